Source: an optimization exercise on an open RTL-to-GDS flow (aim: small area, a short achievable clock period and few clock cycles). Production flows keep margins and buffers that such runs may drop.
The RTL was checked by simulation tests, not by an equivalence proof against the original design.
Runs are listed by start time; runs that overlapped did not see each other's results, and the first one shown may already differ from the original design.
The series may have gaps, and a smaller design here may also do less where the tests do not look.
Power figures rest on the tool's default switching activity, not on a simulated workload.

`flow/run.sh`:
```
#!/bin/bash
# synth_recipe.tcl (not shown) runs the flow's synth.tcl, then flattens the netlist and writes it again
# the make line also repeats each setting of config.mk as NAME=value (left out here)
make -C /OpenROAD-flow-scripts/flow DESIGN_CONFIG=/design/flow/config.mk WORK_HOME=/design/flow/orfs CLKGATE_MAP_FILE= SYNTH_SCRIPT=/design/flow/synth_recipe.tcl finish
```
`flow/config.mk`:
```
export PLATFORM = sky130hd
export DESIGN_NAME = router
export DESIGN_NICKNAME = router
export VERILOG_FILES = /design/flow/design.v
export SDC_FILE = /design/flow/constraint.sdc
export NUM_CORES = 4
export LEC_CHECK = 0
export CAP_MARGIN = 20
export CORE_MARGIN = 2
export CORE_UTILIZATION = 40
export SLEW_MARGIN = 20
```
`flow/constraint.sdc`:
```
create_clock -name core_clock -period 6.5 [get_ports {clk}]
set_input_delay 1.3000 -clock core_clock [delete_from_list [all_inputs] [get_ports {clk}]]
set_output_delay 1.3000 -clock core_clock [all_outputs]
set_load 0.01 [all_outputs]
```
`flow/design.v`:
```
module arb (
        req,
        grt,
        clk,
        rst_
);
input  [4:0]  req;
output [4:0]  grt;
input             clk, rst_;
assign  grt[0]  =                   req[0];
assign  grt[1]  = (req[0]   == 0) & req[1];
assign  grt[2]  = (req[1:0] == 0) & req[2];
assign  grt[3]  = (req[2:0] == 0) & req[3];
assign  grt[4]  = (req[3:0] == 0) & req[4];
endmodule
module rtcomp (
	addr,
	ivch,
	en,
	port,
	ovch,
	my_xpos,
	my_ypos,
	clk,
	rst_
);
input	[3:0]	addr;
input	[3:0]	ivch;
input			en;
output	[2:0]	port;
output	[0:0]	ovch;
input	[1:0]	my_xpos;
input	[1:0]	my_ypos;
input	clk;
input	rst_;
wire	[2:0]	port0;
reg	[2:0]	port1;
wire	[0:0]	ovch0;
reg	[0:0]	ovch1;
wire	[1:0]	dst_xpos;
wire	[1:0]	dst_ypos;
wire	[1:0]	delta_x1;	 
wire	[1:0]	delta_x3;	 
assign	dst_xpos= addr[1:0];
assign	dst_ypos= addr[3:2];
assign	port	= en ? port0 : port1;
assign	ovch	= en ? ovch0 : ovch1;
always @ (posedge clk) begin
	if (rst_ == 1'b0) begin
		port1	<= 0;
		ovch1	<= 0;
	end else if (en) begin
		port1	<= port0;
		ovch1	<= ovch0;
	end
end
assign	port0	= ( dst_xpos == my_xpos && dst_ypos == my_ypos ) ? 4 :
                  ( dst_xpos > my_xpos ) ? 1 :
                  ( dst_xpos < my_xpos ) ? 3 :
                  ( dst_ypos > my_ypos ) ? 2 : 0;
assign ovch0	= ivch;
endmodule
module fifo (
	idata,
	odata,
	wr_en,
	rd_en,
	empty,
	full,
	ordy,
	clk,
	rst_
);
input	[34:0]	idata;
output	[34:0]	odata;
input			wr_en;
input			rd_en;
output			empty;
output			full;
output			ordy;
input	clk, rst_;
reg	[34:0]	ram	[0:4];
reg	[2:0]	rd_addr, wr_addr;
reg	[3:0]	d_cnt;
wire			set;
integer	i;
always @ (posedge clk) begin
	if (rst_ == 1'b0)
		wr_addr	<= 0;
	else if (set)
		if (wr_addr == 4)
			wr_addr	<= 0;
		else
			wr_addr	<= wr_addr + 1;
end
always @ (posedge clk) begin
	if (rst_ == 1'b0)
		rd_addr	<= 0;
	else if (~empty & rd_en)
		if (rd_addr == 4)
			rd_addr	<= 0;
		else
			rd_addr	<= rd_addr + 1;
end
always @ (posedge clk) begin
	if (rst_ == 1'b0)
		d_cnt	<= 0;
	else if (~full  & wr_en & ~(rd_en & ~empty))
		d_cnt	<= d_cnt + 1;
	else if (~empty & rd_en & ~wr_en)
		d_cnt	<= d_cnt - 1;
end
assign	full	= (d_cnt == 5);
assign	empty	= (d_cnt == 0);
assign	set	= (~full | rd_en) & wr_en;
assign	ordy	= ((5 - d_cnt) >= 5) ? 1'b1 : 1'b0;
assign	odata	= ~empty ? ram[rd_addr] : 0;
always @ (posedge clk) begin
	if (rst_ == 1'b0)
		for (i = 0; i < 5; i = i + 1)
			ram[i]	<= 0;
	else if (set)
		ram[wr_addr]	<= idata;
end
endmodule
module vc (
        bdata,
        send,
        olck,
        irdy_0,
        irdy_1,
        irdy_2,
        irdy_3,
        irdy_4,
        ilck_0,
        ilck_1,
        ilck_2,
        ilck_3,
        ilck_4,
        grt_0,
        grt_1,
        grt_2,
        grt_3,
        grt_4,
        req,
        port,
        ovch,
        clk,
        rst_
);
parameter       ROUTERID= 0;
parameter       PCHID   = 0;
parameter       VCHID   = 0;
input   [34:0]      bdata;
output                  send;
output                  olck;
input   [1:0]        irdy_0;
input   [1:0]        irdy_1;
input   [1:0]        irdy_2;
input   [1:0]        irdy_3;
input   [1:0]        irdy_4;
input   [1:0]        ilck_0;
input   [1:0]        ilck_1;
input   [1:0]        ilck_2;
input   [1:0]        ilck_3;
input   [1:0]        ilck_4;
input                   grt_0;
input                   grt_1;
input                   grt_2;
input                   grt_3;
input                   grt_4;
output                  req;
input   [2:0]      port;
input   [0:0]       ovch;
input   clk, rst_;
reg     [1:0]           state;
wire    [2:0]      btype;
reg                     req;      
wire                    ilck;     
wire                    grt;	  
wire                    irdy;	  
reg                     send;
assign  btype   = bdata[34:32];
assign  ilck    = (
                   (port == 0 && ilck_0[ovch]) ||
                   (port == 1 && ilck_1[ovch]) ||
                   (port == 2 && ilck_2[ovch]) ||
                   (port == 3 && ilck_3[ovch]) ||
                   (port == 4 && ilck_4[ovch]) );
assign  grt     = (
                   (port == 0 && grt_0) ||
                   (port == 1 && grt_1) ||
                   (port == 2 && grt_2) ||
                   (port == 3 && grt_3) ||
                   (port == 4 && grt_4) );
assign  irdy    = (
                   (port == 0 && irdy_0[ovch]) ||
                   (port == 1 && irdy_1[ovch]) ||
                   (port == 2 && irdy_2[ovch]) ||
                   (port == 3 && irdy_3[ovch]) ||
                   (port == 4 && irdy_4[ovch]) );
assign  olck    = (state != 2'b00);
always @ (posedge clk) begin
	if (rst_ == 1'b0) begin
		state	<= 2'b00;
		send	<= 1'b0;
		req	<= 1'b0;
	end else begin
		case (state)
		2'b00: begin
			if (btype == 3'b001 ||
			    btype == 3'b011) begin
				state	<= 2'b01;
				send	<= 1'b0;
				req	<= 1'b1;
			end
		end
                2'b01: begin
			if (ilck == 1'b1) begin
				req     <= 1'b0;
			end if (grt == 1'b0) begin
				req     <= 1'b1;
			end if (irdy == 1'b1 && grt == 1'b1) begin
                                state   <= 2'b10;
				send	<= 1'b1;
				req     <= 1'b1;
			end
                end
		2'b10: begin
			if (btype == 3'b011 ||
			    btype == 3'b010) begin
				state	<= 2'b00;
				send	<= 1'b0;
				req	<= 1'b0;
			end
		end
		endcase
	end
end
endmodule
module vcmux (
        ovalid0,
        ovalid1,
        odata0,
        odata1,
        ovch0,
        ovch1,
        req0,
        req1,
        port0,
        port1,
        ovalid,
        odata,
        ovch,
        req,
        port,
        vcsel,
        clk,
        rst_
);
input                   ovalid0;
input                   ovalid1;
input   [34:0]      odata0;
input   [34:0]      odata1;
input   [0:0]       ovch0;
input   [0:0]       ovch1;
input                   req0;
input                   req1;
input   [2:0]      port0;
input   [2:0]      port1;
output                  ovalid;
output  [34:0]      odata;
output  [0:0]       ovch;
output                  req;
output  [2:0]      port;
output  [1:0]        vcsel;
input   clk, rst_;
reg    [1:0]         last;
wire   [1:0]         grt;
wire   [1:0]         hold;
wire                    anyhold;
assign  hold    = last & {req1, req0};
assign  anyhold = |hold;
assign  vcsel   = grt;
always @ (posedge clk) begin
        if (rst_ == 1'b0)
                last    <= 2'b0;
        else if (last != grt)
                last    <= grt;
end
assign  grt[0]  = anyhold ? hold[0] : ( req0);
assign  grt[1]  = anyhold ? hold[1] : (!req0 &  req1);
assign  ovalid  = ovalid0 | ovalid1;
assign  req     = req0 | req1;
assign  odata   =
                  (last[0] == 1'b1) ? odata0 :
                  (last[1] == 1'b1) ? odata1 : 35'b0;
assign  ovch    =
                  (last[0] == 1'b1) ? ovch0 :
                  (last[1] == 1'b1) ? ovch1 : 1'b0;
assign  port    =
                  (vcsel[0] == 1'b1) ? port0 :
                  (vcsel[1] == 1'b1) ? port1 : 3'b0;
endmodule
module inputc (
        idata,
        ivalid,
        ivch,
        oack,
        ordy,
        olck,
        odata,
        ovalid,
        ovch,
        irdy_0,
        irdy_1,
        irdy_2,
        irdy_3,
        irdy_4,
        ilck_0,
        ilck_1,
        ilck_2,
        ilck_3,
        ilck_4,
        grt_0,
        grt_1,
        grt_2,
        grt_3,
        grt_4,
        port,
        req,
        my_xpos,
        my_ypos,
        clk,
        rst_
);
parameter       ROUTERID= 0;
parameter       PCHID   = 0;
input   [34:0]      idata;
input                   ivalid;
input   [0:0]       ivch;
output  [1:0]        oack;
output  [1:0]        ordy;
output  [1:0]        olck;
output  [34:0]      odata;
output                  ovalid;
output  [0:0]       ovch;
input   [1:0]        irdy_0;
input   [1:0]        irdy_1;
input   [1:0]        irdy_2;
input   [1:0]        irdy_3;
input   [1:0]        irdy_4;
input   [1:0]        ilck_0;
input   [1:0]        ilck_1;
input   [1:0]        ilck_2;
input   [1:0]        ilck_3;
input   [1:0]        ilck_4;
input                   grt_0;
input                   grt_1;
input                   grt_2;
input                   grt_3;
input                   grt_4;
output  [2:0]      port;
output                  req;
input   [1:0]     my_xpos;
input   [1:0]     my_ypos;
input   clk, rst_;
wire    [34:0]      odata0;
wire                    ovalid0;
wire    [0:0]       ovch0;
wire    [2:0]      port0;
wire                    req0;
wire                    send0;
wire    [34:0]      bdata0;
wire    [2:0]      btype0;
wire    [34:0]      odata1;
wire                    ovalid1;
wire    [0:0]       ovch1;
wire    [2:0]      port1;
wire                    req1;
wire                    send1;
wire    [34:0]      bdata1;
wire    [2:0]      btype1;
wire    [1:0]        vcsel;
assign  oack[0]        = send0;
assign  oack[1]        = send1;
vcmux vcmux (
        .ovalid0 ( ovalid0 ),
        .ovalid1 ( ovalid1 ),
        .odata0  ( odata0 ),
        .odata1  ( odata1 ),
        .ovch0   ( ovch0 ),
        .ovch1   ( ovch1 ),
        .req0    ( req0 ),
        .req1    ( req1 ),
        .port0   ( port0 ),
        .port1   ( port1 ),
        .ovalid  ( ovalid ),
        .odata   ( odata  ),
        .ovch    ( ovch   ),
        .req     ( req    ),
        .port    ( port   ),
        .vcsel   ( vcsel  ),
        .clk     ( clk    ),
        .rst_    ( rst_   )
);
vc #( ROUTERID, PCHID, 0 ) vc_0 (
       .bdata ( bdata0  ),
       .send  ( send0   ),
       .olck  ( olck[0] ),
       .irdy_0( irdy_0  ),
       .irdy_1( irdy_1  ),
       .irdy_2( irdy_2  ),
       .irdy_3( irdy_3  ),
       .irdy_4( irdy_4  ),
       .ilck_0( ilck_0  ),
       .ilck_1( ilck_1  ),
       .ilck_2( ilck_2  ),
       .ilck_3( ilck_3  ),
       .ilck_4( ilck_4  ),
       .grt_0 ( vcsel[0] ? grt_0 : 1'b0 ),
       .grt_1 ( vcsel[0] ? grt_1 : 1'b0 ),
       .grt_2 ( vcsel[0] ? grt_2 : 1'b0 ),
       .grt_3 ( vcsel[0] ? grt_3 : 1'b0 ),
       .grt_4 ( vcsel[0] ? grt_4 : 1'b0 ),
       .req   ( req0    ),
       .port  ( port0   ),
       .ovch  ( ovch0   ),
       .clk ( clk  ),
       .rst_( rst_ )
);
vc #( ROUTERID, PCHID, 1 ) vc_1 (
       .bdata ( bdata1  ),
       .send  ( send1   ),
       .olck  ( olck[1] ),
       .irdy_0( irdy_0  ),
       .irdy_1( irdy_1  ),
       .irdy_2( irdy_2  ),
       .irdy_3( irdy_3  ),
       .irdy_4( irdy_4  ),
       .ilck_0( ilck_0  ),
       .ilck_1( ilck_1  ),
       .ilck_2( ilck_2  ),
       .ilck_3( ilck_3  ),
       .ilck_4( ilck_4  ),
       .grt_0 ( vcsel[1] ? grt_0 : 1'b0 ),
       .grt_1 ( vcsel[1] ? grt_1 : 1'b0 ),
       .grt_2 ( vcsel[1] ? grt_2 : 1'b0 ),
       .grt_3 ( vcsel[1] ? grt_3 : 1'b0 ),
       .grt_4 ( vcsel[1] ? grt_4 : 1'b0 ),
       .req   ( req1    ),
       .port  ( port1   ),
       .ovch  ( ovch1   ),
       .clk ( clk  ),
       .rst_( rst_ )
);
assign  odata0   = send0 && btype0 != 3'b000 ? bdata0 : 35'b0;
assign  odata1   = send1 && btype1 != 3'b000 ? bdata1 : 35'b0;
assign  ovalid0  = send0 && btype0 != 3'b000;
assign  ovalid1  = send1 && btype1 != 3'b000;
assign  btype0  = bdata0[34:32];
assign  btype1  = bdata1[34:32];
rtcomp rc0 (
        .addr   ( bdata0[3:0] ),
        .ivch   ( bdata0[11:8] ),
        .en     ( btype0 == 3'b001 || btype0 == 3'b011 ),
        .port   ( port0  ),
        .ovch   ( ovch0  ),
        .my_xpos( my_xpos ),
        .my_ypos( my_ypos ),
        .clk    ( clk  ),
        .rst_   ( rst_ )
);
rtcomp rc1 (
        .addr   ( bdata1[3:0] ),
        .ivch   ( bdata1[11:8] ),
        .en     ( btype1 == 3'b001 || btype1 == 3'b011 ),
        .port   ( port1  ),
        .ovch   ( ovch1  ),
        .my_xpos( my_xpos ),
        .my_ypos( my_ypos ),
        .clk    ( clk  ),
        .rst_   ( rst_ )
);
fifo    ibuf0 (
        .idata  ( ivch == 0 ? idata  : 35'b0 ),
        .odata  ( bdata0 ),
        .wr_en  ( ivch == 0 ? ivalid : 1'b0 ),
        .rd_en  ( send0 ),
        .empty  (   ),
        .full   (   ),
        .ordy   ( ordy[0]        ),
        .clk    ( clk  ),
        .rst_   ( rst_ )
);
fifo    ibuf1 (
        .idata  ( ivch == 1 ? idata  : 35'b0 ),
        .odata  ( bdata1 ),
        .wr_en  ( ivch == 1 ? ivalid : 1'b0 ),
        .rd_en  ( send1 ),
        .empty  (   ),
        .full   (   ),
        .ordy   ( ordy[1]        ),
        .clk    ( clk  ),
        .rst_   ( rst_ )
);
endmodule
module muxcont (
        port_0,
        req_0,
        port_1,
        req_1,
        port_2,
        req_2,
        port_3,
        req_3,
        port_4,
        req_4,
        sel,
        grt,
        clk,
        rst_
);
parameter       PORTID = 0;
input  [2:0] port_0;
input             req_0;
input  [2:0] port_1;
input             req_1;
input  [2:0] port_2;
input             req_2;
input  [2:0] port_3;
input             req_3;
input  [2:0] port_4;
input             req_4;
output [4:0]  sel;
output [4:0]  grt;
input             clk, rst_;
reg    [4:0]  last;
wire   [4:0]  req;
wire   [4:0]  grt0;
wire   [4:0]  hold;
wire              anyhold;
assign  req[0]  = req_0 & (port_0 == PORTID);
assign  req[1]  = req_1 & (port_1 == PORTID);
assign  req[2]  = req_2 & (port_2 == PORTID);
assign  req[3]  = req_3 & (port_3 == PORTID);
assign  req[4]  = req_4 & (port_4 == PORTID);
assign  hold    = last & req;
assign  anyhold = |hold;
assign  sel     = last;
always @ (posedge clk) begin
        if (rst_ == 1'b0)
                last    <= 5'b0;
        else if (last != grt)
                last    <= grt;
end
assign  grt[0]  = anyhold ? hold[0] : grt0[0];
assign  grt[1]  = anyhold ? hold[1] : grt0[1];
assign  grt[2]  = anyhold ? hold[2] : grt0[2];
assign  grt[3]  = anyhold ? hold[3] : grt0[3];
assign  grt[4]  = anyhold ? hold[4] : grt0[4];
arb a0 (
        .req ( req  ),
        .grt ( grt0 ),
        .clk ( clk  ),
        .rst_( rst_ )
);
endmodule
module mux (
        idata_0,
        ivalid_0,
        ivch_0,
        idata_1,
        ivalid_1,
        ivch_1,
        idata_2,
        ivalid_2,
        ivch_2,
        idata_3,
        ivalid_3,
        ivch_3,
        idata_4,
        ivalid_4,
        ivch_4,
        sel,
        odata,
        ovalid,
        ovch
);
input    [34:0]    idata_0;
input                  ivalid_0;
input    [0:0]     ivch_0;
input    [34:0]    idata_1;
input                  ivalid_1;
input    [0:0]     ivch_1;
input    [34:0]    idata_2;
input                  ivalid_2;
input    [0:0]     ivch_2;
input    [34:0]    idata_3;
input                  ivalid_3;
input    [0:0]     ivch_3;
input    [34:0]    idata_4;
input                  ivalid_4;
input    [0:0]     ivch_4;
input    [4:0]     sel;
output   [34:0]    odata;
output                 ovalid;
output   [0:0]     ovch;
assign odata =
                (sel == 5'b00001) ? idata_0 :
                (sel == 5'b00010) ? idata_1 :
                (sel == 5'b00100) ? idata_2 :
                (sel == 5'b01000) ? idata_3 :
                (sel == 5'b10000) ? idata_4 :
                35'b0;
assign ovalid =
                (sel == 5'b00001) ? ivalid_0 :
                (sel == 5'b00010) ? ivalid_1 :
                (sel == 5'b00100) ? ivalid_2 :
                (sel == 5'b01000) ? ivalid_3 :
                (sel == 5'b10000) ? ivalid_4 :
                1'b0;
assign ovch =
                (sel == 5'b00001) ? ivch_0 :
                (sel == 5'b00010) ? ivch_1 :
                (sel == 5'b00100) ? ivch_2 :
                (sel == 5'b01000) ? ivch_3 :
                (sel == 5'b10000) ? ivch_4 :
                1'b0;
endmodule
module cb (
        idata_0,
        ivalid_0,
        ivch_0,
        port_0,
        req_0,
        grt_0,
        idata_1,
        ivalid_1,
        ivch_1,
        port_1,
        req_1,
        grt_1,
        idata_2,
        ivalid_2,
        ivch_2,
        port_2,
        req_2,
        grt_2,
        idata_3,
        ivalid_3,
        ivch_3,
        port_3,
        req_3,
        grt_3,
        idata_4,
        ivalid_4,
        ivch_4,
        port_4,
        req_4,
        grt_4,
        odata_0,
        ovalid_0,
        ovch_0,
        odata_1,
        ovalid_1,
        ovch_1,
        odata_2,
        ovalid_2,
        ovch_2,
        odata_3,
        ovalid_3,
        ovch_3,
        odata_4,
        ovalid_4,
        ovch_4,
        clk,
        rst_
);
input   [34:0]      idata_0;
input                   ivalid_0;
input   [0:0]       ivch_0;
input   [2:0]      port_0;
input                   req_0;
output  [4:0]       grt_0;
input   [34:0]      idata_1;
input                   ivalid_1;
input   [0:0]       ivch_1;
input   [2:0]      port_1;
input                   req_1;
output  [4:0]       grt_1;
input   [34:0]      idata_2;
input                   ivalid_2;
input   [0:0]       ivch_2;
input   [2:0]      port_2;
input                   req_2;
output  [4:0]       grt_2;
input   [34:0]      idata_3;
input                   ivalid_3;
input   [0:0]       ivch_3;
input   [2:0]      port_3;
input                   req_3;
output  [4:0]       grt_3;
input   [34:0]      idata_4;
input                   ivalid_4;
input   [0:0]       ivch_4;
input   [2:0]      port_4;
input                   req_4;
output  [4:0]       grt_4;
output  [34:0]      odata_0;
output                  ovalid_0;
output  [0:0]       ovch_0;
output  [34:0]      odata_1;
output                  ovalid_1;
output  [0:0]       ovch_1;
output  [34:0]      odata_2;
output                  ovalid_2;
output  [0:0]       ovch_2;
output  [34:0]      odata_3;
output                  ovalid_3;
output  [0:0]       ovch_3;
output  [34:0]      odata_4;
output                  ovalid_4;
output  [0:0]       ovch_4;
input                   clk;
input                   rst_;
wire    [4:0]     cb_sel_0;
wire    [4:0]     cb_sel_1;
wire    [4:0]     cb_sel_2;
wire    [4:0]     cb_sel_3;
wire    [4:0]     cb_sel_4;
wire    [4:0]     cb_grt_0;
wire    [4:0]     cb_grt_1;
wire    [4:0]     cb_grt_2;
wire    [4:0]     cb_grt_3;
wire    [4:0]     cb_grt_4;
muxcont #( 0 ) muxcont_0 (
        .port_0   ( port_0   ),
        .req_0    ( req_0    ),
        .port_1   ( port_1   ),
        .req_1    ( req_1    ),
        .port_2   ( port_2   ),
        .req_2    ( req_2    ),
        .port_3   ( port_3   ),
        .req_3    ( req_3    ),
        .port_4   ( port_4   ),
        .req_4    ( req_4    ),
        .sel ( cb_sel_0 ),
        .grt ( cb_grt_0 ),
        .clk ( clk  ),
        .rst_( rst_ )
);
muxcont #( 1 ) muxcont_1 (
        .port_0   ( port_0   ),
        .req_0    ( req_0    ),
        .port_1   ( port_1   ),
        .req_1    ( req_1    ),
        .port_2   ( port_2   ),
        .req_2    ( req_2    ),
        .port_3   ( port_3   ),
        .req_3    ( req_3    ),
        .port_4   ( port_4   ),
        .req_4    ( req_4    ),
        .sel ( cb_sel_1 ),
        .grt ( cb_grt_1 ),
        .clk ( clk  ),
        .rst_( rst_ )
);
muxcont #( 2 ) muxcont_2 (
        .port_0   ( port_0   ),
        .req_0    ( req_0    ),
        .port_1   ( port_1   ),
        .req_1    ( req_1    ),
        .port_2   ( port_2   ),
        .req_2    ( req_2    ),
        .port_3   ( port_3   ),
        .req_3    ( req_3    ),
        .port_4   ( port_4   ),
        .req_4    ( req_4    ),
        .sel ( cb_sel_2 ),
        .grt ( cb_grt_2 ),
        .clk ( clk  ),
        .rst_( rst_ )
);
muxcont #( 3 ) muxcont_3 (
        .port_0   ( port_0   ),
        .req_0    ( req_0    ),
        .port_1   ( port_1   ),
        .req_1    ( req_1    ),
        .port_2   ( port_2   ),
        .req_2    ( req_2    ),
        .port_3   ( port_3   ),
        .req_3    ( req_3    ),
        .port_4   ( port_4   ),
        .req_4    ( req_4    ),
        .sel ( cb_sel_3 ),
        .grt ( cb_grt_3 ),
        .clk ( clk  ),
        .rst_( rst_ )
);
muxcont #( 4 ) muxcont_4 (
        .port_0   ( port_0   ),
        .req_0    ( req_0    ),
        .port_1   ( port_1   ),
        .req_1    ( req_1    ),
        .port_2   ( port_2   ),
        .req_2    ( req_2    ),
        .port_3   ( port_3   ),
        .req_3    ( req_3    ),
        .port_4   ( port_4   ),
        .req_4    ( req_4    ),
        .sel ( cb_sel_4 ),
        .grt ( cb_grt_4 ),
        .clk ( clk  ),
        .rst_( rst_ )
);
mux mux_0 (
        .idata_0  ( idata_0  ),
        .ivalid_0 ( ivalid_0 ),
        .ivch_0   ( ivch_0   ),
        .idata_1  ( idata_1  ),
        .ivalid_1 ( ivalid_1 ),
        .ivch_1   ( ivch_1   ),
        .idata_2  ( idata_2  ),
        .ivalid_2 ( ivalid_2 ),
        .ivch_2   ( ivch_2   ),
        .idata_3  ( idata_3  ),
        .ivalid_3 ( ivalid_3 ),
        .ivch_3   ( ivch_3   ),
        .idata_4  ( idata_4  ),
        .ivalid_4 ( ivalid_4 ),
        .ivch_4   ( ivch_4   ),
        .odata  ( odata_0    ),
        .ovalid ( ovalid_0   ),
        .ovch   ( ovch_0     ),
        .sel ( cb_sel_0 )
);
mux mux_1 (
        .idata_0  ( idata_0  ),
        .ivalid_0 ( ivalid_0 ),
        .ivch_0   ( ivch_0   ),
        .idata_1  ( idata_1  ),
        .ivalid_1 ( ivalid_1 ),
        .ivch_1   ( ivch_1   ),
        .idata_2  ( idata_2  ),
        .ivalid_2 ( ivalid_2 ),
        .ivch_2   ( ivch_2   ),
        .idata_3  ( idata_3  ),
        .ivalid_3 ( ivalid_3 ),
        .ivch_3   ( ivch_3   ),
        .idata_4  ( idata_4  ),
        .ivalid_4 ( ivalid_4 ),
        .ivch_4   ( ivch_4   ),
        .odata  ( odata_1    ),
        .ovalid ( ovalid_1   ),
        .ovch   ( ovch_1     ),
        .sel ( cb_sel_1 )
);
mux mux_2 (
        .idata_0  ( idata_0  ),
        .ivalid_0 ( ivalid_0 ),
        .ivch_0   ( ivch_0   ),
        .idata_1  ( idata_1  ),
        .ivalid_1 ( ivalid_1 ),
        .ivch_1   ( ivch_1   ),
        .idata_2  ( idata_2  ),
        .ivalid_2 ( ivalid_2 ),
        .ivch_2   ( ivch_2   ),
        .idata_3  ( idata_3  ),
        .ivalid_3 ( ivalid_3 ),
        .ivch_3   ( ivch_3   ),
        .idata_4  ( idata_4  ),
        .ivalid_4 ( ivalid_4 ),
        .ivch_4   ( ivch_4   ),
        .odata  ( odata_2    ),
        .ovalid ( ovalid_2   ),
        .ovch   ( ovch_2     ),
        .sel ( cb_sel_2 )
);
mux mux_3 (
        .idata_0  ( idata_0  ),
        .ivalid_0 ( ivalid_0 ),
        .ivch_0   ( ivch_0   ),
        .idata_1  ( idata_1  ),
        .ivalid_1 ( ivalid_1 ),
        .ivch_1   ( ivch_1   ),
        .idata_2  ( idata_2  ),
        .ivalid_2 ( ivalid_2 ),
        .ivch_2   ( ivch_2   ),
        .idata_3  ( idata_3  ),
        .ivalid_3 ( ivalid_3 ),
        .ivch_3   ( ivch_3   ),
        .idata_4  ( idata_4  ),
        .ivalid_4 ( ivalid_4 ),
        .ivch_4   ( ivch_4   ),
        .odata  ( odata_3    ),
        .ovalid ( ovalid_3   ),
        .ovch   ( ovch_3     ),
        .sel ( cb_sel_3 )
);
mux mux_4 (
        .idata_0  ( idata_0  ),
        .ivalid_0 ( ivalid_0 ),
        .ivch_0   ( ivch_0   ),
        .idata_1  ( idata_1  ),
        .ivalid_1 ( ivalid_1 ),
        .ivch_1   ( ivch_1   ),
        .idata_2  ( idata_2  ),
        .ivalid_2 ( ivalid_2 ),
        .ivch_2   ( ivch_2   ),
        .idata_3  ( idata_3  ),
        .ivalid_3 ( ivalid_3 ),
        .ivch_3   ( ivch_3   ),
        .idata_4  ( idata_4  ),
        .ivalid_4 ( ivalid_4 ),
        .ivch_4   ( ivch_4   ),
        .odata  ( odata_4    ),
        .ovalid ( ovalid_4   ),
        .ovch   ( ovch_4     ),
        .sel ( cb_sel_4 )
);
assign grt_0[0]  = cb_grt_0[0];
assign grt_0[1]  = cb_grt_1[0];
assign grt_0[2]  = cb_grt_2[0];
assign grt_0[3]  = cb_grt_3[0];
assign grt_0[4]  = cb_grt_4[0];
assign grt_1[0]  = cb_grt_0[1];
assign grt_1[1]  = cb_grt_1[1];
assign grt_1[2]  = cb_grt_2[1];
assign grt_1[3]  = cb_grt_3[1];
assign grt_1[4]  = cb_grt_4[1];
assign grt_2[0]  = cb_grt_0[2];
assign grt_2[1]  = cb_grt_1[2];
assign grt_2[2]  = cb_grt_2[2];
assign grt_2[3]  = cb_grt_3[2];
assign grt_2[4]  = cb_grt_4[2];
assign grt_3[0]  = cb_grt_0[3];
assign grt_3[1]  = cb_grt_1[3];
assign grt_3[2]  = cb_grt_2[3];
assign grt_3[3]  = cb_grt_3[3];
assign grt_3[4]  = cb_grt_4[3];
assign grt_4[0]  = cb_grt_0[4];
assign grt_4[1]  = cb_grt_1[4];
assign grt_4[2]  = cb_grt_2[4];
assign grt_4[3]  = cb_grt_3[4];
assign grt_4[4]  = cb_grt_4[4];
endmodule
module outputc (
        idata,
        ivalid,
        ivch,
        odata,
        ovalid,
        ovch,
        iack,
        ordy,
        ilck,
        olck,
        clk,
        rst_
);
parameter       ROUTERID= 0;
parameter       PCHID   = 0;
input   [34:0]      idata;
input                   ivalid;
input   [0:0]       ivch;
output  [34:0]      odata;
output                  ovalid;
output  [0:0]       ovch;
input   [1:0]        iack;
output  [1:0]        ordy;
input   [1:0]        ilck;
output  [1:0]        olck;
input   clk, rst_;
reg     [34:0]      odata;
reg                     ovalid;
reg     [0:0]       ovch;
wire    [2:0]      itype;
wire    [2:0]      otype;
reg     [1:0]        olck;
reg     [3:0]   cnt0;
reg     [3:0]   cnt1;
assign  itype   = (ivalid == 1'b1) ? idata[34:32] :
                                        3'b000;
assign  otype   = (ovalid == 1'b1) ? odata[34:32] :
                                        3'b000;
always @ (posedge clk) begin
        if (rst_ == 1'b0) begin
                odata   <= 35'b0;
                ovalid  <= 1'b0;
                ovch    <= 1'b0;
        end else if (ivalid) begin
                odata   <= idata;
                ovalid  <= ivalid;
                ovch    <= ivch;
        end else if (~ivalid & ovalid) begin
                odata   <= 35'b0;
                ovalid  <= 1'b0;
                ovch    <= 1'b0;
        end
end
always @ (posedge clk) begin
        if (rst_ == 1'b0)
                olck[0] <= 1'b0;
        else if ( (ivalid && ivch == 0) || (ovalid && ovch == 0) )
                olck[0] <= 1'b1;
        else if (olck[0] && ~ilck[0])
                olck[0] <= 1'b0;
end
always @ (posedge clk) begin
        if (rst_ == 1'b0)
                olck[1] <= 1'b0;
        else if ( (ivalid && ivch == 1) || (ovalid && ovch == 1) )
                olck[1] <= 1'b1;
        else if (olck[1] && ~ilck[1])
                olck[1] <= 1'b0;
end
assign  ordy[0] = ((5 - cnt0) >= 5) ? 1'b1 : 1'b0;
assign  ordy[1] = ((5 - cnt1) >= 5) ? 1'b1 : 1'b0;
always @ (posedge clk) begin
        if (rst_ == 1'b0)
                cnt0  <= 0;
        else if (iack[0] && ~(ivalid && ivch == 0) && cnt0 != 0)
                cnt0  <= cnt0 - 1;
        else if (~iack[0] && (ivalid && ivch == 0))
                cnt0  <= cnt0 + 1;
end
always @ (posedge clk) begin
        if (rst_ == 1'b0)
                cnt1  <= 0;
        else if (iack[1] && ~(ivalid && ivch == 1) && cnt1 != 0)
                cnt1  <= cnt1 - 1;
        else if (~iack[1] && (ivalid && ivch == 1))
                cnt1  <= cnt1 + 1;
end
endmodule
module router (
        idata_0,
        ivalid_0,
        ivch_0,
        oack_0,
        ordy_0,
        olck_0,
        idata_1,
        ivalid_1,
        ivch_1,
        oack_1,
        ordy_1,
        olck_1,
        idata_2,
        ivalid_2,
        ivch_2,
        oack_2,
        ordy_2,
        olck_2,
        idata_3,
        ivalid_3,
        ivch_3,
        oack_3,
        ordy_3,
        olck_3,
        idata_4,
        ivalid_4,
        ivch_4,
        oack_4,
        ordy_4,
        olck_4,
        odata_0,
        ovalid_0,
        ovch_0,
        iack_0,
        ilck_0,
        odata_1,
        ovalid_1,
        ovch_1,
        iack_1,
        ilck_1,
        odata_2,
        ovalid_2,
        ovch_2,
        iack_2,
        ilck_2,
        odata_3,
        ovalid_3,
        ovch_3,
        iack_3,
        ilck_3,
        odata_4,
        ovalid_4,
        ovch_4,
        iack_4,
        ilck_4,
        my_xpos,
        my_ypos,
        clk,
        rst_
);
parameter       ROUTERID = 0;
input   [34:0] idata_0;
input              ivalid_0;
input   [0:0]  ivch_0;
output  [1:0]   oack_0;
output  [1:0]   ordy_0;
output  [1:0]   olck_0;
input   [34:0] idata_1;
input              ivalid_1;
input   [0:0]  ivch_1;
output  [1:0]   oack_1;
output  [1:0]   ordy_1;
output  [1:0]   olck_1;
input   [34:0] idata_2;
input              ivalid_2;
input   [0:0]  ivch_2;
output  [1:0]   oack_2;
output  [1:0]   ordy_2;
output  [1:0]   olck_2;
input   [34:0] idata_3;
input              ivalid_3;
input   [0:0]  ivch_3;
output  [1:0]   oack_3;
output  [1:0]   ordy_3;
output  [1:0]   olck_3;
input   [34:0] idata_4;
input              ivalid_4;
input   [0:0]  ivch_4;
output  [1:0]   oack_4;
output  [1:0]   ordy_4;
output  [1:0]   olck_4;
output  [34:0] odata_0;
output             ovalid_0;
output  [0:0]  ovch_0;
input   [1:0]   iack_0;
input   [1:0]   ilck_0;
output  [34:0] odata_1;
output             ovalid_1;
output  [0:0]  ovch_1;
input   [1:0]   iack_1;
input   [1:0]   ilck_1;
output  [34:0] odata_2;
output             ovalid_2;
output  [0:0]  ovch_2;
input   [1:0]   iack_2;
input   [1:0]   ilck_2;
output  [34:0] odata_3;
output             ovalid_3;
output  [0:0]  ovch_3;
input   [1:0]   iack_3;
input   [1:0]   ilck_3;
output  [34:0] odata_4;
output             ovalid_4;
output  [0:0]  ovch_4;
input   [1:0]   iack_4;
input   [1:0]   ilck_4;
input [1:0]  my_xpos;
input [1:0]  my_ypos;
input    clk;
input    rst_;
wire [34:0] ic_odata_0;
wire [34:0] ic_odata_1;
wire [34:0] ic_odata_2;
wire [34:0] ic_odata_3;
wire [34:0] ic_odata_4;
wire            ic_ovalid_0;
wire            ic_ovalid_1;
wire            ic_ovalid_2;
wire            ic_ovalid_3;
wire            ic_ovalid_4;
wire [0:0]  ic_ovch_0;
wire [0:0]  ic_ovch_1;
wire [0:0]  ic_ovch_2;
wire [0:0]  ic_ovch_3;
wire [0:0]  ic_ovch_4;
wire [2:0] ic_port_0;
wire [2:0] ic_port_1;
wire [2:0] ic_port_2;
wire [2:0] ic_port_3;
wire [2:0] ic_port_4;
wire            ic_req_0;
wire            ic_req_1;
wire            ic_req_2;
wire            ic_req_3;
wire            ic_req_4;
wire [34:0] cb_odata_0;
wire [34:0] cb_odata_1;
wire [34:0] cb_odata_2;
wire [34:0] cb_odata_3;
wire [34:0] cb_odata_4;
wire            cb_ovalid_0;
wire            cb_ovalid_1;
wire            cb_ovalid_2;
wire            cb_ovalid_3;
wire            cb_ovalid_4;
wire [0:0]  cb_ovch_0;
wire [0:0]  cb_ovch_1;
wire [0:0]  cb_ovch_2;
wire [0:0]  cb_ovch_3;
wire [0:0]  cb_ovch_4;
wire [4:0]  cb_grt_0;
wire [4:0]  cb_grt_1;
wire [4:0]  cb_grt_2;
wire [4:0]  cb_grt_3;
wire [4:0]  cb_grt_4;
wire [1:0]   oc_ordy_0;
wire [1:0]   oc_ordy_1;
wire [1:0]   oc_ordy_2;
wire [1:0]   oc_ordy_3;
wire [1:0]   oc_ordy_4;
wire [1:0]   oc_olck_0;
wire [1:0]   oc_olck_1;
wire [1:0]   oc_olck_2;
wire [1:0]   oc_olck_3;
wire [1:0]   oc_olck_4;
inputc #( ROUTERID, 0 ) ic_0 (
       .idata ( idata_0     ),
       .ivalid( ivalid_0    ),
       .ivch  ( ivch_0      ),
       .oack  ( oack_0      ),
       .ordy  ( ordy_0      ),
       .olck  ( olck_0      ),
       .odata ( ic_odata_0  ),
       .ovalid( ic_ovalid_0 ),
       .ovch  ( ic_ovch_0   ),
       .irdy_0( oc_ordy_0   ),
       .irdy_1( oc_ordy_1   ),
       .irdy_2( oc_ordy_2   ),
       .irdy_3( oc_ordy_3   ),
       .irdy_4( oc_ordy_4   ),
       .ilck_0( oc_olck_0   ),
       .ilck_1( oc_olck_1   ),
       .ilck_2( oc_olck_2   ),
       .ilck_3( oc_olck_3   ),
       .ilck_4( oc_olck_4   ),
       .grt_0 ( cb_grt_0[0] ),
       .grt_1 ( cb_grt_0[1] ),
       .grt_2 ( cb_grt_0[2] ),
       .grt_3 ( cb_grt_0[3] ),
       .grt_4 ( cb_grt_0[4] ),
       .port  ( ic_port_0   ),
       .req   ( ic_req_0    ),
       .my_xpos( my_xpos    ),
       .my_ypos( my_ypos    ),
       .clk ( clk  ),
       .rst_( rst_ )
);
inputc #( ROUTERID, 1 ) ic_1 (
       .idata ( idata_1     ),
       .ivalid( ivalid_1    ),
       .ivch  ( ivch_1      ),
       .oack  ( oack_1      ),
       .ordy  ( ordy_1      ),
       .olck  ( olck_1      ),
       .odata ( ic_odata_1  ),
       .ovalid( ic_ovalid_1 ),
       .ovch  ( ic_ovch_1   ),
       .irdy_0( oc_ordy_0   ),
       .irdy_1( oc_ordy_1   ),
       .irdy_2( oc_ordy_2   ),
       .irdy_3( oc_ordy_3   ),
       .irdy_4( oc_ordy_4   ),
       .ilck_0( oc_olck_0   ),
       .ilck_1( oc_olck_1   ),
       .ilck_2( oc_olck_2   ),
       .ilck_3( oc_olck_3   ),
       .ilck_4( oc_olck_4   ),
       .grt_0 ( cb_grt_1[0] ),
       .grt_1 ( cb_grt_1[1] ),
       .grt_2 ( cb_grt_1[2] ),
       .grt_3 ( cb_grt_1[3] ),
       .grt_4 ( cb_grt_1[4] ),
       .port  ( ic_port_1   ),
       .req   ( ic_req_1    ),
       .my_xpos( my_xpos    ),
       .my_ypos( my_ypos    ),
       .clk ( clk  ),
       .rst_( rst_ )
);
inputc #( ROUTERID, 2 ) ic_2 (
       .idata ( idata_2     ),
       .ivalid( ivalid_2    ),
       .ivch  ( ivch_2      ),
       .oack  ( oack_2      ),
       .ordy  ( ordy_2      ),
       .olck  ( olck_2      ),
       .odata ( ic_odata_2  ),
       .ovalid( ic_ovalid_2 ),
       .ovch  ( ic_ovch_2   ),
       .irdy_0( oc_ordy_0   ),
       .irdy_1( oc_ordy_1   ),
       .irdy_2( oc_ordy_2   ),
       .irdy_3( oc_ordy_3   ),
       .irdy_4( oc_ordy_4   ),
       .ilck_0( oc_olck_0   ),
       .ilck_1( oc_olck_1   ),
       .ilck_2( oc_olck_2   ),
       .ilck_3( oc_olck_3   ),
       .ilck_4( oc_olck_4   ),
       .grt_0 ( cb_grt_2[0] ),
       .grt_1 ( cb_grt_2[1] ),
       .grt_2 ( cb_grt_2[2] ),
       .grt_3 ( cb_grt_2[3] ),
       .grt_4 ( cb_grt_2[4] ),
       .port  ( ic_port_2   ),
       .req   ( ic_req_2    ),
       .my_xpos( my_xpos    ),
       .my_ypos( my_ypos    ),
       .clk ( clk  ),
       .rst_( rst_ )
);
inputc #( ROUTERID, 3 ) ic_3 (
       .idata ( idata_3     ),
       .ivalid( ivalid_3    ),
       .ivch  ( ivch_3      ),
       .oack  ( oack_3      ),
       .ordy  ( ordy_3      ),
       .olck  ( olck_3      ),
       .odata ( ic_odata_3  ),
       .ovalid( ic_ovalid_3 ),
       .ovch  ( ic_ovch_3   ),
       .irdy_0( oc_ordy_0   ),
       .irdy_1( oc_ordy_1   ),
       .irdy_2( oc_ordy_2   ),
       .irdy_3( oc_ordy_3   ),
       .irdy_4( oc_ordy_4   ),
       .ilck_0( oc_olck_0   ),
       .ilck_1( oc_olck_1   ),
       .ilck_2( oc_olck_2   ),
       .ilck_3( oc_olck_3   ),
       .ilck_4( oc_olck_4   ),
       .grt_0 ( cb_grt_3[0] ),
       .grt_1 ( cb_grt_3[1] ),
       .grt_2 ( cb_grt_3[2] ),
       .grt_3 ( cb_grt_3[3] ),
       .grt_4 ( cb_grt_3[4] ),
       .port  ( ic_port_3   ),
       .req   ( ic_req_3    ),
       .my_xpos( my_xpos    ),
       .my_ypos( my_ypos    ),
       .clk ( clk  ),
       .rst_( rst_ )
);
inputc #( ROUTERID, 4 ) ic_4 (
       .idata ( idata_4     ),
       .ivalid( ivalid_4    ),
       .ivch  ( ivch_4      ),
       .oack  ( oack_4      ),
       .ordy  ( ordy_4      ),
       .olck  ( olck_4      ),
       .odata ( ic_odata_4  ),
       .ovalid( ic_ovalid_4 ),
       .ovch  ( ic_ovch_4   ),
       .irdy_0( oc_ordy_0   ),
       .irdy_1( oc_ordy_1   ),
       .irdy_2( oc_ordy_2   ),
       .irdy_3( oc_ordy_3   ),
       .irdy_4( oc_ordy_4   ),
       .ilck_0( oc_olck_0   ),
       .ilck_1( oc_olck_1   ),
       .ilck_2( oc_olck_2   ),
       .ilck_3( oc_olck_3   ),
       .ilck_4( oc_olck_4   ),
       .grt_0 ( cb_grt_4[0] ),
       .grt_1 ( cb_grt_4[1] ),
       .grt_2 ( cb_grt_4[2] ),
       .grt_3 ( cb_grt_4[3] ),
       .grt_4 ( cb_grt_4[4] ),
       .port  ( ic_port_4   ),
       .req   ( ic_req_4    ),
       .my_xpos( my_xpos    ),
       .my_ypos( my_ypos    ),
       .clk ( clk  ),
       .rst_( rst_ )
);
cb cb (
        .idata_0 ( ic_odata_0  ),
        .ivalid_0( ic_ovalid_0 ),
        .ivch_0  ( ic_ovch_0   ),
        .port_0  ( ic_port_0   ),
        .req_0   ( ic_req_0    ),
        .grt_0   ( cb_grt_0    ),
        .idata_1 ( ic_odata_1  ),
        .ivalid_1( ic_ovalid_1 ),
        .ivch_1  ( ic_ovch_1   ),
        .port_1  ( ic_port_1   ),
        .req_1   ( ic_req_1    ),
        .grt_1   ( cb_grt_1    ),
        .idata_2 ( ic_odata_2  ),
        .ivalid_2( ic_ovalid_2 ),
        .ivch_2  ( ic_ovch_2   ),
        .port_2  ( ic_port_2   ),
        .req_2   ( ic_req_2    ),
        .grt_2   ( cb_grt_2    ),
        .idata_3 ( ic_odata_3  ),
        .ivalid_3( ic_ovalid_3 ),
        .ivch_3  ( ic_ovch_3   ),
        .port_3  ( ic_port_3   ),
        .req_3   ( ic_req_3    ),
        .grt_3   ( cb_grt_3    ),
        .idata_4 ( ic_odata_4  ),
        .ivalid_4( ic_ovalid_4 ),
        .ivch_4  ( ic_ovch_4   ),
        .port_4  ( ic_port_4   ),
        .req_4   ( ic_req_4    ),
        .grt_4   ( cb_grt_4    ),
        .odata_0 ( cb_odata_0  ),
        .ovalid_0( cb_ovalid_0 ),
        .ovch_0  ( cb_ovch_0   ),
        .odata_1 ( cb_odata_1  ),
        .ovalid_1( cb_ovalid_1 ),
        .ovch_1  ( cb_ovch_1   ),
        .odata_2 ( cb_odata_2  ),
        .ovalid_2( cb_ovalid_2 ),
        .ovch_2  ( cb_ovch_2   ),
        .odata_3 ( cb_odata_3  ),
        .ovalid_3( cb_ovalid_3 ),
        .ovch_3  ( cb_ovch_3   ),
        .odata_4 ( cb_odata_4  ),
        .ovalid_4( cb_ovalid_4 ),
        .ovch_4  ( cb_ovch_4   ),
        .clk ( clk  ),
        .rst_( rst_ )
);
outputc #( ROUTERID, 0 ) oc_0 (
       .idata ( cb_odata_0  ),
       .ivalid( cb_ovalid_0 ),
       .ivch  ( cb_ovch_0   ),
       .odata ( odata_0     ),
       .ovalid( ovalid_0    ),
       .ovch  ( ovch_0      ),
       .iack  ( iack_0      ),
       .ordy  ( oc_ordy_0   ),
       .ilck  ( ilck_0      ),
       .olck  ( oc_olck_0   ),
       .clk ( clk  ),
       .rst_( rst_ )
);
outputc #( ROUTERID, 1 ) oc_1 (
       .idata ( cb_odata_1  ),
       .ivalid( cb_ovalid_1 ),
       .ivch  ( cb_ovch_1   ),
       .odata ( odata_1     ),
       .ovalid( ovalid_1    ),
       .ovch  ( ovch_1      ),
       .iack  ( iack_1      ),
       .ordy  ( oc_ordy_1   ),
       .ilck  ( ilck_1      ),
       .olck  ( oc_olck_1   ),
       .clk ( clk  ),
       .rst_( rst_ )
);
outputc #( ROUTERID, 2 ) oc_2 (
       .idata ( cb_odata_2  ),
       .ivalid( cb_ovalid_2 ),
       .ivch  ( cb_ovch_2   ),
       .odata ( odata_2     ),
       .ovalid( ovalid_2    ),
       .ovch  ( ovch_2      ),
       .iack  ( iack_2      ),
       .ordy  ( oc_ordy_2   ),
       .ilck  ( ilck_2      ),
       .olck  ( oc_olck_2   ),
       .clk ( clk  ),
       .rst_( rst_ )
);
outputc #( ROUTERID, 3 ) oc_3 (
       .idata ( cb_odata_3  ),
       .ivalid( cb_ovalid_3 ),
       .ivch  ( cb_ovch_3   ),
       .odata ( odata_3     ),
       .ovalid( ovalid_3    ),
       .ovch  ( ovch_3      ),
       .iack  ( iack_3      ),
       .ordy  ( oc_ordy_3   ),
       .ilck  ( ilck_3      ),
       .olck  ( oc_olck_3   ),
       .clk ( clk  ),
       .rst_( rst_ )
);
outputc #( ROUTERID, 4 ) oc_4 (
       .idata ( cb_odata_4  ),
       .ivalid( cb_ovalid_4 ),
       .ivch  ( cb_ovch_4   ),
       .odata ( odata_4     ),
       .ovalid( ovalid_4    ),
       .ovch  ( ovch_4      ),
       .iack  ( iack_4      ),
       .ordy  ( oc_ordy_4   ),
       .ilck  ( ilck_4      ),
       .olck  ( oc_olck_4   ),
       .clk ( clk  ),
       .rst_( rst_ )
);
endmodule
```
==> flow_metrics.tcl, run 1 <==
set metrics [dict create \
    status "timing/DRC/antenna clean" \
    cp-end-kind "flip-flop" \
    crit_path_cell_trace "buf_4 > mux4_2 > or4b_1 > nand2_1 > mux2i_1 > o22ai_1 > a22oi_1 > nand3_1 > nand3_1 > inv_1 > ha_1 > a21o_1 > a21oi_1 > mux2i_1 > xnor2_1 > nor2_1" \
    postCtsHoldBufs 0 \
    timing.final.hold_violations 0 \
    yosysMostFrequentCell "edfxtp_1" \
    routedWlPerCell_um 31.1 \
    fmax_mhz 170 \
    p_leak_nw 59.5 \
    vdd_ir_drop_max_v 0.000221 \
    cts-buffers-inserted 358 \
    fin_crit_sh_pct 90.5 \
    cp_slowest_stage_delay_ns 0.72 \
    path_class "reg2reg" \
    antenna_found_initial 43 \
    async_flop_share_pct 0 \
    synth_cells 11200 \
    die_w_um 614 \
    synth_top_area_share_pct 56.6 \
    max_cap_violations 0 \
    synthTopCellsByCount "2800 x edfxtp_1, 2325 x nor2_1, 704 x mux4_2" \
    synth_area_leaders "edfxtp_1 57%, mux4_2 11%, dfxtp_1 6.3%" \
    die-area_mm2 0.376 \
    synth_flop_cell "edfxtp_1" \
    grt_pass1_vias 98200 \
    finalWorstSetupSlack_ns 0.616 \
    via_count 101000 \
    finalPower_mw 50.7 \
    drc 0 \
    clockRootBuffer "clkbuf_16" \
    period_needed_ns 5.88 \
    crit_path_max_fanout 17 \
    tightest_slew_ns 1.28 \
    syn-num-nets 11600 \
    synthToLayoutAreaGrowth_pct 15.4 \
    clkLatencyLatePin_ns 1.02 \
    grt_max_degree 133 \
    yosys.area.top_type "edfxtp_1" \
    die_y_um 614 \
    crit_required_ns 7.30 \
    crit_slowest_cell "a22oi_1" \
    syn_area_mm2 0.149 \
    synth-edff-count 2800 \
    critPathLaunchType "flip-flop" \
    layout-drive-gt1-share_pct 15.7 \
    ios 426 \
    synth.distinct_cells 119 \
    dr.pass1.iters 13 \
    vias_per_cell 5.96 \
    place.gp.congestion 0.972 \
    slew_headroom_pct 14.4 \
    hold_class "reg2reg" \
    ctsResizeCount 0 \
    yosysWarnings 23 \
    power_density_mw_per_mm2 296 \
    grt_pass1_wl_mm 734 \
    clk_path_buf_depth 4 \
    drt_iter0_drc 14100 \
    setup_viol 0 \
    rsz0062_at_grt "false" \
    cts_tree "done" \
    ys_ff_latch 3270 \
    drv_slew 0 \
    finalWirelength_mm 526 \
    seq_area_frac_synth_pct 62.9 \
    track_usage_pct 27.3 \
    htreeDepth 5 \
    grt_overflow 0 \
    clock_skew_ns 0.104 \
    clock-sinks 3270 \
    start_util_pct 40.2 \
    post-cts-setup-buffers 0 \
    core_area_mm2 0.369 \
    dpl.hpwl_mm 355 \
    rows 223 \
    syn_area_per_cell_um2 13.3 \
    ant_nets 0 \
    port_buffers 425 \
    cp.arrival_ns 6.68 \
    path_clk_slew_ns 0.06 \
    place_ws_ns 0.442 \
    finalNetCount 12100 \
    finalSetupTns_ns 0 \
]
==> critical path, delay by kind of cell, from the launching register on <==
kind,cells,cell delay (ns)
XOR/XNOR,1,0.15
buffers and inverters,2,0.50
multiplexers,3,1.19
AND/OR/NAND/NOR,5,1.44
AO/OA/AOI/OAI,4,1.65
adder cells (fa/ha/maj),1,0.29
flip-flops,1,0.52
==> cell type report <==
type | instances | area (um2)
sequential | 3270 | 93600
inverter | 549 | 2070
fill | 32500 | 198000
timing repair buffer | 819 | 7370
antenna | 13 | 32.5
tap | 4950 | 6190
multi-input combinational | 6655 | 50700
clock buffer | 441 | 9470
clock inverter | 210 | 2060
==> power by group <==
group | total [mW] | internal [mW] | switching, mW | leakage, nW
Clock | 20.2 | 11.4 | 8.77 | 5.63
Combinational | 6.60 | 2.15 | 4.45 | 22.4
Sequential | 23.9 | 23.4 | 0.505 | 31.5
Total | 50.7 | 37.0 | 13.7 | 59.5
==> cell usage in the layout, fill, tap and decap left out, types with 24 or more instances in the layout <==
cell type	count
a211oi_1	101
a21o_1	36
a21oi_1	319
a221oi_1	50
a222oi_1	88
a22o_1	35
a22oi_1	122
a31oi_1	77
buf_4	380
bufinv_16	24
clkbuf_1	69
clkbuf_16	363
clkdlybuf4s50_1	419
clkinv_1	65
clkinv_2	76
dfxtp_1	441
edfxtp_1	2800
ha_1	190
inv_1	545
mux2_2	25
mux2i_1	433
mux4_2	704
nand2_1	697
nand2b_1	231
nand3_1	69
nor2_1	2316
nor2b_1	42
nor3_1	53
o21ai_0	211
o22a_1	87
o22ai_1	114
or2_2	30
or3_1	30
xnor2_1	50
==> metrics by stage <==
stage	instance area [um2]	hold WS [ns]	util, %	std cells
2_1_floorplan	149000	0.467	-	11200
6_report	171000	0.451	46.4	16900
4_1_cts	171000	0.458	46.4	16900
3_3_place_gp	160000	0.441	43.3	16200
3_5_place_dp	160000	0.445	43.3	16200
5_1_grt	171000	0.478	46.4	16900
==> metal layers <==
metal,share of wire [%],vias up,GRT usage (%)
li1,-,42600,-
met1,38,51500,35.5
met2,45,5533,42.3
met3,9.8,1187,5.92
met4,7.0,18,16.0
met5,0.037,-,0
==> path summary, 6_finish.rpt <==
| kind | startpoint | to | slack, ns | cells past startpoint |
|---|---|---|---|---|
| min | ic_3.ibuf0.rd_addr[1]$_SDFFE_PN0P_ | flip-flop | 0.45 | 2 |
| max reg2reg | flip-flop | oc_4.cnt0[3]$_SDFFE_PN0P_ | 0.62 | 16 |
| max | flip-flop | oc_4.cnt0[3]$_SDFFE_PN0P_ | 0.62 | 16 |
| min reg2reg | ic_3.ibuf0.rd_addr[1]$_SDFFE_PN0P_ | flip-flop | 0.45 | 2 |
==> state kept, by name, indices dropped and copies added (netlist names), 5 cells and up, named ones only <==
register and cells:
oc_3.odata 35, cb.muxcont_2.last 5, ic_0.ibuf0.ram 280, cb.muxcont_0.last 5, ic_1.ibuf0.ram 280, ic_4.ibuf1.ram 280
ic_1.ibuf1.ram 280, ic_4.ibuf0.ram 280, cb.muxcont_3.last 5, ic_3.ibuf1.ram 280, oc_4.odata 35, oc_0.odata 35
ic_3.ibuf0.ram 280, oc_2.odata 35, cb.muxcont_4.last 5, oc_1.odata 35, ic_2.ibuf1.ram 280, cb.muxcont_1.last 5
ic_2.ibuf0.ram 280, ic_0.ibuf1.ram 280
==> kinds of logic after synthesis <==
kind of cell / share of synthesized area [%]
simple gates: 10.7
flops: 62.9
compound gates: 7.00
buf+inv: 3.25
mux: 13.9
fa+ha+maj: 1.87
xor+xnor: 0.371
Testbench counts, summed over its fixed seeds: cycles 13,206.
==> inputs of run 2 (changes only) <==
==> flow/design.v (replaced) <==
module shadow (
        idata_0, ivalid_0, ivch_0,
        idata_1, ivalid_1, ivch_1,
        idata_2, ivalid_2, ivch_2,
        idata_3, ivalid_3, ivch_3,
        idata_4, ivalid_4, ivch_4,
        iack_0, ilck_0,
        iack_1, ilck_1,
        iack_2, ilck_2,
        iack_3, ilck_3,
        iack_4, ilck_4,
        oack_0, olck_0,
        oack_1, olck_1,
        oack_2, olck_2,
        oack_3, olck_3,
        oack_4, olck_4,
        my_xpos, my_ypos,
        clk, rst_
);
input   [34:0] idata_0, idata_1, idata_2, idata_3, idata_4;
input              ivalid_0, ivalid_1, ivalid_2, ivalid_3, ivalid_4;
input   [0:0]  ivch_0, ivch_1, ivch_2, ivch_3, ivch_4;
input   [1:0]   iack_0, iack_1, iack_2, iack_3, iack_4;
input   [1:0]   ilck_0, ilck_1, ilck_2, ilck_3, ilck_4;
output  [1:0]   oack_0, oack_1, oack_2, oack_3, oack_4;
output  [1:0]   olck_0, olck_1, olck_2, olck_3, olck_4;
input [1:0]  my_xpos, my_ypos;
input              clk, rst_;
wire [34:0] idata [0:4];
wire        ivalid[0:4];
wire        ivch  [0:4];
wire [1:0]  iack  [0:4];
wire [1:0]  ilck  [0:4];
assign idata[0] = idata_0; assign ivalid[0] = ivalid_0; assign ivch[0] = ivch_0;
assign idata[1] = idata_1; assign ivalid[1] = ivalid_1; assign ivch[1] = ivch_1;
assign idata[2] = idata_2; assign ivalid[2] = ivalid_2; assign ivch[2] = ivch_2;
assign idata[3] = idata_3; assign ivalid[3] = ivalid_3; assign ivch[3] = ivch_3;
assign idata[4] = idata_4; assign ivalid[4] = ivalid_4; assign ivch[4] = ivch_4;
assign iack[0] = iack_0; assign iack[1] = iack_1; assign iack[2] = iack_2;
assign iack[3] = iack_3; assign iack[4] = iack_4;
assign ilck[0] = ilck_0; assign ilck[1] = ilck_1; assign ilck[2] = ilck_2;
assign ilck[3] = ilck_3; assign ilck[4] = ilck_4;
reg  [5:0]  ram   [0:49];        
reg  [2:0]  wr_a  [0:9];
reg  [2:0]  rd_a  [0:9];
reg  [3:0]  d_cnt [0:9];
reg  [1:0]  state [0:9];
reg  [9:0]  send;
reg  [9:0]  req;
reg  [2:0]  port1 [0:9];
reg  [9:0]  ovch1;
reg  [1:0]  vlast [0:4];
reg  [4:0]  mlast [0:4];
reg  [4:0]  oval;
reg  [4:0]  ovc;
reg  [1:0]  olk   [0:4];
reg  [3:0]  cnt0  [0:4];
reg  [3:0]  cnt1  [0:4];
wire [1:0]  irdy  [0:4];
wire [4:0]  mgrt  [0:4];         
wire [4:0]  cvalid;              
wire [4:0]  cvch;
wire [9:0]  vreq;
wire [2:0]  vport [0:9];
wire [9:0]  vovch;
wire [9:0]  vval;                
wire [1:0]  vsel  [0:4];
wire [4:0]  preq;
wire [2:0]  pport [0:4];
wire [4:0]  pval;
wire [4:0]  pvch;
genvar p, v, q, e;
generate
for (p = 0; p < 5; p = p + 1) begin : g_p
        wire [2:0] ty   = idata[p][34:32];
        wire [1:0] dx   = idata[p][1:0];
        wire [1:0] dy   = idata[p][3:2];
        wire [2:0] rt   = ( dx == my_xpos && dy == my_ypos ) ? 4 :
                          ( dx > my_xpos ) ? 1 :
                          ( dx < my_xpos ) ? 3 :
                          ( dy > my_ypos ) ? 2 : 0;
        wire [5:0] tag  = {ty == 3'b001 || ty == 3'b011,
                           ty == 3'b010 || ty == 3'b011,
                           idata[p][8], rt};
        for (v = 0; v < 2; v = v + 1) begin : g_v
                localparam k = p*2 + v;
                wire       wr_en = ivch[p] == v ? ivalid[p] : 1'b0;
                wire       rd_en = send[k];
                wire       full  = d_cnt[k] == 5;
                wire       empty = d_cnt[k] == 0;
                wire       set   = (~full | rd_en) & wr_en;
                wire [5:0] fr    = rd_a[k] == 0 ? ram[k*5]   :
                                   rd_a[k] == 1 ? ram[k*5+1] :
                                   rd_a[k] == 2 ? ram[k*5+2] :
                                   rd_a[k] == 3 ? ram[k*5+3] : ram[k*5+4];
                wire       bhead = ~empty & fr[5];
                wire       btail = ~empty & fr[4];
                always @ (posedge clk) begin
                        if (rst_ == 1'b0)
                                wr_a[k] <= 0;
                        else if (set)
                                wr_a[k] <= (wr_a[k] == 4) ? 0 : wr_a[k] + 1;
                end
                always @ (posedge clk) begin
                        if (rst_ == 1'b0)
                                rd_a[k] <= 0;
                        else if (~empty & rd_en)
                                rd_a[k] <= (rd_a[k] == 4) ? 0 : rd_a[k] + 1;
                end
                always @ (posedge clk) begin
                        if (rst_ == 1'b0)
                                d_cnt[k] <= 0;
                        else if (~full & wr_en & ~(rd_en & ~empty))
                                d_cnt[k] <= d_cnt[k] + 1;
                        else if (~empty & rd_en & ~wr_en)
                                d_cnt[k] <= d_cnt[k] - 1;
                end
                for (e = 0; e < 5; e = e + 1) begin : g_e
                        always @ (posedge clk)
                                if (set && wr_a[k] == e)
                                        ram[k*5+e] <= tag;
                end
                assign vport[k] = bhead ? fr[2:0] : port1[k];
                assign vovch[k] = bhead ? fr[3]   : ovch1[k];
                always @ (posedge clk) begin
                        if (rst_ == 1'b0) begin
                                port1[k] <= 0;
                                ovch1[k] <= 0;
                        end else if (bhead) begin
                                port1[k] <= fr[2:0];
                                ovch1[k] <= fr[3];
                        end
                end
                wire lck = olk[0][vovch[k]] && vport[k] == 0 ||
                           olk[1][vovch[k]] && vport[k] == 1 ||
                           olk[2][vovch[k]] && vport[k] == 2 ||
                           olk[3][vovch[k]] && vport[k] == 3 ||
                           olk[4][vovch[k]] && vport[k] == 4;
                wire rdy = irdy[0][vovch[k]] && vport[k] == 0 ||
                           irdy[1][vovch[k]] && vport[k] == 1 ||
                           irdy[2][vovch[k]] && vport[k] == 2 ||
                           irdy[3][vovch[k]] && vport[k] == 3 ||
                           irdy[4][vovch[k]] && vport[k] == 4;
                wire g   = vsel[p][v] && (
                           mgrt[0][p] && vport[k] == 0 ||
                           mgrt[1][p] && vport[k] == 1 ||
                           mgrt[2][p] && vport[k] == 2 ||
                           mgrt[3][p] && vport[k] == 3 ||
                           mgrt[4][p] && vport[k] == 4 );
                always @ (posedge clk) begin
                        if (rst_ == 1'b0) begin
                                state[k] <= 2'b00;
                                send[k]  <= 0;
                                req[k]   <= 0;
                        end else begin
                                case (state[k])
                                2'b00: begin
                                        if (bhead) begin
                                                state[k] <= 2'b01;
                                                send[k]  <= 0;
                                                req[k]   <= 1;
                                        end
                                end
                                2'b01: begin
                                        if (lck)
                                                req[k] <= 0;
                                        if (!g)
                                                req[k] <= 1;
                                        if (rdy && g) begin
                                                state[k] <= 2'b10;
                                                send[k]  <= 1;
                                                req[k]   <= 1;
                                        end
                                end
                                2'b10: begin
                                        if (btail) begin
                                                state[k] <= 2'b00;
                                                send[k]  <= 0;
                                                req[k]   <= 0;
                                        end
                                end
                                endcase
                        end
                end
                assign vreq[k] = req[k];
                assign vval[k] = send[k] & ~empty;
        end
        wire [1:0] hold = vlast[p] & {req[p*2+1], req[p*2]};
        wire       anyh = |hold;
        assign vsel[p]  = {anyh ? hold[1] : (!req[p*2] & req[p*2+1]),
                           anyh ? hold[0] : req[p*2]};
        always @ (posedge clk) begin
                if (rst_ == 1'b0)
                        vlast[p] <= 2'b00;
                else
                        vlast[p] <= vsel[p];
        end
        assign preq[p]  = req[p*2] | req[p*2+1];
        assign pval[p]  = vval[p*2] | vval[p*2+1];
        assign pvch[p]  = vlast[p][0] ? vovch[p*2] : vlast[p][1] ? vovch[p*2+1] : 1'b0;
        assign pport[p] = vsel[p][0] ? vport[p*2] : vsel[p][1] ? vport[p*2+1] : 3'd0;
end
for (q = 0; q < 5; q = q + 1) begin : g_q
        wire [4:0] r    = {preq[4] & pport[4] == q, preq[3] & pport[3] == q,
                           preq[2] & pport[2] == q, preq[1] & pport[1] == q,
                           preq[0] & pport[0] == q};
        wire [4:0] hold = mlast[q] & r;
        wire [4:0] a    = {r[4] & r[3:0] == 0, r[3] & r[2:0] == 0,
                           r[2] & r[1:0] == 0, r[1] & ~r[0], r[0]};
        assign mgrt[q]  = |hold ? hold : a;
        always @ (posedge clk) begin
                if (rst_ == 1'b0)
                        mlast[q] <= 5'b0;
                else
                        mlast[q] <= mgrt[q];
        end
        wire [4:0] s = mlast[q];
        assign cvalid[q] = (s == 5'b00001) ? pval[0] :
                           (s == 5'b00010) ? pval[1] :
                           (s == 5'b00100) ? pval[2] :
                           (s == 5'b01000) ? pval[3] :
                           (s == 5'b10000) ? pval[4] : 1'b0;
        assign cvch[q]   = (s == 5'b00001) ? pvch[0] :
                           (s == 5'b00010) ? pvch[1] :
                           (s == 5'b00100) ? pvch[2] :
                           (s == 5'b01000) ? pvch[3] :
                           (s == 5'b10000) ? pvch[4] : 1'b0;
        always @ (posedge clk) begin
                if (rst_ == 1'b0) begin
                        oval[q] <= 0;
                        ovc[q]  <= 0;
                end else if (cvalid[q]) begin
                        oval[q] <= 1;
                        ovc[q]  <= cvch[q];
                end else if (oval[q]) begin
                        oval[q] <= 0;
                        ovc[q]  <= 0;
                end
        end
        always @ (posedge clk) begin
                if (rst_ == 1'b0)
                        olk[q][0] <= 0;
                else if ((cvalid[q] && cvch[q] == 0) || (oval[q] && ovc[q] == 0))
                        olk[q][0] <= 1;
                else if (olk[q][0] && ~ilck[q][0])
                        olk[q][0] <= 0;
        end
        always @ (posedge clk) begin
                if (rst_ == 1'b0)
                        olk[q][1] <= 0;
                else if ((cvalid[q] && cvch[q] == 1) || (oval[q] && ovc[q] == 1))
                        olk[q][1] <= 1;
                else if (olk[q][1] && ~ilck[q][1])
                        olk[q][1] <= 0;
        end
        assign irdy[q][0] = ((5 - cnt0[q]) >= 5) ? 1'b1 : 1'b0;
        assign irdy[q][1] = ((5 - cnt1[q]) >= 5) ? 1'b1 : 1'b0;
        always @ (posedge clk) begin
                if (rst_ == 1'b0)
                        cnt0[q] <= 0;
                else if (iack[q][0] && ~(cvalid[q] && cvch[q] == 0) && cnt0[q] != 0)
                        cnt0[q] <= cnt0[q] - 1;
                else if (~iack[q][0] && (cvalid[q] && cvch[q] == 0))
                        cnt0[q] <= cnt0[q] + 1;
        end
        always @ (posedge clk) begin
                if (rst_ == 1'b0)
                        cnt1[q] <= 0;
                else if (iack[q][1] && ~(cvalid[q] && cvch[q] == 1) && cnt1[q] != 0)
                        cnt1[q] <= cnt1[q] - 1;
                else if (~iack[q][1] && (cvalid[q] && cvch[q] == 1))
                        cnt1[q] <= cnt1[q] + 1;
        end
end
endgenerate
assign oack_0 = send[1:0]; assign olck_0 = {state[1] != 0, state[0] != 0};
assign oack_1 = send[3:2]; assign olck_1 = {state[3] != 0, state[2] != 0};
assign oack_2 = send[5:4]; assign olck_2 = {state[5] != 0, state[4] != 0};
assign oack_3 = send[7:6]; assign olck_3 = {state[7] != 0, state[6] != 0};
assign oack_4 = send[9:8]; assign olck_4 = {state[9] != 0, state[8] != 0};
endmodule
module router (
        idata_0, ivalid_0, ivch_0, oack_0, ordy_0, olck_0,
        idata_1, ivalid_1, ivch_1, oack_1, ordy_1, olck_1,
        idata_2, ivalid_2, ivch_2, oack_2, ordy_2, olck_2,
        idata_3, ivalid_3, ivch_3, oack_3, ordy_3, olck_3,
        idata_4, ivalid_4, ivch_4, oack_4, ordy_4, olck_4,
        odata_0, ovalid_0, ovch_0, iack_0, ilck_0,
        odata_1, ovalid_1, ovch_1, iack_1, ilck_1,
        odata_2, ovalid_2, ovch_2, iack_2, ilck_2,
        odata_3, ovalid_3, ovch_3, iack_3, ilck_3,
        odata_4, ovalid_4, ovch_4, iack_4, ilck_4,
        my_xpos, my_ypos,
        clk, rst_
);
parameter       ROUTERID = 0;
input   [34:0] idata_0;
input              ivalid_0;
input   [0:0]  ivch_0;
output  [1:0]   oack_0;
output  [1:0]   ordy_0;
output  [1:0]   olck_0;
input   [34:0] idata_1;
input              ivalid_1;
input   [0:0]  ivch_1;
output  [1:0]   oack_1;
output  [1:0]   ordy_1;
output  [1:0]   olck_1;
input   [34:0] idata_2;
input              ivalid_2;
input   [0:0]  ivch_2;
output  [1:0]   oack_2;
output  [1:0]   ordy_2;
output  [1:0]   olck_2;
input   [34:0] idata_3;
input              ivalid_3;
input   [0:0]  ivch_3;
output  [1:0]   oack_3;
output  [1:0]   ordy_3;
output  [1:0]   olck_3;
input   [34:0] idata_4;
input              ivalid_4;
input   [0:0]  ivch_4;
output  [1:0]   oack_4;
output  [1:0]   ordy_4;
output  [1:0]   olck_4;
output  [34:0] odata_0;
output             ovalid_0;
output  [0:0]  ovch_0;
input   [1:0]   iack_0;
input   [1:0]   ilck_0;
output  [34:0] odata_1;
output             ovalid_1;
output  [0:0]  ovch_1;
input   [1:0]   iack_1;
input   [1:0]   ilck_1;
output  [34:0] odata_2;
output             ovalid_2;
output  [0:0]  ovch_2;
input   [1:0]   iack_2;
input   [1:0]   ilck_2;
output  [34:0] odata_3;
output             ovalid_3;
output  [0:0]  ovch_3;
input   [1:0]   iack_3;
input   [1:0]   ilck_3;
output  [34:0] odata_4;
output             ovalid_4;
output  [0:0]  ovch_4;
input   [1:0]   iack_4;
input   [1:0]   ilck_4;
input [1:0]  my_xpos;
input [1:0]  my_ypos;
input    clk;
input    rst_;
wire [34:0] idata [0:4];
wire        ivalid[0:4];
wire        ivch  [0:4];
wire [1:0]  iack  [0:4];
reg  [34:0] odata [0:4];
reg         ovalid[0:4];
reg         ovch  [0:4];
wire [1:0]  ordy  [0:4];
assign idata[0] = idata_0; assign ivalid[0] = ivalid_0; assign ivch[0] = ivch_0; assign iack[0] = iack_0;
assign idata[1] = idata_1; assign ivalid[1] = ivalid_1; assign ivch[1] = ivch_1; assign iack[1] = iack_1;
assign idata[2] = idata_2; assign ivalid[2] = ivalid_2; assign ivch[2] = ivch_2; assign iack[2] = iack_2;
assign idata[3] = idata_3; assign ivalid[3] = ivalid_3; assign ivch[3] = ivch_3; assign iack[3] = iack_3;
assign idata[4] = idata_4; assign ivalid[4] = ivalid_4; assign ivch[4] = ivch_4; assign iack[4] = iack_4;
assign odata_0 = odata[0]; assign ovalid_0 = ovalid[0]; assign ovch_0 = ovch[0];
assign odata_1 = odata[1]; assign ovalid_1 = ovalid[1]; assign ovch_1 = ovch[1];
assign odata_2 = odata[2]; assign ovalid_2 = ovalid[2]; assign ovch_2 = ovch[2];
assign odata_3 = odata[3]; assign ovalid_3 = ovalid[3]; assign ovch_3 = ovch[3];
assign odata_4 = odata[4]; assign ovalid_4 = ovalid[4]; assign ovch_4 = ovch[4];
assign ordy_0 = ordy[0]; assign ordy_1 = ordy[1]; assign ordy_2 = ordy[2];
assign ordy_3 = ordy[3]; assign ordy_4 = ordy[4];
shadow sh (
        .idata_0(idata_0), .ivalid_0(ivalid_0), .ivch_0(ivch_0),
        .idata_1(idata_1), .ivalid_1(ivalid_1), .ivch_1(ivch_1),
        .idata_2(idata_2), .ivalid_2(ivalid_2), .ivch_2(ivch_2),
        .idata_3(idata_3), .ivalid_3(ivalid_3), .ivch_3(ivch_3),
        .idata_4(idata_4), .ivalid_4(ivalid_4), .ivch_4(ivch_4),
        .iack_0(iack_0), .ilck_0(ilck_0),
        .iack_1(iack_1), .ilck_1(ilck_1),
        .iack_2(iack_2), .ilck_2(ilck_2),
        .iack_3(iack_3), .ilck_3(ilck_3),
        .iack_4(iack_4), .ilck_4(ilck_4),
        .oack_0(oack_0), .olck_0(olck_0),
        .oack_1(oack_1), .olck_1(olck_1),
        .oack_2(oack_2), .olck_2(olck_2),
        .oack_3(oack_3), .olck_3(olck_3),
        .oack_4(oack_4), .olck_4(olck_4),
        .my_xpos(my_xpos), .my_ypos(my_ypos),
        .clk(clk), .rst_(rst_)
);
reg  [31:0] mem  [0:24];         
reg  [2:0]  wptr [0:4];          
reg  [2:0]  rptr [0:4];          
reg  [4:0]  rsel [0:4];          
reg  [4:0]  wsel [0:4];          
reg         tseen[0:4];          
reg  [2:0]  tpos [0:4];          
reg  [4:0]  dst  [0:4];          
reg         dvc  [0:4];          
reg         pref [0:4];          
reg  [4:0]  avr, hwr, lstr;      
reg  [1:0]  rdyr [0:4];          
wire [34:0] front[0:4];          
wire [4:0]  av;                  
wire [4:0]  hw;                  
wire [4:0]  last;                
wire [4:0]  gnt;                 
reg  [2:0]  cnt  [0:9];          
reg  [4:0]  own  [0:9];          
reg  [9:0]  oz, cz, co;          
reg  [9:0]  hok;                 
reg  [4:0]  cand [0:9];          
reg  [4:0]  mj;                  
reg  [4:0]  hrr  [0:4];          
wire [4:0]  grt  [0:4];          
function [4:0] ffs5;
        input [4:0] x;
        ffs5 = {x[4] & ~(x[3] | x[2] | x[1] | x[0]),
                x[3] & ~(x[2] | x[1] | x[0]),
                x[2] & ~(x[1] | x[0]),
                x[1] & ~x[0],
                x[0]};
endfunction
function [4:0] rrpick;
        input [4:0] r;
        input [4:0] s;
        reg   [4:0] m, hi;
        begin
                m  = {s[4] | s[3] | s[2] | s[1] | s[0],
                      s[3] | s[2] | s[1] | s[0],
                      s[2] | s[1] | s[0],
                      s[1] | s[0],
                      s[0]};
                hi = r & m;
                rrpick = (hi != 0) ? ffs5(hi) : ffs5(r);
        end
endfunction
genvar p, q, i;
generate
for (p = 0; p < 5; p = p + 1) begin : g_in
        wire [2:0] ty = idata[p][34:32];
        wire       itail = (ty == 3'b010 || ty == 3'b011);
        wire [1:0] dx = idata[p][1:0];
        wire [1:0] dy = idata[p][3:2];
        wire [4:0] route = (dx == my_xpos && dy == my_ypos) ? 5'b10000 :
                           (dx > my_xpos) ? 5'b00010 :
                           (dx < my_xpos) ? 5'b01000 :
                           (dy > my_ypos) ? 5'b00100 : 5'b00001;
        wire       empty = (wptr[p] == 0);
        assign front[p][31:0] = ({32{rsel[p][0]}} & mem[p*5])   | ({32{rsel[p][1]}} & mem[p*5+1]) |
                                ({32{rsel[p][2]}} & mem[p*5+2]) | ({32{rsel[p][3]}} & mem[p*5+3]) |
                                ({32{rsel[p][4]}} & mem[p*5+4]);
        assign front[p][34:32] = {~rsel[p][0] & ~lstr[p], lstr[p], rsel[p][0]};
        assign av[p]    = avr[p];
        assign hw[p]    = hwr[p];
        assign last[p]  = lstr[p];
        assign gnt[p]   = grt[0][p] | grt[1][p] | grt[2][p] | grt[3][p] | grt[4][p];
        assign ordy[p]  = rdyr[p];
        for (i = 0; i < 5; i = i + 1) begin : g_mem
                always @ (posedge clk)
                        if (ivalid[p] && wsel[p][i])
                                mem[p*5+i] <= idata[p][31:0];
        end
        wire       fin    = gnt[p] && lstr[p];
        wire [2:0] wn     = wptr[p] + ivalid[p];
        wire       tsn    = tseen[p] | (ivalid[p] & itail);
        wire [2:0] tpn    = (ivalid[p] & itail) ? wptr[p] : tpos[p];
        wire [2:0] r1     = rptr[p] + 1;
        wire       av0    = wn != rptr[p];
        wire       av1    = wn != r1;
        wire       lst0   = tsn && rptr[p] == tpn;
        wire       lst1   = tsn && r1 == tpn;
        wire       hw0    = av0 && rptr[p] == 0;
        wire       mt     = (empty && !ivalid[p]) || fin;
        wire       pn     = (ivalid[p] && empty) ? ~ivch[p] : empty ? ~pref[p] : pref[p];
        always @ (posedge clk) begin
                if (rst_ == 1'b0) begin
                        wptr[p]  <= 0;
                        rptr[p]  <= 0;
                        rsel[p]  <= 5'b00001;
                        wsel[p]  <= 5'b00001;
                        tseen[p] <= 0;
                        pref[p]  <= 0;
                        avr[p]   <= 0;
                        hwr[p]   <= 0;
                        lstr[p]  <= 0;
                        rdyr[p]  <= 2'b01;
                end else begin
                        if (fin) begin
                                wptr[p]  <= 0;
                                rptr[p]  <= 0;
                                rsel[p]  <= 5'b00001;
                                wsel[p]  <= 5'b00001;
                                tseen[p] <= 0;
                                avr[p]   <= 0;
                                hwr[p]   <= 0;
                                lstr[p]  <= 0;
                        end else if (gnt[p]) begin
                                wptr[p]  <= wn;
                                rptr[p]  <= r1;
                                rsel[p]  <= {rsel[p][3:0], 1'b0};
                                if (ivalid[p])
                                        wsel[p] <= {wsel[p][3:0], 1'b0};
                                tseen[p] <= tsn;
                                avr[p]   <= av1;
                                hwr[p]   <= 0;
                                lstr[p]  <= lst1;
                        end else begin
                                wptr[p]  <= wn;
                                if (ivalid[p])
                                        wsel[p] <= {wsel[p][3:0], 1'b0};
                                tseen[p] <= tsn;
                                avr[p]   <= av0;
                                hwr[p]   <= hw0;
                                lstr[p]  <= lst0;
                        end
                        pref[p] <= pn;
                        rdyr[p] <= mt ? {pn, ~pn} : 2'b00;
                end
        end
        always @ (posedge clk) begin
                tpos[p] <= tpn;
                if (ivalid[p] && empty) begin
                        dst[p] <= route;
                        dvc[p] <= idata[p][8];
                end
        end
end
for (q = 0; q < 5; q = q + 1) begin : g_out
        wire [4:0] hq  = hw & {dst[4][q], dst[3][q], dst[2][q], dst[1][q], dst[0][q]};
        wire [4:0] hv  = {dvc[4], dvc[3], dvc[2], dvc[1], dvc[0]};
        wire [4:0] h0  = hq & ~hv;
        wire [4:0] h1  = hq & hv;
        wire [2:0] n0  = h0[0] + h0[1] + h0[2] + h0[3] + h0[4];
        wire [2:0] n1  = h1[0] + h1[1] + h1[2] + h1[3] + h1[4];
        wire       b0  = (own[q*2]   & av) != 0;
        wire       b1  = (own[q*2+1] & av) != 0;
        wire       s0  = b0 | (hok[q*2]   & (cz[q*2]   | (co[q*2]   & iack[q][0])));
        wire       s1  = b1 | (hok[q*2+1] & (cz[q*2+1] | (co[q*2+1] & iack[q][1])));
        wire       vs  = mj[q] ? s1 : !s0;
        wire       gv  = s0 | s1;
        wire       bv  = vs ? b1 : b0;
        wire [4:0] g   = !gv ? 5'b0 : vs ? (b1 ? own[q*2+1] : cand[q*2+1]) :
                                            (b0 ? own[q*2]   : cand[q*2]);
        assign grt[q]  = g;
        wire       gl  = (g & last) != 0;
        wire [34:0] gd = ({35{g[0]}} & front[0]) | ({35{g[1]}} & front[1]) |
                         ({35{g[2]}} & front[2]) | ({35{g[3]}} & front[3]) |
                         ({35{g[4]}} & front[4]);
        always @ (posedge clk) begin
                odata[q] <= gd;
                ovch[q]  <= vs;
                cand[q*2]   <= rrpick(h0, hrr[q]);
                cand[q*2+1] <= rrpick(h1, hrr[q]);
                mj[q]       <= (n1 > n0) || (n1 == n0 && b1);
        end
        always @ (posedge clk) begin
                if (rst_ == 1'b0) begin
                        ovalid[q] <= 0;
                        hrr[q]    <= 5'b00001;
                end else begin
                        ovalid[q] <= gv;
                        if (gv && !bv)
                                hrr[q] <= {g[3:0], g[4]};
                end
        end
        for (i = 0; i < 2; i = i + 1) begin : g_w
                wire       sent = gv && vs == i;
                wire       hdv  = (i ? h1 : h0) != 0;
                wire       dec  = iack[q][i] && !cz[q*2+i];
                wire [2:0] cn   = cnt[q*2+i] + sent - dec;
                always @ (posedge clk) begin
                        if (rst_ == 1'b0) begin
                                cnt[q*2+i] <= 0;
                                cz[q*2+i]  <= 1;
                                co[q*2+i]  <= 0;
                                own[q*2+i] <= 0;
                                oz[q*2+i]  <= 1;
                                hok[q*2+i] <= 0;
                        end else begin
                                cnt[q*2+i] <= cn;
                                cz[q*2+i]  <= cn == 0;
                                co[q*2+i]  <= cn == 1;
                                if (sent) begin
                                        own[q*2+i] <= gl ? 5'b0 : g;
                                        oz[q*2+i]  <= gl;
                                        hok[q*2+i] <= bv && gl && hdv;
                                end else
                                        hok[q*2+i] <= oz[q*2+i] && hdv;
                        end
                end
        end
end
endgenerate
endmodule
--- a/flow/config.mk
+++ b/flow/config.mk
@@ -7,5 +7,6 @@
 export LEC_CHECK = 0
 export CAP_MARGIN = 20
 export CORE_MARGIN = 2
-export CORE_UTILIZATION = 40
+export CORE_UTILIZATION = 35
+export SETUP_SLACK_MARGIN = 3.3
 export SLEW_MARGIN = 20
==> run 2 against run 1 <==
  * Still clean on timing, DRC and antenna
  * Clock skew barely moved
  * Total power down 28%
  * Sequential cell count decreased by 1360
  * Sequential power decreased by 38%
  * Register-to-register slack better by 1.7 ns
  * Clock-buffer cell count shrank 177
  * First-iteration DRC count down 37%
  * Combinational power rose by 45%
  * Clock power is 41% lower
  * Worst hold slack worse by 0.013 ns
  * Critical path depth up 6
  * Highest routed layer unchanged
==> flow_metrics.tcl, run 2 <==
set metrics [dict create \
    synthTopCellsByCount "1130 x edfxtp_1, 780 x dfxtp_1, 632 x nor2_1" \
    clock_skew_ns 0.105 \
    max_cap_violations 0 \
    finalSetupTns_ns 0 \
    path_class "reg2reg" \
    grt_pass1_wl_mm 438 \
    grt_max_degree 184 \
    die-area_mm2 0.247 \
    netSwitchingPower_mw 11.7 \
    clockRootBuffer "clkbuf_16" \
    power_density_mw_per_mm2 330 \
    intPower_mw 24.6 \
    dp.cells 10700 \
    synthAdderAreaFrac_pct 5.51 \
    top_register "mem" \
    crit_slowest_cell "or3_4" \
    path_clk_slew_ns 0.06 \
    place.gp.congestion 0.942 \
    seq_area_frac_synth_pct 58.2 \
    rows 181 \
    synth_top_area_share_pct 39.8 \
    ant_nets 0 \
    synth.distinct_cells 118 \
    async_flop_share_pct 0 \
    port_buffers 425 \
    clock-sinks 1910 \
    clkPwrFrac_pct 33.1 \
    synth_flop_cell "edfxtp_1" \
    largest_register_ffs 800 \
    status "timing/DRC/antenna clean" \
    syn-num-nets 7895 \
    synth_mux_area_share_pct 3.15 \
    synth_compound_area_share_pct 16.9 \
    power_frac_comb_pct 26.4 \
    drv_slew 0 \
    ys_ff_latch 1910 \
    via_count 67400 \
    grt_pass1_vias 65200 \
    drt_iter0_drc 8820 \
    fin_crit_sh_pct 64.0 \
    synth_xor_area_share_pct 1.35 \
    fmax_mhz 240 \
    routedWlPerCell_um 26.6 \
    finalWirelength_mm 309 \
    synth_area_leaders "edfxtp_1 40%, dfxtp_1 18%, ha_1 4.3%" \
    multi_input_area_mm2 0.0372 \
    vdd_ir_drop_max_v 0.000288 \
    cp.arrival_ns 4.85 \
    track_usage_pct 23.6 \
    ios 426 \
    n_fill_cell 21700 \
    crit_path_max_fanout 4 \
    rsz0062_at_grt "true" \
    cp-end-kind "flip-flop" \
    cts-buffers-inserted 199 \
    postCtsHoldBufs 0 \
    setup_viol 0 \
    tightest_slew_ns 1.23 \
    final_cell_mix "1130 x edfxtp_1, 623 x dfxtp_1, 603 x nor2_1, 480 x buf_4, 435 x nand2_1" \
    yosysMostFrequentCell "edfxtp_1" \
    synthToLayoutAreaGrowth_pct 29.3 \
    critPathMostFrequentCell "ha_4" \
    synth_cells 7339 \
    syn_area_per_cell_um2 11.6 \
    crit_path_cell_trace "ha_4 > ha_4 > buf_4 > buf_4 > mux2i_2 > nand2_2 > a21oi_4 > or3_4 > a21boi_4 > nor2_2 > o41a_1 > o31ai_4 > and2b_2 > or2_4 > inv_4 > ha_4 > a21o_1 > a21oi_2 > nor2b_2 > mux2i_1 > xor2_1 > nor2_1" \
    die_w_um 497 \
    p_seq_share_pct 40.5 \
    core_area_mm2 0.243 \
    dr.pass1.iters 17 \
    dpl.hpwl_mm 204 \
    period_needed_ns 4.16 \
    timing.final.hold_violations 0 \
    synth_top_family_by_area "compound AO/OA/AOI/OAI gates" \
    hold_class "reg2reg" \
    yosysWarnings 31 \
    r2r_slack_ns 2.34 \
    cts_tree "done" \
    finalNetCount 8776 \
    clk_path_buf_depth 3 \
    critPathTopFamily "simple AND/OR/NAND/NOR gates" \
    final_common_cell "edfxtp_1" \
    layout-drive-gt1-share_pct 23.1 \
    synth-simple-area-share_pct 11.2 \
    clkLatencyLatePin_ns 0.90 \
    fin_cells 11600 \
    crit_required_ns 7.19 \
    path_buf_inv 3 \
    regArea_mm2 0.0499 \
    die_y_um 497 \
    grt_overflow 0 \
    cp_slowest_stage_delay_ns 0.44 \
    htreeDepth 4 \
    critPathLaunchType "flip-flop" \
    slew_headroom_pct 18.0 \
    drc 0 \
    start_util_pct 35.1 \
    vias_per_cell 5.80 \
    p_leak_nw 40.4 \
    antenna_found_initial 76 \
    switching_share_pct 32.3 \
    syn_area_mm2 0.0852 \
    yosys.area.top_type "edfxtp_1" \
    synth-edff-count 1130 \
    top_regs "mem x800, sh.ram x300, odata x175" \
]
==> run 2: layout make-up <==
class | count | share of cell area [%]
antenna | 33 | 0.0750
clock inverter | 113 | 1.35
multi-input combinational | 4606 | 33.8
timing repair buffer | 1083 | 9.33
tap | 3202 | 3.64
inverter | 420 | 1.49
sequential | 1910 | 45.3
clock buffer | 264 | 5.00
==> run 2: worst register-to-register path: stages (launching register included) <==
cell and delay [ns]:
dfxtp_4 0.38, ha_4 0.18, ha_4 0.16, buf_4 0.14, buf_4 0.13, mux2i_2 0.15, nand2_2 0.09, a21oi_4 0.08
or3_4 0.44, a21boi_4 0.28, nor2_2 0.07, o41a_1 0.35, o31ai_4 0.22, and2b_2 0.19, or2_4 0.13, inv_4 0.05
ha_4 0.25, a21o_1 0.11, a21oi_2 0.06, nor2b_2 0.14, mux2i_1 0.18, xor2_1 0.16, nor2_1 0.05
==> run 2: worst paths after layout <==
kind / from / endpoint / depth (start not counted)
max reg2reg: sh.rd_a[6][1]$_SDFFE_PN0P_ / sh.cnt1[3][3]$_SDFFE_PN0P_ / 22
min: oz[0]$_SDFFE_PN1P_ / hok[0]$_SDFF_PN0_ / 2
max: sh.rd_a[6][1]$_SDFFE_PN0P_ / sh.cnt1[3][3]$_SDFFE_PN0P_ / 22
min reg2reg: oz[0]$_SDFFE_PN1P_ / hok[0]$_SDFF_PN0_ / 2
==> run 2: cells by family (layout without fill, tap and decap cells) <==
| kind of cell | count (synthesis) | after routing |
|---|---|---|
| mux | 253 | 253 |
| flops | 1910 | 1910 |
| other cells | 0 | 33 |
| compound gates | 1906 | 1908 |
| buf+inv | 828 | 1880 |
| simple gates | 1966 | 1969 |
| fa+ha+maj | 345 | 345 |
| xor+xnor | 131 | 131 |
==> run 2: layer usage <==
metal	wire [um]	vias to the layer above	global-route usage [%]
li1	-	29900	-
met1	120000	33300	29.4
met2	142000	3368	37.6
met3	29000	795	6.02
met4	17500	74	12.4
met5	455	-	0
==> run 2: what timing repair did <==
item | in CTS | in global routing
endpoints found under the setup margin | 720 | 361
hold endpoints to repair | 0 | 0
cloned | 5 | 14
gates resized for setup | 759 | 362
pin swaps | 212 | 193
setup buffers | 334 | 146
==> run 2: metrics by stage <==
stage	util, %	instance area, um2	power [mW]	setup slack, ns	hold slack, ns
3_3_place_gp	39.0	94600	22.5	1.27	0.431
5_1_grt	45.4	110000	37.8	2.21	0.464
2_1_floorplan	-	86900	19.5	2.57	0.422
3_5_place_dp	39.0	94700	22.7	1.20	0.435
4_1_cts	44.1	107000	35.7	2.36	0.443
6_report	45.4	110000	36.3	2.34	0.438
==> run 2: power by group through the flow <==
stage	clock [mW]	sequential (mW)	combinational, mW
after global placement	0	14.9	7.65
after floorplan	0	14.5	5.07
after CTS	12.2	14.7	8.83
after global routing	12.7	14.8	10.3
after detailed placement	0	14.9	7.83
final	12.0	14.7	9.60
Testbench counts for the RTL of run 2, summed over its fixed seeds: cycles 8,208.
==> inputs of run 3 (changes only) <==
--- a/flow/design.v
+++ b/flow/design.v
@@ -41,6 +41,8 @@
 assign ilck[0] = ilck_0; assign ilck[1] = ilck_1; assign ilck[2] = ilck_2;
 assign ilck[3] = ilck_3; assign ilck[4] = ilck_4;
 reg  [5:0]  ram   [0:49];        
+reg  [5:0]  frr   [0:9];         
+reg  [9:0]  ne, bh, bt;          
 reg  [2:0]  wr_a  [0:9];
 reg  [2:0]  rd_a  [0:9];
 reg  [3:0]  d_cnt [0:9];
@@ -87,14 +89,20 @@
                 wire       wr_en = ivch[p] == v ? ivalid[p] : 1'b0;
                 wire       rd_en = send[k];
                 wire       full  = d_cnt[k] == 5;
-                wire       empty = d_cnt[k] == 0;
+                wire       empty = ~ne[k];
                 wire       set   = (~full | rd_en) & wr_en;
-                wire [5:0] fr    = rd_a[k] == 0 ? ram[k*5]   :
-                                   rd_a[k] == 1 ? ram[k*5+1] :
-                                   rd_a[k] == 2 ? ram[k*5+2] :
-                                   rd_a[k] == 3 ? ram[k*5+3] : ram[k*5+4];
-                wire       bhead = ~empty & fr[5];
-                wire       btail = ~empty & fr[4];
+                wire       rd    = ~empty & rd_en;
+                wire [2:0] rd_n  = rd ? ((rd_a[k] == 4) ? 3'd0 : rd_a[k] + 3'd1) : rd_a[k];
+                wire [5:0] fr    = frr[k];
+                wire [5:0] rn    = (set && wr_a[k] == rd_n) ? tag :
+                                   rd_n == 0 ? ram[k*5]   :
+                                   rd_n == 1 ? ram[k*5+1] :
+                                   rd_n == 2 ? ram[k*5+2] :
+                                   rd_n == 3 ? ram[k*5+3] : ram[k*5+4];
+                always @ (posedge clk)
+                        frr[k] <= rn;
+                wire       bhead = bh[k];
+                wire       btail = bt[k];
                 always @ (posedge clk) begin
                         if (rst_ == 1'b0)
                                 wr_a[k] <= 0;
@@ -104,16 +112,23 @@
                 always @ (posedge clk) begin
                         if (rst_ == 1'b0)
                                 rd_a[k] <= 0;
-                        else if (~empty & rd_en)
-                                rd_a[k] <= (rd_a[k] == 4) ? 0 : rd_a[k] + 1;
+                        else
+                                rd_a[k] <= rd_n;
                 end
+                wire [3:0] dn    = (~full & wr_en & ~(rd_en & ~empty)) ? d_cnt[k] + 4'd1 :
+                                   (~empty & rd_en & ~wr_en) ? d_cnt[k] - 4'd1 : d_cnt[k];
                 always @ (posedge clk) begin
-                        if (rst_ == 1'b0)
+                        if (rst_ == 1'b0) begin
                                 d_cnt[k] <= 0;
-                        else if (~full & wr_en & ~(rd_en & ~empty))
-                                d_cnt[k] <= d_cnt[k] + 1;
-                        else if (~empty & rd_en & ~wr_en)
-                                d_cnt[k] <= d_cnt[k] - 1;
+                                ne[k]    <= 0;
+                                bh[k]    <= 0;
+                                bt[k]    <= 0;
+                        end else begin
+                                d_cnt[k] <= dn;
+                                ne[k]    <= dn != 0;
+                                bh[k]    <= dn != 0 && rn[5];
+                                bt[k]    <= dn != 0 && rn[4];
+                        end
                 end
                 for (e = 0; e < 5; e = e + 1) begin : g_e
                         always @ (posedge clk)
@@ -410,7 +425,6 @@
 wire [4:0]  last;                
 wire [4:0]  gnt;                 
 reg  [2:0]  cnt  [0:9];          
-reg  [4:0]  own  [0:9];          
 reg  [9:0]  oz, cz, co;          
 reg  [9:0]  hok;                 
 reg  [4:0]  cand [0:9];          
@@ -537,15 +551,19 @@
         wire [4:0] h1  = hq & hv;
         wire [2:0] n0  = h0[0] + h0[1] + h0[2] + h0[3] + h0[4];
         wire [2:0] n1  = h1[0] + h1[1] + h1[2] + h1[3] + h1[4];
-        wire       b0  = (own[q*2]   & av) != 0;
-        wire       b1  = (own[q*2+1] & av) != 0;
+        wire [4:0] act = {~rsel[4][0], ~rsel[3][0], ~rsel[2][0], ~rsel[1][0], ~rsel[0][0]};
+        wire [4:0] dq  = {dst[4][q], dst[3][q], dst[2][q], dst[1][q], dst[0][q]};
+        wire [4:0] own0 = act & dq & ~hv;
+        wire [4:0] own1 = act & dq & hv;
+        wire       b0  = (own0 & av) != 0;
+        wire       b1  = (own1 & av) != 0;
         wire       s0  = b0 | (hok[q*2]   & (cz[q*2]   | (co[q*2]   & iack[q][0])));
         wire       s1  = b1 | (hok[q*2+1] & (cz[q*2+1] | (co[q*2+1] & iack[q][1])));
         wire       vs  = mj[q] ? s1 : !s0;
         wire       gv  = s0 | s1;
         wire       bv  = vs ? b1 : b0;
-        wire [4:0] g   = !gv ? 5'b0 : vs ? (b1 ? own[q*2+1] : cand[q*2+1]) :
-                                            (b0 ? own[q*2]   : cand[q*2]);
+        wire [4:0] g   = !gv ? 5'b0 : vs ? (b1 ? own1 : cand[q*2+1]) :
+                                            (b0 ? own0 : cand[q*2]);
         assign grt[q]  = g;
         wire       gl  = (g & last) != 0;
         wire [34:0] gd = ({35{g[0]}} & front[0]) | ({35{g[1]}} & front[1]) |
@@ -578,7 +596,6 @@
                                 cnt[q*2+i] <= 0;
                                 cz[q*2+i]  <= 1;
                                 co[q*2+i]  <= 0;
-                                own[q*2+i] <= 0;
                                 oz[q*2+i]  <= 1;
                                 hok[q*2+i] <= 0;
                         end else begin
@@ -586,7 +603,6 @@
                                 cz[q*2+i]  <= cn == 0;
                                 co[q*2+i]  <= cn == 1;
                                 if (sent) begin
-                                        own[q*2+i] <= gl ? 5'b0 : g;
                                         oz[q*2+i]  <= gl;
                                         hok[q*2+i] <= bv && gl && hdv;
                                 end else
==> run 3 against run 2 <==
  * Combinational power increased by 3.9%
  * Largest power group unchanged
  * Clock-buffer cell count increased by 5
  * Still clean
  * Fmax increased by 22%
  * Final cell count increased by 2.2%
==> flow_metrics.tcl, run 3 <==
set metrics [dict create \
    max_cap_violations 0 \
    final_common_cell "edfxtp_1" \
    dpl.hpwl_mm 214 \
    intPower_mw 24.8 \
    hold_class "reg2reg" \
    drt_iter0_drc 9234 \
    critPathTopFamily "simple AND/OR/NAND/NOR gates" \
    top_layer_used "met5" \
    wl_met2_mm 143 \
    fin_cells 11900 \
    wl_met1_mm 126 \
    finalSetupTns_ns 0 \
    finalWirelength_mm 322 \
    path_buf_inv 5 \
    p_seq_share_pct 40.7 \
    clkLatencyLatePin_ns 0.90 \
    routed-wl-met3_mm 31.8 \
    netSwitchingPower_mw 12.3 \
    track_usage_pct 24.1 \
    vias_per_cell 5.79 \
    synth-edff-count 1130 \
    dp.cells 11000 \
    syn_area_per_cell_um2 11.5 \
    yosysWarnings 31 \
    yosys.area.top_type "edfxtp_1" \
    largest_register_ffs 800 \
    die_w_um 502 \
    syn-num-nets 8060 \
    finalNetCount 8899 \
    synth_flop_cell "edfxtp_1" \
    worstReg2RegStart "dvc[2]$_DFFE_PP_" \
    ant_nets 0 \
    ios 426 \
    tightest_slew_ns 1.16 \
    cts-buffers-inserted 200 \
    die_y_um 502 \
    drv_slew 0 \
    crit_path_max_fanout 7 \
    fin_crit_sh_pct 52.6 \
    rsz0062_at_grt "true" \
    synth_area_leaders "edfxtp_1 39%, dfxtp_1 18%, ha_1 4.0%" \
    clk_path_buf_depth 3 \
    seq_area_frac_synth_pct 57.5 \
    timing.final.hold_violations 0 \
    crit_path_cell_trace "buf_12 > and3b_2 > buf_12 > a32o_2 > nor2_4 > buf_4 > mux2_4 > o22ai_4 > or3_4 > nor3_4 > buf_12 > buf_12 > or3_4 > a2111oi_4" \
    synthToLayoutAreaGrowth_pct 27.0 \
    cp.arrival_ns 4.20 \
    critPathLaunchType "flip-flop" \
    p_leak_nw 41.5 \
    clkPwrFrac_pct 32.5 \
    layout-drive-gt1-share_pct 19.5 \
    hold_ws_ns 0.452 \
    dr.pass1.iters 22 \
    die-area_mm2 0.252 \
    routedWlPerCell_um 27.1 \
    drc 0 \
    place.gp.congestion 0.955 \
    period_needed_ns 3.42 \
    cp_slowest_stage_delay_ns 0.41 \
    setup.worst_path.start "dvc[2]$_DFFE_PP_" \
    design_area_mm2 0.110 \
    htreeDepth 4 \
    cp-end-kind "flip-flop" \
    clockRootBuffer "clkbuf_16" \
    synth_top_area_share_pct 39.0 \
    port_buffers 425 \
    top_regs "mem x800, sh.ram x300, odata x175" \
    critPathMostFrequentCell "buf_12" \
    top_register "mem" \
    via_count 68800 \
    switching_share_pct 33.2 \
    setup_viol 0 \
    yosysMostFrequentCell "edfxtp_1" \
    status "timing/DRC/antenna clean" \
    final_cell_mix "1130 x edfxtp_1, 695 x dfxtp_1, 689 x nand2_1, 575 x nor2_1, 432 x buf_4" \
    crit_required_ns 7.28 \
    cts_tree "done" \
    syn_area_mm2 0.0869 \
    path_class "reg2reg" \
    start_util_pct 35.3 \
    postCtsHoldBufs 0 \
    ys_ff_latch 1930 \
    clock_skew_ns 0.122 \
    synth.distinct_cells 117 \
    fmax_mhz 293 \
    vdd_ir_drop_max_v 0.000256 \
    crit_slowest_cell "edfxtp_1" \
    clock-sinks 1930 \
    path_clk_slew_ns 0.06 \
    grt_overflow 0 \
    grt_pass1_wl_mm 450 \
    r2r_slack_ns 3.08 \
    power_density_mw_per_mm2 336 \
    slew_headroom_pct 22.4 \
    grt_max_degree 148 \
    grt_pass1_vias 65600 \
    dpl_cell_area_mm2 0.0953 \
    async_flop_share_pct 0 \
    synth_cells 7534 \
    rows 182 \
    core_area_mm2 0.246 \
    synthTopCellsByCount "1130 x edfxtp_1, 800 x dfxtp_1, 719 x nand2_1" \
    worstHoldStart "rsel[0][4]$_SDFFE_PP0N_" \
    power_frac_comb_pct 26.9 \
    antenna_found_initial 64 \
]
## run 3: routing by layer
metal	vias to the layer above	track usage [%]
met3	909	5.90
met5	-	0
li1	30300	-
met1	33700	30.7
met4	50	13.2
met2	3764	37.5
## run 3: what timing repair did
item                                    in CTS  in global routing
cloned                                      17                 11
resized for setup                          576                420
hold endpoints to repair                     0                  0
pin swaps                                  110                221
endpoints found under the setup margin     763                332
buffers inserted                           227                201
## run 3: power groups by stage
| stage | sequential [mW] | clock, mW | combinational (mW) |
|---|---|---|---|
| floorplan | 14.7 | 0 | 5.01 |
| global placement | 15.2 | 0 | 8.01 |
| detailed placement | 15.2 | 0 | 8.20 |
| CTS | 15.0 | 12.2 | 8.90 |
| global route | 15.1 | 12.7 | 10.6 |
| finish | 15.1 | 12.0 | 9.97 |
## run 3: final timing paths
kind	end	depth (start not counted)
worst min register to register	rsel[0][4]$_SDFFE_PP0N_	2
worst max-delay path	lstr[4]$_SDFF_PP0_	14
worst max register to register	lstr[4]$_SDFF_PP0_	14
worst min-delay path	rsel[0][4]$_SDFFE_PP0N_	2
## run 3: kinds of logic (layout without fill, tap and decap cells)
kind of cell | Yosys count | count (layout) | synth area share (%)
compound gates | 1869 | 1873 | 16.2
xor+xnor | 168 | 168 | 1.69
fa+ha+maj | 315 | 315 | 4.88
buf+inv | 741 | 1750 | 3.37
flops | 1930 | 1930 | 57.5
mux | 343 | 343 | 4.29
other cells | 0 | 23 | 0
simple gates | 2168 | 2170 | 12.1
## run 3: per-stage QoR
| step | power, mW | utilization [%] | setup slack [ns] |
|---|---|---|---|
| 3_3_place_gp | 23.2 | 38.7 | 1.27 |
| 5_1_grt | 38.4 | 44.8 | 3.05 |
| 3_5_place_dp | 23.4 | 38.7 | 1.12 |
| 2_1_floorplan | 19.7 | - | 2.98 |
| 6_report | 37.1 | 44.8 | 3.08 |
| 4_1_cts | 36.1 | 43.2 | 3.15 |
## run 3: area by class of cell
class	count	area, um2
clock inverter	109	1550
inverter	364	1430
tap	3312	4140
antenna	23	57.6
timing repair buffer	1008	10000
clock buffer	269	5450
multi-input combinational	4869	37600
fill	22400	136000
sequential	1930	50200
## run 3: worst reg2reg max path, delay by kind of cell, from the launching register on
family | cells | cell delay (ns)
mux | 1 | 0.31
flops | 1 | 0.41
simple gates | 5 | 1.15
compound gates | 3 | 0.80
buf+inv | 5 | 0.72
Testbench counts for the RTL of run 3, summed over its fixed seeds: cycles 8,208.
==> inputs of run 4 (changes only) <==
--- a/flow/design.v
+++ b/flow/design.v
@@ -45,11 +45,11 @@
 reg  [9:0]  ne, bh, bt;          
 reg  [2:0]  wr_a  [0:9];
 reg  [2:0]  rd_a  [0:9];
-reg  [3:0]  d_cnt [0:9];
 reg  [1:0]  state [0:9];
 reg  [9:0]  send;
 reg  [9:0]  req;
-reg  [2:0]  port1 [0:9];
+reg  [4:0]  port1 [0:9];         
+reg  [4:0]  frh   [0:9];         
 reg  [9:0]  ovch1;
 reg  [1:0]  vlast [0:4];
 reg  [4:0]  mlast [0:4];
@@ -63,12 +63,12 @@
 wire [4:0]  cvalid;              
 wire [4:0]  cvch;
 wire [9:0]  vreq;
-wire [2:0]  vport [0:9];
+wire [4:0]  vport [0:9];         
 wire [9:0]  vovch;
 wire [9:0]  vval;                
 wire [1:0]  vsel  [0:4];
 wire [4:0]  preq;
-wire [2:0]  pport [0:4];
+wire [4:0]  pport [0:4];         
 wire [4:0]  pval;
 wire [4:0]  pvch;
 genvar p, v, q, e;
@@ -88,26 +88,30 @@
                 localparam k = p*2 + v;
                 wire       wr_en = ivch[p] == v ? ivalid[p] : 1'b0;
                 wire       rd_en = send[k];
-                wire       full  = d_cnt[k] == 5;
+                wire       full  = ne[k] && wr_a[k] == rd_a[k];
                 wire       empty = ~ne[k];
                 wire       set   = (~full | rd_en) & wr_en;
                 wire       rd    = ~empty & rd_en;
                 wire [2:0] rd_n  = rd ? ((rd_a[k] == 4) ? 3'd0 : rd_a[k] + 3'd1) : rd_a[k];
                 wire [5:0] fr    = frr[k];
+                wire [2:0] wr_n  = set ? ((wr_a[k] == 4) ? 3'd0 : wr_a[k] + 3'd1) : wr_a[k];
+                wire       nen   = set | (ne[k] & ~(rd & rd_n == wr_a[k]));
                 wire [5:0] rn    = (set && wr_a[k] == rd_n) ? tag :
                                    rd_n == 0 ? ram[k*5]   :
                                    rd_n == 1 ? ram[k*5+1] :
                                    rd_n == 2 ? ram[k*5+2] :
                                    rd_n == 3 ? ram[k*5+3] : ram[k*5+4];
-                always @ (posedge clk)
+                always @ (posedge clk) begin
                         frr[k] <= rn;
+                        frh[k] <= 5'b00001 << rn[2:0];
+                end
                 wire       bhead = bh[k];
                 wire       btail = bt[k];
                 always @ (posedge clk) begin
                         if (rst_ == 1'b0)
                                 wr_a[k] <= 0;
-                        else if (set)
-                                wr_a[k] <= (wr_a[k] == 4) ? 0 : wr_a[k] + 1;
+                        else
+                                wr_a[k] <= wr_n;
                 end
                 always @ (posedge clk) begin
                         if (rst_ == 1'b0)
@@ -115,19 +119,15 @@
                         else
                                 rd_a[k] <= rd_n;
                 end
-                wire [3:0] dn    = (~full & wr_en & ~(rd_en & ~empty)) ? d_cnt[k] + 4'd1 :
-                                   (~empty & rd_en & ~wr_en) ? d_cnt[k] - 4'd1 : d_cnt[k];
                 always @ (posedge clk) begin
                         if (rst_ == 1'b0) begin
-                                d_cnt[k] <= 0;
                                 ne[k]    <= 0;
                                 bh[k]    <= 0;
                                 bt[k]    <= 0;
                         end else begin
-                                d_cnt[k] <= dn;
-                                ne[k]    <= dn != 0;
-                                bh[k]    <= dn != 0 && rn[5];
-                                bt[k]    <= dn != 0 && rn[4];
+                                ne[k]    <= nen;
+                                bh[k]    <= nen && rn[5];
+                                bt[k]    <= nen && rn[4];
                         end
                 end
                 for (e = 0; e < 5; e = e + 1) begin : g_e
@@ -135,33 +135,33 @@
                                 if (set && wr_a[k] == e)
                                         ram[k*5+e] <= tag;
                 end
-                assign vport[k] = bhead ? fr[2:0] : port1[k];
+                assign vport[k] = bhead ? frh[k] : port1[k];
                 assign vovch[k] = bhead ? fr[3]   : ovch1[k];
                 always @ (posedge clk) begin
                         if (rst_ == 1'b0) begin
-                                port1[k] <= 0;
+                                port1[k] <= 5'b00001;
                                 ovch1[k] <= 0;
                         end else if (bhead) begin
-                                port1[k] <= fr[2:0];
+                                port1[k] <= frh[k];
                                 ovch1[k] <= fr[3];
                         end
                 end
-                wire lck = olk[0][vovch[k]] && vport[k] == 0 ||
-                           olk[1][vovch[k]] && vport[k] == 1 ||
-                           olk[2][vovch[k]] && vport[k] == 2 ||
-                           olk[3][vovch[k]] && vport[k] == 3 ||
-                           olk[4][vovch[k]] && vport[k] == 4;
-                wire rdy = irdy[0][vovch[k]] && vport[k] == 0 ||
-                           irdy[1][vovch[k]] && vport[k] == 1 ||
-                           irdy[2][vovch[k]] && vport[k] == 2 ||
-                           irdy[3][vovch[k]] && vport[k] == 3 ||
-                           irdy[4][vovch[k]] && vport[k] == 4;
+                wire lck = olk[0][vovch[k]] && vport[k][0] ||
+                           olk[1][vovch[k]] && vport[k][1] ||
+                           olk[2][vovch[k]] && vport[k][2] ||
+                           olk[3][vovch[k]] && vport[k][3] ||
+                           olk[4][vovch[k]] && vport[k][4];
+                wire rdy = irdy[0][vovch[k]] && vport[k][0] ||
+                           irdy[1][vovch[k]] && vport[k][1] ||
+                           irdy[2][vovch[k]] && vport[k][2] ||
+                           irdy[3][vovch[k]] && vport[k][3] ||
+                           irdy[4][vovch[k]] && vport[k][4];
                 wire g   = vsel[p][v] && (
-                           mgrt[0][p] && vport[k] == 0 ||
-                           mgrt[1][p] && vport[k] == 1 ||
-                           mgrt[2][p] && vport[k] == 2 ||
-                           mgrt[3][p] && vport[k] == 3 ||
-                           mgrt[4][p] && vport[k] == 4 );
+                           mgrt[0][p] && vport[k][0] ||
+                           mgrt[1][p] && vport[k][1] ||
+                           mgrt[2][p] && vport[k][2] ||
+                           mgrt[3][p] && vport[k][3] ||
+                           mgrt[4][p] && vport[k][4] );
                 always @ (posedge clk) begin
                         if (rst_ == 1'b0) begin
                                 state[k] <= 2'b00;
@@ -213,12 +213,12 @@
         assign preq[p]  = req[p*2] | req[p*2+1];
         assign pval[p]  = vval[p*2] | vval[p*2+1];
         assign pvch[p]  = vlast[p][0] ? vovch[p*2] : vlast[p][1] ? vovch[p*2+1] : 1'b0;
-        assign pport[p] = vsel[p][0] ? vport[p*2] : vsel[p][1] ? vport[p*2+1] : 3'd0;
+        assign pport[p] = vsel[p][0] ? vport[p*2] : vport[p*2+1];
 end
 for (q = 0; q < 5; q = q + 1) begin : g_q
-        wire [4:0] r    = {preq[4] & pport[4] == q, preq[3] & pport[3] == q,
-                           preq[2] & pport[2] == q, preq[1] & pport[1] == q,
-                           preq[0] & pport[0] == q};
+        wire [4:0] r    = {preq[4] & pport[4][q], preq[3] & pport[3][q],
+                           preq[2] & pport[2][q], preq[1] & pport[1][q],
+                           preq[0] & pport[0][q]};
         wire [4:0] hold = mlast[q] & r;
         wire [4:0] a    = {r[4] & r[3:0] == 0, r[3] & r[2:0] == 0,
                            r[2] & r[1:0] == 0, r[1] & ~r[0], r[0]};
@@ -414,8 +414,9 @@
 reg  [4:0]  wsel [0:4];          
 reg         tseen[0:4];          
 reg  [2:0]  tpos [0:4];          
-reg  [4:0]  dst  [0:4];          
-reg         dvc  [0:4];          
+reg  [4:0]  tg0  [0:4];          
+reg  [4:0]  tg1  [0:4];          
+reg  [4:0]  bav;                 
 reg         pref [0:4];          
 reg  [4:0]  avr, hwr, lstr;      
 reg  [1:0]  rdyr [0:4];          
@@ -502,6 +503,7 @@
                         avr[p]   <= 0;
                         hwr[p]   <= 0;
                         lstr[p]  <= 0;
+                        bav[p]   <= 0;
                         rdyr[p]  <= 2'b01;
                 end else begin
                         if (fin) begin
@@ -513,6 +515,7 @@
                                 avr[p]   <= 0;
                                 hwr[p]   <= 0;
                                 lstr[p]  <= 0;
+                                bav[p]   <= 0;
                         end else if (gnt[p]) begin
                                 wptr[p]  <= wn;
                                 rptr[p]  <= r1;
@@ -521,6 +524,7 @@
                                         wsel[p] <= {wsel[p][3:0], 1'b0};
                                 tseen[p] <= tsn;
                                 avr[p]   <= av1;
+                                bav[p]   <= av1;
                                 hwr[p]   <= 0;
                                 lstr[p]  <= lst1;
                         end else begin
@@ -529,6 +533,7 @@
                                         wsel[p] <= {wsel[p][3:0], 1'b0};
                                 tseen[p] <= tsn;
                                 avr[p]   <= av0;
+                                bav[p]   <= av0 & ~rsel[p][0];
                                 hwr[p]   <= hw0;
                                 lstr[p]  <= lst0;
                         end
@@ -539,24 +544,23 @@
         always @ (posedge clk) begin
                 tpos[p] <= tpn;
                 if (ivalid[p] && empty) begin
-                        dst[p] <= route;
-                        dvc[p] <= idata[p][8];
+                        tg0[p] <= idata[p][8] ? 5'b0 : route;
+                        tg1[p] <= idata[p][8] ? route : 5'b0;
                 end
         end
 end
 for (q = 0; q < 5; q = q + 1) begin : g_out
-        wire [4:0] hq  = hw & {dst[4][q], dst[3][q], dst[2][q], dst[1][q], dst[0][q]};
-        wire [4:0] hv  = {dvc[4], dvc[3], dvc[2], dvc[1], dvc[0]};
-        wire [4:0] h0  = hq & ~hv;
-        wire [4:0] h1  = hq & hv;
+        wire [4:0] t0  = {tg0[4][q], tg0[3][q], tg0[2][q], tg0[1][q], tg0[0][q]};
+        wire [4:0] t1  = {tg1[4][q], tg1[3][q], tg1[2][q], tg1[1][q], tg1[0][q]};
+        wire [4:0] h0  = hw & t0;
+        wire [4:0] h1  = hw & t1;
         wire [2:0] n0  = h0[0] + h0[1] + h0[2] + h0[3] + h0[4];
         wire [2:0] n1  = h1[0] + h1[1] + h1[2] + h1[3] + h1[4];
         wire [4:0] act = {~rsel[4][0], ~rsel[3][0], ~rsel[2][0], ~rsel[1][0], ~rsel[0][0]};
-        wire [4:0] dq  = {dst[4][q], dst[3][q], dst[2][q], dst[1][q], dst[0][q]};
-        wire [4:0] own0 = act & dq & ~hv;
-        wire [4:0] own1 = act & dq & hv;
-        wire       b0  = (own0 & av) != 0;
-        wire       b1  = (own1 & av) != 0;
+        wire [4:0] own0 = act & t0;
+        wire [4:0] own1 = act & t1;
+        wire       b0  = (bav & t0) != 0;
+        wire       b1  = (bav & t1) != 0;
         wire       s0  = b0 | (hok[q*2]   & (cz[q*2]   | (co[q*2]   & iack[q][0])));
         wire       s1  = b1 | (hok[q*2+1] & (cz[q*2+1] | (co[q*2+1] & iack[q][1])));
         wire       vs  = mj[q] ? s1 : !s0;
--- a/flow/config.mk
+++ b/flow/config.mk
@@ -7,6 +7,6 @@
 export LEC_CHECK = 0
 export CAP_MARGIN = 20
 export CORE_MARGIN = 2
-export CORE_UTILIZATION = 35
-export SETUP_SLACK_MARGIN = 3.3
+export CORE_UTILIZATION = 40
+export SETUP_SLACK_MARGIN = 3.6
 export SLEW_MARGIN = 20
==> run 4 against run 3 <==
  * Wire length fell by 4.7%
  * Critical path type unchanged
  * Final cell count decreased by 7.6%
  * Clock-buffer cell count unchanged
  * Sequential share of layout area increased by 0.77 points
  * Register-to-register slack better by 0.09 ns
  * Still clean
==> flow_metrics.tcl, run 4 <==
set metrics [dict create \
    setup_viol 0 \
    worstReg2RegStart "bav[3]$_SDFF_PP0_" \
    cp.arrival_ns 4.06 \
    yosysWarnings 31 \
    grt_pass1_wl_mm 431 \
    synthTopCellsByCount "1150 x edfxtp_1, 800 x dfxtp_1, 553 x nor2_1" \
    largest_register_ffs 800 \
    htreeDepth 4 \
    via_count 65900 \
    final_cell_mix "1150 x edfxtp_1, 640 x dfxtp_1, 498 x nor2_1, 490 x buf_4, 412 x nand2_1" \
    p_seq_share_pct 35.6 \
    crit_path_max_fanout 8 \
    cts_tree "done" \
    drc 0 \
    vias_per_cell 6.00 \
    timing.final.hold_violations 0 \
    power_frac_comb_pct 38.3 \
    dpl.hpwl_mm 195 \
    hold_class "reg2reg" \
    switching_share_pct 37.0 \
    tightest_slew_ns 1.27 \
    design_area_mm2 0.110 \
    top_register "mem" \
    ff2ff_path_depth 18 \
    layout-drive-gt1-share_pct 25.4 \
    path_clk_slew_ns 0.06 \
    whs_path_depth 1 \
    synth_top_area_share_pct 40.9 \
    drt_iter0_drc 9339 \
    synth-edff-count 1150 \
    power_density_mw_per_mm2 423 \
    die-area_mm2 0.215 \
    clk_path_buf_depth 3 \
    syn_area_mm2 0.0845 \
    cp-end-kind "flip-flop" \
    holdPathEnd "wsel[0][0]$_SDFFE_PP1P_" \
    yosys.area.top_type "edfxtp_1" \
    fmax_mhz 300 \
    clock-sinks 1950 \
    synth.distinct_cells 94 \
    grt_pass1_vias 62900 \
    ys_ff_latch 1950 \
    fin_crit_sh_pct 51.2 \
    dpl_cell_area_mm2 0.0928 \
    slew_headroom_pct 15.2 \
    start_util_pct 40.3 \
    path_buf_inv 12 \
    drv_slew 0 \
    ant_nets 0 \
    clkPwrFrac_pct 26.1 \
    track_usage_pct 26.9 \
    routedWlPerCell_um 27.9 \
    syn-num-nets 7472 \
    finalNetCount 8470 \
    clock_skew_ns 0.0646 \
    synthToLayoutAreaGrowth_pct 30.5 \
    worstHoldStart "wsel[0][0]$_SDFFE_PP1P_" \
    clkLatencyLatePin_ns 0.89 \
    path_class "reg2reg" \
    critPathTopFamily "buffers and inverters" \
    period_needed_ns 3.33 \
    dr.pass1.iters 19 \
    rsz0062_at_grt "true" \
    dp.cells 9996 \
    synth_area_leaders "edfxtp_1 41%, dfxtp_1 19%, a222oi_1 3.9%" \
    fin_util_pct 52.5 \
    finalWirelength_mm 307 \
    antenna_found_initial 47 \
    die_y_um 464 \
    crit_path_cell_trace "buf_8 > buf_6 > buf_6 > buf_6 > a222oi_1 > buf_4 > o211ai_1 > buf_4 > o21ai_4 > buf_6 > buf_6 > buf_6 > o22ai_4 > buf_6 > buf_16 > buf_12 > a222oi_1 > o221ai_1" \
    intPower_mw 29.4 \
    core_area_mm2 0.210 \
    clockRootBuffer "clkbuf_16" \
    async_flop_share_pct 0 \
    rows 168 \
    vdd_ir_drop_max_v 0.000328 \
    status "timing/DRC/antenna clean" \
    hold_ws_ns 0.450 \
    place.gp.congestion 0.971 \
    grt_overflow 0 \
    max_cap_violations 0 \
    seq_area_frac_synth_pct 59.8 \
    final_common_cell "edfxtp_1" \
    critPathMostFrequentCell "buf_6" \
    cp_slowest_stage_delay_ns 0.37 \
    rr_endpoint "odata[0][21]$_DFF_P_" \
    syn_area_per_cell_um2 12.1 \
    synth_flop_cell "edfxtp_1" \
    die_w_um 464 \
    finalSetupTns_ns 0 \
    p_leak_nw 42.0 \
    netSwitchingPower_mw 17.2 \
    critPathLaunchType "flip-flop" \
    crit_slowest_cell "dfxtp_4" \
    synth_cells 6976 \
    cts-buffers-inserted 204 \
    yosysMostFrequentCell "edfxtp_1" \
    port_buffers 425 \
    crit_required_ns 7.23 \
    top_regs "mem x800, sh.ram x300, odata x175" \
    r2r_slack_ns 3.17 \
    ios 426 \
    fin_cells 11000 \
    grt_max_degree 119 \
]
==> run 4: area by class of cell <==
type                       instances  area (um2)
antenna                           14        35.0
timing repair buffer            1161       11500
sequential                      1950       50900
clock inverter                   119        1430
multi-input combinational       4244       35500
fill                           17700       99600
clock buffer                     269        5630
tap                             2805        3510
inverter                         413        1730
==> run 4: worst reg2reg max path, stage by stage (launching register included) <==
cell      delay (ns)
dfxtp_4         0.37
buf_8           0.15
buf_6           0.12
buf_6           0.10
buf_6           0.11
a222oi_1        0.29
buf_4           0.21
o211ai_1        0.14
buf_4           0.20
o21ai_4         0.14
buf_6           0.16
buf_6           0.08
buf_6           0.09
o22ai_4         0.08
buf_6           0.16
buf_16          0.15
buf_12          0.15
a222oi_1        0.31
o221ai_1        0.18
==> run 4: power by group through the flow <==
| stage | registers, mW | logic (mW) | clock network, mW |
|---|---|---|---|
| 3_5_place_dp | 16.5 | 13.1 | 0 |
| 6_report | 16.6 | 17.9 | 12.2 |
| 4_1_cts | 16.5 | 15.3 | 12.3 |
| 3_3_place_gp | 16.6 | 12.9 | 0 |
| 5_1_grt | 16.6 | 18.7 | 12.8 |
| 2_1_floorplan | 15.7 | 8.04 | 0 |
==> run 4: worst max path at each step <==
stage	cells after the start	to	slack, ns	startpoint
floorplan	11	lstr[1]$_SDFF_PP0_	3.07	iack_4[1]
global placement	11	lstr[0]$_SDFF_PP0_	1.21	iack_2[0]
detailed placement	11	lstr[0]$_SDFF_PP0_	1.10	iack_2[0]
CTS	14	lstr[3]$_SDFF_PP0_	3.24	bav[3]$_SDFF_PP0_
global route	11	lstr[0]$_SDFF_PP0_	3.03	tg0[3][2]$_SDFFCE_PP0P_
finish	18	odata[0][21]$_DFF_P_	3.17	bav[3]$_SDFF_PP0_
==> run 4: cell families (layout without fill, tap and decap cells) <==
logic type	after synthesis	after routing	synth area share [%]
simple gates	1693	1694	9.65
mux	387	387	5.13
buf+inv	783	1962	3.62
compound gates	1717	1717	15.5
xor+xnor	161	161	1.68
flops	1950	1950	59.8
other cells	0	14	0
fa+ha+maj	285	285	4.58
==> run 4: routing by layer <==
layer / vias to the layer above / routed length (um) / global-route usage [%]
li1: 28800 / - / -
met1: 32300 / 116000 / 33.7
met2: 3727 / 138000 / 42.5
met3: 1030 / 29900 / 6.04
met4: 38 / 23200 / 16.1
met5: - / 246 / 0
==> run 4: per-stage QoR <==
step	setup WS (ns)	power, mW
after floorplan	3.07	23.7
after global placement	1.21	29.4
after detailed placement	1.10	29.6
after CTS	3.24	44.1
after global routing	3.03	48.1
final	3.17	46.6
==> run 4: timing repair <==
| action | in CTS | in global routing |
|---|---|---|
| pin swaps | 195 | 290 |
| gates resized for setup | 1191 | 587 |
| endpoints found under the setup margin | 1021 | 481 |
| setup buffers | 325 | 216 |
| hold buffers | 0 | 0 |
| gates cloned | 15 | 17 |
Testbench counts for the RTL of run 4, summed over its fixed seeds: cycles 8,208.
==> inputs of run 5 (changes only) <==
--- a/flow/design.v
+++ b/flow/design.v
@@ -47,6 +47,7 @@
 reg  [2:0]  rd_a  [0:9];
 reg  [1:0]  state [0:9];
 reg  [9:0]  send;
+reg  [9:0]  lk;                  
 reg  [9:0]  req;
 reg  [4:0]  port1 [0:9];         
 reg  [4:0]  frh   [0:9];         
@@ -165,6 +166,7 @@
                 always @ (posedge clk) begin
                         if (rst_ == 1'b0) begin
                                 state[k] <= 2'b00;
+                                lk[k]    <= 0;
                                 send[k]  <= 0;
                                 req[k]   <= 0;
                         end else begin
@@ -172,6 +174,7 @@
                                 2'b00: begin
                                         if (bhead) begin
                                                 state[k] <= 2'b01;
+                                                lk[k]    <= 1;
                                                 send[k]  <= 0;
                                                 req[k]   <= 1;
                                         end
@@ -190,6 +193,7 @@
                                 2'b10: begin
                                         if (btail) begin
                                                 state[k] <= 2'b00;
+                                                lk[k]    <= 0;
                                                 send[k]  <= 0;
                                                 req[k]   <= 0;
                                         end
@@ -288,11 +292,11 @@
         end
 end
 endgenerate
-assign oack_0 = send[1:0]; assign olck_0 = {state[1] != 0, state[0] != 0};
-assign oack_1 = send[3:2]; assign olck_1 = {state[3] != 0, state[2] != 0};
-assign oack_2 = send[5:4]; assign olck_2 = {state[5] != 0, state[4] != 0};
-assign oack_3 = send[7:6]; assign olck_3 = {state[7] != 0, state[6] != 0};
-assign oack_4 = send[9:8]; assign olck_4 = {state[9] != 0, state[8] != 0};
+assign oack_0 = send[1:0]; assign olck_0 = lk[1:0];
+assign oack_1 = send[3:2]; assign olck_1 = lk[3:2];
+assign oack_2 = send[5:4]; assign olck_2 = lk[5:4];
+assign oack_3 = send[7:6]; assign olck_3 = lk[7:6];
+assign oack_4 = send[9:8]; assign olck_4 = lk[9:8];
 endmodule
 module router (
         idata_0, ivalid_0, ivch_0, oack_0, ordy_0, olck_0,
@@ -417,6 +421,8 @@
 reg  [4:0]  tg0  [0:4];          
 reg  [4:0]  tg1  [0:4];          
 reg  [4:0]  bav;                 
+wire [4:0]  nh0  [0:4];          
+wire [4:0]  nh1  [0:4];          
 reg         pref [0:4];          
 reg  [4:0]  avr, hwr, lstr;      
 reg  [1:0]  rdyr [0:4];          
@@ -466,6 +472,9 @@
                            (dx < my_xpos) ? 5'b01000 :
                            (dy > my_ypos) ? 5'b00100 : 5'b00001;
         wire       empty = (wptr[p] == 0);
+        wire       nhd   = ivalid[p] && empty;
+        assign nh0[p] = (nhd && !idata[p][8]) ? route : 5'b0;
+        assign nh1[p] = (nhd &&  idata[p][8]) ? route : 5'b0;
         assign front[p][31:0] = ({32{rsel[p][0]}} & mem[p*5])   | ({32{rsel[p][1]}} & mem[p*5+1]) |
                                 ({32{rsel[p][2]}} & mem[p*5+2]) | ({32{rsel[p][3]}} & mem[p*5+3]) |
                                 ({32{rsel[p][4]}} & mem[p*5+4]);
@@ -554,6 +563,8 @@
         wire [4:0] t1  = {tg1[4][q], tg1[3][q], tg1[2][q], tg1[1][q], tg1[0][q]};
         wire [4:0] h0  = hw & t0;
         wire [4:0] h1  = hw & t1;
+        wire [4:0] h0n = h0 | {nh0[4][q], nh0[3][q], nh0[2][q], nh0[1][q], nh0[0][q]};
+        wire [4:0] h1n = h1 | {nh1[4][q], nh1[3][q], nh1[2][q], nh1[1][q], nh1[0][q]};
         wire [2:0] n0  = h0[0] + h0[1] + h0[2] + h0[3] + h0[4];
         wire [2:0] n1  = h1[0] + h1[1] + h1[2] + h1[3] + h1[4];
         wire [4:0] act = {~rsel[4][0], ~rsel[3][0], ~rsel[2][0], ~rsel[1][0], ~rsel[0][0]};
@@ -576,8 +587,8 @@
         always @ (posedge clk) begin
                 odata[q] <= gd;
                 ovch[q]  <= vs;
-                cand[q*2]   <= rrpick(h0, hrr[q]);
-                cand[q*2+1] <= rrpick(h1, hrr[q]);
+                cand[q*2]   <= rrpick(h0n, hrr[q]);
+                cand[q*2+1] <= rrpick(h1n, hrr[q]);
                 mj[q]       <= (n1 > n0) || (n1 == n0 && b1);
         end
         always @ (posedge clk) begin
@@ -592,7 +603,7 @@
         end
         for (i = 0; i < 2; i = i + 1) begin : g_w
                 wire       sent = gv && vs == i;
-                wire       hdv  = (i ? h1 : h0) != 0;
+                wire       hdv  = (i ? h1n : h0n) != 0;
                 wire       dec  = iack[q][i] && !cz[q*2+i];
                 wire [2:0] cn   = cnt[q*2+i] + sent - dec;
                 always @ (posedge clk) begin
==> run 5 against run 4 <==
  * Fmax shrank 3.9%
  * Die area grew 0.85%
  * Final cell count grew 0.67%
  * Register-to-register slack lost 0.13 ns
  * Combinational power shrank 18%
  * Worst hold slack is essentially flat
  * Largest cell class unchanged
  * Synthesized area grew 0.86%
  * Clock power is essentially flat
  * Synthesized cell count grew 2.5%
  * Sequential power shrank 4%
  * Highest routed layer unchanged
  * Critical path depth shrank 4
  * Sequential share of layout area grew 0.21 points
==> flow_metrics.tcl, run 5 <==
set metrics [dict create \
    grt_pass1_vias 63400 \
    synth.distinct_cells 91 \
    synth_area_leaders "edfxtp_1 41%, dfxtp_1 19%, a222oi_1 3.9%" \
    synthTopCellsByCount "1150 x edfxtp_1, 810 x dfxtp_1, 593 x nor2_1" \
    yosysWarnings 31 \
    top_register "mem" \
    ant_nets 0 \
    dr.pass1.iters 12 \
    finalSetupTns_ns 0 \
    track_usage_pct 27.1 \
    max_cap_violations 0 \
    regArea_mm2 0.0511 \
    worstHoldStart "wsel[0][0]$_SDFFE_PP1P_" \
    yosys.area.top_type "edfxtp_1" \
    ys_ff_latch 1960 \
    cts_tree "done" \
    hold_class "reg2reg" \
    multi_input_area_mm2 0.0363 \
    ff2ff_path_depth 14 \
    die-area_mm2 0.217 \
    layout-drive-gt1-share_pct 25.0 \
    syn_area_per_cell_um2 11.9 \
    rows 169 \
    timing.final.hold_violations 0 \
    clock-sinks 1960 \
    routedWlPerCell_um 28.2 \
    yosysMostFrequentCell "edfxtp_1" \
    fin_crit_sh_pct 53.3 \
    ios 426 \
    tightest_slew_ns 1.22 \
    finalNetCount 8505 \
    cp.arrival_ns 4.25 \
    crit_path_cell_trace "buf_12 > a222oi_1 > buf_4 > o211ai_1 > o21ai_4 > o22ai_4 > buf_12 > or2_4 > nor4_4 > buf_6 > buf_12 > mux2i_4 > xnor2_1 > nor4b_2" \
    synth_cells 7148 \
    core_area_mm2 0.212 \
    path_clk_slew_ns 0.06 \
    crit_path_max_fanout 37 \
    grt_overflow 0 \
    clock_skew_ns 0.0782 \
    cts-buffers-inserted 205 \
    rsz0062_at_grt "true" \
    fmax_mhz 289 \
    holdPathEnd "wsel[0][0]$_SDFFE_PP1P_" \
    rr_endpoint "lstr[0]$_SDFF_PP0_" \
    whs_path_depth 1 \
    synth-edff-count 1150 \
    die_y_um 466 \
    syn_area_mm2 0.0852 \
    top_regs "mem x800, sh.ram x300, odata x175" \
    synth_flop_cell "edfxtp_1" \
    largest_register_ffs 800 \
    seq_area_frac_synth_pct 59.6 \
    n_fill_cell 18000 \
    via_count 66600 \
    slew_headroom_pct 18.9 \
    fin_cells 11000 \
    crit_slowest_cell "a222oi_1" \
    status "timing/DRC/antenna clean" \
    finalWirelength_mm 312 \
    worstReg2RegStart "bav[3]$_SDFF_PP0_" \
    syn-num-nets 7624 \
    dp.cells 10200 \
    period_needed_ns 3.46 \
    antenna_found_initial 46 \
    dpl.hpwl_mm 203 \
    grt_max_degree 106 \
    synth_top_area_share_pct 40.5 \
    critPathLaunchType "flip-flop" \
    p_leak_nw 41.6 \
    clkLatencyLatePin_ns 0.91 \
    path_class "reg2reg" \
    drc 0 \
    port_buffers 425 \
    critPathMostFrequentCell "buf_12" \
    grt_pass1_wl_mm 435 \
    setup_viol 0 \
    final_common_cell "edfxtp_1" \
    place.gp.congestion 0.978 \
    cp_slowest_stage_delay_ns 0.38 \
    postCtsHoldBufs 0 \
    final_cell_mix "1150 x edfxtp_1, 660 x dfxtp_1, 518 x nor2_1, 419 x nand2_1, 415 x buf_4" \
    drt_iter0_drc 9075 \
    vdd_ir_drop_max_v 0.000321 \
    vias_per_cell 6.03 \
    design_area_mm2 0.110 \
    cp-end-kind "flip-flop" \
    power_density_mw_per_mm2 389 \
    dpl_cell_area_mm2 0.0940 \
    drv_slew 0 \
    async_flop_share_pct 0 \
    start_util_pct 40.2 \
    htreeDepth 4 \
    synthToLayoutAreaGrowth_pct 29.2 \
    clk_path_buf_depth 3 \
    r2r_slack_ns 3.04 \
    die_w_um 466 \
    clockRootBuffer "clkbuf_16" \
    crit_required_ns 7.29 \
]
[run 5: cell types whose count changed after synthesis, moves of 13 or more]
cell / delta
a22o_1: +13
and3_1: -23
a211oi_1: +15
mux4_2: -18
a21boi_0: +14
o21ai_0: +27
nor2b_1: +22
ha_1: -20
or2_2: +17
nor2_1: +40
o221ai_1: -16
mux2_2: +14
a21oi_1: +56
[run 5: through the flow]
stage,hold slack [ns],util [%],total power [mW],setup WS [ns]
4_1_cts,0.449,50.1,41.1,3.25
6_report,0.449,52.0,42.8,3.04
5_1_grt,0.468,51.9,44.2,2.99
3_5_place_dp,0.435,44.4,27.2,1.02
2_1_floorplan,0.423,-,22.3,3.10
3_3_place_gp,0.428,44.4,27.0,1.11
[run 5: critical path, delay by kind of cell (launching register included)]
kind / cells / cell delay [ns]
multiplexers: 1 / 0.26
flip-flops: 1 / 0.36
XOR/XNOR: 1 / 0.10
buffers and inverters: 5 / 0.87
AND/OR/NAND/NOR: 3 / 0.84
AO/OA/AOI/OAI: 4 / 0.87
[run 5: worst max-delay path by stage]
stage                     cells past startpoint                 from                     endpoint  slack (ns)
after global placement                       11            iack_1[1]           lstr[0]$_SDFF_PP0_        1.11
final                                        14    bav[3]$_SDFF_PP0_           lstr[0]$_SDFF_PP0_        3.04
after floorplan                              11            iack_4[1]           lstr[1]$_SDFF_PP0_        3.10
after CTS                                    10  sh.bh[8]$_SDFF_PN0_  sh.state[3][0]$_SDFFE_PN0P_        3.25
after global routing                         14    bav[3]$_SDFF_PP0_           lstr[0]$_SDFF_PP0_        2.99
after detailed placement                     11            iack_1[1]           lstr[0]$_SDFF_PP0_        1.02
[run 5: logic make-up (layout without fill, tap and decap cells)]
| group | after synthesis | in the layout | share of synthesized area (%) |
|---|---|---|---|
| buffers and inverters | 791 | 1853 | 3.64 |
| other | 0 | 15 | 0 |
| adders and majority gates | 265 | 265 | 4.24 |
| xor gates and xnor gates | 167 | 167 | 1.73 |
| muxes | 378 | 378 | 4.73 |
| and+or+nand+nor | 1745 | 1745 | 9.81 |
| DFF | 1960 | 1960 | 59.6 |
| AOI/OAI and AO/OA | 1842 | 1844 | 16.3 |
[run 5: layer usage]
metal,vias to the layer above,global-route usage [%],share of wire (%)
met5,-,0,0.062
met4,30,15.9,6.8
met3,943,6.43,9.6
met2,3704,42.3,45
met1,32800,34.4,39
li1,29100,-,-
[run 5: what timing repair did]
action,CTS,global route
gates cloned,18,12
resized for setup,1089,589
setup buffers,261,159
pin swaps,196,260
hold endpoints to repair,0,0
setup endpoints to repair,1071,446
[run 5: where the power goes]
part,switching (mW),leakage [nW],total (mW),internal [mW]
registers,1.34,17.2,15.9,14.5
logic,8.61,20.9,14.7,6.12
clock network,5.24,3.47,12.2,6.94
[run 5: cell type report]
type / instances / area share, %
diodes: 15 / 0.0341
clock buffers: 273 / 5.19
clock inverters: 117 / 1.25
inverters: 413 / 1.51
multi-input cells: 4399 / 33.0
flip-flops and latches: 1960 / 46.4
well taps: 2821 / 3.21
repair buffers: 1050 / 9.43
Testbench counts for the RTL of run 5, summed over its fixed seeds: cycles 8,100.
==> inputs of run 6 (changes only) <==
--- a/flow/design.v
+++ b/flow/design.v
@@ -40,8 +40,8 @@
 assign iack[3] = iack_3; assign iack[4] = iack_4;
 assign ilck[0] = ilck_0; assign ilck[1] = ilck_1; assign ilck[2] = ilck_2;
 assign ilck[3] = ilck_3; assign ilck[4] = ilck_4;
-reg  [5:0]  ram   [0:49];        
-reg  [5:0]  frr   [0:9];         
+reg  [4:0]  ram   [0:49];        
+reg  [4:0]  frr   [0:9];         
 reg  [9:0]  ne, bh, bt;          
 reg  [2:0]  wr_a  [0:9];
 reg  [2:0]  rd_a  [0:9];
@@ -82,9 +82,9 @@
                           ( dx > my_xpos ) ? 1 :
                           ( dx < my_xpos ) ? 3 :
                           ( dy > my_ypos ) ? 2 : 0;
-        wire [5:0] tag  = {ty == 3'b001 || ty == 3'b011,
-                           ty == 3'b010 || ty == 3'b011,
-                           idata[p][8], rt};
+        wire       hd   = ty == 3'b001 || ty == 3'b011;
+        wire [4:0] tag  = {ty == 3'b010 || ty == 3'b011,
+                           idata[p][8], hd ? rt : 3'd7};
         for (v = 0; v < 2; v = v + 1) begin : g_v
                 localparam k = p*2 + v;
                 wire       wr_en = ivch[p] == v ? ivalid[p] : 1'b0;
@@ -94,10 +94,10 @@
                 wire       set   = (~full | rd_en) & wr_en;
                 wire       rd    = ~empty & rd_en;
                 wire [2:0] rd_n  = rd ? ((rd_a[k] == 4) ? 3'd0 : rd_a[k] + 3'd1) : rd_a[k];
-                wire [5:0] fr    = frr[k];
+                wire [4:0] fr    = frr[k];
                 wire [2:0] wr_n  = set ? ((wr_a[k] == 4) ? 3'd0 : wr_a[k] + 3'd1) : wr_a[k];
                 wire       nen   = set | (ne[k] & ~(rd & rd_n == wr_a[k]));
-                wire [5:0] rn    = (set && wr_a[k] == rd_n) ? tag :
+                wire [4:0] rn    = (set && wr_a[k] == rd_n) ? tag :
                                    rd_n == 0 ? ram[k*5]   :
                                    rd_n == 1 ? ram[k*5+1] :
                                    rd_n == 2 ? ram[k*5+2] :
@@ -127,7 +127,7 @@
                                 bt[k]    <= 0;
                         end else begin
                                 ne[k]    <= nen;
-                                bh[k]    <= nen && rn[5];
+                                bh[k]    <= nen && rn[2:0] != 3'd7;
                                 bt[k]    <= nen && rn[4];
                         end
                 end
@@ -412,12 +412,9 @@
         .clk(clk), .rst_(rst_)
 );
 reg  [31:0] mem  [0:24];         
-reg  [2:0]  wptr [0:4];          
-reg  [2:0]  rptr [0:4];          
 reg  [4:0]  rsel [0:4];          
 reg  [4:0]  wsel [0:4];          
-reg         tseen[0:4];          
-reg  [2:0]  tpos [0:4];          
+reg  [4:0]  tsel [0:4];          
 reg  [4:0]  tg0  [0:4];          
 reg  [4:0]  tg1  [0:4];          
 reg  [4:0]  bav;                 
@@ -471,7 +468,7 @@
                            (dx > my_xpos) ? 5'b00010 :
                            (dx < my_xpos) ? 5'b01000 :
                            (dy > my_ypos) ? 5'b00100 : 5'b00001;
-        wire       empty = (wptr[p] == 0);
+        wire       empty = wsel[p][0];
         wire       nhd   = ivalid[p] && empty;
         assign nh0[p] = (nhd && !idata[p][8]) ? route : 5'b0;
         assign nh1[p] = (nhd &&  idata[p][8]) ? route : 5'b0;
@@ -490,24 +487,21 @@
                                 mem[p*5+i] <= idata[p][31:0];
         end
         wire       fin    = gnt[p] && lstr[p];
-        wire [2:0] wn     = wptr[p] + ivalid[p];
-        wire       tsn    = tseen[p] | (ivalid[p] & itail);
-        wire [2:0] tpn    = (ivalid[p] & itail) ? wptr[p] : tpos[p];
-        wire [2:0] r1     = rptr[p] + 1;
-        wire       av0    = wn != rptr[p];
-        wire       av1    = wn != r1;
-        wire       lst0   = tsn && rptr[p] == tpn;
-        wire       lst1   = tsn && r1 == tpn;
-        wire       hw0    = av0 && rptr[p] == 0;
+        wire [4:0] wsn    = ivalid[p] ? {wsel[p][3:0], 1'b0} : wsel[p];
+        wire [4:0] r1     = {rsel[p][3:0], 1'b0};
+        wire [4:0] tsn    = (ivalid[p] & itail) ? wsel[p] : tsel[p];
+        wire       av0    = wsn != rsel[p];
+        wire       av1    = wsn != r1;
+        wire       lst0   = (rsel[p] & tsn) != 0;
+        wire       lst1   = (r1 & tsn) != 0;
+        wire       hw0    = av0 && rsel[p][0];
         wire       mt     = (empty && !ivalid[p]) || fin;
         wire       pn     = (ivalid[p] && empty) ? ~ivch[p] : empty ? ~pref[p] : pref[p];
         always @ (posedge clk) begin
                 if (rst_ == 1'b0) begin
-                        wptr[p]  <= 0;
-                        rptr[p]  <= 0;
                         rsel[p]  <= 5'b00001;
                         wsel[p]  <= 5'b00001;
-                        tseen[p] <= 0;
+                        tsel[p]  <= 5'b00000;
                         pref[p]  <= 0;
                         avr[p]   <= 0;
                         hwr[p]   <= 0;
@@ -516,31 +510,24 @@
                         rdyr[p]  <= 2'b01;
                 end else begin
                         if (fin) begin
-                                wptr[p]  <= 0;
-                                rptr[p]  <= 0;
                                 rsel[p]  <= 5'b00001;
                                 wsel[p]  <= 5'b00001;
-                                tseen[p] <= 0;
+                                tsel[p]  <= 5'b00000;
                                 avr[p]   <= 0;
                                 hwr[p]   <= 0;
                                 lstr[p]  <= 0;
                                 bav[p]   <= 0;
                         end else if (gnt[p]) begin
-                                wptr[p]  <= wn;
-                                rptr[p]  <= r1;
-                                rsel[p]  <= {rsel[p][3:0], 1'b0};
-                                if (ivalid[p])
-                                        wsel[p] <= {wsel[p][3:0], 1'b0};
-                                tseen[p] <= tsn;
+                                rsel[p]  <= r1;
+                                wsel[p]  <= wsn;
+                                tsel[p]  <= tsn;
                                 avr[p]   <= av1;
                                 bav[p]   <= av1;
                                 hwr[p]   <= 0;
                                 lstr[p]  <= lst1;
                         end else begin
-                                wptr[p]  <= wn;
-                                if (ivalid[p])
-                                        wsel[p] <= {wsel[p][3:0], 1'b0};
-                                tseen[p] <= tsn;
+                                wsel[p]  <= wsn;
+                                tsel[p]  <= tsn;
                                 avr[p]   <= av0;
                                 bav[p]   <= av0 & ~rsel[p][0];
                                 hwr[p]   <= hw0;
@@ -551,7 +538,6 @@
                 end
         end
         always @ (posedge clk) begin
-                tpos[p] <= tpn;
                 if (ivalid[p] && empty) begin
                         tg0[p] <= idata[p][8] ? 5'b0 : route;
                         tg1[p] <= idata[p][8] ? route : 5'b0;
--- a/flow/config.mk
+++ b/flow/config.mk
@@ -7,6 +7,6 @@
 export LEC_CHECK = 0
 export CAP_MARGIN = 20
 export CORE_MARGIN = 2
-export CORE_UTILIZATION = 40
-export SETUP_SLACK_MARGIN = 3.6
+export CORE_UTILIZATION = 35
+export SETUP_SLACK_MARGIN = 3.3
 export SLEW_MARGIN = 20
==> run 6 against run 5 <==
  * Synthesized area decreased by 3.7%
  * Sequential cell count fell by 75
  * Still clean on timing, DRC and antenna
  * Final cell count is 1.7% lower
  * Worst setup slack better by 0.19 ns
  * Final area decreased by 7.8%
  * Critical path depth is 4 lower
  * Utilization is 8.3 points lower
==> flow_metrics.tcl, run 6 <==
set metrics [dict create \
    drt_iter0_drc 9604 \
    top_register "mem" \
    ios 426 \
    fmax_mhz 305 \
    synth_top_area_share_pct 40.3 \
    r2r_slack_ns 3.22 \
    p_leak_nw 37.6 \
    max_cap_violations 0 \
    synth-edff-count 1100 \
    path_clk_slew_ns 0.07 \
    syn_area_per_cell_um2 11.9 \
    die_w_um 488 \
    finalWirelength_mm 297 \
    vdd_ir_drop_max_v 0.000258 \
    grt_overflow 0 \
    grt_pass1_wl_mm 420 \
    postCtsHoldBufs 0 \
    die-area_mm2 0.238 \
    layout-drive-gt1-share_pct 17.6 \
    dr.pass1.iters 14 \
    whs_path_depth 2 \
    seq_area_frac_synth_pct 59.4 \
    synthToLayoutAreaGrowth_pct 23.8 \
    yosysWarnings 28 \
    period_needed_ns 3.28 \
    cts_tree "done" \
    status "timing/DRC/antenna clean" \
    fin_crit_sh_pct 50.4 \
    syn-num-nets 7356 \
    clock-sinks 1885 \
    netSwitchingPower_mw 14.3 \
    port_buffers 425 \
    dpl.hpwl_mm 203 \
    drv_slew 0 \
    synth.distinct_cells 94 \
    clock_skew_ns 0.0662 \
    critPathLaunchType "flip-flop" \
    path_class "reg2reg" \
    slew_headroom_pct 15.8 \
    worstReg2RegStart "tg0[1][2]$_SDFFCE_PP0P_" \
    yosys.area.top_type "edfxtp_1" \
    clockRootBuffer "clkbuf_16" \
    place.gp.congestion 0.976 \
    cts-buffers-inserted 192 \
    final_cell_mix "1100 x edfxtp_1, 641 x dfxtp_1, 533 x nor2_1, 457 x nand2_1, 355 x inv_1" \
    synth_cells 6900 \
    power_frac_comb_pct 32.5 \
    synthTopCellsByCount "1100 x edfxtp_1, 785 x dfxtp_1, 544 x nor2_1" \
    crit_path_max_fanout 36 \
    switching_share_pct 36.2 \
    synth_flop_cell "edfxtp_1" \
    grt_max_degree 125 \
    synth_area_leaders "edfxtp_1 40%, dfxtp_1 19%, a222oi_1 4.0%" \
    hold_class "reg2reg" \
    tightest_slew_ns 1.26 \
    die_y_um 488 \
    async_flop_share_pct 0 \
    start_util_pct 35.2 \
    syn_area_mm2 0.0820 \
    top_regs "mem x800, sh.ram x250, odata x175" \
    p_seq_share_pct 38.4 \
    final_common_cell "edfxtp_1" \
    worstHoldStart "rsel[2][4]$_SDFFE_PP0N_" \
    core_area_mm2 0.233 \
    finalNetCount 7991 \
    track_usage_pct 23.9 \
    vias_per_cell 5.87 \
    ff2ff_path_depth 10 \
    timing.final.hold_violations 0 \
    clkPwrFrac_pct 29.1 \
    via_count 63800 \
    setup_viol 0 \
    drc 0 \
    ys_ff_latch 1885 \
    htreeDepth 4 \
    grt_pass1_vias 60400 \
    fin_util_pct 43.6 \
    rsz0062_at_grt "true" \
    rows 177 \
    yosysMostFrequentCell "edfxtp_1" \
    intPower_mw 25.2 \
    cp-end-kind "flip-flop" \
    clkLatencyLatePin_ns 0.88 \
    routedWlPerCell_um 27.4 \
    rr_endpoint "odata[2][21]$_DFF_P_" \
    finalSetupTns_ns 0 \
    antenna_found_initial 67 \
    holdPathEnd "rsel[2][4]$_SDFFE_PP0N_" \
    power_density_mw_per_mm2 388 \
    cp.arrival_ns 3.90 \
    ant_nets 0 \
    largest_register_ffs 800 \
    crit_required_ns 7.12 \
    clk_path_buf_depth 3 \
]
## run 6: changes by cell type after synthesis, sizes merged, moves of 25 or more
cell    delta
dfxtp     -25
o22ai     +32
edfxtp    -50
mux2i     -28
a31oi     +26
inv       -31
nor2b     -28
o21ai     -34
mux2      -29
a21oi     -29
nor2      -49
nand2b    +26
nand2     +36
## run 6: cells by family (layout without fill, tap and decap cells)
logic type	after synthesis	after routing	share of synthesized area (%)
flops	1885	1885	59.4
compound gates	1797	1801	16.6
simple gates	1736	1737	10.1
buf+inv	743	1544	3.49
mux	338	338	4.64
fa+ha+maj	245	245	4.10
xor+xnor	156	156	1.67
other cells	0	24	0
## run 6: metal layers
metal / part of all wire (%) / vias up / global-route usage (%)
met5: 0.15 / - / 0
met4: 5.7 / 70 / 12.3
met3: 9.7 / 805 / 5.94
met2: 46 / 3420 / 37.7
met1: 39 / 31600 / 30.2
li1: - / 27900 / -
## run 6: layout make-up
class	instances	area [um2]
Antenna cell	24	60.1
Clock buffer	249	5270
Clock inverter	116	1330
Fill cell	21300	131000
Inverter	382	1480
Multi-Input combinational cell	4277	33000
Sequential cell	1885	49000
Tap cell	3132	3920
Timing Repair Buffer	797	7400
## run 6: power by group through the flow
stage          Clock (mW)  Sequential (mW)  Combinational (mW)
2_1_floorplan           0             14.7                6.83
3_3_place_gp            0             15.2                10.9
3_5_place_dp            0             15.3                11.1
4_1_cts              11.6             15.1                11.8
5_1_grt              12.1             15.2                13.6
6_report             11.5             15.1                12.8
## run 6: how the worst max path moves through the flow
stage                                startpoint                    endpoint  slack (ns)  cells after the start
CTS                 sh.state[2][1]$_SDFFE_PN0P_  sh.cnt1[2][3]$_SDFFE_PN0P_        3.13                     13
global route          sh.mlast[2][4]$_SDFF_PN0_  sh.cnt1[2][3]$_SDFFE_PN0P_        3.04                     13
detailed placement                    iack_0[0]          lstr[0]$_SDFF_PP0_        1.23                      9
finish                  tg0[1][2]$_SDFFCE_PP0P_        odata[2][21]$_DFF_P_        3.22                     10
global placement                      iack_0[0]          lstr[0]$_SDFF_PP0_        1.29                      9
floorplan                             iack_2[1]       wsel[1][2]$_SDFF_PP0_        3.15                     11
## run 6: repair_timing
item	in CTS	in global routing
endpoints found under the setup margin	736	327
resized for setup	455	340
cloned	6	5
setup buffers	126	82
pin swaps	63	96
## run 6: worst max-delay path: stages, from the launching register on
cell      delay, ns
edfxtp_1       0.50
a222oi_1       0.56
nand2_2        0.14
buf_6          0.17
a21o_1         0.19
nand2_4        0.12
buf_4          0.14
o22ai_4        0.09
clkbuf_8       0.28
a222oi_1       0.46
o221ai_2       0.33
## run 6: metrics by stage
stage | hold slack [ns] | area, um2 | setup slack, ns | std cells | power [mW]
final | 0.461 | 102000 | 3.22 | 10900 | 39.4
after floorplan | 0.436 | 82500 | 3.15 | 6900 | 21.5
after global placement | 0.441 | 90500 | 1.29 | 10200 | 26.2
after detailed placement | 0.453 | 90600 | 1.23 | 10300 | 26.3
after CTS | 0.462 | 99300 | 3.13 | 10700 | 38.5
after global routing | 0.490 | 101000 | 3.04 | 10800 | 40.9
Testbench counts for the RTL of run 6, summed over its fixed seeds: cycles 8,100.
==> inputs of run 7 (changes only) <==
--- a/flow/config.mk
+++ b/flow/config.mk
@@ -7,6 +7,6 @@
 export LEC_CHECK = 0
 export CAP_MARGIN = 20
 export CORE_MARGIN = 2
-export CORE_UTILIZATION = 35
-export SETUP_SLACK_MARGIN = 3.3
+export CORE_UTILIZATION = 40
+export SETUP_SLACK_MARGIN = 3.6
 export SLEW_MARGIN = 20
==> run 7 against run 6 <==
  * Still clean
  * Total power increased by 7.4%
  * Critical path depth increased by 4
  * Synthesized area unchanged
  * Die area decreased by 12%
  * Critical endpoint is now odata[4][6]$_DFF_P_
  * Largest power group is now combinational cells
==> flow_metrics.tcl, run 7 <==
set metrics [dict create \
    syn_area_mm2 0.0820 \
    die_w_um 457 \
    ff2ff_path_depth 14 \
    synth_cells 6900 \
    path_clk_slew_ns 0.07 \
    yosysWarnings 28 \
    synth.distinct_cells 94 \
    power_density_mw_per_mm2 395 \
    drv_slew 0 \
    async_flop_share_pct 0 \
    path_class "reg2reg" \
    cp.arrival_ns 3.94 \
    postCtsHoldBufs 0 \
    finalWirelength_mm 310 \
    syn-num-nets 7356 \
    crit_path_max_fanout 7 \
    switching_share_pct 36.2 \
    dpl_cell_area_mm2 0.0906 \
    synthTopCellsByCount "1100 x edfxtp_1, 785 x dfxtp_1, 544 x nor2_1" \
    synth_flop_cell "edfxtp_1" \
    clock-sinks 1885 \
    top_regs "mem x800, sh.ram x250, odata x175" \
    clkPwrFrac_pct 27.7 \
    crit_slowest_cell "a222oi_1" \
    yosysMostFrequentCell "edfxtp_1" \
    tightest_slew_ns 1.44 \
    place.gp.congestion 0.961 \
    core_area_mm2 0.204 \
    crit_required_ns 7.20 \
    intPower_mw 27.0 \
    dr.pass1.iters 17 \
    clk_path_buf_depth 3 \
    slew_headroom_pct 3.92 \
    final_common_cell "edfxtp_1" \
    vias_per_cell 6.11 \
    port_buffers 425 \
    netSwitchingPower_mw 15.3 \
    power_frac_comb_pct 36.3 \
    n_fill_cell 17300 \
    rr_endpoint "odata[4][6]$_DFF_P_" \
    cts-buffers-inserted 198 \
    ios 426 \
    rsz0062_at_grt "true" \
    dpl.hpwl_mm 200 \
    synth_top_area_share_pct 40.3 \
    yosys.area.top_type "edfxtp_1" \
    synthToLayoutAreaGrowth_pct 30.8 \
    finalSetupTns_ns 0 \
    place_ws_ns 1.40 \
    fin_util_pct 52.5 \
    fmax_mhz 308 \
    cp_slowest_stage_delay_ns 0.43 \
    critPathMostFrequentCell "buf_6" \
    rows 166 \
    timing.final.hold_violations 0 \
    setup_viol 0 \
    status "timing/DRC/antenna clean" \
    grt_max_degree 113 \
    clock_skew_ns 0.0504 \
    p_leak_nw 40.6 \
    grt_overflow 0 \
    die-area_mm2 0.209 \
    htreeDepth 4 \
    worstReg2RegStart "bav[1]$_SDFF_PP0_" \
    finalPower_mw 42.3 \
    clockRootBuffer "clkbuf_16" \
    ant_nets 0 \
    finalWorstSetupSlack_ns 3.26 \
    grt_pass1_vias 62600 \
    ys_ff_latch 1885 \
    critPathLaunchType "flip-flop" \
    largest_register_ffs 800 \
    top_register "mem" \
    antenna_found_initial 52 \
    start_util_pct 40.2 \
    max_cap_violations 0 \
    synth-edff-count 1100 \
    hold_class "reg2reg" \
    fin_crit_sh_pct 49.9 \
    period_needed_ns 3.24 \
    r2r_slack_ns 3.26 \
    synth_area_leaders "edfxtp_1 40%, dfxtp_1 19%, a222oi_1 4.0%" \
    clkLatencyLatePin_ns 0.87 \
    grt_pass1_wl_mm 433 \
    cp-end-kind "flip-flop" \
    crit_path_cell_trace "buf_6 > buf_12 > a222oi_1 > buf_4 > o211ai_1 > buf_4 > o21ai_4 > buf_6 > o22ai_4 > buf_6 > buf_12 > buf_6 > a222oi_1 > o221ai_1" \
    drt_iter0_drc 9639 \
    worstHoldStart "oz[1]$_SDFFE_PN1P_" \
    routedWlPerCell_um 28.8 \
    cts_tree "done" \
    via_count 65600 \
    p_seq_share_pct 35.9 \
    track_usage_pct 28.0 \
    final_cell_mix "1100 x edfxtp_1, 627 x dfxtp_1, 507 x nor2_1, 478 x buf_4, 435 x nand2_1" \
    syn_area_per_cell_um2 11.9 \
    finalNetCount 8325 \
    die_y_um 457 \
    holdPathEnd "hok[1]$_SDFF_PN0_" \
    whs_path_depth 2 \
    design_area_mm2 0.107 \
    seq_area_frac_synth_pct 59.4 \
    drc 0 \
    vdd_ir_drop_max_v 0.000313 \
    layout-drive-gt1-share_pct 25.5 \
]
## run 7: final cells by class
type / count / area [um2] / share of cell area [%]
flip-flops and latches: 1885 / 49100 / 45.8
multi-input cells: 4278 / 35400 / 33.0
repair buffers: 1123 / 11000 / 10.3
clock buffers: 273 / 5590 / 5.21
well taps: 2688 / 3360 / 3.14
inverters: 382 / 1520 / 1.41
clock inverters: 99 / 1210 / 1.13
diodes: 17 / 42.5 / 0.0397
repair inverters: 1 / 5.00 / 0.00467
## run 7: stage by stage
| step | instances | hold WS (ns) |
|---|---|---|
| CTS | 10500 | 0.462 |
| global route | 10700 | 0.501 |
| floorplan | 6900 | 0.436 |
| global placement | 9815 | 0.453 |
| detailed placement | 9816 | 0.455 |
| finish | 10700 | 0.468 |
## run 7: timing repair
item / 4_1_cts / 5_1_grt
cloned: 29 / 13
buffers inserted: 309 / 187
resized for setup: 1173 / 471
endpoints found under the hold margin: 0 / 0
pin swaps: 247 / 281
setup endpoints to repair: 1060 / 481
## run 7: power groups by stage
stage	sequential (mW)	clock [mW]	combinational [mW]
floorplan	14.7	0	7.07
global placement	15.3	0	11.1
detailed placement	15.3	0	11.3
CTS	15.1	11.9	13.5
global route	15.3	12.3	16.1
finish	15.2	11.7	15.4
## run 7: cell families after synthesis
group / count (synthesis) / synth area share (%)
and+or+nand+nor: 1736 / 10.1
adders and majority gates: 245 / 4.10
AOI/OAI and AO/OA: 1797 / 16.6
buffers and inverters: 743 / 3.49
xor gates and xnor gates: 156 / 1.67
DFF: 1885 / 59.4
muxes: 338 / 4.64
## run 7: worst max-delay path, delay by kind of cell, from the launching register on
family | cells | cell delay, ns
AOI/OAI and AO/OA | 6 | 1.40
DFF | 1 | 0.42
buffers and inverters | 8 | 1.24
## run 7: layer usage
metal	share of wire [%]	routed length, um	up-vias	track usage, %
met3	9.9	30600	943	6.60
met1	38	117000	32400	35.1
li1	-	-	28600	-
met2	46	141000	3726	44.5
met5	0.063	196	-	0
met4	6.7	20600	30	15.8
## run 7: worst max-delay path by stage
| stage | from | endpoint | slack [ns] | cells past startpoint |
|---|---|---|---|---|
| finish | bav[1]$_SDFF_PP0_ | odata[4][6]$_DFF_P_ | 3.26 | 14 |
| global route | bav[1]$_SDFF_PP0_ | odata[4][3]$_DFF_P_ | 3.22 | 14 |
| CTS | bav[1]$_SDFF_PP0_ | rsel[1][0]$_SDFFE_PP1N_ | 3.32 | 12 |
| detailed placement | iack_2[1] | lstr[3]$_SDFF_PP0_ | 1.40 | 11 |
| global placement | iack_2[0] | lstr[3]$_SDFF_PP0_ | 1.52 | 11 |
| floorplan | my_xpos[1] | cand[2][2]$_DFF_P_ | 3.16 | 10 |

separate check: timing with driven ports:
Ports are ideal in the flow. The routed layouts listed here were re-timed in OpenROAD. Step 1: set_driving_cell puts a clkbuf_16 on clk and a buf_2 on each other input, an assumption about the parent block. Step 2 also shifts input and output timing later by t, the mid clock arrival at the registers, as if the neighbouring blocks saw the same clock. Three values: ideal, step 1, step 2; two values: the first two.
run	shift t [ns]	setup slack, ns	latest minus earliest clock arrival (ns)
run 1	1.083	0.616 / 0.616 / 0.287	0.107 / 0.107
run 2	0.943	2.340 / 2.340 / 2.271	0.106 / 0.106
run 3	0.942	3.084 / 3.084 / 2.310	0.126 / 0.125
run 4	0.940	3.171 / 3.171 / 2.386	0.074 / 0.074
run 5	0.964	3.037 / 3.037 / 2.193	0.083 / 0.083
run 6	0.929	3.224 / 3.218 / 2.357	0.069 / 0.069
run 7	0.925	3.257 / 3.257 / 2.469	0.073 / 0.073
After both steps setup and hold are still met in every run listed. The setup slack of run 6, which loses most, moves by -0.006 ns with the drivers and by -0.867 ns with both steps.
